Background: an optimization exercise with open tools, aiming at small area. Do not read the settings as production practice.
In this exercise RTL edits were held to simulation tests only and were not proved equivalent to the original.
Order is by start time. A run may have started before the one above it ended, and the first run may already hold edits.
Not every run is shown, and edits may drop behaviour that the tests do not exercise.
Power is estimated from default activity; no workload was simulated.

==> flow/design.v <==
`default_nettype none
module fir #(
    parameter BITS_PER_ELEM = 8,
    parameter SUM_TRUNCATION = 8,
    parameter NUM_ELEM = 7,
    parameter FILTER_VAL = 0,
    parameter MAX_BITS = $clog2({BITS_PER_ELEM{1'b1}}*{BITS_PER_ELEM{1'b1}}*NUM_ELEM)
) (
    input wire clk,
    input wire rst,
    input wire i_start_calc,
    input wire [NUM_ELEM * BITS_PER_ELEM - 1:0] taps,
    output wire signed [SUM_TRUNCATION - 1:0] o_wavelet
);
  wire [NUM_ELEM * BITS_PER_ELEM - 1:0] filter = FILTER_VAL;
  reg signed [MAX_BITS - 1:0] sum;
  reg signed [MAX_BITS - 1:0] working_sum;
  assign o_wavelet = sum[(MAX_BITS - 1): (MAX_BITS) - SUM_TRUNCATION];  
  integer i;
  always @(*) begin
    working_sum = 0;
    for (i = 0; i < NUM_ELEM; i = i + 1) begin
      working_sum = working_sum + $signed(filter[BITS_PER_ELEM*i+:BITS_PER_ELEM]) * $signed(taps[BITS_PER_ELEM*i+:BITS_PER_ELEM]);
    end
  end
  always @(posedge clk) begin
    if (rst) begin
      sum <= 0;
    end else begin
      if (i_start_calc) begin
        sum <= working_sum;
      end
      else begin
        sum <= sum;
      end
    end
  end
endmodule
`default_nettype none
module shift_register_line #(
    parameter TOTAL_TAPS = 9,
    parameter BITS_PER_TAP = 8,
    parameter TOTAL_BITS = 9 * 8
) (
    input wire clk,
    input wire rst,
    input wire signed [BITS_PER_TAP - 1:0] i_value,
    input wire i_data_clk,
    output wire o_start_calc,
    output reg [TOTAL_BITS - 1:0] o_taps
);
  reg stb;
  reg start_calc;
  reg data_clk_previous;  
  reg data_clk_two_previous;  
  always @(posedge clk) begin
    if (rst) begin
      o_taps <= 0;
      stb <= 0;
      start_calc <= 0;
      data_clk_previous <= 0;
      data_clk_two_previous <= 0;
    end else begin
      o_taps <= o_taps;
      start_calc <= 0;
      if (i_data_clk & ~data_clk_previous & ~data_clk_two_previous) begin  
        o_taps <= {o_taps[((TOTAL_BITS-1)-BITS_PER_TAP):0], i_value};
        start_calc <= 1;
      end
      data_clk_previous <= i_data_clk;
      data_clk_two_previous <= data_clk_previous;
    end
  end
  assign o_start_calc = start_calc;
endmodule
`default_nettype none
module output_multiplexer #(
    parameter NUM_FILTERS = 8,
    parameter SUM_TRUNCATION = 8
) (
    input wire clk,
    input wire rst,
    input wire [(NUM_FILTERS*SUM_TRUNCATION - 1):0] i_truncated_wavelet_out,
    input wire [7:0] i_select_output_channel,
    output wire [SUM_TRUNCATION - 1:0] o_multiplexed_wavelet_out
);
  reg [7:0] multiplexer_out;
  assign o_multiplexed_wavelet_out = multiplexer_out;
  always @(posedge clk) begin
    if (rst) begin
      multiplexer_out <= 8'b0;
    end else begin
        case (i_select_output_channel)
          0: multiplexer_out <= i_truncated_wavelet_out[0*(SUM_TRUNCATION) +:SUM_TRUNCATION];
          1: multiplexer_out <= i_truncated_wavelet_out[1*(SUM_TRUNCATION) +:SUM_TRUNCATION];
          2: multiplexer_out <= i_truncated_wavelet_out[2*(SUM_TRUNCATION) +:SUM_TRUNCATION];
          3: multiplexer_out <= i_truncated_wavelet_out[3*(SUM_TRUNCATION) +:SUM_TRUNCATION];
          4: multiplexer_out <= i_truncated_wavelet_out[4*(SUM_TRUNCATION) +:SUM_TRUNCATION];
          5: multiplexer_out <= i_truncated_wavelet_out[5*(SUM_TRUNCATION) +:SUM_TRUNCATION];
          6: multiplexer_out <= i_truncated_wavelet_out[6*(SUM_TRUNCATION) +:SUM_TRUNCATION];
          default: multiplexer_out <= i_truncated_wavelet_out[0+:SUM_TRUNCATION];
        endcase
    end
  end
endmodule
`default_nettype none
`timescale 1ns/1ns
module wavelet_transform #(
    parameter BITS_PER_ELEM = 8,
    parameter TOTAL_FILTERS = 7,
    parameter SUM_TRUNCATION = 8
) (
    input wire clk,
    input wire rst,
    input wire signed [BITS_PER_ELEM - 1:0] i_value,
    input wire i_data_clk,
    input wire [7:0] i_select_output_channel,
    output wire [SUM_TRUNCATION - 1:0] o_multiplexed_wavelet_out,
    output wire o_active,
    output [8:0] io_oeb
);
  wire [(TOTAL_FILTERS*SUM_TRUNCATION - 1):0] truncated_wavelet_out;
  assign io_oeb = 9'b0_0000_0000;
  wire start_calc;
  parameter BASE_FREQ = 1;
  parameter BASE_NUM_ELEM = 3;
  parameter NUM_FILTERS = TOTAL_FILTERS;
  parameter TOTAL_TAPS = 81;  
  parameter BITS_PER_TAP = BITS_PER_ELEM;
  parameter TOTAL_BITS = BITS_PER_TAP * TOTAL_TAPS;
  wire [TOTAL_BITS - 1:0] taps;
  reg active;
  assign o_active = active;
  always @(posedge clk) begin
    if (rst) begin
      active <= 1'b0;
    end else begin
      active <= 1'b1;
    end
  end
  output_multiplexer #(
      .NUM_FILTERS(NUM_FILTERS),
      .SUM_TRUNCATION(SUM_TRUNCATION)
  ) om_1 (
      .clk(clk),
      .rst(rst),
      .i_truncated_wavelet_out(truncated_wavelet_out),
      .i_select_output_channel(i_select_output_channel),
      .o_multiplexed_wavelet_out(o_multiplexed_wavelet_out)
  );
  shift_register_line #(
      .TOTAL_TAPS(TOTAL_TAPS),
      .BITS_PER_TAP(BITS_PER_ELEM),
      .TOTAL_BITS(TOTAL_BITS)
  ) srl_1 (
      .clk  (clk),
      .rst(rst),
      .i_value(i_value),
      .i_data_clk (i_data_clk),
      .o_start_calc (start_calc),
      .o_taps (taps[TOTAL_BITS-1:0])
    );
    fir #(
      .BITS_PER_ELEM(BITS_PER_ELEM),
      .SUM_TRUNCATION(SUM_TRUNCATION),
      .NUM_ELEM(3),
      .FILTER_VAL(24'hC77FC7),
      .MAX_BITS(16)
    ) fir_0 (
      .clk(clk),
      .rst(rst),
      .taps (taps[(BITS_PER_ELEM*3) - 1:0]),
      .o_wavelet(truncated_wavelet_out[7:0]),
      .i_start_calc(start_calc)
    );
    fir #(
      .BITS_PER_ELEM(BITS_PER_ELEM),
      .SUM_TRUNCATION(SUM_TRUNCATION),
      .NUM_ELEM(5),
      .FILTER_VAL(40'hE4DD7FDDE4),
      .MAX_BITS(16)
    ) fir_1 (
      .clk(clk),
      .rst(rst),
      .taps (taps[(BITS_PER_ELEM*5) - 1:0]),
      .o_wavelet(truncated_wavelet_out[15:8]),
      .i_start_calc(start_calc)
    );
    fir #(
      .BITS_PER_ELEM(BITS_PER_ELEM),
      .SUM_TRUNCATION(SUM_TRUNCATION),
      .NUM_ELEM(9),
      .FILTER_VAL(72'hF9DFC81F7F1FC8DFF9),
      .MAX_BITS(17)
    ) fir_2 (
      .clk(clk),
      .rst(rst),
      .taps (taps[(BITS_PER_ELEM*9) - 1:0]),
      .o_wavelet(truncated_wavelet_out[23:16]),
      .i_start_calc(start_calc)
    );
    fir #(
      .BITS_PER_ELEM(BITS_PER_ELEM),
      .SUM_TRUNCATION(SUM_TRUNCATION),
      .NUM_ELEM(15),
      .FILTER_VAL(120'hFEF7E7CFC9F9507F50F9C9CFE7F7FE),
      .MAX_BITS(18)
    ) fir_3 (
      .clk(clk),
      .rst(rst),
      .taps (taps[(BITS_PER_ELEM*15) - 1:0]),
      .o_wavelet(truncated_wavelet_out[31:24]),
      .i_start_calc(start_calc)
    );
    fir #(
      .BITS_PER_ELEM(BITS_PER_ELEM),
      .SUM_TRUNCATION(SUM_TRUNCATION),
      .NUM_ELEM(27),
      .FILTER_VAL(216'h00FEFBF6EDE0D2C8CBE10C416D7F6D410CE1CBC8D2E0EDF6FBFE00),
      .MAX_BITS(18)
    ) fir_4 (
      .clk(clk),
      .rst(rst),
      .taps (taps[(BITS_PER_ELEM*27) - 1:0]),
      .o_wavelet(truncated_wavelet_out[39:32]),
      .i_start_calc(start_calc)
    );
    fir #(
      .BITS_PER_ELEM(BITS_PER_ELEM),
      .SUM_TRUNCATION(SUM_TRUNCATION),
      .NUM_ELEM(47),
      .FILTER_VAL(376'h0000fefdfcfaf6f2ebe4dcd3ccc7c8cfddf30e2e4d67787f78674d2e0ef3ddcfc8c7ccd3dce4ebf2f6fafcfdfe0000),
      .MAX_BITS(19)
    ) fir_5 (
      .clk(clk),
      .rst(rst),
      .taps (taps[(BITS_PER_ELEM*47) - 1:0]),
      .o_wavelet(truncated_wavelet_out[47:40]),
      .i_start_calc(start_calc)
    );
    fir #(
      .BITS_PER_ELEM(BITS_PER_ELEM),
      .SUM_TRUNCATION(SUM_TRUNCATION),
      .NUM_ELEM(81),
      .FILTER_VAL(648'h00000000fefefdfdfcfaf9f7f4f1eeeae5e0dbd6d2cdcac7c7c8ccd2dbe7f505172a3c4e5e6c767c7f7c766c5e4e3c2a1705f5e7dbd2ccc8c7c7cacdd2d6dbe0e5eaeef1f4f7f9fafcfdfdfefe00000000),
      .MAX_BITS(20)
    ) fir_6 (
      .clk(clk),
      .rst(rst),
      .taps (taps[(BITS_PER_ELEM*81) - 1:0]),
      .o_wavelet(truncated_wavelet_out[55:48]),
      .i_start_calc(start_calc)
    );
endmodule
==> flow/run.sh <==
#!/bin/bash
# synth_recipe.tcl (not shown) runs the flow's synth.tcl, then flattens the netlist and writes it again
# the make line also repeats each setting of config.mk as NAME=value (left out here)
make -C /OpenROAD-flow-scripts/flow DESIGN_CONFIG=/design/flow/config.mk WORK_HOME=/design/flow/orfs CLKGATE_MAP_FILE= SYNTH_SCRIPT=/design/flow/synth_recipe.tcl finish
==> flow/config.mk <==
export PLATFORM = sky130hd
export DESIGN_NAME = wavelet_transform
export DESIGN_NICKNAME = wavelet_transform
export VERILOG_FILES = /design/flow/design.v
export SDC_FILE = /design/flow/constraint.sdc
export NUM_CORES = 4
export LEC_CHECK = 0
export CAP_MARGIN = 20
export CORE_MARGIN = 2
export CORE_UTILIZATION = 40
export SLEW_MARGIN = 20
==> flow/constraint.sdc <==
create_clock -name core_clock -period 14.0 [get_ports {clk}]
set_input_delay 2.8000 -clock core_clock [delete_from_list [all_inputs] [get_ports {clk}]]
set_output_delay 2.8000 -clock core_clock [all_outputs]
set_load 0.01 [all_outputs]
==> out/metrics.yaml, run 1 <==
run_status:
  status: "complete, no violations"
grt:
  grt_use_total_pct: 27.4
  grt_pass1_wl_um: 1050000
  grt_max_degree: 144
  antenna_found_initial: 20
  grt_pass1_vias: 151000
  grt_overflow: 0
power:
  netSwitchingPower_w: 0.00346
  cellLeakagePower_nw: 116
  combPwrFrac_pct: 38.9
  p_sw_share_pct: 40.6
  intPower_w: 0.00506
  power.density_nw_per_um2: 38.4
  power_frac_seq_pct: 23.8
  p_clk_share_pct: 37.3
  peakVddDrop_uv: 207
worst_setup_path:
  critPathSlowestCell: "dfxtp_1"
  critPathTopFamily: "adder cells"
  critical-path-top-cell-by-count: "fa_1"
  worstSetupStartpointType: "register"
  cpPeakStageDelay_ps: 650
  cp_data_required_time_ps: 14770
  critical_path_class: "reg -> reg"
  worstSetupEndpointType: "register"
  worstPathArrival_ps: 13500
  cp_num_buf_inv: 12
  crit_path_max_fanout: 10
placement:
  place_area_um2: 218000
  place_inst: 28900
  hpwl_um: 639000
  gp_congestion: 1.03
  portBuffers: 27
clock_network:
  clock-sinks: 684
  clk_pin_slew_ps: 80
  tritoncts: "done"
  cts-hold-fix-buffers: 0
  htreeDepth: 3
  clk-insertion-delay-late_ps: 950
  cts_setup_buffers: 0
  numCtsBuffers: 109
  post_cts_resize_count: 0
  clockBufferDepth: 4
  cts-root-buf: "clkbuf_16"
cells_and_area:
  design_area_um2: 222000
  area_delta_synth_final_pct: 6.40
  num-fill-cells: 51200
  fin_cells: 29100
  final_util_pct: 42.7
  layout-drive-gt1-share_pct: 2.14
  finalNetCount: 30100
synthesis:
  synth_area_leaders: "fa_1, ha_1, inv_1"
  yosysWarnings: 10
  synth_top_cell_by_area: "fa_1"
  synth_edf_count: 0
  synth_area_um2: 209000
  yosys.area.top_type_share_pct: 37.1
  seq_area_frac_synth_pct: 6.56
  syn_area_per_cell_um2: 9.48
  synth_commonest_cells: "inv_1, ha_1, fa_1"
  synth-adder-area-share_pct: 61.7
  synth.distinct_cells: 79
  synth-simple-area-share_pct: 5.08
  synth_top_family_by_area: "adder cells"
  synthArstFlopShare_pct: 0
  synth-xor-area-share_pct: 7.20
  ys.flop_type: "dfxtp_1"
  synth_compound_area_share_pct: 7.35
  netlist_instances: 22000
  ys_ff_latch: 684
  yosysMostFrequentCell: "inv_1"
  synthMuxAreaShare_pct: 0.516
route:
  wire_per_inst_um: 24.6
  drc: 0
  ant_nets: 0
  viasPerCell: 4.96
  num_vias: 144000
  drt_pass1_iterations: 7
  wl_um: 716000
  drt-initial-drc-count: 9901
timing:
  holdWs_ps: 462
  fmax_mhz: 78.6
  worst_pin_slew_ps: 1300
  fin_crit_ps: 12730
  final_max_slew_viol_count: 0
  fin_crit_sh_pct: 90.9
  setup_tns_ps: 0
  hold_violations: 0
  rsz0062_at_grt: "no"
  max_slew_margin_pct: 12.6
  fin_skew_ps: 96.7
  setup_viol: 0
die:
  coreArea_um2: 521000
  initial_utilization_pct: 40.1
  die_h_um: 727
  fp.dieW_um: 727
  rows: 265
  fp.dieArea_um2: 528000
  pin_count: 37
job:
  maxCapViolations: 0
hold_path:
  min_path_type: "reg -> reg"
[metrics by stage]
step | setup slack, ps | power [W]
final | 1270 | 0.00852
after global routing | 693 | 0.00897
after CTS | 1230 | 0.00856
after detailed placement | 1220 | 0.00533
after global placement | 1100 | 0.00531
after floorplan | 2640 | 0.00411
[layout by cell type, fill, tap and decap left out, types with 26 or more instances in the layout]
cell / Yosys / layout
xor2_1: 397 / 395
a21oi_1: 1383 / 1383
nor2b_1: 164 / 164
mux2i_1: 56 / 56
nand2_1: 1531 / 1530
a21boi_0: 53 / 53
nor3_1: 77 / 77
clkdlybuf4s50_1: 0 / 26
nand2b_1: 147 / 147
o21a_1: 78 / 78
ha_1: 4102 / 4102
o21bai_1: 285 / 285
buf_4: 9 / 168
dfxtp_1: 684 / 683
o21ai_0: 336 / 336
nor2_1: 429 / 429
xnor2_1: 1287 / 1267
a31oi_1: 47 / 45
inv_1: 6187 / 6187
mux2_2: 46 / 46
clkbuf_16: 0 / 109
nand3_1: 50 / 50
a21o_1: 296 / 296
fa_1: 3869 / 3869
[tightest hold or removal path, cell delays in order, from the launching register on]
cell,delay [ps]
dfxtp_1,330
nand2_1,60
a21oi_1,50
[final cells by class]
type | count | area (µm²) | share of cell area, %
flip-flops and latches | 684 | 13700 | 6.16
multi-input cells | 14900 | 171000 | 77.0
clock buffers | 132 | 2930 | 1.32
clock inverters | 64 | 951 | 0.428
inverters | 6194 | 23200 | 10.5
repair buffers | 199 | 1620 | 0.727
well taps | 6942 | 8690 | 3.91
diodes | 5 | 12.5 | 0.00563
[metal layers]
metal	track usage, %	wire length, µm
met1	36.1	303000
met2	45.2	334000
met3	3.46	39800
met4	12.0	39500
met5	0	103
[power by group through the flow]
stage	Combinational [W]	Clock, W	Sequential [W]
global route	0.00365	0.00330	0.00203
detailed placement	0.00327	0	0.00207
finish	0.00332	0.00318	0.00203
global placement	0.00325	0	0.00207
floorplan	0.00207	0	0.00205
CTS	0.00329	0.00325	0.00202
[cell families after synthesis]
group,Yosys count
adder cells (fa/ha/maj),7972
AND/OR/NAND/NOR,2497
multiplexers,102
buffers and inverters,6468
flip-flops,684
other,1
AO/OA/AOI/OAI,2601
XOR/XNOR,1697
[path summary, 6_finish.rpt]
path                                   startpoint                end  slack, ps  cells after the start
worst max-delay path            srl_1.o_taps[148]      fir_6.sum[18]       1270                     41
worst min-delay path            srl_1.o_taps[607]  srl_1.o_taps[615]        460                      2
worst max register to register  srl_1.o_taps[148]      fir_6.sum[18]       1270                     41
worst min register to register  srl_1.o_taps[607]  srl_1.o_taps[615]        460                      2
[state kept, by name, summed over array words and instances (netlist names)]
signal	flops
srl_1.start_calc	1
fir_2.sum	8
fir_1.sum	8
om_1.multiplexer_out	8
srl_1.o_taps	616
srl_1.data_clk_two_previous	1
fir_4.sum	8
active	1
fir_3.sum	8
fir_0.sum	8
fir_6.sum	8
srl_1.data_clk_previous	1
fir_5.sum	8
--- run 2: outline of the changes from run 1 ---
flow/design.v: 254 -> 3299 lines; modules unchanged: 0
  wavelet_transform: edited, 147 -> 3298 lines, shown in part
  removed: fir, shift_register_line, output_multiplexer
  code outside the modules changed too, not shown
==> module wavelet_transform, changes in run 2, first 82 of 3410 lines <==
@@ -13,135 +13,3286 @@
     output [8:0] io_oeb
 );
-  wire [(TOTAL_FILTERS*SUM_TRUNCATION - 1):0] truncated_wavelet_out;
-  assign io_oeb = 9'b0_0000_0000;
-  wire start_calc;
-  parameter BASE_FREQ = 1;
-  parameter BASE_NUM_ELEM = 3;
-  parameter NUM_FILTERS = TOTAL_FILTERS;
-  parameter TOTAL_TAPS = 81;  
-  parameter BITS_PER_TAP = BITS_PER_ELEM;
-  parameter TOTAL_BITS = BITS_PER_TAP * TOTAL_TAPS;
-  wire [TOTAL_BITS - 1:0] taps;
+  assign io_oeb = 9'b0;
   reg active;
   assign o_active = active;
+  reg dprev, dprev2, ph0, ph1, ph2;
+  reg [7:0] mux_out;
+  assign o_multiplexed_wavelet_out = mux_out;
+  wire capture = i_data_clk & ~dprev & ~dprev2;
+  wire phany = ph0 | ph1 | ph2;
+  reg [7:0] u0;
+  reg [7:0] u1;
+  reg [7:0] u2;
+  reg [7:0] u3;
+  reg [7:0] u4;
+  reg [7:0] u5;
+  reg [7:0] u6;
+  reg [7:0] u7;
+  reg [7:0] u8;
+  reg [7:0] u9;
+  reg [7:0] u10;
+  reg [7:0] u11;
+  reg [7:0] u12;
+  reg [7:0] u13;
+  reg [7:0] u14;
+  reg [7:0] u15;
+  reg [7:0] u16;
+  reg [7:0] u17;
+  reg [7:0] u18;
+  reg [7:0] u19;
+  reg [7:0] u20;
+  reg [7:0] u21;
+  reg [7:0] u22;
+  reg [7:0] u23;
+  reg [7:0] u24;
+  reg [7:0] u25;
+  reg [7:0] u26;
+  reg [7:0] u27;
+  reg [7:0] u28;
+  reg [7:0] u29;
+  reg [7:0] u30;
+  reg [7:0] u31;
+  reg [7:0] u32;
+  reg [7:0] u33;
+  reg [7:0] u34;
+  reg [7:0] u35;
+  reg [7:0] u36;
+  reg [7:0] u37;
+  reg [7:0] u38;
+  reg [7:0] u39;
+  reg [7:0] u40;
+  reg [7:0] u41;
+  reg [7:0] u42;
+  reg [7:0] u43;
+  reg [7:0] u44;
+  reg [7:0] u45;
+  reg [7:0] u46;
+  reg [7:0] u47;
+  reg [7:0] u48;
+  reg [7:0] u49;
+  reg [7:0] u50;
+  reg [7:0] u51;
+  reg [7:0] u52;
+  reg [7:0] u53;
+  reg [7:0] u54;
+  reg [7:0] u55;
+  reg [7:0] u56;
+  reg [7:0] u57;
+  reg [7:0] u58;
+  reg [7:0] u59;
+  reg [7:0] u60;
==> run 2 against run 1 <==
  * Clock-buffer cell count is 2 lower
  * Critical path depth did not move
  * Flip-flop and latch count grew 118
  * Final area fell by 71%
==> out/metrics.yaml, run 2 <==
timing:
  max_slew_margin_pct: 23.4  # was 12.6%
  fin_crit_ps: 13400  # was 12,730 ps
  worst_pin_slew_ps: 1150  # was 1300 ps
  setup_viol: 0  # unchanged
  fin_skew_ps: 62.7  # was 96.7 ps
  hold_violations: 0  # unchanged
  rsz0062_at_grt: "no"  # unchanged
  final_max_slew_viol_count: 0  # unchanged
  fmax_mhz: 74.6  # was 78.6 MHz
  setup_tns_ps: 0  # unchanged
  fin_crit_sh_pct: 95.7  # was 90.9%
worst_setup_path:
  worst-r2r-setup-slack_ps: 600  # was 1270 ps
  worstPathArrival_ps: 14060  # was 13,500 ps
  critPathSlowestCell: "a222oi_1"  # was dfxtp_1
  crit_start: "ph1"  # was srl_1.o_taps[148]
  cpPeakStageDelay_ps: 910  # was 650 ps
  cp_data_required_time_ps: 14660  # was 14,770 ps
  crit_path_max_fanout: 56  # was 10
  worstSetupStartpointType: "register"  # unchanged
  critical_path_class: "reg -> reg"  # unchanged
  critical-path-top-cell-by-count: "fa_1"  # unchanged
  worstRegToRegCells: 41  # unchanged
  worstSetupEndpointType: "register"  # unchanged
  timing.rr.end: "acc6[19]"  # was fir_6.sum[18]
  r2r_start: "ph1"  # was srl_1.o_taps[148]
synthesis:
  yosysWarnings: 1  # was 10
  synth_top_family_by_area: "adder cells"  # unchanged
  synth-xor-area-share_pct: 0.257  # was 7.20%
  synth_top_cell_by_area: "fa_1"  # unchanged
  synthMuxAreaShare_pct: 0.891  # was 0.516%
  synthArstFlopShare_pct: 0  # unchanged
  synth_commonest_cells: "nand2_1, inv_1, fa_1"  # was inv_1, ha_1, fa_1
  synth_edf_count: 0  # unchanged
  yosys.area.top_type_share_pct: 32.4  # was 37.1%
  synth-simple-area-share_pct: 11.5  # was 5.08%
  synth_compound_area_share_pct: 10.3  # was 7.35%
  ys.flop_type: "dfxtp_1"  # unchanged
  yosysMostFrequentCell: "nand2_1"  # was inv_1
  synth_area_um2: 58000  # was 209,000 µm²
  ys_ff_latch: 802  # was 684
  synth-adder-area-share_pct: 38.8  # was 61.7%
  synth_area_leaders: "fa_1, dfxtp_1, nand2_1"  # was fa_1, ha_1, inv_1
  synth.distinct_cells: 45  # was 79
  seq_area_frac_synth_pct: 27.7  # was 6.56%
  syn_area_per_cell_um2: 9.25  # was 9.48 µm²
  netlist_instances: 6268  # was 22.0k
clock_network:
  post_cts_resize_count: 0  # unchanged
  cts-root-buf: "clkbuf_16"  # unchanged
  clock-sinks: 802  # was 684
  clockBufferDepth: 3  # was 4
  htreeDepth: 3  # unchanged
  clk_pin_slew_ps: 60  # was 80 ps
  cts_setup_buffers: 0  # unchanged
  clk-insertion-delay-late_ps: 740  # was 950 ps
  numCtsBuffers: 93  # was 109
  cts-hold-fix-buffers: 0  # unchanged
  tritoncts: "done"  # unchanged
hold_path:
  hold_path_end: "u24[5]"  # was srl_1.o_taps[615]
  hold_depth: 2  # unchanged
  min_path_type: "reg -> reg"  # unchanged
  hp-start: "u23[5]"  # was srl_1.o_taps[607]
placement:
  hpwl_um: 149000  # was 639,000 µm
  portBuffers: 27  # unchanged
  gp_congestion: 1.04  # was 1.03
route:
  drt-met1-wl_um: 82700  # was 303,000 µm
  wire_per_inst_um: 23.1  # was 24.6 µm
  highest_layer: "met4"  # was met5
  drt-initial-drc-count: 4680  # was 9,901
  dr_wl_met2_um: 84400  # was 334,000 µm
  wl_met3_um: 13400  # was 39,800 µm
  drc: 0  # unchanged
  viasPerCell: 5.21  # was 4.96
  ant_nets: 0  # unchanged
  wl_um: 189000  # was 716,000 µm
  num_vias: 42500  # was 144k
  drt_pass1_iterations: 11  # was 7
die:
  die_h_um: 385  # was 727 µm
  coreArea_um2: 144000  # was 521,000 µm²
  fp.dieW_um: 385  # was 727 µm
  fp.dieArea_um2: 148000  # was 528,000 µm²
  initial_utilization_pct: 40.3  # was 40.1%
  rows: 139  # was 265
  pin_count: 37  # unchanged
cells_and_area:
  multiInputGateArea_um2: 35900  # was 171,000 µm²
  finalNetCount: 7432  # was 30.1k
  final_cell_mix: "nand2_1, inv_1, fa_1"  # was inv_1, ha_1, fa_1
  layout_commonest_cell: "nand2_1"  # was inv_1
  largest_register: "acc6"  # was srl_1.o_taps
  ff_latch_area_um2: 16100  # was 13,700 µm²
  num-fill-cells: 14000  # was 51.2k
  largest_reg_flops: 20  # was 616
  largestRegisters: "acc6: 20 flops, acc5: 19 flops"
  layout-drive-gt1-share_pct: 4.87  # was 2.14%
  area_delta_synth_final_pct: 9.66  # was 6.40%
grt:
  grt_pass1_wl_um: 283000  # was 1,050,000 µm
  grt_use_total_pct: 25.9  # was 27.4%
  grt_max_degree: 207  # was 144
  grt_pass1_vias: 43000  # was 151k
  antenna_found_initial: 0  # was 20
  grt_overflow: 0  # unchanged
job:
  maxCapViolations: 0  # unchanged
run_status:
  status: "complete, no violations"  # unchanged
run 2: how the worst max path moves through the flow:
stage                     to  slack, ps  depth (start not counted)
floorplan           acc6[19]       1360                         45
global placement    acc6[19]        590                         42
detailed placement  acc6[19]        610                         42
CTS                 acc6[19]        600                         42
global route        acc6[19]        150                         43
finish              acc6[19]        600                         41
run 2: critical path, delay by kind of cell (launching register included):
family	cells	cell delay [ps]
adder cells (fa/ha/maj)	27	10640
AO/OA/AOI/OAI	3	1240
AND/OR/NAND/NOR	1	70
buffers and inverters	9	790
flip-flops	1	440
XOR/XNOR	1	120
run 2: final cells by class:
cell class	count	area share [%]
Timing Repair Buffer	156	2.13
Multi-Input combinational cell	3911	56.5
Sequential cell	802	25.3
Clock buffer	130	4.16
Tap cell	1903	3.74
Inverter	1217	7.19
Antenna cell	2	0.00787
Clock inverter	45	1.05
run 2: through the flow:
step	worst slack (ps)	std cells	utilization [%]	hold WS (ps)	area [µm²]
floorplan	1360	6276	-	424	58000
global placement	593	7987	41.9	441	60300
detailed placement	608	7988	41.9	444	60300
CTS	597	8163	44.2	435	63600
global route	145	8164	44.2	454	63600
finish	599	8166	44.2	435	63600
run 2: cell families (layout without fill, tap and decap cells):
family          after synthesis  after routing
fa+ha+maj                  1237           1237
other cells                   1             11
simple gates               1658           1658
flops                       802            802
mux                          51             51
xor+xnor                     17             17
compound gates              939            939
buf+inv                    1563           1548
run 2: metal layers:
metal,track usage [%],vias up
li1,-,19300
met1,36.3,21500
met2,39.8,1455
met3,4.83,308
met4,9.86,0
met5,0,-
Power of run 2 is not shown: the default activity estimate is doubtful for this run.
==> run 3, diff against run 2 <==
==> flow/flow/run.sh (new file) <==
#!/bin/bash
# Own flow: the standard synthesis, then fixinv.py removes the inverters
# that synthesis left around full-adder cells (a full adder is self-dual, so
# some fa cells are flipped to take and give complemented signals), then
# the standard layout from floorplan to finish on that netlist.
set -euo pipefail
R=orfs/results/${FLOW_PLATFORM}/wavelet_transform/base
bash standard.sh synth > synth.log 2>&1
cp "$R/1_2_yosys.v" 1_2_yosys.std.v
python3 flow/fixinv.py 1_2_yosys.std.v "$R/1_2_yosys.v" > fixinv.log 2>&1
rm -f "$R/1_synth.odb" "$R/1_synth.sdc"
bash standard.sh finish > finish.log 2>&1
==> flow/flow/fixinv.py (new file) <==
#!/usr/bin/env python3
"""Remove inverters around full adders in a flat Yosys netlist.

A full adder is self-dual: FA(~a, ~b, ~c) = ~FA(a, b, c) for both outputs.
So each sky130 fa cell may be "flipped": its inputs take the complements of
what they took and its outputs then carry the complements of what they
carried.  This script removes every inverter, chooses which full adders to
flip so that as few signals as possible are needed in both polarities, and
adds back one inverter per signal that is still needed inverted.  The logic
function of the netlist is unchanged.

usage: fixinv.py IN.v OUT.v
"""
import re
import sys
import random

INV = re.compile(r'^sky130_fd_sc_hd__(inv|clkinv)_\d+$')
FA = re.compile(r'^sky130_fd_sc_hd__fa_\d+$')
OUTPINS = {'X', 'Y', 'Q', 'Q_N', 'SUM', 'COUT', 'HI', 'LO'}

src = open(sys.argv[1]).read()
lines = src.split('\n')

# --- parse ---------------------------------------------------------------
ports = set()
mod_start = None
cells = []          # dict(type, name, pins: list[(pin, net)], lo, hi)
i = 0
first_cell_line = None
while i < len(lines):
    ln = lines[i]
    m = re.match(r'^\s*(input|output|inout)\s+(\[[^\]]*\]\s*)?(.*);', ln)
    if m:
        for p in m.group(3).split(','):
            ports.add(p.strip())
    m = re.match(r'^\s*(sky130_fd_sc_hd__\w+)\s+(\S+(?: )?)\s*\($', ln)
    if m:
        if first_cell_line is None:
            first_cell_line = i
        ty, nm = m.group(1), m.group(2)
        pins = []
        j = i + 1
        while not re.match(r'^\s*\);\s*$', lines[j]):
            pm = re.match(r'^\s*\.(\w+)\((.*)\),?\s*$', lines[j])
            assert pm, lines[j]
            pins.append((pm.group(1), pm.group(2).strip()))
            j += 1
        cells.append(dict(type=ty, name=nm, pins=pins, lo=i, hi=j))
        i = j + 1
        continue
    i += 1


def portbase(net):
    n = net.lstrip('\\').strip()
    return re.sub(r'\[\d+\]$', '', n)


isport = lambda net: portbase(net) in ports

driver = {}
for c in cells:
    for p, n in c['pins']:
        if p in OUTPINS:
            driver[n] = c

# removable inverters: output not a port
removable = set()
for ci, c in enumerate(cells):
    if INV.match(c['type']):
        y = dict(c['pins'])['Y']
        if not isport(y):
            removable.add(ci)
inv_in = {}
for ci in removable:
    d = dict(cells[ci]['pins'])
    inv_in[d['Y']] = d['A']


def literal(net):
    p = 0
    while net in inv_in:
        net = inv_in[net]
        p ^= 1
    return net, p


cellidx = {id(c): k for k, c in enumerate(cells)}
isfa = [bool(FA.match(c['type'])) for c in cells]
# FA whose outputs are ports cannot flip
flippable = [False] * len(cells)
for k, c in enumerate(cells):
    if isfa[k]:
        outs = [n for p, n in c['pins'] if p in OUTPINS]
        flippable[k] = not any(isport(n) for n in outs)

# loads: (cell index, pin index, root, parity)
loads = []
byroot = {}
for k, c in enumerate(cells):
    if k in removable:
        continue
    for pi, (p, n) in enumerate(c['pins']):
        if p in OUTPINS:
            continue
        r, par = literal(n)
        loads.append((k, pi, r, par))
        byroot.setdefault(r, []).append(len(loads) - 1)
# port nets that are roots need parity 0 (they are loads of themselves)
portroot = set()
for c in cells:
    for p, n in c['pins']:
        if p in OUTPINS and isport(n):
            portroot.add(n)

rootdrv = {}
for r in byroot:
    d = driver.get(r)
    rootdrv[r] = cellidx[id(d)] if d is not None else None

s = [0] * len(cells)


def phys(li):
    k, pi, r, par = loads[li]
    v = par
    d = rootdrv[r]
    if d is not None:
        v ^= s[d]
    if isfa[k] and cells[k]['pins'][pi][0] in ('A', 'B', 'CIN'):
        v ^= s[k]
    return v


def rootcost(r):
    return 1 if any(phys(li) for li in byroot[r]) else 0


# roots touched by each FA
touch = {}
for k in range(len(cells)):
    if not (isfa[k] and flippable[k]):
        continue
    rs = set()
    for p, n in cells[k]['pins']:
        if p in OUTPINS:
            if n in byroot:
                rs.add(n)
        else:
            rs.add(literal(n)[0])
    touch[k] = rs

total0 = sum(rootcost(r) for r in byroot)
cands = list(touch.keys())
rng = random.Random(1)
import math
cur = total0
best = cur
bests = list(s)
T = 2.0
steps = 400 * max(1, len(cands))
for it in range(steps):
    k = cands[rng.randrange(len(cands))]
    before = sum(rootcost(r) for r in touch[k])
    s[k] ^= 1
    d = sum(rootcost(r) for r in touch[k]) - before
    if d <= 0 or rng.random() < math.exp(-d / T):
        cur += d
        if cur < best:
            best = cur
            bests = list(s)
    else:
        s[k] ^= 1
    T = max(0.05, 2.0 * (1 - it / steps))
s = bests
passes = steps
total1 = sum(rootcost(r) for r in byroot)

def vnet(n):
    return n + ' ' if n.startswith('\\') else n


# --- rewrite ---------------------------------------------------------------
newinv = {}
newcells = []
newwires = []
conn = {}   # (k, pi) -> net
for li, (k, pi, r, par) in enumerate(loads):
    if phys(li):
        if r not in newinv:
            nm = 'fixinv_n%d' % len(newinv)
            newinv[r] = nm
            newwires.append(nm)
            newcells.append('  sky130_fd_sc_hd__inv_1 fixinv_%d (\n    .A(%s),\n    .Y(%s)\n  );'
                            % (len(newinv) - 1, vnet(r), nm))
        conn[(k, pi)] = newinv[r]
    else:
        conn[(k, pi)] = r

drop = set()
for ci in removable:
    for x in range(cells[ci]['lo'], cells[ci]['hi'] + 1):
        drop.add(x)
repl = {}
for k, c in enumerate(cells):
    if k in removable:
        continue
    for pi, (p, n) in enumerate(c['pins']):
        if (k, pi) in conn and conn[(k, pi)] != n:
            ln = c['lo'] + 1 + pi
            repl[ln] = re.sub(r'\.(\w+)\((.*)\)', lambda m: '.%s(%s)' % (m.group(1), vnet(conn[(k, pi)])), lines[ln], count=1)

out = []
for x, ln in enumerate(lines):
    if x == first_cell_line:
        out.extend('  wire %s;' % w for w in newwires)
    if x in drop:
        continue
    out.append(repl.get(x, ln))
    if x == first_cell_line - 1:
        pass
# append new inverter cells before endmodule
em = max(x for x, ln in enumerate(out) if ln.strip() == 'endmodule')
out[em:em] = newcells
open(sys.argv[2], 'w').write('\n'.join(out))
sys.stderr.write('inverters: %d removable, %d before, %d after; %d fa flipped of %d; passes %d\n'
                 % (len(removable), total0, total1, sum(s), len(cands), passes))
==> flow/standard.sh (new file) <==
#!/bin/bash
# synth_recipe.tcl (not shown) runs the flow's synth.tcl, then flattens the netlist and writes it again
# the make line also repeats each setting of config.mk as NAME=value (left out here)
make -C /OpenROAD-flow-scripts/flow DESIGN_CONFIG=/design/flow/config.mk WORK_HOME=/design/flow/orfs CLKGATE_MAP_FILE= SYNTH_SCRIPT=/design/flow/synth_recipe.tcl "${@:-finish}"
removed: flow/run.sh
==> run 3 against run 2 <==
  * Wire length down 1.4%
  * Via count down 5.8%
  * Non-clock buffer count up 14
  * Core utilization up 0.066 points
  * Highest routed layer unchanged
  * Die area down 4.6%
  * Maximum frequency down 2.5%
  * Sequential share of layout area up 1.2 points
==> out/metrics.yaml, run 3 <==
run_status:
  status: "complete, no violations"  # unchanged
timing:
  fin_crit_ps: 13750  # was 13,400 ps
  worst_pin_slew_ps: 1190  # was 1150 ps
  fmax_mhz: 72.7  # was 74.6 MHz
  holdWs_ps: 390  # was 435 ps
  setup_tns_ps: 0  # unchanged
  rsz0062_at_grt: "no"  # unchanged
  final_max_slew_viol_count: 0  # unchanged
  fin_skew_ps: 111  # was 62.7 ps
  fin_crit_sh_pct: 98.2  # was 95.7%
  max_slew_margin_pct: 21.0  # was 23.4%
  hold_violations: 0  # unchanged
  setup_viol: 0  # unchanged
route:
  num_vias: 40000  # was 42.5k
  ant_nets: 0  # unchanged
  drt_pass1_iterations: 11  # unchanged
  wire_per_inst_um: 25.3  # was 23.1 µm
  viasPerCell: 5.45  # was 5.21
  drc: 0  # unchanged
  drt-initial-drc-count: 4729  # was 4,680
  wl_um: 186000  # was 189,000 µm
grt:
  grt_pass1_wl_um: 275000  # was 283,000 µm
  grt_max_degree: 231  # was 207
  grt_overflow: 0  # unchanged
  grt_use_total_pct: 26.6  # was 25.9%
  grt_pass1_vias: 40300  # was 43.0k
  antenna_found_initial: 1  # was 0
die:
  fp.dieW_um: 376  # was 385 µm
  initial_utilization_pct: 40.3  # about the same
  coreArea_um2: 137000  # was 144,000 µm²
  rows: 136  # was 139
  fp.dieArea_um2: 141000  # was 148,000 µm²
  pin_count: 37  # unchanged
  die_h_um: 376  # was 385 µm
worst_setup_path:
  cpPeakStageDelay_ps: 1030  # was 910 ps
  critical_path_class: "reg -> reg"  # unchanged
  critical-path-top-cell-by-count: "fa_1"  # unchanged
  cp_data_required_time_ps: 14680  # was 14,660 ps
  worstPathArrival_ps: 14430  # was 14,060 ps
  worstSetupEndpointType: "register"  # unchanged
  worstSetupStartpointType: "register"  # unchanged
  critPathSlowestCell: "a222oi_1"  # unchanged
  crit_path_max_fanout: 21  # was 56
synthesis:
  syn_area_per_cell_um2: 9.96  # was 9.25 µm²
  synth_area_um2: 55300  # was 58,000 µm²
  netlist_instances: 5551  # was 6,268
  yosysWarnings: 1  # unchanged
placement:
  gp_congestion: 1.01  # was 1.04
  portBuffers: 27  # unchanged
  hpwl_um: 148000  # was 149,000 µm
clock_network:
  cts-root-buf: "clkbuf_16"  # unchanged
  clockBufferDepth: 3  # unchanged
  tritoncts: "done"  # unchanged
  post_cts_resize_count: 0  # unchanged
  numCtsBuffers: 94  # was 93
  clk_pin_slew_ps: 70  # was 60 ps
  clock-sinks: 802  # unchanged
  clk-insertion-delay-late_ps: 770  # was 740 ps
  cts_setup_buffers: 0  # unchanged
  cts-hold-fix-buffers: 0  # unchanged
  htreeDepth: 3  # unchanged
cells_and_area:
  layout_commonest_cell: "nand2_1"  # unchanged
  area_delta_synth_final_pct: 9.96  # was 9.66%
  finalNetCount: 6730  # was 7,432
  largest_register: "acc6"  # unchanged
  final_util_pct: 44.3  # was 44.2%
  largest_reg_flops: 20  # unchanged
  layout-drive-gt1-share_pct: 5.69  # was 4.87%
  largestRegisters: "acc6: 20 flops, acc5: 19 flops"  # unchanged
  final_cell_mix: "nand2_1, fa_1, dfxtp_1"  # was nand2_1, inv_1, fa_1
job:
  maxCapViolations: 0  # unchanged
hold_path:
  min_path_type: "reg -> reg"  # unchanged
-- run 3: layer usage --
metal,part of all wire [%],up-vias,track usage [%]
li1,-,17900,-
met1,44,20500,37.8
met2,45,1373,40.5
met3,6.8,272,4.51
met4,4.0,0,9.99
met5,0,-,0
-- run 3: final cells by class --
class | instances | area, µm²
well taps | 1794 | 2240
flip-flops and latches | 802 | 16100
fillers | 13000 | 76500
repair buffers | 170 | 1500
clock inverters | 38 | 503
clock buffers | 134 | 2710
diodes | 1 | 2.50
inverters | 500 | 1880
multi-input cells | 3911 | 35900
-- run 3: path summary, 6_finish.rpt --
| kind | cells past startpoint | to | start | slack (ps) |
|---|---|---|---|---|
| hold / removal | 2 | u75[5] | u74[5] | 390 |
| setup / recovery | 38 | acc6[19] | ph0 | 250 |
| setup reg to reg | 38 | acc6[19] | ph0 | 250 |
| hold reg to reg | 2 | u75[5] | u74[5] | 390 |
-- run 3: through the flow --
stage / cells / setup slack, ps / cell area (µm²)
floorplan: 5559 / 1330 / 55300
global placement: 7175 / 323 / 57600
detailed placement: 7177 / 346 / 57600
CTS: 7349 / 362 / 60800
global route: 7349 / 94.7 / 60800
finish: 7350 / 252 / 60800
-- run 3: worst max-delay path, delay by kind of cell, from the launching register on --
family          cells  cell delay (ps)
fa+ha+maj          28            11090
compound gates      2             1200
buf+inv             6              620
flops               1              440
xor+xnor            1              190
simple gates        1               80
Power of run 3 is not shown: the default activity estimate is doubtful for this run.
## Run 4: large edit since run 3, in outline
flow/design.v: 3299 -> 3306 lines; modules unchanged: 0
  wavelet_transform: edited, 3298 -> 3305 lines, shown in part
==> module wavelet_transform as of run 4, first 89 of 3305 lines <==
module wavelet_transform #(
    parameter BITS_PER_ELEM = 8,
    parameter TOTAL_FILTERS = 7,
    parameter SUM_TRUNCATION = 8
) (
    input wire clk,
    input wire rst,
    input wire signed [BITS_PER_ELEM - 1:0] i_value,
    input wire i_data_clk,
    input wire [7:0] i_select_output_channel,
    output wire [SUM_TRUNCATION - 1:0] o_multiplexed_wavelet_out,
    output wire o_active,
    output [8:0] io_oeb
);
  assign io_oeb = 9'b0;
  reg active;
  assign o_active = active;
  reg dprev, dprev2, ph0, ph1, ph2;
  reg [7:0] mux_out;
  assign o_multiplexed_wavelet_out = mux_out;
  wire capture = i_data_clk & ~dprev & ~dprev2;
  wire phany = ph0 | ph1 | ph2;
  reg [7:0] u0;
  reg [7:0] u1;
  reg [7:0] u2;
  reg [7:0] u3;
  reg [7:0] u4;
  reg [7:0] u5;
  reg [7:0] u6;
  reg [7:0] u7;
  reg [7:0] u8;
  reg [7:0] u9;
  reg [7:0] u10;
  reg [7:0] u11;
  reg [7:0] u12;
  reg [7:0] u13;
  reg [7:0] u14;
  reg [7:0] u15;
  reg [7:0] u16;
  reg [7:0] u17;
  reg [7:0] u18;
  reg [7:0] u19;
  reg [7:0] u20;
  reg [7:0] u21;
  reg [7:0] u22;
  reg [7:0] u23;
  reg [7:0] u24;
  reg [7:0] u25;
  reg [7:0] u26;
  reg [7:0] u27;
  reg [7:0] u28;
  reg [7:0] u29;
  reg [7:0] u30;
  reg [7:0] u31;
  reg [7:0] u32;
  reg [7:0] u33;
  reg [7:0] u34;
  reg [7:0] u35;
  reg [7:0] u36;
  reg [7:0] u37;
  reg [7:0] u38;
  reg [7:0] u39;
  reg [7:0] u40;
  reg [7:0] u41;
  reg [7:0] u42;
  reg [7:0] u43;
  reg [7:0] u44;
  reg [7:0] u45;
  reg [7:0] u46;
  reg [7:0] u47;
  reg [7:0] u48;
  reg [7:0] u49;
  reg [7:0] u50;
  reg [7:0] u51;
  reg [7:0] u52;
  reg [7:0] u53;
  reg [7:0] u54;
  reg [7:0] u55;
  reg [7:0] u56;
  reg [7:0] u57;
  reg [7:0] u58;
  reg [7:0] u59;
  reg [7:0] u60;
  reg [7:0] u61;
  reg [7:0] u62;
  reg [7:0] u63;
  reg [7:0] u64;
  reg [7:0] u65;
  reg [7:0] u66;
==> run 4 against run 3 <==
  * Clock skew shrank 66 ps
  * Non-clock buffer count grew 163
  * Register-to-register slack lost 30 ps
  * Critical path depth grew 4
  * Clock-buffer cell count shrank 12
  * Wire length shrank 12%
  * Flip-flop and latch count shrank 32
  * Synthesized cell count shrank 29%
  * Final area shrank 5.3%
==> out/metrics.yaml, run 4 <==
synthesis:
  syn_area_per_cell_um2: 12.9  # was 9.96 µm²
  synth_area_um2: 50700  # was 55,300 µm²
  yosysWarnings: 1  # unchanged
  netlist_instances: 3933  # was 5,551
die:
  pin_count: 37  # unchanged
  fp.dieArea_um2: 129000  # was 141,000 µm²
  fp.dieW_um: 360  # was 376 µm
  coreArea_um2: 126000  # was 137,000 µm²
  initial_utilization_pct: 40.3  # about the same
  rows: 130  # was 136
  die_h_um: 360  # was 376 µm
timing:
  fmax_mhz: 72.6  # was 72.7 MHz
  worst_pin_slew_ps: 1140  # was 1190 ps
  max_slew_margin_pct: 24.1  # was 21.0%
  fin_crit_ps: 13780  # was 13,750 ps
  fin_skew_ps: 45.1  # was 111 ps
  holdWs_ps: 454  # was 390 ps
  final_max_slew_viol_count: 0  # unchanged
  worst_slack_ps: 222  # was 252 ps
  rsz0062_at_grt: "yes"  # was no
  fin_crit_sh_pct: 98.4  # was 98.2%
  hold_violations: 0  # unchanged
  setup_viol: 0  # unchanged
worst_setup_path:
  crit_path_max_fanout: 14  # was 21
  critPathSlowestCell: "fa_1"  # was a222oi_1
  worstSetupStartpointType: "register"  # unchanged
  worstPathArrival_ps: 14360  # was 14,430 ps
  r2r_start: "ph2"  # was ph0
  crit_start: "ph2"  # was ph0
  worstRegToRegCells: 42  # was 38
  cpPeakStageDelay_ps: 600  # was 1030 ps
  cp_data_required_time_ps: 14580  # was 14,680 ps
  critical_path_class: "reg -> reg"  # unchanged
  cp-endpoint: "acc6[18]"  # was acc6[19]
  timing.rr.end: "acc6[18]"  # was acc6[19]
  worst-r2r-setup-slack_ps: 220  # was 250 ps
  worstSetupEndpointType: "register"  # unchanged
  critical-path-top-cell-by-count: "fa_2"  # was fa_1
clock_network:
  clk_pin_slew_ps: 60  # was 70 ps
  clockBufferDepth: 3  # unchanged
  cts-root-buf: "clkbuf_16"  # unchanged
  numCtsBuffers: 84  # was 94
  clk-insertion-delay-late_ps: 720  # was 770 ps
  tritoncts: "done"  # unchanged
  clock-sinks: 770  # was 802
  htreeDepth: 3  # unchanged
grt:
  grt_max_degree: 214  # was 231
  grt_pass1_vias: 35000  # was 40.3k
  grt_pass1_wl_um: 241000  # was 275,000 µm
  grt_use_total_pct: 25.5  # was 26.6%
  grt_overflow: 0  # unchanged
  antenna_found_initial: 6  # was 1
route:
  wire_per_inst_um: 28.3  # was 25.3 µm
  drt_pass1_iterations: 9  # was 11
  num_vias: 33600  # was 40.0k
  ant_nets: 0  # unchanged
  wl_um: 165000  # was 186,000 µm
  drt-initial-drc-count: 3657  # was 4,729
  drc: 0  # unchanged
  viasPerCell: 5.78  # was 5.45
job:
  maxCapViolations: 0  # unchanged
cells_and_area:
  layout_commonest_cell: "fa_1"  # was nand2_1
  area_delta_synth_final_pct: 13.6  # was 9.96%
  finalNetCount: 5365  # was 6,730
  num-fill-cells: 11400  # was 13.0k
  fin_cells: 5821  # was 7,350
  final_cell_mix: "fa_1, dfxtp_1, a22o_1"  # was nand2_1, fa_1, dfxtp_1
  largest_register: "acc6"  # unchanged
  layout-drive-gt1-share_pct: 12.3  # was 5.69%
  largestRegisters: "acc6: 20 flops, acc5: 19 flops"  # unchanged
  largest_reg_flops: 20  # unchanged
  design_area_um2: 57600  # was 60,800 µm²
placement:
  gp_congestion: 1.06  # was 1.01
  portBuffers: 27  # unchanged
  hpwl_um: 134000  # was 148,000 µm
  place_area_um2: 54300  # was 57,600 µm²
  place_inst: 5652  # was 7,177
  place_ws_ps: -327  # was 346 ps
hold_path:
  min_path_type: "reg -> reg"  # unchanged
  hold_depth: 2  # unchanged
run_status:
  status: "complete, no violations"  # unchanged
[run 4: area by class of cell]
type,instances,area (µm²),share of cell area [%]
Sequential cell,770,15400,26.8
Clock buffer,122,2470,4.29
Antenna cell,2,5.00,0.00870
Timing Repair Buffer,333,2730,4.74
Tap cell,1650,2060,3.59
Inverter,348,1320,2.29
Clock inverter,29,390,0.678
Multi-Input combinational cell,2567,33200,57.6
[run 4: critical path: cells and delay by family (launching register included)]
| kind | cells | cell delay, ps |
|---|---|---|
| AOI/OAI and AO/OA | 2 | 680 |
| xor gates and xnor gates | 2 | 310 |
| adders and majority gates | 31 | 11780 |
| buffers and inverters | 7 | 520 |
| DFF | 1 | 370 |
[run 4: repair_timing]
| action | 4_1_cts | 5_1_grt |
|---|---|---|
| endpoints found under the setup margin | 6 | 8 |
| pin swaps | 43 | 48 |
| cloned | 0 | 2 |
| resized for setup | 24 | 38 |
| setup buffers | 3 | 10 |
| hold buffers | 0 | 0 |
[run 4: worst min-delay path by stage]
stage          startpoint       end
3_5_place_dp     acc4[17]  acc4[17]
4_1_cts          acc4[17]  acc4[17]
6_report         acc4[17]  acc4[17]
2_1_floorplan    acc4[15]  acc4[15]
5_1_grt          acc4[17]  acc4[17]
3_3_place_gp     acc4[15]  acc4[15]
[run 4: per-layer routing]
metal / GRT usage (%) / up-vias / part of all wire, %
met3: 7.26 / 309 / 9.5
met4: 9.63 / 10 / 4.1
met2: 37.9 / 1463 / 44
met5: 0 / - / 0.038
li1: - / 14300 / -
met1: 35.4 / 17500 / 42
[run 4: per-stage QoR]
step           utilization, %  setup TNS [ps]
6_report                 45.8               0
5_1_grt                  45.8            -281
4_1_cts                  45.6               0
3_5_place_dp             43.3           -1030
3_3_place_gp             43.3            -527
2_1_floorplan               -               0
Power of run 4 is not shown: default switching activity piles up to over one toggle a cycle in this logic, so the estimate is an artifact.
==> run 5, diff against run 4 <==
==> flow/flow/run.sh (replaced) <==
#!/bin/bash
# Own flow: the standard synthesis, then fixinv.py removes the inverters
# that synthesis left around full-adder cells (a full adder is self-dual, so
# some fa cells are flipped to take and give complemented signals), then
# the standard layout from floorplan to finish on that netlist, with
# clock tree synthesis told to use smaller clock buffers and no dummy loads.
set -euo pipefail
R=orfs/results/${FLOW_PLATFORM}/wavelet_transform/base
bash standard.sh synth > synth.log 2>&1
cp "$R/1_2_yosys.v" 1_2_yosys.std.v
python3 flow/fixinv.py 1_2_yosys.std.v "$R/1_2_yosys.v" > fixinv.log 2>&1
rm -f "$R/1_synth.odb" "$R/1_synth.sdc"
CTS="-sink_clustering_enable -repair_clock_nets -dont_use_dummy_load"
if [[ -f flow/cts_args ]]; then CTS="$CTS $(cat flow/cts_args)"; fi
bash standard.sh finish "CTS_ARGS=$CTS" > finish.log 2>&1
==> flow/flow/cts_args (new file) <==
-buf_list sky130_fd_sc_hd__clkbuf_8
==> run 5 against run 4 <==
  * Highest routed layer unchanged
  * Cell count is 0.26% lower
  * First-iteration DRC count hardly changed
  * Flip-flop and latch count is the same
  * Via count is 0.30% higher
  * Maximum frequency fell by 0.58%
  * Critical path type unchanged
==> out/metrics.yaml, run 5 <==
clock_network:
  cts-hold-fix-buffers: 0  # unchanged
  clockBufferDepth: 3  # unchanged
  htreeDepth: 4  # was 3
  cts-root-buf: "clkbuf_8"  # was clkbuf_16
  clock-sinks: 770  # unchanged
  clk_pin_slew_ps: 50  # was 60 ps
  clk-insertion-delay-late_ps: 890  # was 720 ps
  numCtsBuffers: 138  # was 84
  tritoncts: "done"  # unchanged
worst_setup_path:
  worstSetupStartpointType: "register"  # unchanged
  cp_data_required_time_ps: 14660  # was 14,580 ps
  critPathSlowestCell: "fa_1"  # unchanged
  critical_path_class: "reg -> reg"  # unchanged
  critical-path-top-cell-by-count: "fa_2"  # unchanged
  worstSetupEndpointType: "register"  # unchanged
  crit_path_max_fanout: 14  # unchanged
  worstPathArrival_ps: 14520  # was 14,360 ps
  cpPeakStageDelay_ps: 620  # was 600 ps
timing:
  final_max_slew_viol_count: 0  # unchanged
  hold_violations: 0  # unchanged
  fin_crit_sh_pct: 99.0  # was 98.4%
  fmax_mhz: 72.2  # was 72.6 MHz
  worst_pin_slew_ps: 1210  # was 1140 ps
  rsz0062_at_grt: "yes"  # unchanged
  fin_crit_ps: 13860  # was 13,780 ps
  setup_viol: 0  # unchanged
  max_slew_margin_pct: 19.4  # was 24.1%
  fin_skew_ps: 131  # was 45.1 ps
die:
  rows: 130  # unchanged
  pin_count: 37  # unchanged
  fp.dieArea_um2: 129000  # unchanged
  coreArea_um2: 126000  # unchanged
  die_h_um: 360  # unchanged
  fp.dieW_um: 360  # unchanged
  initial_utilization_pct: 40.3  # unchanged
cells_and_area:
  num-fill-cells: 11500  # was 11.4k
  largestRegisters: "acc6: 20 flops, acc5: 19 flops"  # unchanged
  finalNetCount: 5416  # was 5,365
  final_cell_mix: "fa_1, dfxtp_1, a22o_1"  # unchanged
  largest_reg_flops: 20  # unchanged
  area_delta_synth_final_pct: 11.7  # was 13.6%
  layout-drive-gt1-share_pct: 12.4  # was 12.3%
  fin_cells: 5806  # was 5,821
  layout_commonest_cell: "fa_1"  # unchanged
  largest_register: "acc6"  # unchanged
synthesis:
  synth_area_um2: 50700  # unchanged
  yosysWarnings: 1  # unchanged
  syn_area_per_cell_um2: 12.9  # unchanged
  netlist_instances: 3933  # unchanged
grt:
  grt_overflow: 0  # unchanged
  grt_pass1_wl_um: 242000  # was 241,000 µm
  grt_pass1_vias: 35300  # was 35.0k
  grt_max_degree: 214  # unchanged
  grt_use_total_pct: 25.8  # was 25.5%
  antenna_found_initial: 4  # was 6
placement:
  portBuffers: 27  # unchanged
  place_inst: 5652  # unchanged
  hpwl_um: 134000  # unchanged
  gp_congestion: 1.06  # unchanged
hold_path:
  min_path_type: "reg -> reg"  # unchanged
route:
  wire_per_inst_um: 28.4  # was 28.3 µm
  drc: 0  # unchanged
  wl_um: 165000  # about the same
  drt_pass1_iterations: 9  # unchanged
  ant_nets: 0  # unchanged
  drt-initial-drc-count: 3660  # was 3,657
  viasPerCell: 5.81  # was 5.78
  num_vias: 33700  # was 33.6k
run_status:
  status: "complete, no violations"  # unchanged
job:
  maxCapViolations: 0  # unchanged
## run 5: changes by cell type in the layout (fill, tap and decap cells not counted), sizes merged, moves of 4 or more
cell,change
bufinv,-4
clkinvlp,-4
clkinv,-14
inv,-7
clkbuf,+13
## run 5: worst paths after layout
check                             from  endpoint  slack, ps  cells after the start
worst max-delay path               ph1  acc6[18]        140                     41
worst min-delay path            u55[3]    u56[3]        440                      1
worst max register to register     ph1  acc6[18]        140                     41
worst min register to register  u55[3]    u56[3]        440                      1
## run 5: critical path, delay by kind of cell (launching register included)
family | cells | cell delay, ps
xor+xnor | 2 | 270
fa+ha+maj | 29 | 11300
buf+inv | 8 | 910
flops | 1 | 360
compound gates | 2 | 750
## run 5: what timing repair did
item | CTS | global route
cloned | 1 | 0
pin swaps | 58 | 34
setup endpoints to repair | 8 | 7
setup buffers | 11 | 1
resized for setup | 39 | 21
## run 5: layout make-up
cell class / instances / area [µm²] / share of cell area [%]
Multi-Input combinational cell: 2567 / 33200 / 58.6
Sequential cell: 770 / 15400 / 27.3
Timing Repair Buffer: 330 / 2690 / 4.75
Tap cell: 1650 / 2060 / 3.65
Clock buffer: 138 / 1900 / 3.36
Inverter: 348 / 1320 / 2.33
Antenna cell: 3 / 7.51 / 0.0133
## run 5: per-layer routing
metal,share of wire [%],global-route usage (%),up-vias
met2,44,37.8,1437
li1,-,-,14300
met5,0.018,0,-
met4,4.4,10.9,6
met1,42,35.2,17600
met3,9.8,7.96,339
## run 5: metrics by stage
| stage | TNS (ps) | hold WS, ps | worst slack [ps] | cell area, µm² | util, % |
|---|---|---|---|---|---|
| global route | -520 | 466 | -216 | 56600 | 45.0 |
| floorplan | 0 | 425 | 41.6 | 50800 | - |
| detailed placement | -1030 | 445 | -327 | 54300 | 43.3 |
| finish | 0 | 444 | 141 | 56600 | 45.0 |
| CTS | 0 | 431 | 24.3 | 56500 | 45.0 |
| global placement | -527 | 439 | -188 | 54300 | 43.3 |
Power of run 5 is left out for the same reason.
--- run 6: outline of the changes from run 5 ---
flow/design.v: 3306 -> 3090 lines; modules unchanged: 0
  wavelet_transform: edited, 3305 -> 3089 lines, shown in part
==> module wavelet_transform as of run 6, first 89 of 3089 lines <==
module wavelet_transform #(
    parameter BITS_PER_ELEM = 8,
    parameter TOTAL_FILTERS = 7,
    parameter SUM_TRUNCATION = 8
) (
    input wire clk,
    input wire rst,
    input wire signed [BITS_PER_ELEM - 1:0] i_value,
    input wire i_data_clk,
    input wire [7:0] i_select_output_channel,
    output wire [SUM_TRUNCATION - 1:0] o_multiplexed_wavelet_out,
    output wire o_active,
    output [8:0] io_oeb
);
  assign io_oeb = 9'b0;
  reg active;
  assign o_active = active;
  reg dprev, dprev2, ph0, ph1, ph2;
  reg [7:0] mux_out;
  assign o_multiplexed_wavelet_out = mux_out;
  wire capture = i_data_clk & ~dprev & ~dprev2;
  wire phany = ph0 | ph1 | ph2;
  reg [7:0] u0;
  reg [7:0] u1;
  reg [7:0] u2;
  reg [7:0] u3;
  reg [7:0] u4;
  reg [7:0] u5;
  reg [7:0] u6;
  reg [7:0] u7;
  reg [7:0] u8;
  reg [7:0] u9;
  reg [7:0] u10;
  reg [7:0] u11;
  reg [7:0] u12;
  reg [7:0] u13;
  reg [7:0] u14;
  reg [7:0] u15;
  reg [7:0] u16;
  reg [7:0] u17;
  reg [7:0] u18;
  reg [7:0] u19;
  reg [7:0] u20;
  reg [7:0] u21;
  reg [7:0] u22;
  reg [7:0] u23;
  reg [7:0] u24;
  reg [7:0] u25;
  reg [7:0] u26;
  reg [7:0] u27;
  reg [7:0] u28;
  reg [7:0] u29;
  reg [7:0] u30;
  reg [7:0] u31;
  reg [7:0] u32;
  reg [7:0] u33;
  reg [7:0] u34;
  reg [7:0] u35;
  reg [7:0] u36;
  reg [7:0] u37;
  reg [7:0] u38;
  reg [7:0] u39;
  reg [7:0] u40;
  reg [7:0] u41;
  reg [7:0] u42;
  reg [7:0] u43;
  reg [7:0] u44;
  reg [7:0] u45;
  reg [7:0] u46;
  reg [7:0] u47;
  reg [7:0] u48;
  reg [7:0] u49;
  reg [7:0] u50;
  reg [7:0] u51;
  reg [7:0] u52;
  reg [7:0] u53;
  reg [7:0] u54;
  reg [7:0] u55;
  reg [7:0] u56;
  reg [7:0] u57;
  reg [7:0] u58;
  reg [7:0] u59;
  reg [7:0] u60;
  reg [7:0] u61;
  reg [7:0] u62;
  reg [7:0] u63;
  reg [7:0] u64;
  reg [7:0] u65;
  reg [7:0] u66;
removed: flow/flow/cts_args
==> flow/flow/run.sh (replaced) <==
#!/bin/bash
# Own flow: the standard synthesis, then fixinv.py removes the inverters
# that synthesis left around full-adder cells (a full adder is self-dual, so
# some fa cells are flipped to take and give complemented signals), then
# the standard layout from floorplan to finish on that netlist.
set -euo pipefail
R=orfs/results/${FLOW_PLATFORM}/wavelet_transform/base
bash standard.sh synth > synth.log 2>&1
cp "$R/1_2_yosys.v" 1_2_yosys.std.v
python3 flow/fixinv.py 1_2_yosys.std.v "$R/1_2_yosys.v" > fixinv.log 2>&1
rm -f "$R/1_synth.odb" "$R/1_synth.sdc"
bash standard.sh finish > finish.log 2>&1
==> run 6 against run 5 <==
  * Still clean on timing, DRC and antenna
  * Wire length is 1.4% lower
  * Die area is 1.9% lower
  * Maximum frequency up 9.9%
  * First-iteration DRC count rose by 3.3%
==> out/metrics.yaml, run 6 <==
die:
  coreArea_um2: 123000  # was 126,000 µm²
  fp.dieArea_um2: 127000  # was 129,000 µm²
  die_h_um: 356  # was 360 µm
  rows: 129  # was 130
  initial_utilization_pct: 40.2  # was 40.3%
  pin_count: 37  # unchanged
  fp.dieW_um: 356  # was 360 µm
job:
  maxCapViolations: 0  # unchanged
timing:
  final_max_slew_viol_count: 0  # unchanged
  setup_viol: 0  # unchanged
  max_slew_margin_pct: 10.3  # was 19.4%
  fin_skew_ps: 65.6  # was 131 ps
  worst_pin_slew_ps: 1350  # was 1210 ps
  fin_crit_sh_pct: 90.1  # was 99.0%
  rsz0062_at_grt: "no"  # was yes
  fin_crit_ps: 12610  # was 13,860 ps
  setup_tns_ps: 0  # unchanged
  hold_violations: 0  # unchanged
  fmax_mhz: 79.3  # was 72.2 MHz
cells_and_area:
  ff_latch_area_um2: 15400  # unchanged
  largestRegisters: "acc6: 20 flops, acc5: 19 flops"  # unchanged
  largest_register: "acc6"  # unchanged
  finalNetCount: 5077  # was 5,416
  num-fill-cells: 11300  # was 11.5k
  largest_reg_flops: 20  # unchanged
  final_cell_mix: "fa_1, dfxtp_1, a22o_1"  # unchanged
  multiInputGateArea_um2: 31600  # was 33,200 µm²
  layout-drive-gt1-share_pct: 6.99  # was 12.4%
  layout_commonest_cell: "fa_1"  # unchanged
  area_delta_synth_final_pct: 10.6  # was 11.7%
clock_network:
  cts_setup_buffers: 0  # was 11
  cts-root-buf: "clkbuf_16"  # was clkbuf_8
  clock-sinks: 770  # unchanged
  clk-insertion-delay-late_ps: 730  # was 890 ps
  numCtsBuffers: 88  # was 138
  htreeDepth: 3  # was 4
  tritoncts: "done"  # unchanged
  post_cts_resize_count: 0  # was 39
  clockBufferDepth: 3  # unchanged
  clk_pin_slew_ps: 60  # was 50 ps
  cts-hold-fix-buffers: 0  # unchanged
route:
  wire_per_inst_um: 28.8  # was 28.4 µm
  drt-initial-drc-count: 3782  # was 3,660
  num_vias: 32400  # was 33.7k
  viasPerCell: 5.74  # was 5.81
  drc: 0  # unchanged
  drt_pass1_iterations: 7  # was 9
  wl_um: 163000  # was 165,000 µm
  ant_nets: 0  # unchanged
worst_setup_path:
  critPathSlowestCell: "a222oi_1"  # was fa_1
  worstPathArrival_ps: 13190  # was 14,520 ps
  cp_data_required_time_ps: 14580  # was 14,660 ps
  cpPeakStageDelay_ps: 1150  # was 620 ps
  worstSetupEndpointType: "register"  # unchanged
  crit_path_max_fanout: 65  # was 14
  critical-path-top-cell-by-count: "fa_1"  # was fa_2
  worstSetupStartpointType: "register"  # unchanged
  critical_path_class: "reg -> reg"  # unchanged
synthesis:
  synth_area_um2: 49700  # was 50,700 µm²
  netlist_instances: 3959  # was 3,933
  syn_area_per_cell_um2: 12.5  # was 12.9 µm²
  yosysWarnings: 1  # unchanged
placement:
  portBuffers: 27  # unchanged
  hpwl_um: 131000  # was 134,000 µm
  gp_congestion: 1.04  # was 1.06
grt:
  grt_overflow: 0  # unchanged
  grt_use_total_pct: 26.3  # was 25.8%
  antenna_found_initial: 1  # was 4
  grt_max_degree: 221  # was 214
  grt_pass1_wl_um: 241000  # was 242,000 µm
  grt_pass1_vias: 33500  # was 35.3k
run_status:
  status: "complete, no violations"  # unchanged
hold_path:
  min_path_type: "reg -> reg"  # unchanged
==> run 6: changes by cell type in the layout (fill, tap and decap cells not counted), moves of 36 or more <==
cell,before,now
buf_4,288,92
clkbuf_16,0,88
clkbuf_8,138,15
fa_2,36,0
ha_1,301,229
inv_1,342,464
==> run 6: worst paths after layout <==
kind	startpoint	end	slack [ps]	cells after the start
setup / recovery	ph2	acc6[19]	1390	31
hold reg to reg	acc4[17]	acc4[17]	460	2
setup reg to reg	ph2	acc6[19]	1390	31
hold / removal	acc4[17]	acc4[17]	460	2
==> run 6: cell type report <==
class	instances	share of cell area, %
diodes	1	0.00455
clock buffers	118	4.49
clock inverters	43	0.991
inverters	465	3.19
multi-input cells	2475	57.4
flip-flops and latches	770	28.1
well taps	1637	3.73
repair buffers	132	2.08
==> run 6: per-stage QoR <==
step | instances | hold slack (ps) | util, % | area (µm²) | worst slack (ps)
final | 5641 | 462 | 44.5 | 54900 | 1390
after global routing | 5640 | 482 | 44.5 | 54900 | 1180
after CTS | 5638 | 466 | 44.5 | 54900 | 1510
after detailed placement | 5477 | 452 | 42.1 | 51900 | 1480
after global placement | 5474 | 444 | 42.0 | 51900 | 1250
after floorplan | 3967 | 425 | - | 49700 | 2170
==> run 6: per-layer routing <==
| metal | GRT usage, % | share of wire (%) | vias up | routed length [µm] |
|---|---|---|---|---|
| met5 | 0 | 0.0080 | - | 13 |
| met4 | 8.08 | 3.3 | 2 | 5400 |
| met3 | 6.80 | 8.9 | 233 | 14500 |
| met2 | 39.5 | 45 | 1300 | 73300 |
| met1 | 37.1 | 43 | 17000 | 69500 |
| li1 | - | - | 13800 | - |
==> run 6: critical path: cells and delay by family (launching register included) <==
kind | cells | cell delay, ps
fa+ha+maj | 25 | 9850
flops | 1 | 560
xor+xnor | 2 | 310
buf+inv | 2 | 440
compound gates | 2 | 1230
Power of run 6 is not shown: the default activity estimate is doubtful for this run.
==> run 7, diff against run 6 <==
==> flow/flow/run.sh (replaced) <==
#!/bin/bash
# Own flow: the standard synthesis, then fixinv.py removes the inverters
# that synthesis left around full-adder cells (a full adder is self-dual, so
# some fa cells are flipped to take and give complemented signals), then
# the standard layout from floorplan to finish on that netlist, with
# clock tree synthesis told to use smaller clock buffers and no dummy loads.
set -euo pipefail
R=orfs/results/${FLOW_PLATFORM}/wavelet_transform/base
bash standard.sh synth > synth.log 2>&1
cp "$R/1_2_yosys.v" 1_2_yosys.std.v
python3 flow/fixinv.py 1_2_yosys.std.v "$R/1_2_yosys.v" > fixinv.log 2>&1
rm -f "$R/1_synth.odb" "$R/1_synth.sdc"
CTS="-sink_clustering_enable -repair_clock_nets -dont_use_dummy_load"
if [[ -f flow/cts_args ]]; then CTS="$CTS $(cat flow/cts_args)"; fi
bash standard.sh finish "CTS_ARGS=$CTS" > finish.log 2>&1
==> flow/flow/cts_args (new file) <==
-buf_list sky130_fd_sc_hd__clkbuf_16 -sink_clustering_size 30 -sink_clustering_max_diameter 100
==> run 7 against run 6 <==
  * Non-clock buffer count up 1
  * Critical path depth down 1
  * Clock-buffer cell count down 78
  * Hold slack worse by 36 ps
  * Clock skew up 23 ps
  * Flip-flop and latch count unchanged
  * First-iteration DRC count down 3.7%
==> out/metrics.yaml, run 7 <==
worst_setup_path:
  critical-path-top-cell-by-count: "fa_1"  # unchanged
  critical_path_class: "reg -> reg"  # unchanged
  worstSetupEndpointType: "register"  # unchanged
  worstPathArrival_ps: 13130  # was 13,190 ps
  cpPeakStageDelay_ps: 1050  # was 1150 ps
  critPathSlowestCell: "a222oi_1"  # unchanged
  crit_path_max_fanout: 69  # was 65
  cp_data_required_time_ps: 14530  # was 14,580 ps
  worstSetupStartpointType: "register"  # unchanged
timing:
  final_max_slew_viol_count: 0  # unchanged
  hold_violations: 0  # unchanged
  fin_crit_ps: 12600  # was 12,610 ps
  fmax_mhz: 79.4  # was 79.3 MHz
  setup_tns_ps: 0  # unchanged
  worst_slack_ps: 1400  # was 1390 ps
  setup_viol: 0  # unchanged
  rsz0062_at_grt: "no"  # unchanged
  fin_skew_ps: 88.3  # was 65.6 ps
  worst_pin_slew_ps: 1250  # was 1350 ps
  fin_crit_sh_pct: 90.0  # was 90.1%
  max_slew_margin_pct: 16.7  # was 10.3%
synthesis:
  syn_area_per_cell_um2: 12.5  # unchanged
  synth_area_um2: 49700  # unchanged
  yosysWarnings: 1  # unchanged
  netlist_instances: 3959  # unchanged
cells_and_area:
  largest_reg_flops: 20  # unchanged
  finalNetCount: 5030  # was 5,077
  largest_register: "acc6"  # unchanged
  layout_commonest_cell: "fa_1"  # unchanged
  layout-drive-gt1-share_pct: 4.51  # was 6.99%
  fin_cells: 5521  # was 5,641
  final_cell_mix: "fa_1, dfxtp_1, a22o_1"  # unchanged
  area_delta_synth_final_pct: 6.60  # was 10.6%
  largestRegisters: "acc6: 20 flops, acc5: 19 flops"  # unchanged
route:
  num_vias: 32000  # was 32.4k
  drc: 0  # unchanged
  drt_pass1_iterations: 7  # unchanged
  wire_per_inst_um: 29.1  # was 28.8 µm
  viasPerCell: 5.79  # was 5.74
  drt-initial-drc-count: 3643  # was 3,782
  ant_nets: 0  # unchanged
  wl_um: 161000  # was 163,000 µm
placement:
  portBuffers: 27  # unchanged
  place_ws_ps: 1480  # unchanged
  hpwl_um: 131000  # unchanged
  gp_congestion: 1.04  # unchanged
  place_inst: 5477  # unchanged
run_status:
  status: "complete, no violations"  # unchanged
job:
  maxCapViolations: 0  # unchanged
die:
  die_h_um: 356  # unchanged
  pin_count: 37  # unchanged
  coreArea_um2: 123000  # unchanged
  initial_utilization_pct: 40.2  # unchanged
  fp.dieW_um: 356  # unchanged
  fp.dieArea_um2: 127000  # unchanged
  rows: 129  # unchanged
clock_network:
  htreeDepth: 2  # was 3
  numCtsBuffers: 40  # was 88
  clockBufferDepth: 3  # unchanged
  cts-root-buf: "clkbuf_16"  # unchanged
  cts-hold-fix-buffers: 0  # unchanged
  tritoncts: "done"  # unchanged
  clk-insertion-delay-late_ps: 660  # was 730 ps
  clock-sinks: 770  # unchanged
  post_cts_resize_count: 0  # unchanged
  cts_setup_buffers: 0  # unchanged
  clk_pin_slew_ps: 110  # was 60 ps
hold_path:
  min_path_type: "reg -> reg"  # unchanged
grt:
  grt_pass1_vias: 32900  # was 33.5k
  grt_max_degree: 221  # unchanged
  grt_use_total_pct: 25.9  # was 26.3%
  grt_overflow: 0  # unchanged
  antenna_found_initial: 1  # unchanged
  grt_pass1_wl_um: 238000  # was 241,000 µm
==> run 7: critical path: cells and delay by family (launching register included) <==
family | cells | cell delay [ps]
adders and majority gates | 25 | 9960
AOI/OAI and AO/OA | 2 | 1240
DFF | 1 | 610
buffers and inverters | 2 | 450
xor gates and xnor gates | 1 | 170
==> run 7: per-layer routing <==
metal / GRT usage, % / share of wire (%) / wire length [µm]
met1: 37.2 / 44 / 70000
met2: 39.0 / 45 / 72500
met3: 5.90 / 8.1 / 13000
met4: 7.76 / 3.2 / 5090
met5: 0 / 0.0081 / 13
==> run 7: cell type report <==
cell class	instances	area (µm²)
diodes	1	2.50
clock buffers	40	1000
fillers	11400	70500
inverters	465	1750
multi-input cells	2475	31600
flip-flops and latches	770	15400
well taps	1637	2050
repair buffers	133	1150
==> run 7: through the flow <==
stage / util, % / hold slack, ps / instance area, µm²
after floorplan: - / 425 / 49700
after global placement: 42.0 / 444 / 51900
after detailed placement: 42.1 / 452 / 51900
after CTS: 42.9 / 423 / 52900
after global routing: 42.9 / 445 / 52900
final: 42.9 / 426 / 52900
==> run 7: final timing paths <==
check	start	to	slack, ps	depth (start not counted)
worst max-delay path	ph1	acc6[18]	1400	30
worst min-delay path	u29[2]	u30[2]	430	1
worst max register to register	ph1	acc6[18]	1400	30
worst min register to register	u29[2]	u30[2]	430	1
Power of run 7 is not shown: the default activity estimate is doubtful for this run.
==> run 8, diff against run 7 <==
--- a/flow/flow/run.sh
+++ b/flow/flow/run.sh
@@ -1,4 +1,4 @@
 #!/bin/bash
-# Own flow: the standard synthesis, then fixinv.py removes the inverters
+# Own flow: the standard synthesis, then fixinv2.py removes inverters
 # that synthesis left around full-adder cells (a full adder is self-dual, so
 # some fa cells are flipped to take and give complemented signals), then
@@ -9,5 +9,5 @@
 bash standard.sh synth > synth.log 2>&1
 cp "$R/1_2_yosys.v" 1_2_yosys.std.v
-python3 flow/fixinv.py 1_2_yosys.std.v "$R/1_2_yosys.v" > fixinv.log 2>&1
+python3 flow/fixinv2.py 1_2_yosys.std.v "$R/1_2_yosys.v" > fixinv.log 2>&1
 rm -f "$R/1_synth.odb" "$R/1_synth.sdc"
 CTS="-sink_clustering_enable -repair_clock_nets -dont_use_dummy_load"
==> flow/flow/cts_args (replaced) <==
-buf_list sky130_fd_sc_hd__clkbuf_16 -sink_clustering_size 30 -sink_clustering_max_diameter 60
==> flow/flow/fixinv2.py (new file) <==
#!/usr/bin/env python3
"""Remove inverters from a flat Yosys netlist of sky130hd cells.

Every inverter is removed; then each cell below may change form, and one
inverter is added back for each signal some load still needs inverted:
  * fa (full adder) is self-dual: FA(~a,~b,~c) = ~FA(a,b,c), so a fa cell may
    take complemented inputs and give complemented outputs;
  * a cell may be swapped for its inverted-output twin with the same pins:
    a22o/a22oi, xor2/xnor2, mux2/mux2i;
  * ha (half adder) may be rebuilt from two gates of the same total area:
    xor2 or xnor2 for the sum, and nand2 (carry given inverted) or nor2 (on
    inverted inputs) for the carry.
The choice minimises the added inverters plus any area change (simulated
annealing).  The logic function of the netlist does not change.

usage: fixinv2.py IN.v OUT.v
"""
import re
import sys
import math
import random

P = 'sky130_fd_sc_hd__'
INV = re.compile(r'^sky130_fd_sc_hd__(inv|clkinv)_\d+$')
OUTPINS = {'X', 'Y', 'Q', 'Q_N', 'SUM', 'COUT', 'HI', 'LO'}
INV_AREA = 3.7536
# twin cells: type -> (twin type, output pin map, area delta of going to twin)
TWIN = {
    'a22o_1': ('a22oi_1', {'X': 'Y'}, 0.0),
    'a22oi_1': ('a22o_1', {'Y': 'X'}, 0.0),
    'xor2_1': ('xnor2_1', {'X': 'Y'}, 0.0),
    'xnor2_1': ('xor2_1', {'Y': 'X'}, 0.0),
    'mux2i_1': ('mux2_1', {'Y': 'X'}, 1.2512),
    'mux2_1': ('mux2i_1', {'X': 'Y'}, -1.2512),
}

lines = open(sys.argv[1]).read().split('\n')

ports = set()
cells = []
first_cell_line = None
i = 0
while i < len(lines):
    ln = lines[i]
    m = re.match(r'^\s*(input|output|inout)\s+(\[[^\]]*\]\s*)?(.*);', ln)
    if m:
        for p in m.group(3).split(','):
            ports.add(p.strip())
    m = re.match(r'^\s*(sky130_fd_sc_hd__\w+)\s+(\S+(?: )?)\s*\($', ln)
    if m:
        if first_cell_line is None:
            first_cell_line = i
        pins = []
        j = i + 1
        while not re.match(r'^\s*\);\s*$', lines[j]):
            pm = re.match(r'^\s*\.(\w+)\((.*)\),?\s*$', lines[j])
            assert pm, lines[j]
            pins.append((pm.group(1), pm.group(2).strip()))
            j += 1
        cells.append(dict(type=m.group(1)[len(P):], name=m.group(2).strip(), pins=pins, lo=i, hi=j))
        i = j + 1
        continue
    i += 1


def portbase(net):
    return re.sub(r'\[\d+\]$', '', net.lstrip('\\').strip())


def isport(net):
    return portbase(net) in ports


def vnet(n):
    return n + ' ' if n.startswith('\\') else n


driver = {}
for k, c in enumerate(cells):
    for p, n in c['pins']:
        if p in OUTPINS:
            driver[n] = (k, p)

removable = set()
inv_in = {}
for k, c in enumerate(cells):
    if INV.match(P + c['type']):
        d = dict(c['pins'])
        if not isport(d['Y']):
            removable.add(k)
            inv_in[d['Y']] = d['A']


def literal(net):
    p = 0
    while net in inv_in:
        net = inv_in[net]
        p ^= 1
    return net, p


# node kinds
KIND = [None] * len(cells)
for k, c in enumerate(cells):
    if k in removable:
        continue
    outs = [n for p, n in c['pins'] if p in OUTPINS]
    if any(isport(n) for n in outs):
        continue
    t = c['type']
    if re.match(r'^fa_\d+$', t):
        KIND[k] = 'fa'
    elif t == 'ha_1' and all(n for p, n in c['pins']) and len(c['pins']) == 4:
        KIND[k] = 'ha'
    elif t in TWIN:
        KIND[k] = 'twin'

# state: fa: 0/1 flip; twin: 0/1 swapped; ha: (mode 0..2, sumpol 0/1)
state = [0] * len(cells)


def outpar(k, pin):
    kd = KIND[k]
    st = state[k]
    if kd == 'fa' or kd == 'twin':
        return st & 1
    if kd == 'ha':
        mode, sp = st >> 1, st & 1
        if pin == 'SUM':
            return 0 if mode == 0 else sp
        return (0, 1, 0)[mode]
    return 0


def inreq(k, pin):
    kd = KIND[k]
    if kd == 'fa':
        return state[k] & 1
    if kd == 'ha':
        return 1 if (state[k] >> 1) == 2 else 0
    return 0


def areadelta(k):
    if KIND[k] == 'twin' and state[k]:
        return TWIN[cells[k]['type']][2]
    return 0.0


loads = []
byroot = {}
for k, c in enumerate(cells):
    if k in removable:
        continue
    for pi, (p, n) in enumerate(c['pins']):
        if p in OUTPINS:
            continue
        r, par = literal(n)
        loads.append((k, pi, p, r, par))
        byroot.setdefault(r, []).append(len(loads) - 1)


def phys(li):
    k, pi, p, r, par = loads[li]
    v = par
    d = driver.get(r)
    if d is not None:
        v ^= outpar(d[0], d[1])
    return v ^ inreq(k, p)


def rootcost(r):
    return INV_AREA if any(phys(li) for li in byroot[r]) else 0.0


touch = {}
for k in range(len(cells)):
    if KIND[k] is None:
        continue
    rs = set()
    for p, n in cells[k]['pins']:
        if p in OUTPINS:
            if n in byroot:
                rs.add(n)
        else:
            rs.add(literal(n)[0])
    touch[k] = list(rs)


def localcost(k):
    return sum(rootcost(r) for r in touch[k]) + areadelta(k)


def moves(k):
    kd = KIND[k]
    if kd in ('fa', 'twin'):
        return [state[k] ^ 1]
    return [x for x in range(6) if x != state[k] and x != 1]   # mode 0 has one sum form


total0 = sum(rootcost(r) for r in byroot)
cands = list(touch.keys())
rng = random.Random(1)
cur = total0
best = cur
bests = list(state)
steps = 400 * max(1, len(cands))
T0 = 2.0 * INV_AREA
for it in range(steps):
    k = cands[rng.randrange(len(cands))]
    old = state[k]
    before = localcost(k)
    state[k] = rng.choice(moves(k))
    d = localcost(k) - before
    T = max(0.05, T0 * (1 - it / steps))
    if d <= 0 or rng.random() < math.exp(-d / T):
        cur += d
        if cur < best - 1e-9:
            best = cur
            bests = list(state)
    else:
        state[k] = old
state = bests
total1 = sum(rootcost(r) for r in byroot) + sum(areadelta(k) for k in range(len(cells)))

# --- rewrite ---------------------------------------------------------------
newinv = {}
newcells = []
newwires = []
conn = {}
for li, (k, pi, p, r, par) in enumerate(loads):
    if phys(li):
        if r not in newinv:
            nm = 'fixinv_n%d' % len(newinv)
            newinv[r] = nm
            newwires.append(nm)
            newcells.append('  %sinv_1 fixinv_%d (\n    .A(%s),\n    .Y(%s)\n  );'
                            % (P, len(newinv) - 1, vnet(r), nm))
        conn[(k, pi)] = newinv[r]
    else:
        conn[(k, pi)] = r

drop = set()
for k in removable:
    drop.update(range(cells[k]['lo'], cells[k]['hi'] + 1))
repl = {}
nha = [0, 0, 0]
ntwin = 0
for k, c in enumerate(cells):
    if k in removable:
        continue
    pins = [(p, conn.get((k, pi), n)) for pi, (p, n) in enumerate(c['pins'])]
    kd = KIND[k]
    if kd == 'ha' and (state[k] >> 1) != 0:
        mode, sp = state[k] >> 1, state[k] & 1
        nha[mode] += 1
        d = dict(pins)
        st = 'xnor2_1' if sp else 'xor2_1'
        ct = 'nand2_1' if mode == 1 else 'nor2_1'
        txt = ['  %s%s %s (' % (P, st, vnet(c['name'] + '_hs')),
               '    .A(%s),' % vnet(d['A']), '    .B(%s),' % vnet(d['B']),
               '    .%s(%s)' % ('Y' if sp else 'X', vnet(d['SUM'])), '  );',
               '  %s%s %s (' % (P, ct, vnet(c['name'] + '_hc')),
               '    .A(%s),' % vnet(d['A']), '    .B(%s),' % vnet(d['B']),
               '    .Y(%s)' % vnet(d['COUT']), '  );']
        for x in range(c['lo'], c['hi'] + 1):
            drop.add(x)
        repl[c['lo']] = '\n'.join(txt)
        continue
    ty = c['type']
    if kd == 'twin' and state[k]:
        ntwin += 1
        ty, pm, _ = TWIN[ty]
        pins = [(pm.get(p, p), n) for p, n in pins]
    if kd == 'fa' and state[k]:
        pass
    txt = ['  %s%s %s (' % (P, ty, vnet(c['name'])) if c['name'].startswith('\\') else '  %s%s %s (' % (P, ty, c['name'])]
    for x, (p, n) in enumerate(pins):
        txt.append('    .%s(%s)%s' % (p, vnet(n), ',' if x < len(pins) - 1 else ''))
    txt.append('  );')
    for x in range(c['lo'], c['hi'] + 1):
        drop.add(x)
    repl[c['lo']] = '\n'.join(txt)

out = []
for x, ln in enumerate(lines):
    if x == first_cell_line:
        out.extend('  wire %s;' % w for w in newwires)
    if x in repl:
        out.append(repl[x])
        continue
    if x in drop:
        continue
    out.append(ln)
em = max(x for x, ln in enumerate(out) if ln.strip() == 'endmodule')
out[em:em] = newcells
open(sys.argv[2], 'w').write('\n'.join(out) + '\n')
sys.stderr.write('inverters removed %d, added back %d; cost %.1f -> %.1f um2; fa flipped %d; '
                 'twins swapped %d; ha rebuilt nand %d nor %d\n'
                 % (len(removable), len(newinv), total0, total1,
                    sum(1 for k in range(len(cells)) if KIND[k] == 'fa' and state[k]),
                    ntwin, nha[1], nha[2]))
--- a/flow/config.mk
+++ b/flow/config.mk
@@ -8,4 +8,4 @@
 export CAP_MARGIN = 20
 export CORE_MARGIN = 2
-export CORE_UTILIZATION = 40
+export CORE_UTILIZATION = 60
 export SLEW_MARGIN = 20
removed: flow/flow/fixinv.py
==> run 8 against run 7 <==
  * Maximum frequency rose by 0.26%
  * Wire length rose by 0.19%
  * Flip-flop and latch count did not move
  * Synthesized cell count fell by 1.0%
  * Sequential share of layout area rose by 0.50 points
  * Cell count fell by 11%
  * Via count rose by 3.4%
  * Clock-buffer cell count rose by 16
  * First-iteration DRC count rose by 25%
  * Clock skew rose by 26 ps
  * Critical path type unchanged
  * Area after synthesis fell by 1.0%
==> out/metrics.yaml, run 8 <==
run_status:
  status: "complete, no violations"  # unchanged
timing:
  final_max_slew_viol_count: 0  # unchanged
  setup_tns_ps: 0  # unchanged
  worst_pin_slew_ps: 1280  # was 1250 ps
  holdWs_ps: 424  # was 426 ps
  fin_skew_ps: 114  # was 88.3 ps
  rsz0062_at_grt: "no"  # unchanged
  setup_viol: 0  # unchanged
  worst_slack_ps: 1430  # was 1400 ps
  fin_crit_ps: 12570  # was 12,600 ps
  fmax_mhz: 79.6  # was 79.4 MHz
  hold_violations: 0  # unchanged
  max_slew_margin_pct: 14.5  # was 16.7%
  fin_crit_sh_pct: 89.8  # was 90.0%
synthesis:
  netlist_instances: 3919  # was 3,959
  yosysWarnings: 1  # unchanged
  synth_area_um2: 49200  # was 49,700 µm²
  syn_area_per_cell_um2: 12.5  # about the same
worst_setup_path:
  cp_data_required_time_ps: 14500  # was 14,530 ps
  worst-r2r-setup-slack_ps: 1430  # was 1400 ps
  worstPathArrival_ps: 13070  # was 13,130 ps
  worstSetupStartpointType: "register"  # unchanged
  worstRegToRegCells: 31  # was 30
  crit_path_max_fanout: 72  # was 69
  critPathSlowestCell: "a222oi_1"  # unchanged
  worstSetupEndpointType: "register"  # unchanged
  critical_path_class: "reg -> reg"  # unchanged
  critical-path-top-cell-by-count: "fa_1"  # unchanged
  cpPeakStageDelay_ps: 830  # was 1050 ps
  r2r_start: "ph0"  # was ph1
  timing.rr.end: "acc6[19]"  # was acc6[18]
placement:
  gp_congestion: 1.08  # was 1.04
  hpwl_um: 131000  # about the same
  place_ws_ps: 1520  # was 1480 ps
  portBuffers: 27  # unchanged
cells_and_area:
  layout_commonest_cell: "fa_1"  # unchanged
  area_delta_synth_final_pct: 5.88  # was 6.60%
  num-fill-cells: 6118  # was 11.4k
  largest_register: "acc6"  # unchanged
  diodes: 0  # was 1
  layout-drive-gt1-share_pct: 4.68  # was 4.51%
  largestRegisters: "acc6: 20 flops, acc5: 19 flops"  # unchanged
  largest_reg_flops: 20  # unchanged
  final_cell_mix: "fa_1, dfxtp_1, a22o_1"  # unchanged
  multiInputGateArea_um2: 31500  # was 31,600 µm²
  ff_latch_area_um2: 15400  # unchanged
  finalNetCount: 4913  # was 5,030
grt:
  grt_overflow: 0  # unchanged
  grt_max_degree: 219  # was 221
  grt_pass1_wl_um: 238000  # about the same
  grt_pass1_vias: 34800  # was 32.9k
  grt_use_total_pct: 39.0  # was 25.9%
  antenna_found_initial: 0  # was 1
route:
  drt-initial-drc-count: 4569  # was 3,643
  num_vias: 33100  # was 32.0k
  wire_per_inst_um: 32.8  # was 29.1 µm
  viasPerCell: 6.74  # was 5.79
  drt_pass1_iterations: 7  # unchanged
  ant_nets: 0  # unchanged
  wl_um: 161000  # about the same
  drc: 0  # unchanged
die:
  coreArea_um2: 80800  # was 123,000 µm²
  die_h_um: 290  # was 356 µm
  pin_count: 37  # unchanged
  initial_utilization_pct: 60.8  # was 40.2%
  fp.dieArea_um2: 84200  # was 127,000 µm²
  fp.dieW_um: 290  # was 356 µm
  rows: 104  # was 129
hold_path:
  hold_path_end: "u8[0]"  # was u30[2]
  hp-start: "u7[0]"  # was u29[2]
  min_path_type: "reg -> reg"  # unchanged
  hold_depth: 1  # unchanged
clock_network:
  clockBufferDepth: 3  # unchanged
  numCtsBuffers: 56  # was 40
  clk-insertion-delay-late_ps: 700  # was 660 ps
  tritoncts: "done"  # unchanged
  htreeDepth: 2  # unchanged
  post_cts_resize_count: 0  # unchanged
  clk_pin_slew_ps: 100  # was 110 ps
  clock-sinks: 770  # unchanged
  cts_setup_buffers: 0  # unchanged
  cts-hold-fix-buffers: 0  # unchanged
  cts-root-buf: "clkbuf_16"  # unchanged
job:
  maxCapViolations: 0  # unchanged
[run 8: area by class of cell]
type	instances	area share, %
inverter	343	2.49
clock buffer	56	2.69
tap	1060	2.55
sequential	770	29.6
timing repair buffer	122	2.08
multi-input combinational	2557	60.5
[run 8: how the worst max path moves through the flow]
stage	endpoint	slack, ps	startpoint
after global routing	acc6[19]	1140	ph0
after detailed placement	acc6[19]	1520	ph0
after CTS	acc6[19]	1540	ph0
final	acc6[19]	1430	ph0
after global placement	acc6[19]	1410	ph0
after floorplan	acc6[18]	2120	ph0
[run 8: worst max-delay path: cells and delay by family (launching register included)]
family                   cells  cell delay (ps)
adder cells (fa/ha/maj)     24             9460
AO/OA/AOI/OAI                2              940
XOR/XNOR                     3              870
flip-flops                   1              600
buffers and inverters        2              450
[run 8: metal layers]
metal	GRT usage, %	vias to the layer above	part of all wire (%)
met3	6.86	453	8.0
met1	50.6	17300	37
met5	0	-	0
met2	61.8	1759	47
met4	23.6	0	7.5
li1	-	13600	-
[run 8: through the flow]
stage	area, µm²	utilization, %	std cells
2_1_floorplan	49200	-	3927
3_3_place_gp	50600	62.6	4843
3_5_place_dp	50600	62.7	4852
4_1_cts	52000	64.4	4908
5_1_grt	52000	64.4	4908
6_report	52000	64.4	4908
Power of run 8 is not shown: the default activity estimate is doubtful for this run.
==> run 9, diff against run 8 <==
==> flow/flow/cts_args (replaced) <==
-buf_list sky130_fd_sc_hd__clkbuf_16 -sink_clustering_size 25 -sink_clustering_max_diameter 80
--- a/flow/config.mk
+++ b/flow/config.mk
@@ -8,4 +8,4 @@
 export CAP_MARGIN = 20
 export CORE_MARGIN = 2
-export CORE_UTILIZATION = 60
+export CORE_UTILIZATION = 40
 export SLEW_MARGIN = 20
==> run 9 against run 8 <==
  * Still clean
  * Wire length is 0.50% higher
  * Synthesized cell count did not move
  * Maximum frequency increased by 0.55%
  * Clock-buffer cell count fell by 5
  * Core utilization fell by 21 points
  * Cell count up 12%
  * Non-clock buffer count is 13 higher
  * Critical path depth decreased by 1
  * Critical path type unchanged
  * Critical endpoint is now acc6[18]
==> out/metrics.yaml, run 9 <==
run_status:
  status: "complete, no violations"  # unchanged
placement:
  portBuffers: 27  # unchanged
  hpwl_um: 131000  # about the same
  gp_congestion: 1.06  # was 1.08
cells_and_area:
  multiInputGateArea_um2: 31500  # about the same
  num-fill-cells: 11200  # was 6,118
  largest_reg_flops: 20  # unchanged
  largestRegisters: "acc6: 20 flops, acc5: 19 flops"  # unchanged
  final_cell_mix: "fa_1, dfxtp_1, a22o_1"  # unchanged
  finalNetCount: 4921  # was 4,913
  ff_latch_area_um2: 15400  # unchanged
  layout-drive-gt1-share_pct: 4.88  # was 4.68%
  diodes: 0  # unchanged
  largest_register: "acc6"  # unchanged
  layout_commonest_cell: "fa_1"  # unchanged
  area_delta_synth_final_pct: 7.23  # was 5.88%
hold_path:
  hold_depth: 1  # unchanged
  min_path_type: "reg -> reg"  # unchanged
grt:
  antenna_found_initial: 0  # unchanged
  grt_use_total_pct: 26.3  # was 39.0%
  grt_max_degree: 237  # was 219
  grt.busiest_layer: "met2"  # unchanged
  grt_overflow: 0  # unchanged
  grtUsageMet3_pct: 5.75  # was 6.86%
  grtUsageMet2_pct: 39.5  # was 61.8%
  met1_usage_pct: 37.5  # was 50.6%
  grt_pass1_wl_um: 240000  # was 238,000 µm
  grt_pass1_vias: 33200  # was 34.8k
route:
  wl_um: 162000  # was 161,000 µm
  drt-initial-drc-count: 3906  # was 4,569
  viasPerCell: 5.85  # was 6.74
  drt_pass1_iterations: 7  # unchanged
  drc: 0  # unchanged
  num_vias: 32000  # was 33.1k
  wire_per_inst_um: 29.5  # was 32.8 µm
  ant_nets: 0  # unchanged
timing:
  fin_crit_sh_pct: 89.3  # was 89.8%
  holdWs_ps: 424  # about the same
  setup_viol: 0  # unchanged
  setup_tns_ps: 0  # unchanged
  rsz0062_at_grt: "no"  # unchanged
  final_max_slew_viol_count: 0  # unchanged
  hold_violations: 0  # unchanged
  fin_skew_ps: 149  # was 114 ps
  max_slew_margin_pct: 18.9  # was 14.5%
  fmax_mhz: 80.0  # was 79.6 MHz
  fin_crit_ps: 12500  # was 12,570 ps
  worst_pin_slew_ps: 1220  # was 1280 ps
clock_network:
  cts_setup_buffers: 0  # unchanged
  clk-insertion-delay-late_ps: 700  # about the same
  clockBufferDepth: 3  # unchanged
  cts-root-buf: "clkbuf_16"  # unchanged
  clock-sinks: 770  # unchanged
  cts-hold-fix-buffers: 0  # unchanged
  tritoncts: "done"  # unchanged
  clk_pin_slew_ps: 100  # about the same
  htreeDepth: 2  # unchanged
  post_cts_resize_count: 0  # unchanged
  numCtsBuffers: 51  # was 56
die:
  fp.dieW_um: 355  # was 290 µm
  fp.dieArea_um2: 126000  # was 84,200 µm²
  initial_utilization_pct: 40.3  # was 60.8%
  coreArea_um2: 122000  # was 80,800 µm²
  pin_count: 37  # unchanged
  die_h_um: 355  # was 290 µm
  rows: 128  # was 104
worst_setup_path:
  crit_path_max_fanout: 38  # was 72
  cp-endpoint: "acc6[18]"  # was acc6[19]
  critical-path-top-cell-by-count: "fa_1"  # unchanged
  timing.rr.end: "acc6[18]"  # was acc6[19]
  r2r_start: "ph2"  # was ph0
  worstSetupStartpointType: "register"  # unchanged
  worstPathArrival_ps: 13100  # was 13,070 ps
  worstRegToRegCells: 30  # was 31
  crit_start: "ph2"  # was ph0
  critPathSlowestCell: "a222oi_1"  # unchanged
  worst-r2r-setup-slack_ps: 1500  # was 1430 ps
  critical_path_class: "reg -> reg"  # unchanged
  worstSetupEndpointType: "register"  # unchanged
  cp_data_required_time_ps: 14600  # was 14,500 ps
  cpPeakStageDelay_ps: 930  # was 830 ps
job:
  maxCapViolations: 0  # unchanged
synthesis:
  syn_area_per_cell_um2: 12.5  # unchanged
  synth_area_um2: 49200  # unchanged
  yosysWarnings: 1  # unchanged
  netlist_instances: 3919  # unchanged
run 9: critical path, delay by kind of cell (launching register included):
kind	cells	cell delay (ps)
fa+ha+maj	24	9610
flops	1	510
compound gates	2	1130
xor+xnor	2	730
buf+inv	2	440
run 9: routing by layer:
layer	wire length (µm)	up-vias
met4	6470	0
met1	69700	17000
met2	72300	1244
met3	13200	234
met5	0	-
li1	-	13600
run 9: worst min path at each step:
| stage | start | end | slack (ps) |
|---|---|---|---|
| after CTS | u66[2] | u67[2] | 430 |
| after global routing | dprev | dprev2 | 430 |
| after detailed placement | acc4[17] | acc4[17] | 460 |
| after global placement | acc4[17] | acc4[17] | 450 |
| final | dprev | dprev2 | 420 |
| after floorplan | acc4[17] | acc4[17] | 420 |
run 9: cell type report:
class | instances | share of cell area (%)
multi-input combinational | 2557 | 59.8
sequential | 770 | 29.3
tap | 1625 | 3.86
inverter | 343 | 2.46
clock buffer | 51 | 2.42
timing repair buffer | 135 | 2.20
run 9: metrics by stage:
step | utilization, % | instances | setup WS (ps) | area (µm²)
2_1_floorplan | - | 3927 | 2120 | 49200
3_3_place_gp | 42.2 | 5425 | 1250 | 51400
3_5_place_dp | 42.2 | 5428 | 1560 | 51400
4_1_cts | 43.2 | 5479 | 1630 | 52700
5_1_grt | 43.2 | 5481 | 1230 | 52700
6_report | 43.2 | 5481 | 1500 | 52700
Power of run 9 is not shown: the default activity estimate is doubtful for this run.
==> run 10, diff against run 9 <==
==> flow/flow/cts_args (replaced) <==
-buf_list sky130_fd_sc_hd__clkbuf_16 -sink_clustering_size 30 -sink_clustering_max_diameter 100
--- a/flow/config.mk
+++ b/flow/config.mk
@@ -8,4 +8,4 @@
 export CAP_MARGIN = 20
 export CORE_MARGIN = 2
-export CORE_UTILIZATION = 40
+export CORE_UTILIZATION = 60
 export SLEW_MARGIN = 20
==> run 10 against run 9 <==
  * Sequential share of layout area rose by 0.68 points
  * Critical path depth is 1 higher
  * Critical path type unchanged
  * Flip-flop and latch count unchanged
  * Cell count fell by 11%
  * First-iteration DRC count rose by 13%
  * Maximum frequency decreased by 0.89%
  * Clock skew fell by 72 ps
  * Wire length is 0.98% lower
  * Critical endpoint is now acc6[19]
  * Hold slack gained 32 ps
  * Synthesized cell count unchanged
==> out/metrics.yaml, run 10 <==
run_status:
  status: "complete, no violations"  # unchanged
clock_network:
  htreeDepth: 2  # unchanged
  clk_pin_slew_ps: 120  # was 100 ps
  clockBufferDepth: 3  # unchanged
  tritoncts: "done"  # unchanged
  cts_setup_buffers: 0  # unchanged
  clk-insertion-delay-late_ps: 640  # was 700 ps
  cts-hold-fix-buffers: 0  # unchanged
  numCtsBuffers: 35  # was 51
  post_cts_resize_count: 0  # unchanged
  clock-sinks: 770  # unchanged
  cts-root-buf: "clkbuf_16"  # unchanged
grt:
  grt.busiest_layer: "met2"  # unchanged
  met1_usage_pct: 50.4  # was 37.5%
  grtUsageMet2_pct: 61.6  # was 39.5%
  grt_max_degree: 219  # was 237
  grt_pass1_vias: 34500  # was 33.2k
  grt_overflow: 0  # unchanged
  antenna_found_initial: 0  # unchanged
  grt_use_total_pct: 38.8  # was 26.3%
  grtUsageMet3_pct: 6.84  # was 5.75%
  grt_pass1_wl_um: 237000  # was 240,000 µm
cells_and_area:
  layout_commonest_cell: "fa_1"  # unchanged
  ff_latch_area_um2: 15400  # unchanged
  num-fill-cells: 6183  # was 11.2k
  multiInputGateArea_um2: 31500  # about the same
  finalNetCount: 4892  # was 4,921
  layout-drive-gt1-share_pct: 4.15  # was 4.88%
  largest_register: "acc6"  # unchanged
  final_cell_mix: "fa_1, dfxtp_1, a22o_1"  # unchanged
  largestRegisters: "acc6: 20 flops, acc5: 19 flops"  # unchanged
  diodes: 0  # unchanged
  largest_reg_flops: 20  # unchanged
  area_delta_synth_final_pct: 4.81  # was 7.23%
worst_setup_path:
  cpPeakStageDelay_ps: 820  # was 930 ps
  critPathTopFamily: "adder cells"  # unchanged
  critical-path-top-cell-by-count: "fa_1"  # unchanged
  worst-r2r-setup-slack_ps: 1390  # was 1500 ps
  worstSetupStartpointType: "register"  # unchanged
  crit_path_max_fanout: 72  # was 38
  timing.rr.end: "acc6[19]"  # was acc6[18]
  worstPathArrival_ps: 13060  # was 13,100 ps
  cp_num_buf_inv: 2  # unchanged
  worstSetupEndpointType: "register"  # unchanged
  crit_start: "ph0"  # was ph2
  worstRegToRegCells: 31  # was 30
  critPathSlowestCell: "a222oi_1"  # unchanged
  r2r_start: "ph0"  # was ph2
  critical_path_class: "reg -> reg"  # unchanged
  cp_data_required_time_ps: 14450  # was 14,600 ps
route:
  ant_nets: 0  # unchanged
  wire_per_inst_um: 32.8  # was 29.5 µm
  drc: 0  # unchanged
  drt-initial-drc-count: 4412  # was 3,906
  viasPerCell: 6.73  # was 5.85
  num_vias: 32900  # was 32.0k
  drt_pass1_iterations: 10  # was 7
  wl_um: 160000  # was 162,000 µm
die:
  initial_utilization_pct: 60.8  # was 40.3%
  pin_count: 37  # unchanged
  fp.dieArea_um2: 84200  # was 126,000 µm²
  fp.dieW_um: 290  # was 355 µm
  rows: 104  # was 128
  coreArea_um2: 80800  # was 122,000 µm²
  die_h_um: 290  # was 355 µm
placement:
  portBuffers: 27  # unchanged
  gp_congestion: 1.08  # was 1.06
  hpwl_um: 131000  # about the same
timing:
  fin_crit_ps: 12610  # was 12,500 ps
  setup_tns_ps: 0  # unchanged
  hold_violations: 0  # unchanged
  fin_crit_sh_pct: 90.1  # was 89.3%
  final_max_slew_viol_count: 0  # unchanged
  max_slew_margin_pct: 9.64  # was 18.9%
  rsz0062_at_grt: "no"  # unchanged
  worst_pin_slew_ps: 1360  # was 1220 ps
  setup_viol: 0  # unchanged
  fmax_mhz: 79.3  # was 80.0 MHz
  fin_skew_ps: 76.6  # was 149 ps
synthesis:
  yosysWarnings: 1  # unchanged
  syn_area_per_cell_um2: 12.5  # unchanged
  netlist_instances: 3919  # unchanged
  synth_area_um2: 49200  # unchanged
job:
  maxCapViolations: 0  # unchanged
hold_path:
  hold_path_end: "u19[2]"  # was dprev2
  min_path_type: "reg -> reg"  # unchanged
  hp-start: "u18[2]"  # was dprev
  hold_depth: 1  # unchanged
## run 10: cell type report
type / instances / share of cell area [%]
multi-input cells: 2557 / 61.2
clock buffers: 35 / 1.70
well taps: 1060 / 2.57
flip-flops and latches: 770 / 29.9
inverters: 343 / 2.51
repair buffers: 122 / 2.11
## run 10: through the flow
step / instances / instance area, µm² / hold WS (ps) / util, % / worst slack (ps)
6_report: 4887 / 51500 / 456 / 63.8 / 1390
5_1_grt: 4887 / 51500 / 454 / 63.8 / 1090
4_1_cts: 4887 / 51500 / 445 / 63.7 / 1500
3_5_place_dp: 4852 / 50600 / 460 / 62.7 / 1520
3_3_place_gp: 4843 / 50600 / 437 / 62.6 / 1410
2_1_floorplan: 3927 / 49200 / 425 / - / 2120
## run 10: worst max path at each step
stage / to / slack (ps) / cells past startpoint
after floorplan: acc6[18] / 2120 / 31
after global placement: acc6[19] / 1410 / 30
after detailed placement: acc6[19] / 1520 / 31
after CTS: acc6[19] / 1500 / 31
after global routing: acc6[19] / 1090 / 31
final: acc6[19] / 1390 / 31
## run 10: per-layer routing
metal  vias to the layer above  share of wire [%]
met4                         0                7.3
met2                      1774                 47
met1                     17200                 37
met3                       421                8.4
met5                         -                  0
li1                      13500                  -
Power of run 10 is not shown: the default activity estimate is doubtful for this run.
==> run 11, diff against run 10 <==
--- a/flow/flow/run.sh
+++ b/flow/flow/run.sh
@@ -9,5 +9,5 @@
 bash standard.sh synth > synth.log 2>&1
 cp "$R/1_2_yosys.v" 1_2_yosys.std.v
-python3 flow/fixinv2.py 1_2_yosys.std.v "$R/1_2_yosys.v" > fixinv.log 2>&1
+python3 flow/fixinv4.py 1_2_yosys.std.v "$R/1_2_yosys.v" > fixinv.log 2>&1
 rm -f "$R/1_synth.odb" "$R/1_synth.sdc"
 CTS="-sink_clustering_enable -repair_clock_nets -dont_use_dummy_load"
==> flow/flow/cts_args (replaced) <==
-buf_list sky130_fd_sc_hd__clkbuf_16 -sink_clustering_size 25 -sink_clustering_max_diameter 80
==> flow/flow/fixinv4.py (new file) <==
#!/usr/bin/env python3
"""Remove inverters from a flat Yosys netlist of sky130hd cells.

Every inverter is removed; then each cell below may change form, and one
inverter is added back for each signal some load still needs inverted:
  * fa (full adder) is self-dual: FA(~a,~b,~c) = ~FA(a,b,c), so a fa cell may
    take complemented inputs and give complemented outputs;
  * a cell may be swapped for its inverted-output twin with the same pins:
    a22o/a22oi, xor2/xnor2, mux2/mux2i;
  * ha (half adder) may be rebuilt from two gates of the same total area:
    xor2 or xnor2 for the sum, and nand2 (carry given inverted) or nor2 (on
    inverted inputs) for the carry.
The choice minimises the added inverters plus any area change (simulated
annealing).  The logic function of the netlist does not change.

usage: fixinv2.py IN.v OUT.v
"""
import re
import sys
import math
import random

P = 'sky130_fd_sc_hd__'
INV = re.compile(r'^sky130_fd_sc_hd__(inv|clkinv)_\d+$')
OUTPINS = {'X', 'Y', 'Q', 'Q_N', 'SUM', 'COUT', 'HI', 'LO'}
INV_AREA = 3.7536
LIB = '/OpenROAD-flow-scripts/flow/platforms/sky130hd/lib/sky130_fd_sc_hd__tt_025C_1v80.lib'


def load_twins():
    """type -> (twin type, output pin map, area delta): cells with the same
    input pins whose single output is the complement of this cell's."""
    import os
    import itertools
    lib = os.path.join(os.environ.get('FLOW_HOME', '/OpenROAD-flow-scripts/flow'),
                       'platforms/sky130hd/lib/sky130_fd_sc_hd__tt_025C_1v80.lib')
    if not os.path.exists(lib):
        lib = LIB
    t = open(lib).read()
    cells = {}
    for m in re.finditer(r'cell \("sky130_fd_sc_hd__(\w+)"\)\s*\{(.*?)\n    \}\n', t, re.S):
        name, body = m.group(1), m.group(2)
        if name.startswith(('lpflow', 'probe')) or 'dont_use : true' in body:
            continue
        if not re.match(r'^[a-z0-9]+_\d+$', name):
            continue
        a = re.search(r'area\s*:\s*([\d.]+)', body)
        pins = re.findall(r'pin \("(\w+)"\)\s*\{(.*?)\n        \}', body, re.S)
        outs = [(p, re.search(r'function\s*:\s*"([^"]*)"', b)) for p, b in pins if 'direction : "output"' in b]
        ins = sorted(p for p, b in pins if 'direction : "input"' in b)
        if len(outs) != 1 or not outs[0][1] or len(ins) > 6 or outs[0][0] == 'Z':
            continue
        if re.search(r'\bff\s*\(|\blatch\s*\(|clock\s*:\s*true', body):
            continue
        fn = outs[0][1].group(1)
        expr = fn.replace('!', ' not ').replace('&', ' and ').replace('|', ' or ').replace('^', ' != ')
        tt = []
        for vals in itertools.product((False, True), repeat=len(ins)):
            env = dict(zip(ins, vals))
            try:
                tt.append(bool(eval(expr, {}, env)))
            except Exception:
                tt = None
                break
        if tt is None:
            continue
        cells[name] = (float(a.group(1)), outs[0][0], tuple(ins), tuple(tt))
    byfn = {}
    for n, (ar, op, ins, tt) in cells.items():
        byfn.setdefault((ins, tt), []).append((ar, n, op))
    tw = {}
    for n, (ar, op, ins, tt) in cells.items():
        comp = tuple(not x for x in tt)
        c = byfn.get((ins, comp))
        if not c:
            continue
        ar2, n2, op2 = min(c)
        tw[n] = (n2, {op: op2}, ar2 - ar)
    return tw


TWIN = load_twins()

lines = open(sys.argv[1]).read().split('\n')

ports = set()
cells = []
first_cell_line = None
i = 0
while i < len(lines):
    ln = lines[i]
    m = re.match(r'^\s*(input|output|inout)\s+(\[[^\]]*\]\s*)?(.*);', ln)
    if m:
        for p in m.group(3).split(','):
            ports.add(p.strip())
    m = re.match(r'^\s*(sky130_fd_sc_hd__\w+)\s+(\S+(?: )?)\s*\($', ln)
    if m:
        if first_cell_line is None:
            first_cell_line = i
        pins = []
        j = i + 1
        while not re.match(r'^\s*\);\s*$', lines[j]):
            pm = re.match(r'^\s*\.(\w+)\((.*)\),?\s*$', lines[j])
            assert pm, lines[j]
            pins.append((pm.group(1), pm.group(2).strip()))
            j += 1
        cells.append(dict(type=m.group(1)[len(P):], name=m.group(2).strip(), pins=pins, lo=i, hi=j))
        i = j + 1
        continue
    i += 1


def portbase(net):
    return re.sub(r'\[\d+\]$', '', net.lstrip('\\').strip())


def isport(net):
    return portbase(net) in ports


def vnet(n):
    return n + ' ' if n.startswith('\\') else n


driver = {}
for k, c in enumerate(cells):
    for p, n in c['pins']:
        if p in OUTPINS:
            driver[n] = (k, p)

BUF = re.compile(r'^sky130_fd_sc_hd__(buf|clkbuf)_\d+$')
DROPBUF = '--keepbuf' not in sys.argv
removable = set()
inv_in = {}
buf_in = {}
for k, c in enumerate(cells):
    if INV.match(P + c['type']):
        d = dict(c['pins'])
        if not isport(d['Y']):
            removable.add(k)
            inv_in[d['Y']] = d['A']
    elif DROPBUF and BUF.match(P + c['type']):
        d = dict(c['pins'])
        if not isport(d['X']) and not isport(d['A']):
            removable.add(k)
            buf_in[d['X']] = d['A']


def literal(net):
    p = 0
    while True:
        if net in inv_in:
            net = inv_in[net]
            p ^= 1
        elif net in buf_in:
            net = buf_in[net]
        else:
            return net, p


# node kinds
KIND = [None] * len(cells)
for k, c in enumerate(cells):
    if k in removable:
        continue
    outs = [n for p, n in c['pins'] if p in OUTPINS]
    if any(isport(n) for n in outs):
        continue
    t = c['type']
    if re.match(r'^fa_\d+$', t):
        KIND[k] = 'fa'
    elif t == 'ha_1' and all(n for p, n in c['pins']) and len(c['pins']) == 4:
        KIND[k] = 'ha'
    elif t in TWIN and TWIN[t][2] < INV_AREA:
        KIND[k] = 'twin'

# state: fa: 0/1 flip; twin: 0/1 swapped; ha: (mode 0..2, sumpol 0/1)
state = [0] * len(cells)


def outpar(k, pin):
    kd = KIND[k]
    st = state[k]
    if kd == 'fa' or kd == 'twin':
        return st & 1
    if kd == 'ha':
        mode, sp = st >> 1, st & 1
        if pin == 'SUM':
            return 0 if mode == 0 else sp
        return (0, 1, 0)[mode]
    return 0


def inreq(k, pin):
    kd = KIND[k]
    if kd == 'fa':
        return state[k] & 1
    if kd == 'ha':
        return 1 if (state[k] >> 1) == 2 else 0
    return 0


def areadelta(k):
    if KIND[k] == 'twin' and state[k]:
        return TWIN[cells[k]['type']][2]
    return 0.0


loads = []
byroot = {}
for k, c in enumerate(cells):
    if k in removable:
        continue
    for pi, (p, n) in enumerate(c['pins']):
        if p in OUTPINS:
            continue
        r, par = literal(n)
        loads.append((k, pi, p, r, par))
        byroot.setdefault(r, []).append(len(loads) - 1)


def phys(li):
    k, pi, p, r, par = loads[li]
    v = par
    d = driver.get(r)
    if d is not None:
        v ^= outpar(d[0], d[1])
    return v ^ inreq(k, p)


def rootcost(r):
    return INV_AREA if any(phys(li) for li in byroot[r]) else 0.0


touch = {}
for k in range(len(cells)):
    if KIND[k] is None:
        continue
    rs = set()
    for p, n in cells[k]['pins']:
        if p in OUTPINS:
            if n in byroot:
                rs.add(n)
        else:
            rs.add(literal(n)[0])
    touch[k] = list(rs)


def localcost(k):
    return sum(rootcost(r) for r in touch[k]) + areadelta(k)


def moves(k):
    kd = KIND[k]
    if kd in ('fa', 'twin'):
        return [state[k] ^ 1]
    return [x for x in range(6) if x != state[k] and x != 1]   # mode 0 has one sum form


total0 = sum(rootcost(r) for r in byroot)
cands = list(touch.keys())
rng = random.Random(1)
cur = total0
best = cur
bests = list(state)
steps = 400 * max(1, len(cands))
T0 = 2.0 * INV_AREA
for it in range(steps):
    k = cands[rng.randrange(len(cands))]
    old = state[k]
    before = localcost(k)
    state[k] = rng.choice(moves(k))
    d = localcost(k) - before
    T = max(0.05, T0 * (1 - it / steps))
    if d <= 0 or rng.random() < math.exp(-d / T):
        cur += d
        if cur < best - 1e-9:
            best = cur
            bests = list(state)
    else:
        state[k] = old
state = bests
total1 = sum(rootcost(r) for r in byroot) + sum(areadelta(k) for k in range(len(cells)))

# --- rewrite ---------------------------------------------------------------
newinv = {}
newcells = []
newwires = []
conn = {}
for li, (k, pi, p, r, par) in enumerate(loads):
    if phys(li):
        if r not in newinv:
            nm = 'fixinv_n%d' % len(newinv)
            newinv[r] = nm
            newwires.append(nm)
            newcells.append('  %sinv_1 fixinv_%d (\n    .A(%s),\n    .Y(%s)\n  );'
                            % (P, len(newinv) - 1, vnet(r), nm))
        conn[(k, pi)] = newinv[r]
    else:
        conn[(k, pi)] = r

drop = set()
for k in removable:
    drop.update(range(cells[k]['lo'], cells[k]['hi'] + 1))
repl = {}
nha = [0, 0, 0]
ntwin = 0
for k, c in enumerate(cells):
    if k in removable:
        continue
    pins = [(p, conn.get((k, pi), n)) for pi, (p, n) in enumerate(c['pins'])]
    kd = KIND[k]
    if kd == 'ha' and (state[k] >> 1) != 0:
        mode, sp = state[k] >> 1, state[k] & 1
        nha[mode] += 1
        d = dict(pins)
        st = 'xnor2_1' if sp else 'xor2_1'
        ct = 'nand2_1' if mode == 1 else 'nor2_1'
        txt = ['  %s%s %s (' % (P, st, vnet(c['name'] + '_hs')),
               '    .A(%s),' % vnet(d['A']), '    .B(%s),' % vnet(d['B']),
               '    .%s(%s)' % ('Y' if sp else 'X', vnet(d['SUM'])), '  );',
               '  %s%s %s (' % (P, ct, vnet(c['name'] + '_hc')),
               '    .A(%s),' % vnet(d['A']), '    .B(%s),' % vnet(d['B']),
               '    .Y(%s)' % vnet(d['COUT']), '  );']
        for x in range(c['lo'], c['hi'] + 1):
            drop.add(x)
        repl[c['lo']] = '\n'.join(txt)
        continue
    ty = c['type']
    if kd == 'twin' and state[k]:
        ntwin += 1
        ty, pm, _ = TWIN[ty]
        pins = [(pm.get(p, p), n) for p, n in pins]
    if kd == 'fa' and state[k]:
        pass
    txt = ['  %s%s %s (' % (P, ty, vnet(c['name'])) if c['name'].startswith('\\') else '  %s%s %s (' % (P, ty, c['name'])]
    for x, (p, n) in enumerate(pins):
        txt.append('    .%s(%s)%s' % (p, vnet(n), ',' if x < len(pins) - 1 else ''))
    txt.append('  );')
    for x in range(c['lo'], c['hi'] + 1):
        drop.add(x)
    repl[c['lo']] = '\n'.join(txt)

out = []
for x, ln in enumerate(lines):
    if x == first_cell_line:
        out.extend('  wire %s;' % w for w in newwires)
    if x in repl:
        out.append(repl[x])
        continue
    if x in drop:
        continue
    out.append(ln)
em = max(x for x, ln in enumerate(out) if ln.strip() == 'endmodule')
out[em:em] = newcells
open(sys.argv[2], 'w').write('\n'.join(out) + '\n')
sys.stderr.write('inverters removed %d, added back %d; cost %.1f -> %.1f um2; fa flipped %d; '
                 'twins swapped %d; ha rebuilt nand %d nor %d\n'
                 % (len(removable), len(newinv), total0, total1,
                    sum(1 for k in range(len(cells)) if KIND[k] == 'fa' and state[k]),
                    ntwin, nha[1], nha[2]))
--- a/flow/config.mk
+++ b/flow/config.mk
@@ -8,4 +8,4 @@
 export CAP_MARGIN = 20
 export CORE_MARGIN = 2
-export CORE_UTILIZATION = 60
+export CORE_UTILIZATION = 40
 export SLEW_MARGIN = 20
removed: flow/flow/fixinv2.py
==> run 11 against run 10 <==
  * Non-clock buffer count grew 18
  * Register-to-register slack gained 290 ps
  * First-iteration DRC count shrank 10%
  * Maximum frequency grew 2.3%
  * Wire length shrank 2.2%
  * Die area grew 46%
  * Global-route usage shrank 13 points
  * Area after synthesis shrank 2.0%
  * Critical path depth shrank 1
  * Clock-buffer cell count grew 12
  * Critical endpoint unchanged
  * Sequential share of layout area shrank 0.59 points
==> out/metrics.yaml, run 11 <==
cells_and_area:
  layout-drive-gt1-share_pct: 4.74  # was 4.15%
  layout_commonest_cell: "fa_1"  # unchanged
  largest_reg_flops: 20  # unchanged
  diodes: 0  # unchanged
  largestRegisters: "acc6: 20 flops, acc5: 19 flops"  # unchanged
  largest_register: "acc6"  # unchanged
  final_cell_mix: "fa_1, dfxtp_1, a22o_1"  # unchanged
  area_delta_synth_final_pct: 9.09  # was 4.81%
  finalNetCount: 4903  # was 4,892
grt:
  grt_max_degree: 200  # was 219
  grt_use_total_pct: 26.2  # was 38.8%
  grt_overflow: 0  # unchanged
  grt_pass1_vias: 32600  # was 34.5k
  antenna_found_initial: 1  # was 0
  grt_pass1_wl_um: 233000  # was 237,000 µm
timing:
  fin_skew_ps: 94.4  # was 76.6 ps
  worst_pin_slew_ps: 1280  # was 1360 ps
  fin_crit_sh_pct: 88.0  # was 90.1%
  rsz0062_at_grt: "no"  # unchanged
  fmax_mhz: 81.1  # was 79.3 MHz
  final_max_slew_viol_count: 0  # unchanged
  fin_crit_ps: 12320  # was 12,610 ps
  setup_tns_ps: 0  # unchanged
  max_slew_margin_pct: 14.9  # was 9.64%
  setup_viol: 0  # unchanged
  hold_violations: 0  # unchanged
worst_setup_path:
  critical-path-top-cell-by-count: "fa_1"  # unchanged
  critical_path_class: "reg -> reg"  # unchanged
  critPathTopFamily: "adder cells"  # unchanged
  cpPeakStageDelay_ps: 890  # was 820 ps
  cp_num_buf_inv: 2  # unchanged
  worstPathArrival_ps: 12840  # was 13,060 ps
  critPathSlowestCell: "a222oi_1"  # unchanged
  crit_path_max_fanout: 70  # was 72
  worstSetupStartpointType: "register"  # unchanged
  worstSetupEndpointType: "register"  # unchanged
  cp_data_required_time_ps: 14520  # was 14,450 ps
route:
  ant_nets: 0  # unchanged
  drt_pass1_iterations: 8  # was 10
  wl_um: 157000  # was 160,000 µm
  num_vias: 32000  # was 32.9k
  drt-initial-drc-count: 3964  # was 4,412
  viasPerCell: 5.85  # was 6.73
  drc: 0  # unchanged
  wire_per_inst_um: 28.6  # was 32.8 µm
clock_network:
  tritoncts: "done"  # unchanged
  clockBufferDepth: 3  # unchanged
  clock-sinks: 770  # unchanged
  cts-hold-fix-buffers: 0  # unchanged
  clk-insertion-delay-late_ps: 680  # was 640 ps
  htreeDepth: 2  # unchanged
  cts_setup_buffers: 0  # unchanged
  clk_pin_slew_ps: 100  # was 120 ps
  numCtsBuffers: 47  # was 35
  post_cts_resize_count: 0  # unchanged
  cts-root-buf: "clkbuf_16"  # unchanged
job:
  maxCapViolations: 0  # unchanged
die:
  fp.dieArea_um2: 123000  # was 84,200 µm²
  fp.dieW_um: 351  # was 290 µm
  rows: 127  # was 104
  die_h_um: 351  # was 290 µm
  initial_utilization_pct: 40.3  # was 60.8%
  pin_count: 37  # unchanged
  coreArea_um2: 120000  # was 80,800 µm²
synthesis:
  yosysWarnings: 1  # unchanged
  synth_area_um2: 48200  # was 49,200 µm²
  netlist_instances: 3677  # was 3,919
  syn_area_per_cell_um2: 13.1  # was 12.5 µm²
placement:
  gp_congestion: 1.08  # about the same
  hpwl_um: 127000  # was 131,000 µm
  portBuffers: 27  # unchanged
hold_path:
  min_path_type: "reg -> reg"  # unchanged
run_status:
  status: "complete, no violations"  # unchanged
==> run 11: final timing paths <==
path                              from  endpoint  slack (ps)  depth (start not counted)
worst max-delay path               ph2  acc6[19]        1680                         30
worst min-delay path            u43[7]    u44[7]         440                          1
worst max register to register     ph2  acc6[19]        1680                         30
worst min register to register  u43[7]    u44[7]         440                          1
==> run 11: through the flow <==
stage / hold slack (ps) / instance area [µm²] / utilization [%] / setup WS (ps) / instances
2_1_floorplan: 425 / 48200 / - / 805 / 3685
3_3_place_gp: 440 / 51300 / 42.9 / 1480 / 5419
3_5_place_dp: 456 / 51400 / 42.9 / 1610 / 5422
4_1_cts: 440 / 52500 / 43.9 / 1670 / 5469
5_1_grt: 466 / 52500 / 43.9 / 1110 / 5470
6_report: 436 / 52500 / 43.9 / 1680 / 5470
==> run 11: final cells by class <==
cell class	count	area [µm²]
clock buffer	47	1180
fill	11000	67100
inverter	324	1220
multi-input combinational	2577	31500
sequential	770	15400
tap	1612	2020
timing repair buffer	140	1190
==> run 11: metal layers <==
layer  global-route usage, %  share of wire, %
met1                    38.9                45
met2                    36.2                42
met3                    6.78               9.4
met4                    9.92               4.5
met5                       0            0.0064
Power of run 11 is not shown: the default activity estimate is doubtful for this run.
==> run 12, diff against run 11 <==
--- a/flow/flow/run.sh
+++ b/flow/flow/run.sh
@@ -9,5 +9,5 @@
 bash standard.sh synth > synth.log 2>&1
 cp "$R/1_2_yosys.v" 1_2_yosys.std.v
-python3 flow/fixinv4.py 1_2_yosys.std.v "$R/1_2_yosys.v" > fixinv.log 2>&1
+python3 flow/fixinv3.py 1_2_yosys.std.v "$R/1_2_yosys.v" > fixinv.log 2>&1
 rm -f "$R/1_synth.odb" "$R/1_synth.sdc"
 CTS="-sink_clustering_enable -repair_clock_nets -dont_use_dummy_load"
==> flow/flow/cts_args (replaced) <==
-buf_list sky130_fd_sc_hd__clkbuf_16 -sink_clustering_size 25 -sink_clustering_max_diameter 100
==> flow/flow/fixinv3.py (new file) <==
#!/usr/bin/env python3
"""Remove inverters from a flat Yosys netlist of sky130hd cells.

Every inverter is removed; then each cell below may change form, and one
inverter is added back for each signal some load still needs inverted:
  * fa (full adder) is self-dual: FA(~a,~b,~c) = ~FA(a,b,c), so a fa cell may
    take complemented inputs and give complemented outputs;
  * a cell may be swapped for its inverted-output twin with the same pins:
    a22o/a22oi, xor2/xnor2, mux2/mux2i;
  * ha (half adder) may be rebuilt from two gates of the same total area:
    xor2 or xnor2 for the sum, and nand2 (carry given inverted) or nor2 (on
    inverted inputs) for the carry.
The choice minimises the added inverters plus any area change (simulated
annealing).  The logic function of the netlist does not change.

usage: fixinv2.py IN.v OUT.v
"""
import re
import sys
import math
import random

P = 'sky130_fd_sc_hd__'
INV = re.compile(r'^sky130_fd_sc_hd__(inv|clkinv)_\d+$')
OUTPINS = {'X', 'Y', 'Q', 'Q_N', 'SUM', 'COUT', 'HI', 'LO'}
INV_AREA = 3.7536
LIB = '/OpenROAD-flow-scripts/flow/platforms/sky130hd/lib/sky130_fd_sc_hd__tt_025C_1v80.lib'


def load_twins():
    """type -> (twin type, output pin map, area delta): cells with the same
    input pins whose single output is the complement of this cell's."""
    import os
    import itertools
    lib = os.path.join(os.environ.get('FLOW_HOME', '/OpenROAD-flow-scripts/flow'),
                       'platforms/sky130hd/lib/sky130_fd_sc_hd__tt_025C_1v80.lib')
    if not os.path.exists(lib):
        lib = LIB
    t = open(lib).read()
    cells = {}
    for m in re.finditer(r'cell \("sky130_fd_sc_hd__(\w+)"\)\s*\{(.*?)\n    \}\n', t, re.S):
        name, body = m.group(1), m.group(2)
        if name.startswith(('lpflow', 'probe')) or 'dont_use : true' in body:
            continue
        if not re.match(r'^[a-z0-9]+_\d+$', name):
            continue
        a = re.search(r'area\s*:\s*([\d.]+)', body)
        pins = re.findall(r'pin \("(\w+)"\)\s*\{(.*?)\n        \}', body, re.S)
        outs = [(p, re.search(r'function\s*:\s*"([^"]*)"', b)) for p, b in pins if 'direction : "output"' in b]
        ins = sorted(p for p, b in pins if 'direction : "input"' in b)
        if len(outs) != 1 or not outs[0][1] or len(ins) > 6 or outs[0][0] == 'Z':
            continue
        if re.search(r'\bff\s*\(|\blatch\s*\(|clock\s*:\s*true', body):
            continue
        fn = outs[0][1].group(1)
        expr = fn.replace('!', ' not ').replace('&', ' and ').replace('|', ' or ').replace('^', ' != ')
        tt = []
        for vals in itertools.product((False, True), repeat=len(ins)):
            env = dict(zip(ins, vals))
            try:
                tt.append(bool(eval(expr, {}, env)))
            except Exception:
                tt = None
                break
        if tt is None:
            continue
        cells[name] = (float(a.group(1)), outs[0][0], tuple(ins), tuple(tt))
    byfn = {}
    for n, (ar, op, ins, tt) in cells.items():
        byfn.setdefault((ins, tt), []).append((ar, n, op))
    tw = {}
    for n, (ar, op, ins, tt) in cells.items():
        comp = tuple(not x for x in tt)
        c = byfn.get((ins, comp))
        if not c:
            continue
        ar2, n2, op2 = min(c)
        tw[n] = (n2, {op: op2}, ar2 - ar)
    return tw


TWIN = load_twins()

lines = open(sys.argv[1]).read().split('\n')

ports = set()
cells = []
first_cell_line = None
i = 0
while i < len(lines):
    ln = lines[i]
    m = re.match(r'^\s*(input|output|inout)\s+(\[[^\]]*\]\s*)?(.*);', ln)
    if m:
        for p in m.group(3).split(','):
            ports.add(p.strip())
    m = re.match(r'^\s*(sky130_fd_sc_hd__\w+)\s+(\S+(?: )?)\s*\($', ln)
    if m:
        if first_cell_line is None:
            first_cell_line = i
        pins = []
        j = i + 1
        while not re.match(r'^\s*\);\s*$', lines[j]):
            pm = re.match(r'^\s*\.(\w+)\((.*)\),?\s*$', lines[j])
            assert pm, lines[j]
            pins.append((pm.group(1), pm.group(2).strip()))
            j += 1
        cells.append(dict(type=m.group(1)[len(P):], name=m.group(2).strip(), pins=pins, lo=i, hi=j))
        i = j + 1
        continue
    i += 1


def portbase(net):
    return re.sub(r'\[\d+\]$', '', net.lstrip('\\').strip())


def isport(net):
    return portbase(net) in ports


def vnet(n):
    return n + ' ' if n.startswith('\\') else n


driver = {}
for k, c in enumerate(cells):
    for p, n in c['pins']:
        if p in OUTPINS:
            driver[n] = (k, p)

removable = set()
inv_in = {}
for k, c in enumerate(cells):
    if INV.match(P + c['type']):
        d = dict(c['pins'])
        if not isport(d['Y']):
            removable.add(k)
            inv_in[d['Y']] = d['A']


def literal(net):
    p = 0
    while net in inv_in:
        net = inv_in[net]
        p ^= 1
    return net, p


# node kinds
KIND = [None] * len(cells)
for k, c in enumerate(cells):
    if k in removable:
        continue
    outs = [n for p, n in c['pins'] if p in OUTPINS]
    if any(isport(n) for n in outs):
        continue
    t = c['type']
    if re.match(r'^fa_\d+$', t):
        KIND[k] = 'fa'
    elif t == 'ha_1' and all(n for p, n in c['pins']) and len(c['pins']) == 4:
        KIND[k] = 'ha'
    elif t in TWIN and TWIN[t][2] < INV_AREA:
        KIND[k] = 'twin'

# state: fa: 0/1 flip; twin: 0/1 swapped; ha: (mode 0..2, sumpol 0/1)
state = [0] * len(cells)


def outpar(k, pin):
    kd = KIND[k]
    st = state[k]
    if kd == 'fa' or kd == 'twin':
        return st & 1
    if kd == 'ha':
        mode, sp = st >> 1, st & 1
        if pin == 'SUM':
            return 0 if mode == 0 else sp
        return (0, 1, 0)[mode]
    return 0


def inreq(k, pin):
    kd = KIND[k]
    if kd == 'fa':
        return state[k] & 1
    if kd == 'ha':
        return 1 if (state[k] >> 1) == 2 else 0
    return 0


def areadelta(k):
    if KIND[k] == 'twin' and state[k]:
        return TWIN[cells[k]['type']][2]
    return 0.0


loads = []
byroot = {}
for k, c in enumerate(cells):
    if k in removable:
        continue
    for pi, (p, n) in enumerate(c['pins']):
        if p in OUTPINS:
            continue
        r, par = literal(n)
        loads.append((k, pi, p, r, par))
        byroot.setdefault(r, []).append(len(loads) - 1)


def phys(li):
    k, pi, p, r, par = loads[li]
    v = par
    d = driver.get(r)
    if d is not None:
        v ^= outpar(d[0], d[1])
    return v ^ inreq(k, p)


def rootcost(r):
    return INV_AREA if any(phys(li) for li in byroot[r]) else 0.0


touch = {}
for k in range(len(cells)):
    if KIND[k] is None:
        continue
    rs = set()
    for p, n in cells[k]['pins']:
        if p in OUTPINS:
            if n in byroot:
                rs.add(n)
        else:
            rs.add(literal(n)[0])
    touch[k] = list(rs)


def localcost(k):
    return sum(rootcost(r) for r in touch[k]) + areadelta(k)


def moves(k):
    kd = KIND[k]
    if kd in ('fa', 'twin'):
        return [state[k] ^ 1]
    return [x for x in range(6) if x != state[k] and x != 1]   # mode 0 has one sum form


total0 = sum(rootcost(r) for r in byroot)
cands = list(touch.keys())
rng = random.Random(1)
cur = total0
best = cur
bests = list(state)
steps = 400 * max(1, len(cands))
T0 = 2.0 * INV_AREA
for it in range(steps):
    k = cands[rng.randrange(len(cands))]
    old = state[k]
    before = localcost(k)
    state[k] = rng.choice(moves(k))
    d = localcost(k) - before
    T = max(0.05, T0 * (1 - it / steps))
    if d <= 0 or rng.random() < math.exp(-d / T):
        cur += d
        if cur < best - 1e-9:
            best = cur
            bests = list(state)
    else:
        state[k] = old
state = bests
total1 = sum(rootcost(r) for r in byroot) + sum(areadelta(k) for k in range(len(cells)))

# --- rewrite ---------------------------------------------------------------
newinv = {}
newcells = []
newwires = []
conn = {}
for li, (k, pi, p, r, par) in enumerate(loads):
    if phys(li):
        if r not in newinv:
            nm = 'fixinv_n%d' % len(newinv)
            newinv[r] = nm
            newwires.append(nm)
            newcells.append('  %sinv_1 fixinv_%d (\n    .A(%s),\n    .Y(%s)\n  );'
                            % (P, len(newinv) - 1, vnet(r), nm))
        conn[(k, pi)] = newinv[r]
    else:
        conn[(k, pi)] = r

drop = set()
for k in removable:
    drop.update(range(cells[k]['lo'], cells[k]['hi'] + 1))
repl = {}
nha = [0, 0, 0]
ntwin = 0
for k, c in enumerate(cells):
    if k in removable:
        continue
    pins = [(p, conn.get((k, pi), n)) for pi, (p, n) in enumerate(c['pins'])]
    kd = KIND[k]
    if kd == 'ha' and (state[k] >> 1) != 0:
        mode, sp = state[k] >> 1, state[k] & 1
        nha[mode] += 1
        d = dict(pins)
        st = 'xnor2_1' if sp else 'xor2_1'
        ct = 'nand2_1' if mode == 1 else 'nor2_1'
        txt = ['  %s%s %s (' % (P, st, vnet(c['name'] + '_hs')),
               '    .A(%s),' % vnet(d['A']), '    .B(%s),' % vnet(d['B']),
               '    .%s(%s)' % ('Y' if sp else 'X', vnet(d['SUM'])), '  );',
               '  %s%s %s (' % (P, ct, vnet(c['name'] + '_hc')),
               '    .A(%s),' % vnet(d['A']), '    .B(%s),' % vnet(d['B']),
               '    .Y(%s)' % vnet(d['COUT']), '  );']
        for x in range(c['lo'], c['hi'] + 1):
            drop.add(x)
        repl[c['lo']] = '\n'.join(txt)
        continue
    ty = c['type']
    if kd == 'twin' and state[k]:
        ntwin += 1
        ty, pm, _ = TWIN[ty]
        pins = [(pm.get(p, p), n) for p, n in pins]
    if kd == 'fa' and state[k]:
        pass
    txt = ['  %s%s %s (' % (P, ty, vnet(c['name'])) if c['name'].startswith('\\') else '  %s%s %s (' % (P, ty, c['name'])]
    for x, (p, n) in enumerate(pins):
        txt.append('    .%s(%s)%s' % (p, vnet(n), ',' if x < len(pins) - 1 else ''))
    txt.append('  );')
    for x in range(c['lo'], c['hi'] + 1):
        drop.add(x)
    repl[c['lo']] = '\n'.join(txt)

out = []
for x, ln in enumerate(lines):
    if x == first_cell_line:
        out.extend('  wire %s;' % w for w in newwires)
    if x in repl:
        out.append(repl[x])
        continue
    if x in drop:
        continue
    out.append(ln)
em = max(x for x, ln in enumerate(out) if ln.strip() == 'endmodule')
out[em:em] = newcells
open(sys.argv[2], 'w').write('\n'.join(out) + '\n')
sys.stderr.write('inverters removed %d, added back %d; cost %.1f -> %.1f um2; fa flipped %d; '
                 'twins swapped %d; ha rebuilt nand %d nor %d\n'
                 % (len(removable), len(newinv), total0, total1,
                    sum(1 for k in range(len(cells)) if KIND[k] == 'fa' and state[k]),
                    ntwin, nha[1], nha[2]))
--- a/flow/config.mk
+++ b/flow/config.mk
@@ -8,4 +8,4 @@
 export CAP_MARGIN = 20
 export CORE_MARGIN = 2
-export CORE_UTILIZATION = 40
+export CORE_UTILIZATION = 60
 export SLEW_MARGIN = 20
removed: flow/flow/fixinv4.py
==> run 12 against run 11 <==
  * Still clean on timing, DRC and antenna
  * Area after synthesis increased by 1.8%
  * Critical path type unchanged
  * First-iteration DRC count increased by 9.8%
  * Global-route usage increased by 13 points
  * Sequential share of layout area increased by 0.54 points
  * Critical path depth increased by 1
  * Highest routed layer unchanged
==> out/metrics.yaml, run 12 <==
placement:
  hpwl_um: 132000  # was 127,000 µm
  gp_congestion: 1.03  # was 1.08
  portBuffers: 27  # unchanged
timing:
  rsz0062_at_grt: "no"  # unchanged
  setup_tns_ps: 0  # unchanged
  fin_crit_ps: 12690  # was 12,320 ps
  fmax_mhz: 78.8  # was 81.1 MHz
  fin_crit_sh_pct: 90.6  # was 88.0%
  worst_pin_slew_ps: 1300  # was 1280 ps
  final_max_slew_viol_count: 0  # unchanged
  holdWs_ps: 455  # was 436 ps
  fin_skew_ps: 91.2  # was 94.4 ps
  max_slew_margin_pct: 13.1  # was 14.9%
  setup_viol: 0  # unchanged
  hold_violations: 0  # unchanged
worst_setup_path:
  worstSetupStartpointType: "register"  # unchanged
  critical_path_class: "reg -> reg"  # unchanged
  worstPathArrival_ps: 13200  # was 12,840 ps
  cp_data_required_time_ps: 14510  # was 14,520 ps
  critical-path-top-cell-by-count: "fa_1"  # unchanged
  worstSetupEndpointType: "register"  # unchanged
  worst-r2r-setup-slack_ps: 1310  # was 1680 ps
  cpPeakStageDelay_ps: 910  # was 890 ps
  critPathSlowestCell: "a222oi_1"  # unchanged
  crit_path_max_fanout: 65  # was 70
route:
  drt_pass1_iterations: 12  # was 8
  drt-initial-drc-count: 4352  # was 3,964
  num_vias: 33100  # was 32.0k
  wire_per_inst_um: 33.5  # was 28.6 µm
  wl_um: 163000  # was 157,000 µm
  viasPerCell: 6.78  # was 5.85
  ant_nets: 0  # unchanged
  drc: 0  # unchanged
grt:
  grt_max_degree: 244  # was 200
  grt_overflow: 0  # unchanged
  antenna_found_initial: 2  # was 1
  grt_use_total_pct: 39.6  # was 26.2%
  grt_pass1_wl_um: 241000  # was 233,000 µm
  grt_pass1_vias: 35100  # was 32.6k
run_status:
  status: "complete, no violations"  # unchanged
cells_and_area:
  largest_register: "acc6"  # unchanged
  ff_latch_area_um2: 15400  # about the same
  largest_reg_flops: 20  # unchanged
  num-fill-cells: 6136  # was 11.0k
  largestRegisters: "acc6: 20 flops, acc5: 19 flops"  # unchanged
  multiInputGateArea_um2: 31500  # about the same
  final_cell_mix: "fa_1, dfxtp_1, a22o_1"  # unchanged
  area_delta_synth_final_pct: 5.16  # was 9.09%
  finalNetCount: 4879  # was 4,903
  layout-drive-gt1-share_pct: 4.42  # was 4.74%
  layout_commonest_cell: "fa_1"  # unchanged
job:
  maxCapViolations: 0  # unchanged
clock_network:
  clk_pin_slew_ps: 100  # about the same
  htreeDepth: 2  # unchanged
  clock-sinks: 770  # unchanged
  cts_setup_buffers: 0  # unchanged
  tritoncts: "done"  # unchanged
  post_cts_resize_count: 0  # unchanged
  clk-insertion-delay-late_ps: 640  # was 680 ps
  cts-root-buf: "clkbuf_16"  # unchanged
  numCtsBuffers: 41  # was 47
  cts-hold-fix-buffers: 0  # unchanged
  clockBufferDepth: 3  # unchanged
synthesis:
  yosysWarnings: 1  # unchanged
  netlist_instances: 3899  # was 3,677
  synth_area_um2: 49100  # was 48,200 µm²
  syn_area_per_cell_um2: 12.6  # was 13.1 µm²
die:
  pin_count: 37  # unchanged
  rows: 104  # was 127
  coreArea_um2: 80700  # was 120,000 µm²
  fp.dieArea_um2: 84100  # was 123,000 µm²
  die_h_um: 290  # was 351 µm
  initial_utilization_pct: 60.8  # was 40.3%
  fp.dieW_um: 290  # was 351 µm
hold_path:
  min_path_type: "reg -> reg"  # unchanged
==> run 12: critical path, delay by kind of cell, from the launching register on <==
kind | cells | cell delay (ps)
AOI/OAI and AO/OA | 3 | 1410
xor gates and xnor gates | 1 | 590
adders and majority gates | 24 | 9350
buffers and inverters | 2 | 490
DFF | 1 | 570
and+or+nand+nor | 1 | 70
==> run 12: area by class of cell <==
cell class / count / area share [%]
diodes: 4 / 0.0194
repair buffers: 129 / 2.10
flip-flops and latches: 770 / 29.9
well taps: 1060 / 2.57
inverters: 317 / 2.34
clock buffers: 41 / 1.99
multi-input cells: 2564 / 61.1
==> run 12: path summary, 6_finish.rpt <==
kind          start  endpoint  cells after the start
max             ph2  acc6[18]                     31
min          u21[2]    u22[2]                      1
max reg2reg     ph2  acc6[18]                     31
min reg2reg  u21[2]    u22[2]                      1
==> run 12: through the flow <==
stage | std cells | area (µm²) | utilization, % | setup WS [ps]
after detailed placement | 4840 | 50500 | 62.7 | 1350
after floorplan | 3907 | 49100 | - | 2200
after global placement | 4833 | 50500 | 62.6 | 1070
after CTS | 4881 | 51600 | 63.9 | 1360
after global routing | 4881 | 51600 | 63.9 | 968
final | 4885 | 51600 | 63.9 | 1310
==> run 12: metal layers <==
layer / GRT usage (%) / up-vias / part of all wire, %
met3: 7.73 / 482 / 8.4
met1: 48.3 / 17300 / 35
met4: 24.5 / 2 / 7.7
li1: - / 13500 / -
met5: 0 / - / 0.0080
met2: 65.4 / 1862 / 49
Power of run 12 is not shown: the default activity estimate is doubtful for this run.
==> run 13, diff against run 12 <==
--- a/flow/flow/run.sh
+++ b/flow/flow/run.sh
@@ -1,4 +1,4 @@
 #!/bin/bash
-# Own flow: the standard synthesis, then fixinv2.py removes inverters
+# Own flow: the standard synthesis, then fixinv3.py removes inverters
 # that synthesis left around full-adder cells (a full adder is self-dual, so
 # some fa cells are flipped to take and give complemented signals), then
==> run 13 against run 12 <==
  * Flip-flop and latch count is the same
  * Worst setup slack is the same
  * Clock-buffer cell count is the same
  * Register-to-register slack is essentially flat
  * Cell count is the same
  * Sequential share of layout area is the same
  * Non-clock buffer count is the same
  * Critical path type unchanged
==> out/metrics.yaml, run 13 <==
cells_and_area:
  num-fill-cells: 6136  # unchanged
  area_delta_synth_final_pct: 5.16  # unchanged
  layout-drive-gt1-share_pct: 4.42  # unchanged
  ff_latch_area_um2: 15400  # unchanged
  layout_commonest_cell: "fa_1"  # unchanged
  largestRegisters: "acc6: 20 flops, acc5: 19 flops"  # unchanged
  finalNetCount: 4879  # unchanged
  final_cell_mix: "fa_1, dfxtp_1, a22o_1"  # unchanged
  largest_register: "acc6"  # unchanged
  largest_reg_flops: 20  # unchanged
  multiInputGateArea_um2: 31500  # unchanged
worst_setup_path:
  critPathTopFamily: "adder cells"  # unchanged
  r2r_start: "ph2"  # unchanged
  crit_path_max_fanout: 65  # unchanged
  crit_start: "ph2"  # unchanged
  cp_data_required_time_ps: 14510  # about the same
  critPathSlowestCell: "a222oi_1"  # unchanged
  critical_path_class: "reg -> reg"  # unchanged
  cpPeakStageDelay_ps: 910  # about the same
  cp_num_buf_inv: 2  # unchanged
  worstPathArrival_ps: 13200  # about the same
  worstSetupStartpointType: "register"  # unchanged
  critical-path-top-cell-by-count: "fa_1"  # unchanged
  worstSetupEndpointType: "register"  # unchanged
clock_network:
  clockBufferDepth: 3  # unchanged
  numCtsBuffers: 41  # unchanged
  clock-sinks: 770  # unchanged
  clk-insertion-delay-late_ps: 640  # about the same
  cts_setup_buffers: 0  # unchanged
  post_cts_resize_count: 0  # unchanged
  htreeDepth: 2  # unchanged
  cts-hold-fix-buffers: 0  # unchanged
  clk_pin_slew_ps: 100  # about the same
  cts-root-buf: "clkbuf_16"  # unchanged
  tritoncts: "done"  # unchanged
route:
  drt-initial-drc-count: 4352  # unchanged
  wl_met3_um: 13700  # unchanged
  highest_layer: "met5"  # unchanged
  drt_pass1_iterations: 12  # unchanged
  ant_nets: 0  # unchanged
  drc: 0  # unchanged
  dr_wl_met2_um: 79500  # unchanged
  viasPerCell: 6.78  # unchanged
  wl_um: 163000  # unchanged
  wire_per_inst_um: 33.5  # unchanged
  num_vias: 33100  # unchanged
  drt-met1-wl_um: 57700  # unchanged
timing:
  max_slew_margin_pct: 13.1  # unchanged
  fin_crit_sh_pct: 90.6  # unchanged
  fmax_mhz: 78.8  # unchanged
  fin_skew_ps: 91.2  # unchanged
  setup_viol: 0  # unchanged
  worst_slack_ps: 1310  # unchanged
  worst_pin_slew_ps: 1300  # unchanged
  fin_crit_ps: 12690  # unchanged
  setup_tns_ps: 0  # unchanged
  hold_violations: 0  # unchanged
  final_max_slew_viol_count: 0  # unchanged
  rsz0062_at_grt: "no"  # unchanged
  holdWs_ps: 455  # unchanged
grt:
  grt_use_total_pct: 39.6  # unchanged
  grt_max_degree: 244  # unchanged
  grt_overflow: 0  # unchanged
  grt_pass1_wl_um: 241000  # unchanged
  grt_pass1_vias: 35100  # unchanged
  antenna_found_initial: 2  # unchanged
run_status:
  status: "complete, no violations"  # unchanged
die:
  pin_count: 37  # unchanged
  rows: 104  # unchanged
  coreArea_um2: 80700  # unchanged
  initial_utilization_pct: 60.8  # unchanged
  fp.dieArea_um2: 84100  # unchanged
  die_h_um: 290  # unchanged
  fp.dieW_um: 290  # unchanged
synthesis:
  netlist_instances: 3899  # unchanged
  synth_area_um2: 49100  # unchanged
  syn_area_per_cell_um2: 12.6  # unchanged
  yosysWarnings: 1  # unchanged
placement:
  portBuffers: 27  # unchanged
  hpwl_um: 132000  # unchanged
  place_ws_ps: 1350  # unchanged
  gp_congestion: 1.03  # unchanged
hold_path:
  hp-start: "u21[2]"  # unchanged
  min_path_type: "reg -> reg"  # unchanged
job:
  maxCapViolations: 0  # unchanged
## run 13: cell counts in the layout (fill, tap and decap cells not counted)
Identical to the previous run, type by type.
## run 13: final cells by class
type / count / area share (%)
timing repair buffer: 129 / 2.10
clock buffer: 41 / 1.99
multi-input combinational: 2564 / 61.1
sequential: 770 / 29.9
inverter: 317 / 2.34
antenna: 4 / 0.0194
tap: 1060 / 2.57
## run 13: through the flow
step                      cells  util (%)  area (µm²)
after detailed placement   4840      62.7       50500
after CTS                  4881      63.9       51600
final                      4885      63.9       51600
after global routing       4881      63.9       51600
after global placement     4833      62.6       50500
after floorplan            3907         -       49100
## run 13: worst reg2reg max path: cells and delay by family, from the launching register on
kind	cells	cell delay, ps
adder cells (fa/ha/maj)	24	9350
AND/OR/NAND/NOR	1	70
buffers and inverters	2	580
AO/OA/AOI/OAI	3	1420
flip-flops	1	570
XOR/XNOR	1	590
## run 13: path summary, 6_finish.rpt
path                            slack, ps        to  depth (start not counted)
worst min-delay path                  450    u22[2]                          1
worst max-delay path                 1310  acc6[18]                         31
worst max register to register       1310  acc6[18]                         31
worst min register to register        450    u22[2]                          1
## run 13: layer usage
layer / global-route usage [%] / up-vias
met5: 0 / -
met2: 65.4 / 1862
li1: - / 13500
met3: 7.73 / 482
met4: 24.5 / 2
met1: 48.3 / 17300
Power of run 13 is not shown: the default activity estimate is doubtful for this run.
==> run 14: too many edits to list; what changed since run 13 <==
flow/design.v: 3090 -> 3050 lines; modules unchanged: 0
  wavelet_transform: edited, 3089 -> 3049 lines, shown in part
==> module wavelet_transform as of run 14, first 89 of 3049 lines <==
module wavelet_transform #(
    parameter BITS_PER_ELEM = 8,
    parameter TOTAL_FILTERS = 7,
    parameter SUM_TRUNCATION = 8
) (
    input wire clk,
    input wire rst,
    input wire signed [BITS_PER_ELEM - 1:0] i_value,
    input wire i_data_clk,
    input wire [7:0] i_select_output_channel,
    output wire [SUM_TRUNCATION - 1:0] o_multiplexed_wavelet_out,
    output wire o_active,
    output [8:0] io_oeb
);
  assign io_oeb = 9'b0;
  reg active;
  assign o_active = active;
  reg dprev, dprev2, ph0, ph1, ph2;
  reg [7:0] mux_out;
  assign o_multiplexed_wavelet_out = mux_out;
  wire capture = i_data_clk & ~dprev & ~dprev2;
  wire phany = ph0 | ph1 | ph2;
  reg [7:0] u0;
  reg [7:0] u1;
  reg [7:0] u2;
  reg [7:0] u3;
  reg [7:0] u4;
  reg [7:0] u5;
  reg [7:0] u6;
  reg [7:0] u7;
  reg [7:0] u8;
  reg [7:0] u9;
  reg [7:0] u10;
  reg [7:0] u11;
  reg [7:0] u12;
  reg [7:0] u13;
  reg [7:0] u14;
  reg [7:0] u15;
  reg [7:0] u16;
  reg [7:0] u17;
  reg [7:0] u18;
  reg [7:0] u19;
  reg [7:0] u20;
  reg [7:0] u21;
  reg [7:0] u22;
  reg [7:0] u23;
  reg [7:0] u24;
  reg [7:0] u25;
  reg [7:0] u26;
  reg [7:0] u27;
  reg [7:0] u28;
  reg [7:0] u29;
  reg [7:0] u30;
  reg [7:0] u31;
  reg [7:0] u32;
  reg [7:0] u33;
  reg [7:0] u34;
  reg [7:0] u35;
  reg [7:0] u36;
  reg [7:0] u37;
  reg [7:0] u38;
  reg [7:0] u39;
  reg [7:0] u40;
  reg [7:0] u41;
  reg [7:0] u42;
  reg [7:0] u43;
  reg [7:0] u44;
  reg [7:0] u45;
  reg [7:0] u46;
  reg [7:0] u47;
  reg [7:0] u48;
  reg [7:0] u49;
  reg [7:0] u50;
  reg [7:0] u51;
  reg [7:0] u52;
  reg [7:0] u53;
  reg [7:0] u54;
  reg [7:0] u55;
  reg [7:0] u56;
  reg [7:0] u57;
  reg [7:0] u58;
  reg [7:0] u59;
  reg [7:0] u60;
  reg [7:0] u61;
  reg [7:0] u62;
  reg [7:0] u63;
  reg [7:0] u64;
  reg [7:0] u65;
  reg [7:0] u66;
==> run 14 against run 13 <==
  * Register-to-register slack lost 430 ps
  * Wire length grew 1.3%
  * Via count is essentially flat
  * Worst setup slack worse by 430 ps
  * Global-route usage is 1.2 points higher
  * Hold slack improved by 6.9 ps
==> out/metrics.yaml, run 14 <==
worst_setup_path:
  timing.rr.end: "acc6[19]"  # was acc6[18]
  critical_path_class: "reg -> reg"  # unchanged
  cp-endpoint: "acc6[19]"  # was acc6[18]
  worst-r2r-setup-slack_ps: 880  # was 1310 ps
  critPathTopFamily: "adder cells"  # unchanged
  critPathSlowestCell: "a222oi_1"  # unchanged
  cp_data_required_time_ps: 14480  # was 14,510 ps
  crit_path_max_fanout: 49  # was 65
  worstSetupStartpointType: "register"  # unchanged
  critical-path-top-cell-by-count: "fa_1"  # unchanged
  cp_num_buf_inv: 3  # was 2
  crit_start: "ph2"  # unchanged
  worstPathArrival_ps: 13590  # was 13,200 ps
  cpPeakStageDelay_ps: 940  # was 910 ps
  worstSetupEndpointType: "register"  # unchanged
  worstRegToRegCells: 31  # unchanged
  r2r_start: "ph2"  # unchanged
  cp.depth: 31  # unchanged
route:
  viasPerCell: 6.82  # was 6.78
  drt-initial-drc-count: 4606  # was 4,352
  drc: 0  # unchanged
  num_vias: 33100  # about the same
  ant_nets: 0  # unchanged
  drt_pass1_iterations: 12  # unchanged
  wl_um: 166000  # was 163,000 µm
  wire_per_inst_um: 34.1  # was 33.5 µm
cells_and_area:
  largest_register: "acc6"  # unchanged
  final_cell_mix: "fa_1, dfxtp_1, a22o_1"  # unchanged
  layout-drive-gt1-share_pct: 5.90  # was 4.42%
  largestRegisters: "acc6: 20 flops, acc5: 19 flops"  # unchanged
  layout_commonest_cell: "fa_1"  # unchanged
  num-fill-cells: 5956  # was 6,136
  area_delta_synth_final_pct: 6.12  # was 5.16%
  finalNetCount: 4856  # was 4,879
  largest_reg_flops: 20  # unchanged
die:
  pin_count: 37  # unchanged
  die_h_um: 288  # was 290 µm
  fp.dieW_um: 288  # was 290 µm
  initial_utilization_pct: 60.4  # was 60.8%
  rows: 104  # unchanged
  coreArea_um2: 80300  # was 80,700 µm²
  fp.dieArea_um2: 83200  # was 84,100 µm²
placement:
  place_ws_ps: 916  # was 1350 ps
  hpwl_um: 135000  # was 132,000 µm
  gp_congestion: 1.05  # was 1.03
  portBuffers: 27  # unchanged
timing:
  fmax_mhz: 76.2  # was 78.8 MHz
  setup_tns_ps: 0  # unchanged
  setup_viol: 0  # unchanged
  fin_crit_ps: 13120  # was 12,690 ps
  worst_pin_slew_ps: 1270  # was 1300 ps
  rsz0062_at_grt: "no"  # unchanged
  hold_violations: 0  # unchanged
  fin_crit_sh_pct: 93.7  # was 90.6%
  worst_slack_ps: 881  # was 1310 ps
  final_max_slew_viol_count: 0  # unchanged
  max_slew_margin_pct: 15.4  # was 13.1%
  fin_skew_ps: 77.6  # was 91.2 ps
  holdWs_ps: 461  # was 455 ps
clock_network:
  cts_setup_buffers: 0  # unchanged
  clock-sinks: 770  # unchanged
  post_cts_resize_count: 0  # unchanged
  cts-hold-fix-buffers: 0  # unchanged
  numCtsBuffers: 40  # was 41
  clk-insertion-delay-late_ps: 630  # was 640 ps
  cts-root-buf: "clkbuf_16"  # unchanged
  clk_pin_slew_ps: 100  # about the same
  clockBufferDepth: 3  # unchanged
  htreeDepth: 2  # unchanged
  tritoncts: "done"  # unchanged
grt:
  grt_pass1_vias: 34700  # was 35.1k
  grt_max_degree: 251  # was 244
  met1_usage_pct: 48.6  # was 48.3%
  grt.busiest_layer: "met2"  # unchanged
  grt_pass1_wl_um: 240000  # was 241,000 µm
  antenna_found_initial: 5  # was 2
  grtUsageMet2_pct: 66.0  # was 65.4%
  grt_overflow: 0  # unchanged
  grtUsageMet3_pct: 8.63  # was 7.73%
  grt_use_total_pct: 40.8  # was 39.6%
synthesis:
  yosysWarnings: 1  # unchanged
  synth_area_um2: 48500  # was 49,100 µm²
  netlist_instances: 3818  # was 3,899
  syn_area_per_cell_um2: 12.7  # was 12.6 µm²
job:
  maxCapViolations: 0  # unchanged
hold_path:
  min_path_type: "reg -> reg"  # unchanged
  hp-start: "dprev"  # was u21[2]
run_status:
  status: "complete, no violations"  # unchanged
==> run 14: changes by cell type in the layout (fill, tap and decap cells not counted), sizes merged, moves of 5 or more <==
cell / before / now
a22o: 523 / 529
and2: 7 / 1
buf: 102 / 157
fa: 897 / 889
ha: 140 / 149
inv: 316 / 296
nand2: 98 / 93
nor2: 141 / 117
nor2b: 35 / 45
o22ai: 34 / 28
or2: 13 / 18
xor2: 62 / 35
==> run 14: stage by stage <==
step / utilization [%] / std cells / instance area (µm²)
floorplan: - / 3826 / 48600
global placement: 62.8 / 4811 / 50500
detailed placement: 62.9 / 4816 / 50500
CTS: 64.1 / 4856 / 51500
global route: 64.1 / 4857 / 51500
finish: 64.1 / 4859 / 51500
==> run 14: layer usage <==
layer,vias up,share of wire [%]
li1,13400,-
met1,17300,34
met2,1839,48
met3,558,8.4
met4,8,9.4
met5,-,0.097
==> run 14: worst min-delay path by stage <==
| stage | to | slack (ps) | cells after the start |
|---|---|---|---|
| finish | dprev2 | 460 | 1 |
| global route | dprev2 | 480 | 1 |
| CTS | dprev2 | 460 | 1 |
| detailed placement | acc6[19] | 450 | 2 |
| global placement | acc5[18] | 440 | 2 |
| floorplan | acc4[17] | 420 | 2 |
==> run 14: worst register-to-register path, delay by kind of cell, from the launching register on <==
family,cells,cell delay (ps)
flip-flops,1,570
XOR/XNOR,1,160
adder cells (fa/ha/maj),24,10580
AND/OR/NAND/NOR,1,230
buffers and inverters,3,480
AO/OA/AOI/OAI,2,1030
==> run 14: area by class of cell <==
| class | instances | area [µm²] | area share (%) |
|---|---|---|---|
| Multi-Input combinational cell | 2506 | 31100 | 60.3 |
| Sequential cell | 770 | 15400 | 30.0 |
| Timing Repair Buffer | 185 | 1560 | 3.02 |
| Tap cell | 1060 | 1330 | 2.58 |
| Inverter | 296 | 1120 | 2.17 |
| Clock buffer | 40 | 1000 | 1.94 |
| Antenna cell | 2 | 5.00 | 0.00972 |
Power of run 14 is not shown: the default activity estimate is doubtful for this run.
==> run 15: too many edits to list; what changed since run 14 <==
flow/design.v: 3050 -> 3024 lines; modules unchanged: 0
  wavelet_transform: edited, 3049 -> 3023 lines, shown in part
==> module wavelet_transform, changes in run 15, first 31 of 4186 lines <==
@@ -588,107 +588,105 @@
   wire f2_gc258 = (dn1_2 & dn5_2) | (dn1_2 & f2_gc256) | (dn5_2 & f2_gc256);
   wire f2_gs259 = dn0_0 ^ dn6_0;
-  wire f2_gc260 = dn0_0 & dn6_0;
-  wire f2_gs261 = dn0_1 ^ dn6_1 ^ f2_gc260;
-  wire f2_gc262 = (dn0_1 & dn6_1) | (dn0_1 & f2_gc260) | (dn6_1 & f2_gc260);
+  wire f2_gc260 = ~(dn0_0 | dn6_0);
+  wire f2_gs261 = dn0_1 ^ dn6_1 ^ ~f2_gc260;
+  wire f2_gc262 = (dn0_1 & dn6_1) | (dn0_1 & ~f2_gc260) | (dn6_1 & ~f2_gc260);
   wire f2_gs263 = dn0_2 ^ dn6_2 ^ f2_gc262;
   wire f2_gc264 = (dn0_2 & dn6_2) | (dn0_2 & f2_gc262) | (dn6_2 & f2_gc262);
   wire f2_gs265 = dn2_0 ^ dn4_0;
-  wire f2_gc266 = dn2_0 & dn4_0;
-  wire f2_gs267 = dn2_1 ^ dn4_1 ^ f2_gc266;
-  wire f2_gc268 = (dn2_1 & dn4_1) | (dn2_1 & f2_gc266) | (dn4_1 & f2_gc266);
+  wire f2_gc266 = ~(dn2_0 | dn4_0);
+  wire f2_gs267 = dn2_1 ^ dn4_1 ^ ~f2_gc266;
+  wire f2_gc268 = (dn2_1 & dn4_1) | (dn2_1 & ~f2_gc266) | (dn4_1 & ~f2_gc266);
   wire f2_gs269 = dn2_2 ^ dn4_2 ^ f2_gc268;
   wire f2_gc270 = (dn2_2 & dn4_2) | (dn2_2 & f2_gc268) | (dn4_2 & f2_gc268);
   wire f2_s271 = 1'b1 ^ ~dn7_0 ^ dn3_0;
   wire f2_c272 = (1'b1 & ~dn7_0) | (1'b1 & dn3_0) | (~dn7_0 & dn3_0);
-  wire f2_s273 = f2_gs259 ^ f2_gs265 ^ f2_s271;
-  wire f2_c274 = (f2_gs259 & f2_gs265) | (f2_gs259 & f2_s271) | (f2_gs265 & f2_s271);
-  wire f2_s275 = ~dn7_1 ^ dn3_1 ^ f2_c272;
-  wire f2_c276 = (~dn7_1 & dn3_1) | (~dn7_1 & f2_c272) | (dn3_1 & f2_c272);
-  wire f2_s277 = f2_gs261 ^ f2_gs267 ^ f2_c274;
-  wire f2_c278 = (f2_gs261 & f2_gs267) | (f2_gs261 & f2_c274) | (f2_gs267 & f2_c274);
-  wire f2_s279 = 1'b1 ^ ~dn7_2 ^ dn3_2;
-  wire f2_c280 = (1'b1 & ~dn7_2) | (1'b1 & dn3_2) | (~dn7_2 & dn3_2);
-  wire f2_s281 = f2_s279 ^ f2_c276 ^ f2_gs263;
==> flow/flow/run.sh (replaced) <==
#!/bin/bash
# Own flow: the standard synthesis; then fixinv3.py removes the inverters
# synthesis left between cells, mostly around full adders (a full adder is
# self-dual, so some fa cells are flipped to take and give complemented
# signals; some gates are swapped for their inverted-output twins); then
# the standard layout from floorplan to finish on that netlist, with clock
# tree synthesis given the buffer list and sink clustering in flow/cts_args
# and no dummy loads.  Each step's output goes to its own log here.
set -euo pipefail
R=orfs/results/${FLOW_PLATFORM}/wavelet_transform/base
bash standard.sh synth > synth.log 2>&1
cp "$R/1_2_yosys.v" 1_2_yosys.std.v
python3 flow/fixinv3.py 1_2_yosys.std.v "$R/1_2_yosys.v" > fixinv.log 2>&1
rm -f "$R/1_synth.odb" "$R/1_synth.sdc"
CTS="-sink_clustering_enable -repair_clock_nets -dont_use_dummy_load"
if [[ -f flow/cts_args ]]; then CTS="$CTS $(cat flow/cts_args)"; fi
bash standard.sh finish "CTS_ARGS=$CTS" > finish.log 2>&1
--- a/flow/flow/fixinv3.py
+++ b/flow/flow/fixinv3.py
@@ -6,6 +6,7 @@
   * fa (full adder) is self-dual: FA(~a,~b,~c) = ~FA(a,b,c), so a fa cell may
     take complemented inputs and give complemented outputs;
-  * a cell may be swapped for its inverted-output twin with the same pins:
-    a22o/a22oi, xor2/xnor2, mux2/mux2i;
+  * a gate may be swapped for its inverted-output twin with the same inputs
+    (a22o/a22oi, xor2/xnor2, nand2/and2, ...; found from the liberty file),
+    which may change its area (counted in the cost);
   * ha (half adder) may be rebuilt from two gates of the same total area:
     xor2 or xnor2 for the sum, and nand2 (carry given inverted) or nor2 (on
@@ -14,5 +15,5 @@
 annealing).  The logic function of the netlist does not change.
 
-usage: fixinv2.py IN.v OUT.v
+usage: fixinv3.py IN.v OUT.v
 """
 import re
==> run 15 against run 14 <==
  * Maximum frequency shrank 2.7%
  * Final area decreased by 0.91%
  * Worst setup slack worse by 370 ps
  * Sequential share of layout area grew 0.27 points
  * Register-to-register slack got worse by 370 ps
  * Largest cell class unchanged
  * Core utilization decreased by 0.48 points
  * Hold slack is essentially flat
==> out/metrics.yaml, run 15 <==
run_status:
  status: "complete, no violations"  # unchanged
route:
  drt_pass1_iterations: 10  # was 12
  ant_nets: 0  # unchanged
  wl_met3_um: 13000  # was 13,800 µm
  drt-met1-wl_um: 56400  # was 57,100 µm
  drc: 0  # unchanged
  num_vias: 32100  # was 33.1k
  drt-initial-drc-count: 4269  # was 4,606
  wl_um: 153000  # was 166,000 µm
  viasPerCell: 6.67  # was 6.82
  dr_wl_met2_um: 73100  # was 78,900 µm
  highest_layer: "met5"  # unchanged
  wire_per_inst_um: 31.7  # was 34.1 µm
die:
  rows: 104  # unchanged
  fp.dieArea_um2: 82900  # was 83,200 µm²
  pin_count: 37  # unchanged
  fp.dieW_um: 288  # about the same
  die_h_um: 288  # about the same
  coreArea_um2: 80200  # was 80,300 µm²
  initial_utilization_pct: 60.4  # about the same
timing:
  worst_pin_slew_ps: 1190  # was 1270 ps
  hold_violations: 0  # unchanged
  setup_viol: 0  # unchanged
  rsz0062_at_grt: "no"  # unchanged
  fin_skew_ps: 113  # was 77.6 ps
  fin_crit_sh_pct: 96.3  # was 93.7%
  fin_crit_ps: 13490  # was 13,120 ps
  final_max_slew_viol_count: 0  # unchanged
  fmax_mhz: 74.1  # was 76.2 MHz
  setup_tns_ps: 0  # unchanged
  max_slew_margin_pct: 20.6  # was 15.4%
placement:
  hpwl_um: 123000  # was 135,000 µm
  portBuffers: 27  # unchanged
  place_inst: 4771  # was 4,816
  gp_congestion: 0.991  # was 1.05
job:
  maxCapViolations: 0  # unchanged
clock_network:
  tritoncts: "done"  # unchanged
  clock-sinks: 770  # unchanged
  clk-insertion-delay-late_ps: 650  # was 630 ps
  clockBufferDepth: 3  # unchanged
  htreeDepth: 2  # unchanged
  numCtsBuffers: 41  # was 40
  clk_pin_slew_ps: 100  # about the same
  post_cts_resize_count: 0  # unchanged
  cts_setup_buffers: 0  # unchanged
  cts-hold-fix-buffers: 0  # unchanged
  cts-root-buf: "clkbuf_16"  # unchanged
hold_path:
  hold_depth: 1  # unchanged
  min_path_type: "reg -> reg"  # unchanged
grt:
  grt_max_degree: 260  # was 251
  grt_use_total_pct: 37.7  # was 40.8%
  grt_pass1_vias: 33700  # was 34.7k
  antenna_found_initial: 2  # was 5
  grt_overflow: 0  # unchanged
  grt_pass1_wl_um: 225000  # was 240,000 µm
worst_setup_path:
  critPathTopFamily: "adder cells"  # unchanged
  critical_path_class: "reg -> reg"  # unchanged
  cp.depth: 31  # unchanged
  critical-path-top-cell-by-count: "fa_1"  # unchanged
  worstRegToRegCells: 31  # unchanged
  critPathSlowestCell: "fa_1"  # was a222oi_1
  worstSetupStartpointType: "register"  # unchanged
  cpPeakStageDelay_ps: 750  # was 940 ps
  worstSetupEndpointType: "register"  # unchanged
  worstPathArrival_ps: 13930  # was 13,590 ps
  cp_data_required_time_ps: 14440  # was 14,480 ps
  cp_num_buf_inv: 2  # was 3
  crit_path_max_fanout: 42  # was 49
cells_and_area:
  layout_commonest_cell: "fa_1"  # unchanged
  area_delta_synth_final_pct: 5.47  # was 6.12%
  layout-drive-gt1-share_pct: 5.03  # was 5.90%
  largest_register: "acc6"  # unchanged
  fin_cells: 4815  # was 4,859
  largestRegisters: "acc6: 20 flops, acc5: 19 flops"  # unchanged
  finalNetCount: 4784  # was 4,856
  largest_reg_flops: 20  # unchanged
  final_cell_mix: "fa_1, dfxtp_1, a22o_1"  # unchanged
  final_util_pct: 63.7  # was 64.1%
synthesis:
  netlist_instances: 3809  # was 3,818
  syn_area_per_cell_um2: 12.7  # about the same
  synth_area_um2: 48400  # was 48,500 µm²
  yosysWarnings: 1  # unchanged
## run 15: worst reg2reg max path: cells and delay by family, from the launching register on
kind / cells / cell delay (ps)
compound gates: 2 / 410
xor+xnor: 1 / 220
flops: 1 / 740
fa+ha+maj: 26 / 11060
buf+inv: 2 / 920
## run 15: through the flow
stage	setup WS [ps]	hold WS [ps]	area, µm²
detailed placement	636	454	50000
global placement	737	438	50000
CTS	604	466	51000
global route	99.8	482	51000
finish	512	462	51000
floorplan	1580	425	48400
## run 15: path summary, 6_finish.rpt
path           from        to  slack, ps
max reg2reg     ph2  acc6[19]        510
max             ph2  acc6[19]        510
min reg2reg  u39[7]    u40[7]        460
min          u39[7]    u40[7]        460
## run 15: cell type report
type	instances	area (µm²)
sequential	770	15400
antenna	1	2.50
multi-input combinational	2499	30900
clock buffer	41	1030
timing repair buffer	148	1250
fill	6252	29100
inverter	296	1130
tap	1060	1330
## run 15: metal layers
metal | vias to the layer above | GRT usage (%)
met4 | 2 | 20.7
li1 | 13300 | -
met3 | 349 | 7.31
met1 | 16900 | 48.5
met5 | - | 0
met2 | 1600 | 60.6
Power of run 15 is left out: the tool's default activity adds up to more than one toggle a clock period on the data nets, which glitch-free logic cannot reach.
==> run 16, diff against run 15 <==
--- a/flow/config.mk
+++ b/flow/config.mk
@@ -9,3 +9,4 @@
 export CORE_MARGIN = 2
 export CORE_UTILIZATION = 60
+export GPL_TIMING_DRIVEN = 0
 export SLEW_MARGIN = 20
==> run 16 against run 15 <==
  * Sequential share of layout area shrank 0.72 points
  * Critical path depth is the same
  * Die area is the same
  * Clock-buffer cell count is the same
  * Hold slack lost 34 ps
  * Global-route usage grew 5.5 points
  * Wire length grew 15%
  * Core utilization grew 1.5 points
  * Cell count grew 6.3%
==> out/metrics.yaml, run 16 <==
run_status:
  status: "complete, no violations"  # unchanged
timing:
  hold_violations: 0  # unchanged
  setup_viol: 0  # unchanged
  rsz0062_at_grt: "no"  # unchanged
  fmax_mhz: 72.8  # was 74.1 MHz
  max_slew_margin_pct: 12.8  # was 20.6%
  fin_crit_sh_pct: 98.2  # was 96.3%
  holdWs_ps: 428  # was 462 ps
  worst_pin_slew_ps: 1310  # was 1190 ps
  final_max_slew_viol_count: 0  # unchanged
  fin_skew_ps: 123  # was 113 ps
  fin_crit_ps: 13740  # was 13,490 ps
worst_setup_path:
  worstSetupEndpointType: "register"  # unchanged
  worst-r2r-setup-slack_ps: 260  # was 510 ps
  cp_data_required_time_ps: 14500  # was 14,440 ps
  worstRegToRegCells: 31  # unchanged
  critPathTopFamily: "adder cells"  # unchanged
  crit_path_max_fanout: 10  # was 42
  worstSetupStartpointType: "register"  # unchanged
  critical-path-top-cell-by-count: "fa_1"  # unchanged
  r2r_start: "ph2"  # unchanged
  cp_num_buf_inv: 3  # was 2
  cpPeakStageDelay_ps: 860  # was 750 ps
  critical_path_class: "reg -> reg"  # unchanged
  worstPathArrival_ps: 14250  # was 13,930 ps
  critPathSlowestCell: "clkbuf_1"  # was fa_1
  timing.rr.end: "acc6[19]"  # unchanged
cells_and_area:
  layout-drive-gt1-share_pct: 8.53  # was 5.03%
  ff_latch_area_um2: 15400  # about the same
  largest_reg_flops: 20  # unchanged
  layout_commonest_cell: "fa_1"  # unchanged
  num-fill-cells: 6141  # was 6,252
  finalNetCount: 5088  # was 4,784
  area_delta_synth_final_pct: 8.00  # was 5.47%
  diodes: 0  # was 1
  multiInputGateArea_um2: 30900  # about the same
  largest_register: "acc6"  # unchanged
  final_cell_mix: "fa_1, dfxtp_1, a22o_1"  # unchanged
  largestRegisters: "acc6: 20 flops, acc5: 19 flops"  # unchanged
placement:
  gp_congestion: 1.07  # was 0.991
  hpwl_um: 146000  # was 123,000 µm
  portBuffers: 26  # was 27
route:
  drc: 0  # unchanged
  drt-initial-drc-count: 4975  # was 4,269
  viasPerCell: 6.71  # was 6.67
  wire_per_inst_um: 34.3  # was 31.7 µm
  wl_um: 175000  # was 153,000 µm
  ant_nets: 0  # unchanged
  drt_pass1_iterations: 10  # unchanged
  num_vias: 34400  # was 32.1k
hold_path:
  hold_depth: 1  # unchanged
  hp-start: "u45[3]"  # was u39[7]
  hold_path_end: "u46[3]"  # was u40[7]
  min_path_type: "reg -> reg"  # unchanged
grt:
  grt_pass1_vias: 35700  # was 33.7k
  grt_pass1_wl_um: 251000  # was 225,000 µm
  grt_use_total_pct: 43.2  # was 37.7%
  antenna_found_initial: 4  # was 2
  grt_max_degree: 26  # was 260
  grt_overflow: 0  # unchanged
die:
  initial_utilization_pct: 60.4  # unchanged
  coreArea_um2: 80200  # unchanged
  fp.dieW_um: 288  # unchanged
  pin_count: 37  # unchanged
  die_h_um: 288  # unchanged
  rows: 104  # unchanged
  fp.dieArea_um2: 82900  # unchanged
synthesis:
  syn_area_per_cell_um2: 12.7  # unchanged
  synth_area_um2: 48400  # unchanged
  netlist_instances: 3809  # unchanged
  yosysWarnings: 1  # unchanged
clock_network:
  numCtsBuffers: 41  # unchanged
  clk_pin_slew_ps: 100  # about the same
  cts-root-buf: "clkbuf_16"  # unchanged
  cts-hold-fix-buffers: 0  # unchanged
  htreeDepth: 2  # unchanged
  clk-insertion-delay-late_ps: 670  # was 650 ps
  clock-sinks: 770  # unchanged
  tritoncts: "done"  # unchanged
  clockBufferDepth: 3  # unchanged
job:
  maxCapViolations: 0  # unchanged
## run 16: cell type report
| type | count | share of cell area, % |
|---|---|---|
| Sequential cell | 770 | 29.5 |
| Timing Repair Buffer | 202 | 2.59 |
| Multi-Input combinational cell | 2499 | 59.2 |
| Inverter | 296 | 2.13 |
| Buffer | 250 | 2.10 |
| Tap cell | 1060 | 2.54 |
| Clock buffer | 41 | 1.96 |
## run 16: routing by layer
metal	vias to the layer above	global-route usage (%)	wire, µm
met2	2175	67.6	81000
met1	17800	52.9	60700
met5	-	0	25
met4	4	31.3	15900
li1	13900	-	-
met3	526	9.97	17800
## run 16: how the worst max path moves through the flow
stage	end	slack (ps)	depth (start not counted)	from
after global routing	acc6[19]	0.6	33	ph0
after CTS	acc6[19]	20	36	ph1
after detailed placement	acc6[18]	-740	32	ph0
final	acc6[19]	260	31	ph2
after global placement	acc6[18]	-1300	31	ph2
after floorplan	acc6[18]	1580	33	ph1
## run 16: what timing repair did
item | 4_1_cts | 5_1_grt
setup endpoints to repair | 5 | 4
gates resized for setup | 19 | 49
pin swaps | 0 | 7
setup buffers | 0 | 9
## run 16: per-stage QoR
| step | worst slack (ps) | setup TNS [ps] | util [%] | instance area (µm²) | cells |
|---|---|---|---|---|---|
| 2_1_floorplan | 1580 | 0 | - | 48400 | 3817 |
| 3_3_place_gp | -1300 | -5710 | 62.4 | 50000 | 4903 |
| 3_5_place_dp | -735 | -2430 | 63.7 | 51000 | 5066 |
| 4_1_cts | 18.3 | 0 | 65.0 | 52100 | 5106 |
| 5_1_grt | 0.644 | 0 | 65.2 | 52300 | 5118 |
| 6_report | 258 | 0 | 65.2 | 52300 | 5118 |
Power of run 16 is left out for the same reason.
==> run 17, diff against run 16 <==
==> flow/flow/cts_args (replaced) <==
-buf_list sky130_fd_sc_hd__clkbuf_8 -sink_clustering_size 15 -sink_clustering_max_diameter 80
--- a/flow/config.mk
+++ b/flow/config.mk
@@ -9,4 +9,3 @@
 export CORE_MARGIN = 2
 export CORE_UTILIZATION = 60
-export GPL_TIMING_DRIVEN = 0
 export SLEW_MARGIN = 20
==> run 17 against run 16 <==
  * Still clean
  * Sequential share of layout area increased by 0.79 points
  * Core utilization decreased by 1.7 points
  * Critical path depth unchanged
  * Die area unchanged
  * Wire length decreased by 13%
  * Highest routed layer unchanged
==> out/metrics.yaml, run 17 <==
synthesis:
  syn_area_per_cell_um2: 12.7  # unchanged
  synth_area_um2: 48400  # unchanged
  netlist_instances: 3809  # unchanged
  yosysWarnings: 1  # unchanged
grt:
  grt_overflow: 0  # unchanged
  met1_usage_pct: 48.5  # was 52.9%
  grt_pass1_wl_um: 226000  # was 251,000 µm
  grt_max_degree: 260  # was 26
  grt.busiest_layer: "met2"  # unchanged
  antenna_found_initial: 5  # was 4
  grt_pass1_vias: 33900  # was 35.7k
  grtUsageMet3_pct: 7.53  # was 9.97%
  grtUsageMet2_pct: 60.3  # was 67.6%
  grt_use_total_pct: 37.9  # was 43.2%
clock_network:
  htreeDepth: 3  # was 2
  clockBufferDepth: 3  # unchanged
  clock-sinks: 770  # unchanged
  post_cts_resize_count: 0  # was 19
  cts-root-buf: "clkbuf_8"  # was clkbuf_16
  tritoncts: "done"  # unchanged
  numCtsBuffers: 66  # was 41
  clk-insertion-delay-late_ps: 730  # was 670 ps
  clk_pin_slew_ps: 90  # was 100 ps
  cts-hold-fix-buffers: 0  # unchanged
  cts_setup_buffers: 0  # unchanged
route:
  wl_um: 153000  # was 175,000 µm
  wire_per_inst_um: 31.7  # was 34.3 µm
  drc: 0  # unchanged
  drt-initial-drc-count: 3986  # was 4,975
  drt_pass1_iterations: 11  # was 10
  ant_nets: 0  # unchanged
  num_vias: 32300  # was 34.4k
  viasPerCell: 6.67  # was 6.71
worst_setup_path:
  critPathSlowestCell: "dfxtp_4"  # was clkbuf_1
  critical-path-top-cell-by-count: "fa_1"  # unchanged
  worstRegToRegCells: 31  # unchanged
  worstSetupEndpointType: "register"  # unchanged
  worstSetupStartpointType: "register"  # unchanged
  worstPathArrival_ps: 13930  # was 14,250 ps
  cp_data_required_time_ps: 14550  # was 14,500 ps
  crit_path_max_fanout: 42  # was 10
  critical_path_class: "reg -> reg"  # unchanged
  cpPeakStageDelay_ps: 750  # was 860 ps
timing:
  setup_viol: 0  # unchanged
  fin_crit_sh_pct: 95.5  # was 98.2%
  max_slew_margin_pct: 19.8  # was 12.8%
  worst_pin_slew_ps: 1200  # was 1310 ps
  fin_crit_ps: 13370  # was 13,740 ps
  rsz0062_at_grt: "no"  # unchanged
  fin_skew_ps: 126  # was 123 ps
  final_max_slew_viol_count: 0  # unchanged
  worst_slack_ps: 627  # was 258 ps
  setup_tns_ps: 0  # unchanged
  fmax_mhz: 74.8  # was 72.8 MHz
  hold_violations: 0  # unchanged
hold_path:
  min_path_type: "reg -> reg"  # unchanged
  hold_depth: 1  # unchanged
cells_and_area:
  layout_commonest_cell: "fa_1"  # unchanged
  finalNetCount: 4809  # was 5,088
  design_area_um2: 50900  # was 52,300 µm²
  largest_register: "acc6"  # unchanged
  ff_latch_area_um2: 15400  # about the same
  final_cell_mix: "fa_1, dfxtp_1, a22o_1"  # unchanged
  layout-drive-gt1-share_pct: 5.66  # was 8.53%
  num-fill-cells: 6285  # was 6,141
  fin_cells: 4842  # was 5,118
  area_delta_synth_final_pct: 5.24  # was 8.00%
  multiInputGateArea_um2: 30900  # about the same
  largest_reg_flops: 20  # unchanged
  largestRegisters: "acc6: 20 flops, acc5: 19 flops"  # unchanged
run_status:
  status: "complete, no violations"  # unchanged
placement:
  portBuffers: 27  # was 26
  place_ws_ps: 636  # was -735 ps
  gp_congestion: 0.991  # was 1.07
  place_area_um2: 50000  # was 51,000 µm²
  place_inst: 4771  # was 5,066
  hpwl_um: 123000  # was 146,000 µm
die:
  initial_utilization_pct: 60.4  # unchanged
  fp.dieW_um: 288  # unchanged
  fp.dieArea_um2: 82900  # unchanged
  pin_count: 37  # unchanged
  rows: 104  # unchanged
  coreArea_um2: 80200  # unchanged
  die_h_um: 288  # unchanged
job:
  maxCapViolations: 0  # unchanged
[run 17: path summary, 6_finish.rpt]
path              startpoint       end  slack [ps]
setup / recovery         ph2  acc6[19]         630
hold / removal        u40[5]    u41[5]         440
setup reg to reg         ph2  acc6[19]         630
hold reg to reg       u40[5]    u41[5]         440
[run 17: final cells by class]
class                   instances  share of cell area [%]
clock buffers                  66                    1.78
diodes                          3                  0.0147
inverters                     296                    2.21
well taps                    1060                    2.60
flip-flops and latches        770                    30.3
repair buffers                148                    2.45
multi-input cells            2499                    60.6
[run 17: stage by stage]
| step | util (%) | hold WS, ps |
|---|---|---|
| CTS | 63.5 | 449 |
| floorplan | - | 425 |
| detailed placement | 62.4 | 454 |
| finish | 63.5 | 443 |
| global placement | 62.4 | 438 |
| global route | 63.5 | 474 |
[run 17: per-layer routing]
layer | part of all wire [%] | vias up
met5 | 0.011 | -
met4 | 7.3 | 2
met3 | 8.6 | 407
met2 | 47 | 1588
met1 | 37 | 17000
li1 | - | 13300
[run 17: critical path, delay by kind of cell, from the launching register on]
kind | cells | cell delay [ps]
compound gates | 2 | 390
xor+xnor | 1 | 180
fa+ha+maj | 26 | 11040
buf+inv | 2 | 830
flops | 1 | 750
Power of run 17 is left out for the same reason.
==> run 18: too many edits to list; what changed since run 17 <==
flow/design.v: 3024 -> 3010 lines; modules unchanged: 0
  wavelet_transform: edited, 3023 -> 3009 lines, shown in part
==> module wavelet_transform, changes in run 18, first 35 of 3300 lines <==
@@ -989,25 +989,25 @@
   reg [7:0] r3;
   wire f4_gs623 = dn6_0 ^ dn18_0;
-  wire f4_gc624 = dn6_0 & dn18_0;
-  wire f4_gs625 = dn6_1 ^ dn18_1 ^ f4_gc624;
-  wire f4_gc626 = (dn6_1 & dn18_1) | (dn6_1 & f4_gc624) | (dn18_1 & f4_gc624);
+  wire f4_gc624 = ~(dn6_0 | dn18_0);
+  wire f4_gs625 = dn6_1 ^ dn18_1 ^ ~f4_gc624;
+  wire f4_gc626 = (dn6_1 & dn18_1) | (dn6_1 & ~f4_gc624) | (dn18_1 & ~f4_gc624);
   wire f4_gs627 = dn6_2 ^ dn18_2 ^ f4_gc626;
   wire f4_gc628 = (dn6_2 & dn18_2) | (dn6_2 & f4_gc626) | (dn18_2 & f4_gc626);
   wire f4_gs629 = dn7_0 ^ dn17_0;
-  wire f4_gc630 = ~(dn7_0 | dn17_0);
-  wire f4_gs631 = dn7_1 ^ dn17_1 ^ ~f4_gc630;
-  wire f4_gc632 = (dn7_1 & dn17_1) | (dn7_1 & ~f4_gc630) | (dn17_1 & ~f4_gc630);
+  wire f4_gc630 = dn7_0 & dn17_0;
+  wire f4_gs631 = dn7_1 ^ dn17_1 ^ f4_gc630;
+  wire f4_gc632 = (dn7_1 & dn17_1) | (dn7_1 & f4_gc630) | (dn17_1 & f4_gc630);
   wire f4_gs633 = dn7_2 ^ dn17_2 ^ f4_gc632;
   wire f4_gc634 = (dn7_2 & dn17_2) | (dn7_2 & f4_gc632) | (dn17_2 & f4_gc632);
   wire f4_gs635 = dn5_0 ^ dn19_0;
-  wire f4_gc636 = dn5_0 & dn19_0;
-  wire f4_gs637 = dn5_1 ^ dn19_1 ^ f4_gc636;
-  wire f4_gc638 = (dn5_1 & dn19_1) | (dn5_1 & f4_gc636) | (dn19_1 & f4_gc636);
+  wire f4_gc636 = ~(dn5_0 | dn19_0);
+  wire f4_gs637 = dn5_1 ^ dn19_1 ^ ~f4_gc636;
+  wire f4_gc638 = (dn5_1 & dn19_1) | (dn5_1 & ~f4_gc636) | (dn19_1 & ~f4_gc636);
   wire f4_gs639 = dn5_2 ^ dn19_2 ^ f4_gc638;
   wire f4_gc640 = (dn5_2 & dn19_2) | (dn5_2 & f4_gc638) | (dn19_2 & f4_gc638);
   wire f4_gs641 = dn4_0 ^ dn20_0;
-  wire f4_gc642 = dn4_0 & dn20_0;
-  wire f4_gs643 = dn4_1 ^ dn20_1 ^ f4_gc642;
-  wire f4_gc644 = (dn4_1 & dn20_1) | (dn4_1 & f4_gc642) | (dn20_1 & f4_gc642);
+  wire f4_gc642 = ~(dn4_0 | dn20_0);
+  wire f4_gs643 = dn4_1 ^ dn20_1 ^ ~f4_gc642;
==> run 18 against run 17 <==
  * Still clean
  * Die area shrank 0.34%
  * Critical endpoint unchanged
  * Flip-flop and latch count is the same
  * Final area shrank 0.29%
  * Critical path type unchanged
  * Clock-buffer cell count is the same
  * Register-to-register slack lost 130 ps
  * Cell count shrank 0.91%
==> out/metrics.yaml, run 18 <==
timing:
  fmax_mhz: 74.1  # was 74.8 MHz
  final_max_slew_viol_count: 0  # unchanged
  rsz0062_at_grt: "no"  # unchanged
  worst_pin_slew_ps: 1330  # was 1200 ps
  fin_skew_ps: 133  # was 126 ps
  setup_viol: 0  # unchanged
  hold_violations: 0  # unchanged
  fin_crit_ps: 13500  # was 13,370 ps
  fin_crit_sh_pct: 96.4  # was 95.5%
  setup_tns_ps: 0  # unchanged
  max_slew_margin_pct: 11.3  # was 19.8%
cells_and_area:
  largestRegisters: "acc6: 20 flops, acc5: 19 flops"  # unchanged
  largest_register: "acc6"  # unchanged
  largest_reg_flops: 20  # unchanged
  layout_commonest_cell: "fa_1"  # unchanged
  finalNetCount: 4788  # was 4,809
  num-fill-cells: 6103  # was 6,285
  final_cell_mix: "fa_1, dfxtp_1, a22o_1"  # unchanged
  layout-drive-gt1-share_pct: 5.58  # was 5.66%
  area_delta_synth_final_pct: 5.29  # was 5.24%
placement:
  gp_congestion: 1.01  # was 0.991
  hpwl_um: 122000  # was 123,000 µm
  portBuffers: 27  # unchanged
clock_network:
  cts_setup_buffers: 0  # unchanged
  post_cts_resize_count: 0  # unchanged
  htreeDepth: 3  # unchanged
  tritoncts: "done"  # unchanged
  cts-root-buf: "clkbuf_8"  # unchanged
  clk-insertion-delay-late_ps: 750  # was 730 ps
  numCtsBuffers: 66  # unchanged
  clk_pin_slew_ps: 100  # was 90 ps
  cts-hold-fix-buffers: 0  # unchanged
  clockBufferDepth: 3  # unchanged
  clock-sinks: 770  # unchanged
worst_setup_path:
  worstPathArrival_ps: 14010  # was 13,930 ps
  cpPeakStageDelay_ps: 950  # was 750 ps
  cp_data_required_time_ps: 14510  # was 14,550 ps
  crit_path_max_fanout: 101  # was 42
  critical_path_class: "reg -> reg"  # unchanged
  critical-path-top-cell-by-count: "fa_1"  # unchanged
  worstSetupStartpointType: "register"  # unchanged
  worstSetupEndpointType: "register"  # unchanged
  critPathSlowestCell: "a222oi_1"  # was dfxtp_4
  worst-r2r-setup-slack_ps: 500  # was 630 ps
grt:
  antenna_found_initial: 4  # was 5
  grt_pass1_wl_um: 225000  # was 226,000 µm
  grt_overflow: 0  # unchanged
  grt_use_total_pct: 37.8  # was 37.9%
  grt_pass1_vias: 33400  # was 33.9k
  grt_max_degree: 261  # was 260
route:
  num_vias: 32000  # was 32.3k
  drt-initial-drc-count: 4073  # was 3,986
  wl_um: 152000  # was 153,000 µm
  ant_nets: 0  # unchanged
  drt_pass1_iterations: 8  # was 11
  wire_per_inst_um: 31.7  # about the same
  viasPerCell: 6.66  # was 6.67
  drc: 0  # unchanged
die:
  initial_utilization_pct: 60.8  # was 60.4%
  pin_count: 37  # unchanged
  coreArea_um2: 79300  # was 80,200 µm²
  fp.dieW_um: 287  # was 288 µm
  fp.dieArea_um2: 82600  # was 82,900 µm²
  rows: 103  # was 104
  die_h_um: 287  # was 288 µm
synthesis:
  syn_area_per_cell_um2: 12.7  # about the same
  yosysWarnings: 1  # unchanged
  synth_area_um2: 48200  # was 48,400 µm²
  netlist_instances: 3783  # was 3,809
run_status:
  status: "complete, no violations"  # unchanged
hold_path:
  min_path_type: "reg -> reg"  # unchanged
job:
  maxCapViolations: 0  # unchanged
==> run 18: routing by layer <==
| layer | wire [µm] | global-route usage, % | vias to the layer above |
|---|---|---|---|
| li1 | - | - | 13200 |
| met1 | 56800 | 48.7 | 16900 |
| met2 | 73600 | 60.9 | 1499 |
| met3 | 11500 | 7.02 | 384 |
| met4 | 10500 | 20.7 | 0 |
| met5 | 0 | 0 | - |
==> run 18: worst paths after layout <==
kind         startpoint        to  depth (start not counted)
min              u48[6]    u49[6]                          1
max reg2reg         ph2  acc6[19]                         29
min reg2reg      u48[6]    u49[6]                          1
max                 ph2  acc6[19]                         29
==> run 18: cell type report <==
| type | instances | area [µm²] | area share (%) |
|---|---|---|---|
| well taps | 1050 | 1310 | 2.59 |
| repair buffers | 144 | 1240 | 2.45 |
| clock buffers | 66 | 908 | 1.79 |
| diodes | 2 | 5.00 | 0.00986 |
| multi-input cells | 2467 | 30700 | 60.6 |
| inverters | 299 | 1130 | 2.23 |
| flip-flops and latches | 770 | 15400 | 30.4 |
==> run 18: per-stage QoR <==
| step | cells | utilization (%) | hold slack [ps] | area (µm²) | setup slack [ps] |
|---|---|---|---|---|---|
| floorplan | 3791 | - | 425 | 48200 | 1090 |
| global route | 4798 | 64.1 | 465 | 50800 | 61.9 |
| detailed placement | 4729 | 62.9 | 465 | 49800 | 584 |
| finish | 4798 | 64.1 | 453 | 50800 | 497 |
| CTS | 4795 | 64.0 | 439 | 50700 | 481 |
| global placement | 4727 | 62.8 | 437 | 49800 | 715 |
==> run 18: worst max-delay path, delay by kind of cell (launching register included) <==
kind / cells / cell delay [ps]
buf+inv: 1 / 240
fa+ha+maj: 25 / 10980
compound gates: 2 / 1040
xor+xnor: 1 / 180
flops: 1 / 520
Power of run 18 is not shown: the default activity estimate is doubtful for this run.
==> run 19, diff against run 18 <==
--- a/flow/config.mk
+++ b/flow/config.mk
@@ -6,6 +6,6 @@
 export NUM_CORES = 4
 export LEC_CHECK = 0
-export CAP_MARGIN = 20
+export CAP_MARGIN = 10
 export CORE_MARGIN = 2
-export CORE_UTILIZATION = 60
-export SLEW_MARGIN = 20
+export CORE_UTILIZATION = 70
+export SLEW_MARGIN = 10
==> run 19 against run 18 <==
  * Worst setup slack better by 16 ps
  * Area after synthesis stayed put
  * Global-route usage is 5.2 points higher
  * Critical path type unchanged
  * Synthesized cell count stayed put
  * Sequential share of layout area is 0.21 points higher
  * Cell count is 3.6% lower
  * Now fails the layout checks on slew limit
  * Final area is 0.69% lower
  * Die area is 14% lower
  * Highest routed layer is now met5
  * Core utilization is 9.7 points higher
  * Register-to-register slack better by 20 ps
  * Via count is 2.2% higher
  * Non-clock buffer count stayed put
==> out/metrics.yaml, run 19 <==
cells_and_area:
  area_delta_synth_final_pct: 4.56  # was 5.29%
  layout-drive-gt1-share_pct: 5.45  # was 5.58%
  fin_cells: 4626  # was 4,798
  largest_register: "acc6"  # unchanged
  multiInputGateArea_um2: 30700  # unchanged
  design_area_um2: 50400  # was 50,800 µm²
  largest_reg_flops: 20  # unchanged
  ff_latch_area_um2: 15400  # unchanged
  num-fill-cells: 4557  # was 6,103
  final_cell_mix: "fa_1, dfxtp_1, a22o_1"  # unchanged
  layout_commonest_cell: "fa_1"  # unchanged
  finalNetCount: 4783  # was 4,788
  largestRegisters: "acc6: 20 flops, acc5: 19 flops"  # unchanged
grt:
  grt_overflow: 0  # unchanged
  antenna_found_initial: 3  # was 4
  grt_max_degree: 247  # was 261
  grt_pass1_vias: 34400  # was 33.4k
  grt_use_total_pct: 43.0  # was 37.8%
  grt_pass1_wl_um: 222000  # was 225,000 µm
worst_setup_path:
  worstPathArrival_ps: 14060  # was 14,010 ps
  critical_path_class: "reg -> reg"  # unchanged
  crit_path_max_fanout: 46  # was 101
  cp_num_buf_inv: 1  # unchanged
  critPathSlowestCell: "a222oi_1"  # unchanged
  worstSetupStartpointType: "register"  # unchanged
  critPathTopFamily: "adder cells"  # unchanged
  worstRegToRegCells: 29  # unchanged
  critical-path-top-cell-by-count: "fa_1"  # unchanged
  cp_data_required_time_ps: 14570  # was 14,510 ps
  cpPeakStageDelay_ps: 1140  # was 950 ps
  cp.depth: 29  # unchanged
  worstSetupEndpointType: "register"  # unchanged
die:
  fp.dieW_um: 266  # was 287 µm
  fp.dieArea_um2: 71000  # was 82,600 µm²
  initial_utilization_pct: 70.5  # was 60.8%
  pin_count: 37  # unchanged
  coreArea_um2: 68300  # was 79,300 µm²
  die_h_um: 266  # was 287 µm
  rows: 96  # was 103
synthesis:
  syn_area_per_cell_um2: 12.7  # unchanged
  netlist_instances: 3783  # unchanged
  synth_area_um2: 48200  # unchanged
  yosysWarnings: 1  # unchanged
clock_network:
  numCtsBuffers: 61  # was 66
  cts-root-buf: "clkbuf_8"  # unchanged
  post_cts_resize_count: 0  # unchanged
  tritoncts: "done"  # unchanged
  htreeDepth: 2  # was 3
  cts-hold-fix-buffers: 0  # unchanged
  cts_setup_buffers: 0  # unchanged
  clk-insertion-delay-late_ps: 770  # was 750 ps
  clk_pin_slew_ps: 90  # was 100 ps
  clock-sinks: 770  # unchanged
  clockBufferDepth: 3  # unchanged
job:
  maxCapViolations: 0  # unchanged
timing:
  rsz0062_at_grt: "no"  # unchanged
  fin_crit_sh_pct: 96.3  # was 96.4%
  fin_skew_ps: 129  # was 133 ps
  final_max_slew_viol_count: 3  # was 0
  fmax_mhz: 74.1  # about the same
  hold_violations: 0  # unchanged
  holdWs_ps: 475  # was 453 ps
  setup_viol: 0  # unchanged
  max_slew_margin_pct: -5.89  # was 11.3%
  worst_pin_slew_ps: 1590  # was 1330 ps
  setup_tns_ps: 0  # unchanged
  fin_crit_ps: 13490  # was 13,500 ps
hold_path:
  min_path_type: "reg -> reg"  # unchanged
  hold_depth: 1  # unchanged
route:
  drt_pass1_iterations: 16  # was 8
  ant_nets: 0  # unchanged
  drc: 0  # unchanged
  num_vias: 32700  # was 32.0k
  wl_um: 148000  # was 152,000 µm
  drt-initial-drc-count: 4918  # was 4,073
  viasPerCell: 7.07  # was 6.66
  wire_per_inst_um: 32.0  # was 31.7 µm
run_status:
  violations: "slew limit"
  status: "complete, but fails checks"  # was complete, no violations
placement:
  place_inst: 4559  # was 4,729
  gp_congestion: 1.06  # was 1.01
  hpwl_um: 120000  # was 122,000 µm
  place_area_um2: 49500  # was 49,800 µm²
  portBuffers: 27  # unchanged
## run 19: cell type report
cell class	instances	area share (%)
diodes	3	0.0149
clock buffers	61	1.67
inverters	299	2.24
multi-input cells	2467	61.0
flip-flops and latches	770	30.6
well taps	882	2.19
repair buffers	144	2.32
## run 19: path summary, 6_finish.rpt
path	from	end	slack, ps
max	ph2	acc6[18]	510
min	u38[2]	u39[2]	480
max reg2reg	ph2	acc6[18]	510
min reg2reg	u38[2]	u39[2]	480
## run 19: per-stage QoR
stage,setup slack [ps],utilization [%]
after detailed placement,672,72.5
final,513,73.8
after global placement,797,72.5
after global routing,97.9,73.8
after floorplan,1090,-
after CTS,611,73.7
## run 19: layer usage
metal	GRT usage (%)	vias to the layer above	routed length [µm]
li1	-	13200	-
met1	53.6	16800	51800
met2	67.4	2072	69000
met3	8.99	556	14000
met4	30.6	2	13300
met5	0	-	19
Power of run 19 is not shown: the default activity estimate is doubtful for this run.
==> run 20, diff against run 19 <==
--- a/flow/config.mk
+++ b/flow/config.mk
@@ -8,4 +8,4 @@
 export CAP_MARGIN = 10
 export CORE_MARGIN = 2
-export CORE_UTILIZATION = 70
+export CORE_UTILIZATION = 60
 export SLEW_MARGIN = 10
==> run 20 against run 19 <==
  * Now clean on timing, DRC and antenna
  * Clock-buffer cell count stayed put
  * Worst setup slack worse by 60 ps
  * Register-to-register slack worse by 60 ps
  * Maximum frequency is 0.44% lower
  * Largest cell class unchanged
  * Highest routed layer is now met4
==> out/metrics.yaml, run 20 <==
route:
  drt_pass1_iterations: 10  # was 16
  drt-initial-drc-count: 4009  # was 4,918
  viasPerCell: 6.67  # was 7.07
  wl_um: 152000  # was 148,000 µm
  drc: 0  # unchanged
  num_vias: 31900  # was 32.7k
  ant_nets: 0  # unchanged
  wire_per_inst_um: 31.8  # was 32.0 µm
cells_and_area:
  layout_commonest_cell: "fa_1"  # unchanged
  multiInputGateArea_um2: 30700  # unchanged
  area_delta_synth_final_pct: 5.07  # was 4.56%
  layout-drive-gt1-share_pct: 5.40  # was 5.45%
  finalNetCount: 4781  # was 4,783
  ff_latch_area_um2: 15400  # unchanged
  largest_register: "acc6"  # unchanged
  largestRegisters: "acc6: 20 flops, acc5: 19 flops"  # unchanged
  largest_reg_flops: 20  # unchanged
  num-fill-cells: 6109  # was 4,557
  final_cell_mix: "fa_1, dfxtp_1, a22o_1"  # unchanged
worst_setup_path:
  cpPeakStageDelay_ps: 990  # was 1140 ps
  critical_path_class: "reg -> reg"  # unchanged
  crit_path_max_fanout: 101  # was 46
  worstSetupEndpointType: "register"  # unchanged
  cp_data_required_time_ps: 14540  # was 14,570 ps
  critical-path-top-cell-by-count: "fa_1"  # unchanged
  worstSetupStartpointType: "register"  # unchanged
  critPathSlowestCell: "a222oi_1"  # unchanged
  worstPathArrival_ps: 14080  # was 14,060 ps
clock_network:
  clock-sinks: 770  # unchanged
  cts_setup_buffers: 0  # unchanged
  clockBufferDepth: 3  # unchanged
  cts-hold-fix-buffers: 0  # unchanged
  post_cts_resize_count: 0  # unchanged
  numCtsBuffers: 61  # unchanged
  htreeDepth: 2  # unchanged
  cts-root-buf: "clkbuf_8"  # unchanged
  clk-insertion-delay-late_ps: 790  # was 770 ps
  tritoncts: "done"  # unchanged
  clk_pin_slew_ps: 100  # was 90 ps
die:
  initial_utilization_pct: 60.8  # was 70.5%
  fp.dieArea_um2: 82600  # was 71,000 µm²
  coreArea_um2: 79300  # was 68,300 µm²
  die_h_um: 287  # was 266 µm
  pin_count: 37  # unchanged
  fp.dieW_um: 287  # was 266 µm
  rows: 103  # was 96
timing:
  fmax_mhz: 73.8  # was 74.1 MHz
  final_max_slew_viol_count: 0  # was 3
  fin_crit_ps: 13550  # was 13,490 ps
  fin_skew_ps: 146  # was 129 ps
  setup_viol: 0  # unchanged
  setup_tns_ps: 0  # unchanged
  hold_violations: 0  # unchanged
  rsz0062_at_grt: "no"  # unchanged
  fin_crit_sh_pct: 96.8  # was 96.3%
  max_slew_margin_pct: 11.2  # was -5.89%
  worst_pin_slew_ps: 1330  # was 1590 ps
grt:
  grt_overflow: 0  # unchanged
  grt_use_total_pct: 37.6  # was 43.0%
  grt_max_degree: 261  # was 247
  grt_pass1_wl_um: 224000  # was 222,000 µm
  grt_pass1_vias: 33400  # was 34.4k
  antenna_found_initial: 3  # unchanged
placement:
  hpwl_um: 122000  # was 120,000 µm
  portBuffers: 27  # unchanged
  gp_congestion: 1.01  # was 1.06
job:
  maxCapViolations: 0  # unchanged
hold_path:
  min_path_type: "reg -> reg"  # unchanged
synthesis:
  yosysWarnings: 1  # unchanged
  synth_area_um2: 48200  # unchanged
  syn_area_per_cell_um2: 12.7  # unchanged
  netlist_instances: 3783  # unchanged
run_status:
  status: "complete, no violations"  # was complete, but fails checks
[run 20: routing by layer]
metal / global-route usage [%] / share of wire, % / wire length, µm / vias to the layer above
li1: - / - / - / 13200
met1: 48.9 / 38 / 57200 / 16800
met2: 61.2 / 48 / 73800 / 1572
met3: 5.89 / 7.4 / 11200 / 367
met4: 20.0 / 6.5 / 9970 / 0
met5: 0 / 0 / 0 / -
[run 20: through the flow]
step           hold WS (ps)  setup WS (ps)  area, µm²  util [%]  std cells
2_1_floorplan           425           1090      48200         -       3791
3_3_place_gp            437            715      49800      62.8       4727
3_5_place_dp            453            597      49800      62.9       4728
4_1_cts                 411            496      50700      63.9       4789
5_1_grt                 436            130      50700      63.9       4790
6_report                406            454      50700      63.9       4790
[run 20: final timing paths]
check                           cells after the start  startpoint        to  slack, ps
worst max-delay path                               29         ph2  acc6[19]        450
worst min-delay path                                1      u18[2]    u19[2]        410
worst max register to register                     29         ph2  acc6[19]        450
worst min register to register                      1      u18[2]    u19[2]        410
[run 20: critical path: cells and delay by family, from the launching register on]
family / cells / cell delay, ps
AO/OA/AOI/OAI: 2 / 1080
XOR/XNOR: 1 / 160
flip-flops: 1 / 530
buffers and inverters: 1 / 250
adder cells (fa/ha/maj): 25 / 11000
[run 20: final cells by class]
cell class | count | share of cell area [%]
multi-input combinational | 2467 | 60.7
clock buffer | 61 | 1.66
inverter | 299 | 2.23
tap | 1050 | 2.59
antenna | 1 | 0.00494
timing repair buffer | 142 | 2.39
sequential | 770 | 30.5
Power of run 20 is not shown: the default activity estimate is doubtful for this run.
==> run 21, diff against run 20 <==
==> flow/flow/cts_args (replaced) <==
-buf_list sky130_fd_sc_hd__clkbuf_4 sky130_fd_sc_hd__clkbuf_8 -sink_clustering_size 15 -sink_clustering_max_diameter 80
==> run 21 against run 20 <==
  * Synthesized cell count did not move
  * Area after synthesis unchanged
  * The run now fails in clock tree synthesis (4_1_cts)
==> out/metrics.yaml, run 21 <==
placement:
  place_inst: 4728  # unchanged
  place_area_um2: 49800  # unchanged
  hpwl_um: 122000  # unchanged
  portBuffers: 27  # unchanged
  gp_congestion: 1.01  # unchanged
synthesis:
  netlist_instances: 3783  # unchanged
  yosysWarnings: 1  # unchanged
  syn_area_per_cell_um2: 12.7  # unchanged
  synth_area_um2: 48200  # unchanged
run_status:
  status: "stopped before the end"  # was complete, no violations
  stop_error: "[ERROR STA-0564] clock_tree_synthesis positional arguments not supported."
  lastStage: "clock tree synthesis (4_1_cts)"
die:
  die_h_um: 287  # unchanged
  rows: 103  # unchanged
  fp.dieW_um: 287  # unchanged
  pin_count: 37  # unchanged
  initial_utilization_pct: 60.8  # unchanged
## run 21: how the worst max path moves through the flow
stage,to,slack [ps],cells past startpoint,from
detailed placement,acc6[19],600,32,ph2
global placement,acc6[19],720,32,ph2
floorplan,acc6[18],1090,35,ph2
## run 21: through the flow
stage | hold slack, ps | worst slack (ps)
2_1_floorplan | 425 | 1090
3_5_place_dp | 453 | 597
3_3_place_gp | 437 | 715
==> run 22, diff against run 21 <==
==> flow/flow/cts_args (replaced) <==
-buf_list sky130_fd_sc_hd__clkbuf_8 -sink_clustering_size 15 -sink_clustering_max_diameter 80
--- a/flow/config.mk
+++ b/flow/config.mk
@@ -8,4 +8,4 @@
 export CAP_MARGIN = 10
 export CORE_MARGIN = 2
-export CORE_UTILIZATION = 60
+export CORE_UTILIZATION = 50
 export SLEW_MARGIN = 10
==> run 22 against run 21 <==
  * Now clean on timing, DRC and antenna
  * Synthesized cell count unchanged
  * Area after synthesis unchanged
==> out/metrics.yaml, run 22 <==
worst_setup_path:
  timing.rr.end: "acc6[19]"
  cp_data_required_time_ps: 14540
  cp_num_buf_inv: 3
  cpPeakStageDelay_ps: 1210
  worstRegToRegCells: 33
  critPathSlowestCell: "a222oi_1"
  r2r_start: "ph2"
  critical-path-top-cell-by-count: "fa_1"
  critical_path_class: "reg -> reg"
  worstPathArrival_ps: 13980
  worstSetupEndpointType: "register"
  critPathTopFamily: "adder cells"
  worst-r2r-setup-slack_ps: 560
  crit_path_max_fanout: 30
  worstSetupStartpointType: "register"
placement:
  gp_congestion: 1.01  # about the same
  portBuffers: 27  # unchanged
  hpwl_um: 117000  # was 122,000 µm
  place_inst: 4960  # was 4,728
timing:
  setup_viol: 0
  fmax_mhz: 74.4
  rsz0062_at_grt: "no"
  final_max_slew_viol_count: 0
  fin_skew_ps: 99.6
  fin_crit_sh_pct: 96.0
  fin_crit_ps: 13440
  hold_violations: 0
  worst_pin_slew_ps: 1440
  max_slew_margin_pct: 3.81
  setup_tns_ps: 0
cells_and_area:
  largestRegisters: "acc6: 20 flops, acc5: 19 flops"
  largest_register: "acc6"
  layout-drive-gt1-share_pct: 5.96
  layout_commonest_cell: "fa_1"
  largest_reg_flops: 20
  final_util_pct: 53.6
  finalNetCount: 4803
  area_delta_synth_final_pct: 5.96
  fin_cells: 5027
  final_cell_mix: "fa_1, dfxtp_1, a22o_1"
hold_path:
  hp-start: "u72[2]"
  hold_depth: 1
  min_path_type: "reg -> reg"
  hold_path_end: "u73[2]"
clock_network:
  cts-hold-fix-buffers: 0
  cts_setup_buffers: 0
  clock-sinks: 770
  clockBufferDepth: 3
  htreeDepth: 3
  post_cts_resize_count: 0
  tritoncts: "done"
  numCtsBuffers: 66
  cts-root-buf: "clkbuf_8"
  clk_pin_slew_ps: 100
  clk-insertion-delay-late_ps: 750
route:
  ant_nets: 0
  drt_pass1_iterations: 10
  viasPerCell: 6.21
  drt-initial-drc-count: 3583
  wire_per_inst_um: 29.4
  num_vias: 31200
  wl_um: 148000
  drc: 0
grt:
  grt_max_degree: 242
  grt_pass1_vias: 32700
  antenna_found_initial: 4
  grt_overflow: 0
  grt_pass1_wl_um: 220000
  grtUsageMet3_pct: 5.35
  met1_usage_pct: 40.5
  grtUsageMet2_pct: 49.0
  grt_use_total_pct: 30.6
  grt.busiest_layer: "met2"
die:
  pin_count: 37  # unchanged
  die_h_um: 315  # was 287 µm
  coreArea_um2: 95300
  fp.dieW_um: 315  # was 287 µm
  rows: 113  # was 103
  fp.dieArea_um2: 98900
  initial_utilization_pct: 50.6  # was 60.8%
synthesis:
  netlist_instances: 3783  # unchanged
  syn_area_per_cell_um2: 12.7  # unchanged
  synth_area_um2: 48200  # unchanged
  yosysWarnings: 1  # unchanged
run_status:
  status: "complete, no violations"  # was stopped before the end
job:
  maxCapViolations: 0
==> run 22: cell type report <==
type	instances	area, µm²
Clock buffer	66	908
Tap cell	1265	1580
Multi-Input combinational cell	2467	30700
Antenna cell	1	2.50
Inverter	299	1130
Timing Repair Buffer	159	1300
Sequential cell	770	15400
Fill cell	8281	44200
==> run 22: through the flow <==
step / worst slack (ps) / instance area (µm²) / hold WS (ps)
2_1_floorplan: 1090 / 48200 / 425
5_1_grt: 211 / 51100 / 461
3_3_place_gp: 798 / 50200 / 446
6_report: 561 / 51100 / 418
4_1_cts: 672 / 51100 / 422
3_5_place_dp: 721 / 50200 / 447
==> run 22: worst max path at each step <==
| stage | startpoint | cells after the start | slack [ps] | end |
|---|---|---|---|---|
| final | ph2 | 33 | 560 | acc6[19] |
| after global routing | ph2 | 30 | 210 | acc6[19] |
| after floorplan | ph2 | 35 | 1090 | acc6[18] |
| after CTS | ph2 | 33 | 670 | acc6[19] |
| after global placement | ph2 | 32 | 800 | acc6[18] |
| after detailed placement | ph2 | 33 | 720 | acc6[19] |
==> run 22: routing by layer <==
layer	vias to the layer above	part of all wire (%)
met3	321	6.4
met5	-	0.032
li1	13300	-
met4	6	5.7
met1	16400	40
met2	1214	48
Power of run 22 is not shown: the default activity estimate is doubtful for this run.
==> run 23, diff against run 22 <==
==> flow/flow/cts_args (replaced) <==
-buf_list {sky130_fd_sc_hd__clkbuf_4 sky130_fd_sc_hd__clkbuf_8} -sink_clustering_size 15 -sink_clustering_max_diameter 80
--- a/flow/config.mk
+++ b/flow/config.mk
@@ -8,4 +8,4 @@
 export CAP_MARGIN = 10
 export CORE_MARGIN = 2
-export CORE_UTILIZATION = 50
+export CORE_UTILIZATION = 60
 export SLEW_MARGIN = 10
==> run 23 against run 22 <==
  * Still clean on timing, DRC and antenna
  * Flip-flop and latch count unchanged
  * Via count increased by 2.4%
  * Critical path depth decreased by 4
  * Critical endpoint unchanged
==> out/metrics.yaml, run 23 <==
run_status:
  status: "complete, no violations"  # unchanged
worst_setup_path:
  cp_data_required_time_ps: 14540  # about the same
  critPathTopFamily: "adder cells"  # unchanged
  worstSetupStartpointType: "register"  # unchanged
  crit_path_max_fanout: 101  # was 30
  worstSetupEndpointType: "register"  # unchanged
  critPathSlowestCell: "a222oi_1"  # unchanged
  cpPeakStageDelay_ps: 990  # was 1210 ps
  cp_num_buf_inv: 1  # was 3
  critical-path-top-cell-by-count: "fa_1"  # unchanged
  worstPathArrival_ps: 14080  # was 13,980 ps
  critical_path_class: "reg -> reg"  # unchanged
synthesis:
  synth_area_um2: 48200  # unchanged
  netlist_instances: 3783  # unchanged
  yosysWarnings: 1  # unchanged
  syn_area_per_cell_um2: 12.7  # unchanged
route:
  wire_per_inst_um: 31.8  # was 29.4 µm
  wl_um: 152000  # was 148,000 µm
  num_vias: 31900  # was 31.2k
  drc: 0  # unchanged
  ant_nets: 0  # unchanged
  drt-initial-drc-count: 4009  # was 3,583
  drt_pass1_iterations: 10  # unchanged
  viasPerCell: 6.67  # was 6.21
grt:
  grt_pass1_vias: 33400  # was 32.7k
  grt_use_total_pct: 37.6  # was 30.6%
  grt_pass1_wl_um: 224000  # was 220,000 µm
  antenna_found_initial: 3  # was 4
  grt_max_degree: 261  # was 242
  grt_overflow: 0  # unchanged
clock_network:
  cts-root-buf: "clkbuf_8"  # unchanged
  htreeDepth: 2  # was 3
  clk-insertion-delay-late_ps: 790  # was 750 ps
  clockBufferDepth: 3  # unchanged
  clock-sinks: 770  # unchanged
  post_cts_resize_count: 0  # unchanged
  cts_setup_buffers: 0  # unchanged
  cts-hold-fix-buffers: 0  # unchanged
  tritoncts: "done"  # unchanged
  numCtsBuffers: 61  # was 66
  clk_pin_slew_ps: 100  # about the same
timing:
  fin_crit_ps: 13550  # was 13,440 ps
  fin_crit_sh_pct: 96.8  # was 96.0%
  hold_violations: 0  # unchanged
  rsz0062_at_grt: "no"  # unchanged
  fmax_mhz: 73.8  # was 74.4 MHz
  final_max_slew_viol_count: 0  # unchanged
  max_slew_margin_pct: 11.2  # was 3.81%
  worst_pin_slew_ps: 1330  # was 1440 ps
  setup_viol: 0  # unchanged
  setup_tns_ps: 0  # unchanged
  fin_skew_ps: 146  # was 99.6 ps
cells_and_area:
  area_delta_synth_final_pct: 5.07  # was 5.96%
  layout-drive-gt1-share_pct: 5.40  # was 5.96%
  final_cell_mix: "fa_1, dfxtp_1, a22o_1"  # unchanged
  largest_reg_flops: 20  # unchanged
  layout_commonest_cell: "fa_1"  # unchanged
  largest_register: "acc6"  # unchanged
  finalNetCount: 4781  # was 4,803
  largestRegisters: "acc6: 20 flops, acc5: 19 flops"  # unchanged
placement:
  portBuffers: 27  # unchanged
  gp_congestion: 1.01  # about the same
  hpwl_um: 122000  # was 117,000 µm
die:
  rows: 103  # was 113
  coreArea_um2: 79300  # was 95,300 µm²
  pin_count: 37  # unchanged
  initial_utilization_pct: 60.8  # was 50.6%
  fp.dieArea_um2: 82600  # was 98,900 µm²
  fp.dieW_um: 287  # was 315 µm
  die_h_um: 287  # was 315 µm
job:
  maxCapViolations: 0  # unchanged
hold_path:
  min_path_type: "reg -> reg"  # unchanged
## run 23: changes by cell type in the layout (fill, tap and decap cells not counted), sizes merged
cell / previous run / this run
buf: 132 / 115
clkbuf: 66 / 61
## run 23: stage by stage
stage          std cells  setup WS, ps  hold slack, ps  utilization, %  instance area (µm²)
2_1_floorplan       3791          1090             425               -                48200
3_3_place_gp        4727           715             437            62.8                49800
3_5_place_dp        4728           597             453            62.9                49800
4_1_cts             4789           496             411            63.9                50700
5_1_grt             4790           130             436            63.9                50700
6_report            4790           454             406            63.9                50700
## run 23: path summary, 6_finish.rpt
check             depth (start not counted)  slack (ps)    from  endpoint
hold reg to reg                           1         410  u18[2]    u19[2]
hold / removal                            1         410  u18[2]    u19[2]
setup / recovery                         29         450     ph2  acc6[19]
setup reg to reg                         29         450     ph2  acc6[19]
## run 23: layout make-up
class,instances,area (µm²)
inverter,299,1130
tap,1050,1310
multi-input combinational,2467,30700
antenna,1,2.50
clock buffer,61,840
fill,6109,28600
sequential,770,15400
timing repair buffer,142,1210
## run 23: routing by layer
layer	part of all wire (%)	vias up	GRT usage [%]	wire length (µm)
met1	38	16800	48.9	57200
met3	7.4	367	5.89	11200
met5	0	-	0	0
met2	48	1572	61.2	73800
li1	-	13200	-	-
met4	6.5	0	20.0	9970
Power of run 23 is not shown: the default activity estimate is doubtful for this run.

what the ideal ports hide:
How much do the figures lean on ideal ports? The routed layouts below were timed once more, with nothing changed but the port constraints. Step 1 assumes that a clkbuf_16 drives the clock port and a buf_2 every other input. Step 2 adds t to the input delays and takes it off the output delays; t is the mean of the earliest and latest rising clock arrival at the registers after step 1. Input paths then give back, and output paths get back, about the clock's delay inside the block. Slacks: no drivers / after step 1 / after step 2; pairs: no drivers / after step 1.
run	t, ns	slack for setup (ns)	worst register clock-pin slew, ns	worst slew at a driven data input, ns	cell pins on the clock port's net
run 1	1.026	1.269 / 1.269 / 1.269	0.09 / 0.09	0.09	1
run 2	0.781	0.599 / 0.599 / 0.599	0.07 / 0.07	0.05	1
run 3	0.784	0.252 / 0.252 / 0.252	0.07 / 0.07	0.05	1
run 4	0.767	0.222 / 0.222 / 0.222	0.07 / 0.07	0.04	1
run 5	0.891	0.141 / 0.141 / 0.141	0.07 / 0.07	0.04	1
run 6	0.773	1.390 / 1.390 / 1.390	0.07 / 0.07	0.08	1
run 7	0.692	1.401 / 1.401 / 1.401	0.12 / 0.12	0.08	1
run 8	0.714	1.433 / 1.433 / 1.433	0.10 / 0.10	0.04	1
run 9	0.702	1.502 / 1.502 / 1.502	0.10 / 0.10	0.05	1
run 10	0.673	1.390 / 1.390 / 1.390	0.12 / 0.12	0.04	1
run 11	0.705	1.676 / 1.676 / 1.676	0.10 / 0.10	0.06	1
run 12	0.672	1.313 / 1.313 / 1.313	0.10 / 0.10	0.04	1
run 13	0.672	1.313 / 1.313 / 1.313	0.10 / 0.10	0.04	1
run 14	0.662	0.881 / 0.881 / 0.881	0.10 / 0.10	0.04	1
run 15	0.667	0.512 / 0.512 / 0.512	0.11 / 0.11	0.04	1
run 16	0.677	0.258 / 0.258 / 0.258	0.11 / 0.11	0.04	1
run 17	0.733	0.627 / 0.627 / 0.627	0.10 / 0.10	0.04	1
run 18	0.742	0.497 / 0.497 / 0.497	0.11 / 0.11	0.06	1
run 19	0.776	0.513 / 0.513 / 0.513	0.10 / 0.10	0.05	1
run 20	0.787	0.454 / 0.454 / 0.454	0.11 / 0.11	0.05	1
run 22	0.772	0.561 / 0.561 / 0.561	0.11 / 0.11	0.03	1
run 23	0.787	0.454 / 0.454 / 0.454	0.11 / 0.11	0.05	1
